From an optimization exercise on the open Yosys and OpenROAD flow, aimed at small area and a short achievable clock period; shortcuts taken in it are not production practice.
RTL that was checked went through simulation tests only; none was proved equivalent to the original.
Runs are listed by start time; runs that overlapped did not see each other's results, and the first one shown may already differ from the original design.
Some runs may be left out. An edit can pass the tests and still lose a function that they never use.
For runs 2, 3, 8 to 10 and 20, only the layout was checked, not whether the RTL still works.
Power figures rest on the tool's default switching activity, not on a simulated workload.

### design.v
`timescale 1ns / 1ps
module stage1(
input logic clk, rst,
output logic [31:0] aluin1, aluin2,
output logic [2:0] operation_q, opselect_q,
output logic [4:0] shift_number,
output logic enable_arith, enable_shift,
input logic enable_ex,
input logic [31:0] src1, src2, imm,
input logic [6:0] control_in,
input logic [31:0] mem_data_read_in,
output logic mem_data_wr_en,
output logic [31:0] mem_data_write_out
    );
logic [2:0] operation, opselect;
logic immp_regn;
always_comb begin
    {operation, immp_regn, opselect} = control_in;
    mem_data_write_out = src2;
    if((opselect == 3'b100) && immp_regn)
        mem_data_wr_en  = 1;
    else
        mem_data_wr_en = 0;  
end    
always_ff@(posedge clk) begin
    if(rst)begin
        aluin1 <= 32'b0;
        aluin2 <= 32'b0;
        operation_q <= 3'b0;
        opselect_q <= 3'b0;
        shift_number <= 5'b0;
        enable_arith <= 1'b0;
        enable_shift <= 1'b0;
    end
    else if(enable_ex == 0) begin
        aluin1 <= aluin1;
        aluin2 <= aluin2;
        operation_q <= operation_q;
        opselect_q <= opselect_q;
        shift_number <= 5'b0;
        enable_arith <= 1'b0;
        enable_shift <= 1'b0;
    end
    else begin
        aluin1 <= src1;
        case({opselect, immp_regn})
            {3'b001, 1'b0}: aluin2 <= src2;
            {3'b001, 1'b1}: aluin2 <= imm;
            {3'b101, 1'b0}: aluin2 <= aluin2;
            {3'b101, 1'b1}: aluin2 <= mem_data_read_in;
            default: aluin2 <= aluin2;
        endcase
        operation_q <= operation;
        opselect_q <= opselect;
        case({opselect, imm[2]})
            {3'b000, 1'b0}: shift_number <= imm[10:6];
            {3'b000, 1'b1}: shift_number <= src2[4:0];  
            default: shift_number <= 0;
        endcase
        case({opselect, immp_regn})
            {3'b001, 1'b0}: enable_arith <= 1'b1;
            {3'b001, 1'b1}: enable_arith <= 1'b1;
            {3'b101, 1'b0}: enable_arith <= 1'b0;
            {3'b101, 1'b1}: enable_arith <= 1'b1;
            default: enable_arith <= 1'b0;
        endcase
        if(opselect == 3'b000)
            enable_shift <= 1'b1;
        else
            enable_shift <= 1'b0;
    end
end
endmodule
`timescale 1ns / 1ps
module stage2(
input logic clk, rst,
input logic [31:0] aluin1, aluin2,
input logic [2:0] operation, opselect,
input logic [4:0] shift_number,
input logic enable_arith, enable_shift,
output logic [31:0]aluout,
output logic carry
);
logic [15:0] h_add;
logic h_carry;
always_ff@(posedge clk) begin
    if(rst) begin
        aluout <= 32'b0;
        carry <= 1'b0;
    end
    else if(enable_shift) begin
        case(operation)
            3'b000: aluout <= aluin1 << shift_number;
            3'b001: aluout <= aluin1 << shift_number; 
            3'b010: aluout <= aluin1 >> shift_number;
            3'b011: aluout <= $signed(aluin1) >>> shift_number;
            default: aluout <= aluout;
        endcase
    end
    else if(enable_arith)begin
        case({opselect, operation})
            {3'b001, 3'b000}:
                {carry, aluout} <= $signed(aluin1) + $signed(aluin2);
            {3'b001, 3'b001}: begin
                {h_carry, h_add} = aluin1[15:0] + aluin2[15:0];
                carry <= h_carry;
                aluout <= $signed(h_add);
                end
            {3'b001, 3'b010}:
                {carry, aluout} <= $signed(aluin2) - $signed(aluin1);
            {3'b001, 3'b011}: begin
                carry <= 1'b0;
                aluout <= ~aluin2;
            end
            {3'b001, 3'b100}:
                aluout <= aluin1 & aluin2;
            {3'b001, 3'b101}:
                aluout <= aluin1 | aluin2;
            {3'b001, 3'b110}:
                aluout <= aluin1 ^ aluin2;
            {3'b001, 3'b111}: begin
                aluout <= {aluin2[15:0], 16'b0};
                carry <= 0;
            end
            {3'b101, 3'b000}: begin
                aluout <= $signed(aluin2[7:0]);
                carry <= 1'b0;
            end 
            {3'b101, 3'b100}: begin
                aluout <= {24'b0, aluin2[7:0]};
                carry <= 1'b0;
            end 
            {3'b101, 3'b001}: begin
                aluout <= $signed(aluin2[15:0]);
                carry <= 1'b0;
            end 
            {3'b101, 3'b101}: begin
                aluout <= {16'b0, aluin2[15 :0]};
                carry <= 1'b0;
            end    
            {3'b101, 3'b010}: begin
                aluout <= aluin2;
                carry <= 1'b0;
            end 
            {3'b101, 3'b110}: begin
                aluout <= aluin2;
                carry <= 1'b0;
            end   
            {3'b101, 3'b111}: begin
                aluout <= aluin2;
                carry <= 1'b0;
            end  
            default: begin
                aluout <= aluout;
                carry <= carry;
            end 
        endcase         
    end
    else begin
        aluout <= aluout;
        carry <= carry;
    end
end
endmodule
`timescale 1ns / 1ps
module DLX_top(
input logic clk, rst,
input logic enable_ex,
input logic [31:0] src1, src2, imm,
input logic [6:0] control_in,
input logic [31:0] mem_data_read_in,
output logic mem_data_wr_en,
output logic [31:0] mem_data_write_out,
output logic [31:0]aluout,
output logic carry
);
logic [31:0] aluin1, aluin2;
logic [2:0] operation, opselect;
logic [4:0] shift_number;
logic enable_arith, enable_shift;
stage1 s1(clk, rst, aluin1, aluin2, operation, opselect, shift_number, enable_arith, enable_shift, enable_ex, src1, src2, imm, control_in, mem_data_read_in, mem_data_wr_en, mem_data_write_out);
stage2 uut(clk, rst, aluin1, aluin2, operation, opselect, shift_number, enable_arith, enable_shift, aluout, carry);
endmodule
### run.sh
#!/bin/bash
# synth_recipe.tcl (not shown) runs the flow's synth.tcl, then flattens the netlist and writes it again
# the make line also repeats each setting of config.mk as NAME=value (left out here)
make -C /OpenROAD-flow-scripts/flow DESIGN_CONFIG=/design/flow/config.mk WORK_HOME=/design/flow/orfs CLKGATE_MAP_FILE= SYNTH_SCRIPT=/design/flow/synth_recipe.tcl finish
### config.mk
export PLATFORM = sky130hd
export DESIGN_NAME = DLX_top
export DESIGN_NICKNAME = DLX_top
export VERILOG_FILES = /design/flow/design.v
export SDC_FILE = /design/flow/constraint.sdc
export NUM_CORES = 4
export LEC_CHECK = 0
export CAP_MARGIN = 20
export CORE_MARGIN = 2
export CORE_UTILIZATION = 40
export SLEW_MARGIN = 20
### constraint.sdc
create_clock -name core_clock -period 4.5 [get_ports {clk}]
set_input_delay 0.9000 -clock core_clock [delete_from_list [all_inputs] [get_ports {clk}]]
set_output_delay 0.9000 -clock core_clock [all_outputs]
set_load 0.01 [all_outputs]
==> flow_summary.toml, run 1 <==
[timing]
finalCritPeriodShare_pct = 92.3
layout_min_cycle_time_ps = 4160
whs_ps = 450
report.final.hold_viol_count = 0
skew_ps = 21.5
worst_pin_slew_ps = 1030
fmax_ghz = 0.241
tns_ps = 0
setup-violations-final = 0
drv_slew = 0
rsz0062_at_grt = "false"
slew-limit-headroom_pct = 30.6

[global_routing]
grt_pass1_vias = 16000
antenna_found_initial = 3
track_usage_pct = 39.1
grt_max_degree = 71
grt_pass1_wl_um = 111000
grt-ovfl-total = 0

[clock_network]
cts_buffer_depth = 2
root_buffer = "clkbuf_16"
cts_buffers = 9
tritoncts = "built"
path_clk_slew_ps = 100
post_cts_buffers = 0
clk_latency_ps = 410
clock_sinks = 110
hold_buffers = 0
cts-htree-levels = 3
cts_resized = 0

[worst_setup_path]
path_class = "reg2reg"
required_ps = 4780
start_kind = "register"
endpoint_kind = "register"
arrival_ps = 4430
critPathMaxFanout = 14

[yosys]
synth-seq-area-share_pct = 14.9
synth-async-reset-ratio_pct = 0
synth_enable_flop_cells = 0
synthCells = 1995
ys_ff_latch = 110
syn_area_per_cell_um2 = 7.41
ys_warn_count = 2
netlist_top_cells_area = "dfxtp_1, mux2i_1, ha_1"
synth_area_leader_cell = "dfxtp_1"
synth_cell_types = 90
syn_nets = 2231
synth_area_um2 = 14800
yosys.area.top_type_share_pct = 14.9
yosys_most_used_dff = "dfxtp_1"

[layout]
fillers = 3741
instances_no_fill = 2588
final_nets = 2351
final_cell_mix = "nor2_1, clkdlybuf4s50_1, a21oi_1"
antennaDiodeCount = 0
final_common_cell = "nor2_1"
drive_above_1_share_pct = 10.5
design_area_um2 = 17500
area.growth.synth_to_final_pct = 18.5

[drt]
wire_per_inst_um = 29.6
via_count = 17300
drt_iter0_markers = 2290
wl_um = 76500
ant_nets = 0
route.detailed.drc = 0
dr.pass1.iters = 6
avgViaCountPerCell = 6.67

[power]
p_leak_uw = 0.00683
p_per_area_nw_per_um2 = 190
irDropWorstVdd_v = 0.000180
total_power_uw = 3330

[floorplan]
initial_core_util_pct = 40.5
rows = 70
die-area_um2 = 38500
die_y_um = 196
io_pins = 204
core_area_um2 = 36500
die_width_um = 196

[place]
placed_cells = 2572
io_buffer_count = 203
gp_congestion = 1.05
dp_hpwl_um = 60300
dpl-instance-area_um2 = 17200

[run]
maxCapViolations = 0

[status]
status = "timing/DRC/antenna clean"

[hold_path]
hp-class = "reg2reg"
==> report_power, final <==
part / switching [uW] / leakage, uW / total, uW / internal (uW)
logic: 822 / 0.00578 / 1350 / 526
registers: 72.5 / 0.000899 / 1080 / 1010
clock network: 509 / 0.000149 / 907 / 398
==> path summary, 6_finish.rpt <==
| check | start | endpoint | slack, ps | cells after the start |
|---|---|---|---|---|
| min | uut.aluout[24] | uut.aluout[24] | 450 | 2 |
| max reg2reg | s1.aluin1[8] | uut.aluout[21] | 340 | 12 |
| max | s1.aluin1[8] | uut.aluout[21] | 340 | 12 |
| min reg2reg | uut.aluout[24] | uut.aluout[24] | 450 | 2 |
==> registers in the layout, summed over array words and instances, names as in the netlist <==
name	cells
s1.aluin1	32
s1.enable_arith	1
s1.enable_shift	1
s1.operation_q	3
uut.carry	1
uut.aluout	32
s1.shift_number	5
s1.opselect_q	3
s1.aluin2	32
==> metal layers <==
layer,wire (um),part of all wire [%],GRT usage [%]
met5,14,0.018,0
met1,31100,41,52.1
met2,32000,42,58.7
met3,8170,11,7.98
met4,5180,6.8,22.6
==> cell families after synthesis <==
| group | Yosys count | share of synthesized area (%) |
|---|---|---|
| AOI/OAI and AO/OA | 640 | 29.9 |
| xor gates and xnor gates | 18 | 1.07 |
| adders and majority gates | 98 | 8.39 |
| buffers and inverters | 303 | 9.31 |
| DFF | 110 | 14.9 |
| muxes | 208 | 17.6 |
| and+or+nand+nor | 618 | 18.7 |
==> per-stage QoR <==
| step | worst slack [ps] | util, % |
|---|---|---|
| 2_1_floorplan | 1540 | - |
| 3_3_place_gp | 620 | 47.1 |
| 3_5_place_dp | 510 | 47.1 |
| 4_1_cts | 470 | 48.0 |
| 5_1_grt | 62.9 | 48.0 |
| 6_report | 345 | 48.0 |
==> critical path: stages, from the launching register on <==
cell and delay [ps]:
dfxtp_1 540, inv_1 140, ha_1 590, nand4_1 290, nor3_2 250, a221oi_2 120, o41ai_4 430, xnor2_1 200
a21oi_2 490, buf_4 260, o211ai_1 90, a221oi_1 510, o21ai_1 100
==> synth_stat cells (6+ instances only) <==
cell type / instances
a2111oi_0: 6
a211o_1: 7
a211oi_1: 71
a21o_1: 20
a21oi_1: 171
a221o_1: 7
a221oi_1: 28
a22o_1: 7
a22oi_1: 15
a311oi_1: 9
a31oi_1: 14
a32o_1: 10
and2_1: 13
buf_1: 22
buf_2: 32
buf_4: 45
clkbuf_1: 88
dfxtp_1: 110
ha_1: 96
inv_1: 110
mux2_2: 21
mux2i_1: 147
mux4_2: 40
nand2_1: 126
nand2b_1: 18
nand3_1: 44
nand4_1: 14
nor2_1: 296
nor2b_1: 14
nor3_1: 36
nor4_1: 15
o2111ai_1: 14
o211ai_1: 23
o21a_1: 10
o21ai_0: 86
o21ai_1: 7
o21bai_1: 11
o221ai_1: 17
o22ai_1: 31
o31ai_1: 17
o41ai_1: 6
or2_2: 8
or3_1: 6
xnor2_1: 18
==> cell type report <==
type	count	area [um^2]	area share, %
multi-input combinational	1582	11200	64.1
timing repair buffer	300	2770	15.8
sequential	110	2210	12.6
clock inverter	7	77.6	0.443
inverter	112	420	2.40
clock buffer	9	225	1.29
tap	468	586	3.34
==> run 2: changes to the inputs <==
==> design.v (replaced) <==
`timescale 1ns / 1ps
module stage1(
input logic clk, rst,
input logic enable_ex,
input logic [31:0] src1, src2, imm,
input logic [6:0] control_in,
input logic [31:0] mem_data_read_in,
input logic [31:0] aluout_d,
input logic carry_d,
output logic mem_data_wr_en,
output logic [31:0] mem_data_write_out,
output logic [31:0] res_q,
output logic carry_q
    );
logic [2:0] operation, opselect;
logic immp_regn;
assign {operation, immp_regn, opselect} = control_in;
assign mem_data_write_out = src2;
assign mem_data_wr_en = (opselect == 3'b100) && immp_regn;
logic [31:0] a, b, m, x;
assign a = src1;
assign b = immp_regn ? imm : src2;
assign m = mem_data_read_in;
logic sub;
assign sub = (operation == 3'b010);
assign x = sub ? ~a : a;
logic [15:0] sum_lo, sum_hi;
logic c16, c32;
assign {c16, sum_lo} = {1'b0, x[15:0]} + {1'b0, b[15:0]} + {16'b0, sub};
assign {c32, sum_hi} = {1'b0, x[31:16]} + {1'b0, b[31:16]} + {16'b0, c16};
logic [4:0] n;
assign n = imm[2] ? src2[4:0] : imm[10:6];
logic left;
assign left = ~operation[1];
logic [31:0] a_rev, sh_in, sh_out, sh_rev;
for (genvar i = 0; i < 32; i++) begin : g_rev
    assign a_rev[i] = a[31-i];
    assign sh_rev[i] = sh_out[31-i];
end
assign sh_in = left ? a_rev : a;
logic fill;
assign fill = operation[0] & operation[1] & a[31];
assign sh_out = $signed({fill, sh_in}) >>> n;
logic arith, memrd, shift;
assign arith = (opselect == 3'b001);
assign memrd = (opselect == 3'b101) && immp_regn;
assign shift = (opselect == 3'b000);
logic [31:0] res;
logic res_c, upd_a, upd_c;
always_comb begin
    res = 32'b0;
    res_c = 1'b0;
    upd_a = 1'b0;
    upd_c = 1'b0;
    if (arith) begin
        upd_a = 1'b1;
        case (operation)
            3'b000, 3'b010: begin res = {sum_hi, sum_lo}; res_c = x[31] ^ b[31] ^ c32; upd_c = 1'b1; end
            3'b001:      begin res = {{16{sum_lo[15]}}, sum_lo}; res_c = c16; upd_c = 1'b1; end
            3'b011:       begin res = ~b; upd_c = 1'b1; end
            3'b100:       res = a & b;
            3'b101:        res = a | b;
            3'b110:       res = a ^ b;
            default:    begin res = {b[15:0], 16'b0}; upd_c = 1'b1; end
        endcase
    end else if (memrd) begin
        upd_a = (operation != 3'b011);
        upd_c = upd_a;
        case (operation)
            3'b000:  res = {{24{m[7]}}, m[7:0]};
            3'b100: res = {24'b0, m[7:0]};
            3'b001:  res = {{16{m[15]}}, m[15:0]};
            3'b101: res = {16'b0, m[15:0]};
            default:    res = m;
        endcase
    end else if (shift) begin
        upd_a = ~operation[2];
        res = left ? sh_rev : sh_out;
    end
    if (!enable_ex || rst) begin
        upd_a = 1'b0;
        upd_c = 1'b0;
    end
end
always_ff@(posedge clk) begin
    res_q <= upd_a ? res : aluout_d;
    carry_q <= upd_c ? res_c : carry_d;
end
endmodule
`timescale 1ns / 1ps
module stage2(
input logic clk, rst,
input logic [31:0] res_q,
input logic carry_q,
output logic [31:0] aluout_d,
output logic carry_d,
output logic [31:0] aluout,
output logic carry
);
assign aluout_d = rst ? 32'b0 : res_q;
assign carry_d  = rst ? 1'b0 : carry_q;
always_ff@(posedge clk) begin
    aluout <= aluout_d;
    carry <= carry_d;
end
endmodule
`timescale 1ns / 1ps
module DLX_top(
input logic clk, rst,
input logic enable_ex,
input logic [31:0] src1, src2, imm,
input logic [6:0] control_in,
input logic [31:0] mem_data_read_in,
output logic mem_data_wr_en,
output logic [31:0] mem_data_write_out,
output logic [31:0]aluout,
output logic carry
);
logic [31:0] res_q, aluout_d;
logic        carry_q, carry_d;
stage1 s1(clk, rst, enable_ex, src1, src2, imm, control_in, mem_data_read_in,
          aluout_d, carry_d, mem_data_wr_en, mem_data_write_out, res_q, carry_q);
stage2 uut(clk, rst, res_q, carry_q, aluout_d, carry_d, aluout, carry);
endmodule
==> flow_summary.toml, run 2 <==
[layout]
final_common_cell = "buf_4"
largestRegisters = "s1.res_q (32), uut.aluout (32)"
design_area_um2 = 15000
instances_no_fill = 2036
final_nets = 1930
drive_above_1_share_pct = 23.6
area.growth.synth_to_final_pct = 41.2
final_cell_mix = "buf_4, clkdlybuf4s50_1, nor2_1"

[global_routing]
grt_pass1_wl_um = 80100
grt-ovfl-total = 0
grt_max_degree = 61
met3_usage_pct = 6.30
grt_pass1_vias = 12200
antenna_found_initial = 1
met2_usage_pct = 62.9
track_usage_pct = 38.3
met1_usage_pct = 49.0
grt-busiest-layer = "met2"

[floorplan]
die_y_um = 167
rows = 59
core_area_um2 = 26100
die-area_um2 = 27900
initial_core_util_pct = 40.8
io_pins = 204
die_width_um = 167

[clock_network]
root_buffer = "clkbuf_16"
clock_sinks = 66
cts_buffer_depth = 2
clk_latency_ps = 340
tritoncts = "built"
cts_buffers = 9
path_clk_slew_ps = 70
cts-htree-levels = 3
hold_buffers = 0

[yosys]
synth_area_leader_cell = "dfxtp_1"
syn_nets = 1592
yosys_most_used_dff = "dfxtp_1"
netlist_top_cells_area = "dfxtp_1, ha_1, mux2i_1"
ys_ff_latch = 66
synth_common_cells = "a21oi_1, nor2_1, nand2_1"
synth_enable_flop_cells = 0
ys_warn_count = 2
synth_cell_types = 83
yosys.area.top_type_share_pct = 12.4
yosysMostFrequentCell = "a21oi_1"
syn_area_per_cell_um2 = 7.83
synth_area_um2 = 10600
synth-async-reset-ratio_pct = 0
synthCells = 1357
synth-seq-area-share_pct = 12.4

[worst_setup_path]
ff2ff_setup_slack_ps = 3210
endpoint_kind = "register"
critPathMaxFanout = 4
start_kind = "primary input"
path_class = "in2reg"
arrival_ps = 5620
required_ps = 4730

[hold_path]
hp-class = "reg2reg"

[drt]
drt_iter0_markers = 1547
ant_nets = 0
via_count = 12800
avgViaCountPerCell = 6.28
wl_um = 55300
route.detailed.drc = 0
wire_per_inst_um = 27.2
dr.pass1.iters = 5

[timing]
fmax_ghz = 0.186
finalCritPeriodShare_pct = 120
fin_ws_ps = -887
rsz0062_at_grt = "true"
skew_ps = 9.68
worst_pin_slew_ps = 792
slew-limit-headroom_pct = 47.0
layout_min_cycle_time_ps = 5390
report.final.hold_viol_count = 0
drv_slew = 0
setup-violations-final = 16

[place]
dpl-instance-area_um2 = 14200
post-place-ws_ps = -1450
placed_cells = 1991
dp_hpwl_um = 44500
gp_congestion = 1.00
io_buffer_count = 203

[power]
p_leak_uw = 0.00640
irDropWorstVdd_v = 0.000268
p_per_area_nw_per_um2 = 225

[run]
maxCapViolations = 0

[status]
status = "failed layout checks"
violations = "setup timing"
run 2: cell count changes after synthesis, sizes merged, moves of 23 or more:
cell    before  now
nor2       296  104
a21oi      175  108
mux2i      147   91
a211oi      73   25
dfxtp      110   66
buf        103   69
inv        111   81
nand3       44   15
clkbuf      88   61
nor2b       14   40
nand2      127  104
run 2: path summary, 6_finish.rpt:
kind	from	to	depth (start not counted)
worst min register to register	s1.res_q[21]	uut.aluout[21]	1
worst max-delay path	control_in[4]	s1.res_q[30]	25
worst max register to register	s1.carry_q	s1.carry_q	4
worst min-delay path	s1.res_q[21]	uut.aluout[21]	1
run 2: cell type report:
type / count / area (um^2)
clock buffers: 9 / 225
diodes: 1 / 2.50
repair buffers: 457 / 4040
well taps: 335 / 419
multi-input cells: 1080 / 8620
fillers: 2482 / 11100
clock inverters: 7 / 75.1
inverters: 81 / 304
flip-flops and latches: 66 / 1320
run 2: power by group:
part	internal, uW	switching [uW]	leakage (uW)	total, uW
registers	612	5.70	0.000537	618
logic	903	1130	0.00571	2030
clock network	434	291	0.000151	725
run 2: through the flow:
stage               hold WS, ps  util, %  setup TNS (ps)  total power, uW
floorplan                   411        -           -9560             1660
global placement            459     54.7          -18600             2510
detailed placement          457     54.7          -19320             2510
CTS                         464     56.9           -9030             3280
global route                480     57.6          -13840             3510
finish                      464     57.6          -10510             3370
run 2: what timing repair did:
item / CTS / global route
setup endpoints to repair: 17 / 18
pin swaps: 16 / 36
buffers inserted: 27 / 9
cloned: 0 / 1
gates resized for setup: 32 / 28
endpoints found under the hold margin: 0 / 0
run 2: cell families after synthesis:
kind of cell	count (synthesis)	synth area share, %
multiplexers	147	19.3
AO/OA/AOI/OAI	446	28.3
adder cells (fa/ha/maj)	97	11.6
flip-flops	66	12.4
buffers and inverters	211	9.47
AND/OR/NAND/NOR	343	14.9
XOR/XNOR	47	3.88
run 2: critical path, cell delays in order:
cell and delay (ps):
buf_4 150, nor3b_4 270, buf_6 170, clkbuf_16 140
xnor2_1 110, ha_1 270, o21a_1 130, o31a_1 130
o31a_1 290, o2111a_1 290, o211a_1 250, o21ai_2 140
nand2b_1 80, a21oi_2 160, fa_2 240, inv_2 40
fa_2 360, a211oi_2 180, o21bai_1 100, o211ai_1 190
nand3_1 150, a31oi_2 170, nor3_1 70, o31a_1 320
o32a_1 300
run 2: per-layer routing:
metal	share of wire (%)	routed length (um)	up-vias
li1	-	-	5722
met2	45	25100	815
met5	0	0	-
met4	5.9	3240	0
met3	9.6	5330	159
met1	39	21600	6088
==> run 3: changes to the inputs <==
==> design.v (replaced) <==
`timescale 1ns / 1ps
module stage1(
input logic clk, rst,
input logic enable_ex,
input logic [31:0] src1, src2, imm,
input logic [6:0] control_in,
input logic [31:0] mem_data_read_in,
output logic mem_data_wr_en,
output logic [31:0] mem_data_write_out,
output logic [31:0] p_q, g_q,
output logic cin_q, hadd_q, upd_a_q,
output logic [1:0] cmode_q       
    );
logic [2:0] operation, opselect;
logic immp_regn;
assign {operation, immp_regn, opselect} = control_in;
assign mem_data_write_out = src2;
assign mem_data_wr_en = (opselect == 3'b100) && immp_regn;
logic [31:0] a, b, m;
assign a = src1;
assign b = immp_regn ? imm : src2;
assign m = mem_data_read_in;
logic [4:0] n;
assign n = imm[2] ? src2[4:0] : imm[10:6];
logic left;
assign left = ~operation[1];
logic [31:0] a_rev, sh_in, sh_out, sh_rev;
for (genvar i = 0; i < 32; i++) begin : g_rev
    assign a_rev[i] = a[31-i];
    assign sh_rev[i] = sh_out[31-i];
end
assign sh_in = left ? a_rev : a;
logic fill;
assign fill = operation[0] & operation[1] & a[31];
assign sh_out = $signed({fill, sh_in}) >>> n;
logic arith, memrd, shift;
assign arith = (opselect == 3'b001);
assign memrd = (opselect == 3'b101) && immp_regn;
assign shift = (opselect == 3'b000);
logic [31:0] p, g;
logic cin, hadd, upd_a;
logic [1:0] cmode;
always_comb begin
    p = 32'b0;
    g = 32'b0;
    cin = 1'b0;
    hadd = 1'b0;
    upd_a = 1'b0;
    cmode = 2'd0;
    if (arith) begin
        upd_a = 1'b1;
        case (operation)
            3'b000:  begin p = a ^ b; g = a & b; cmode = 2'd2; end
            3'b010:  begin p = ~a ^ b; g = ~a & b; cin = 1'b1; cmode = 2'd2; end
            3'b001: begin p = a ^ b; g = a & b; hadd = 1'b1; cmode = 2'd3; end
            3'b011:  begin p = ~b; cmode = 2'd1; end
            3'b100:  p = a & b;
            3'b101:   p = a | b;
            3'b110:  p = a ^ b;
            default: begin p = {b[15:0], 16'b0}; cmode = 2'd1; end
        endcase
    end else if (memrd) begin
        upd_a = (operation != 3'b011);
        cmode = upd_a ? 2'd1 : 2'd0;
        case (operation)
            3'b000:  p = {{24{m[7]}}, m[7:0]};
            3'b100: p = {24'b0, m[7:0]};
            3'b001:  p = {{16{m[15]}}, m[15:0]};
            3'b101: p = {16'b0, m[15:0]};
            default:    p = m;
        endcase
    end else if (shift) begin
        upd_a = ~operation[2];
        p = left ? sh_rev : sh_out;
    end
    if (!enable_ex || rst) begin
        upd_a = 1'b0;
        cmode = 2'd0;
    end
end
always_ff@(posedge clk) begin
    p_q <= p;
    g_q <= g;
    cin_q <= cin;
    hadd_q <= hadd;
    upd_a_q <= upd_a;
    cmode_q <= cmode;
end
endmodule
`timescale 1ns / 1ps
module stage2(
input logic clk, rst,
input logic [31:0] p, g,
input logic cin, hadd, upd_a,
input logic [1:0] cmode,
output logic [31:0] aluout,
output logic carry
);
logic [32:0] pp, gg, c;
always_comb begin
    pp = {p, 1'b0};
    gg = {g, cin};
    for (int l = 0; l < 6; l++)
        for (int i = 0; i < 33; i++)
            if ((i >> l) & 1) begin
                gg[i] = pp[i] ? gg[((i >> l) << l) - 1] : gg[i];
                pp[i] = pp[i] & pp[((i >> l) << l) - 1];
            end
    c = gg;
end
logic [31:0] sum, res;
assign sum = p ^ c[31:0];
assign res = hadd ? {{16{sum[15]}}, sum[15:0]} : sum;
logic cres;
always_comb begin
    case (cmode)
        2'd0: cres = carry;
        2'd1: cres = 1'b0;
        2'd2: cres = p[31] ^ c[32];
        default: cres = c[16];
    endcase
end
always_ff@(posedge clk) begin
    if (rst) begin
        aluout <= 32'b0;
        carry <= 1'b0;
    end else begin
        if (upd_a) aluout <= res;
        carry <= cres;
    end
end
endmodule
`timescale 1ns / 1ps
module DLX_top(
input logic clk, rst,
input logic enable_ex,
input logic [31:0] src1, src2, imm,
input logic [6:0] control_in,
input logic [31:0] mem_data_read_in,
output logic mem_data_wr_en,
output logic [31:0] mem_data_write_out,
output logic [31:0]aluout,
output logic carry
);
logic [31:0] p, g;
logic cin, hadd, upd_a;
logic [1:0] cmode;
stage1 s1(clk, rst, enable_ex, src1, src2, imm, control_in, mem_data_read_in,
          mem_data_wr_en, mem_data_write_out, p, g, cin, hadd, upd_a, cmode);
stage2 uut(clk, rst, p, g, cin, hadd, upd_a, cmode, aluout, carry);
endmodule
==> flow_summary.toml, run 3 <==
[layout]
drive_above_1_share_pct = 9.43
final_common_cell = "clkdlybuf4s50_1"
instances_no_fill = 1826
largestRegisters = "s1.g_q (32), s1.p_q (32), uut.aluout (32)"
design_area_um2 = 12600
area.growth.synth_to_final_pct = 23.2
final_nets = 1631
antennaDiodeCount = 0
final_cell_mix = "clkdlybuf4s50_1, nor2_1, a21oi_1"

[yosys]
synth_enable_flop_cells = 0
ys_warn_count = 2
syn_area_per_cell_um2 = 7.29
yosysMostFrequentCell = "nor2_1"
syn_nets = 1538
yosys.area.top_type_share_pct = 20.0
ys_ff_latch = 102
synth_common_cells = "nor2_1, a21oi_1, clkbuf_1"
netlist_top_cells_area = "dfxtp_1, mux2i_1, nor2_1"
synth_area_um2 = 10200
yosys_most_used_dff = "dfxtp_1"
synthCells = 1398
synth_area_leader_cell = "dfxtp_1"
synth-async-reset-ratio_pct = 0
synth_cell_types = 77
synth-seq-area-share_pct = 20.0

[worst_setup_path]
cp_cell_sequence = "clkdlybuf4s50_1 -> buf_4 -> mux2_1 -> nor2_1 -> a21oi_1 -> a21oi_1 -> a21oi_1 -> mux2_2 -> o21ai_0"
crit_top_cell = "a21oi_1"
endpoint_kind = "register"
max_stage_delay_ps = 600
start_kind = "primary input"
path_class = "in2reg"
path_delay_family = "compound AO/OA/AOI/OAI gates"
required_ps = 4750
critPathMaxFanout = 9
critPathBufInv = 2
arrival_ps = 4160
crit_slowest_cell = "nor2_1"

[place]
placed_cells = 1810
dpl-instance-area_um2 = 12200
dp_hpwl_um = 35600
io_buffer_count = 203
gp_congestion = 1.00

[floorplan]
die-area_um2 = 26800
initial_core_util_pct = 40.6
rows = 58
io_pins = 204
die_y_um = 164
core_area_um2 = 25100
die_width_um = 164

[global_routing]
grt_max_degree = 71
grt_pass1_vias = 10300
antenna_found_initial = 4
grt-ovfl-total = 0
track_usage_pct = 33.1
grt_pass1_wl_um = 66200

[drt]
avgViaCountPerCell = 6.33
route.detailed.drc = 0
via_count = 11600
dr.pass1.iters = 10
drt_iter0_markers = 1401
wire_per_inst_um = 24.9
wl_um = 45400
ant_nets = 0

[timing]
slew-limit-headroom_pct = 46.7
worst_pin_slew_ps = 799
fmax_ghz = 0.255
skew_ps = 12.8
rsz0062_at_grt = "false"
report.final.hold_viol_count = 0
setup-violations-final = 0
finalCritPeriodShare_pct = 87.0
tns_ps = 0
drv_slew = 0
layout_min_cycle_time_ps = 3920

[clock_network]
cts_buffers = 9
clk_latency_ps = 360
cts_buffer_depth = 2
hold_buffers = 0
path_clk_slew_ps = 80
cts-htree-levels = 3
post_cts_buffers = 0
tritoncts = "built"
root_buffer = "clkbuf_16"
clock_sinks = 102
cts_resized = 0

[status]
status = "timing/DRC/antenna clean"

[power]
power.share.switching_pct = 37.1
combinationalPowerShare_pct = 39.4
p_leak_uw = 0.00444
p_switching_uw = 1120
irDropWorstVdd_v = 0.000224
p_int_uw = 1890
pwr-share-clk_pct = 27.4
seqPwrFrac_pct = 33.2
p_per_area_nw_per_um2 = 240

[run]
maxCapViolations = 0

[hold_path]
hp-class = "reg2reg"
## run 3: final timing paths
check                                    start              to  slack (ps)  depth (start not counted)
worst min register to register  uut.aluout[27]  uut.aluout[27]         480                          2
worst max register to register       s1.p_q[0]  uut.aluout[29]        1480                          8
worst max-delay path                    imm[2]      s1.p_q[24]         580                          9
worst min-delay path            uut.aluout[27]  uut.aluout[27]         480                          2
## run 3: kinds of logic after synthesis
group           count (synthesis)  share of synthesized area (%)
mux                           133                           16.7
simple gates                  447                           19.8
buf+inv                       190                           8.59
xor+xnor                       43                           3.69
compound gates                479                           30.7
flops                         102                           20.0
fa+ha+maj                       4                          0.442
## run 3: tightest hold or removal path: stages (launching register included)
cell and delay (ps):
dfxtp_1 320, nor2_1 80, a211oi_1 40
## run 3: per-layer routing
metal	vias to the layer above	track usage, %	part of all wire [%]
li1	5366	-	-
met1	5410	46.0	42
met2	672	51.8	44
met3	112	4.65	8.6
met4	0	12.7	4.6
met5	-	0	0
## run 3: power by group through the flow
stage	Clock [uW]	Combinational, uW	Sequential [uW]
global placement	0	1160	1020
finish	825	1190	998
global route	877	1260	1000
CTS	833	1160	998
floorplan	0	729	996
detailed placement	0	1160	1020
## run 3: area by class of cell
cell class / instances / area [um^2]
clock inverter: 5 / 63.8
clock buffer: 11 / 243
fill: 2509 / 12600
sequential: 102 / 2040
timing repair buffer: 252 / 2400
multi-input combinational: 1106 / 7320
tap: 330 / 413
inverter: 20 / 75.1
## run 3: stage by stage
| step | total power [uW] | setup WS, ps | utilization (%) | hold WS (ps) |
|---|---|---|---|---|
| 2_1_floorplan | 1720 | 1300 | - | 497 |
| 3_3_place_gp | 2180 | 290 | 48.8 | 473 |
| 3_5_place_dp | 2170 | 317 | 48.8 | 470 |
| 4_1_cts | 2990 | 682 | 50.0 | 485 |
| 5_1_grt | 3150 | 434 | 50.0 | 517 |
| 6_report | 3010 | 583 | 50.0 | 484 |
==> run 4: changes to the inputs <==
==> design.v (replaced) <==
`timescale 1ns / 1ps
module stage1(
input logic clk, rst,
input logic enable_ex,
input logic [31:0] src1, src2, imm,
input logic [6:0] control_in,
input logic [31:0] mem_data_read_in,
output logic mem_data_wr_en,
output logic [31:0] mem_data_write_out,
output logic [31:0] p_q, g_q,
output logic [4:0] n_q,
output logic cin_q, hadd_q, fill_q, shr_q, shl_q, upd_a_q,
output logic [1:0] cmode_q       
    );
logic [2:0] operation, opselect;
logic immp_regn;
assign {operation, immp_regn, opselect} = control_in;
assign mem_data_write_out = src2;
assign mem_data_wr_en = (opselect == 3'b100) && immp_regn;
logic [31:0] a, a_rev;
for (genvar i = 0; i < 32; i++) begin : g_rev
    assign a_rev[i] = a[31-i];
end
assign a = src1;
logic arith, memrd, shift, issue;
assign issue = enable_ex & ~rst;
assign arith = (opselect == 3'b001);
assign memrd = (opselect == 3'b101) && immp_regn;
assign shift = (opselect == 3'b000);
logic [31:0] bm, b;
assign bm = memrd ? mem_data_read_in : immp_regn ? imm : src2;
logic lhg;
assign lhg = arith && (operation == 3'b111);
assign b = {lhg ? bm[15:0] : bm[31:16], bm[15:0]};
logic sub, shl_op;
assign sub = arith && (operation == 3'b010);
assign shl_op = shift & ~operation[1];
logic [31:0] x;
assign x = shl_op ? a_rev : a ^ {32{sub}};
logic [3:0] t_lo, t_mid, t_hi;
logic addop;
logic cin, hadd, fill, shr, shl, upd_a;
logic [1:0] cmode;
always_comb begin
    t_lo = 4'b0000;
    addop = 1'b0;
    cin = 1'b0;
    hadd = 1'b0;
    fill = 1'b0;
    shr = 1'b0;
    shl = 1'b0;
    upd_a = 1'b0;
    cmode = 2'd0;
    if (arith) begin
        upd_a = 1'b1;
        case (operation)
            3'b000:  begin t_lo = 4'b0110; addop = 1'b1; cmode = 2'd2; end
            3'b010:  begin t_lo = 4'b0110; addop = 1'b1; cin = 1'b1; cmode = 2'd2; end
            3'b001: begin t_lo = 4'b0110; addop = 1'b1; hadd = 1'b1; cmode = 2'd3; end
            3'b011:  begin t_lo = 4'b0101; cmode = 2'd1; end
            3'b100:  t_lo = 4'b1000;
            3'b101:   t_lo = 4'b1110;
            3'b110:  t_lo = 4'b0110;
            default: begin t_lo = 4'b0000; cmode = 2'd1; end
        endcase
    end else if (memrd) begin
        upd_a = (operation != 3'b011);
        cmode = upd_a ? 2'd1 : 2'd0;
        t_lo = 4'b1010;
    end else if (shift) begin
        upd_a = ~operation[2];
        shl = ~operation[1];
        shr = operation[1];
        fill = operation[0] & operation[1] & a[31];
        t_lo = 4'b1100;
    end
    t_mid = t_lo;
    t_hi = t_lo;
    if (lhg) t_hi = 4'b1010;
    if (memrd) begin
        if (operation[1:0] == 2'b00) t_mid = {4{~operation[2] & bm[7]}};
        if (operation[1] == 1'b0) t_hi = {4{~operation[2] & (operation[0] ? bm[15] : bm[7])}};
    end
    if (!issue) begin
        upd_a = 1'b0;
        cmode = 2'd0;
    end
end
logic [31:0] p, g;
for (genvar i = 0; i < 32; i++) begin : g_p
    if (i < 8) assign p[i] = t_lo[{x[i], b[i]}];
    else if (i < 16) assign p[i] = t_mid[{x[i], b[i]}];
    else assign p[i] = t_hi[{x[i], b[i]}];
end
assign g = addop ? x & b : 32'b0;
always_ff@(posedge clk) begin
    p_q <= p;
    g_q <= g;
    n_q <= imm[2] ? src2[4:0] : imm[10:6];
    cin_q <= cin;
    hadd_q <= hadd;
    fill_q <= fill;
    shr_q <= shr;
    shl_q <= shl;
    upd_a_q <= upd_a;
    cmode_q <= cmode;
end
endmodule
`timescale 1ns / 1ps
module stage2(
input logic clk, rst,
input logic [31:0] p, g,
input logic [4:0] n,
input logic cin, hadd, fill, shr, shl, upd_a,
input logic [1:0] cmode,
output logic [31:0] aluout,
output logic carry
);
logic [32:0] pp, gg, c;
always_comb begin
    pp = {p, 1'b0};
    gg = {g, cin};
    for (int l = 0; l < 6; l++)
        for (int i = 0; i < 33; i++)
            if ((i >> l) & 1) begin
                gg[i] = pp[i] ? gg[((i >> l) << l) - 1] : gg[i];
                pp[i] = pp[i] & pp[((i >> l) << l) - 1];
            end
    c = gg;
end
logic [31:0] sum, sh, sh_rev, res;
assign sum = p ^ c[31:0];
assign sh = $signed({fill, p}) >>> n;
for (genvar i = 0; i < 32; i++) begin : g_rev
    assign sh_rev[i] = sh[31-i];
end
always_comb begin
    if (shr) res = sh;
    else if (shl) res = sh_rev;
    else if (hadd) res = {{16{sum[15]}}, sum[15:0]};
    else res = sum;
end
logic cres;
always_comb begin
    case (cmode)
        2'd0: cres = carry;
        2'd1: cres = 1'b0;
        2'd2: cres = p[31] ^ c[32];
        default: cres = c[16];
    endcase
end
always_ff@(posedge clk) begin
    if (rst) begin
        aluout <= 32'b0;
        carry <= 1'b0;
    end else begin
        if (upd_a) aluout <= res;
        carry <= cres;
    end
end
endmodule
`timescale 1ns / 1ps
module DLX_top(
input logic clk, rst,
input logic enable_ex,
input logic [31:0] src1, src2, imm,
input logic [6:0] control_in,
input logic [31:0] mem_data_read_in,
output logic mem_data_wr_en,
output logic [31:0] mem_data_write_out,
output logic [31:0]aluout,
output logic carry
);
logic [31:0] p, g;
logic [4:0] n;
logic cin, hadd, fill, shr, shl, upd_a;
logic [1:0] cmode;
stage1 s1(clk, rst, enable_ex, src1, src2, imm, control_in, mem_data_read_in,
          mem_data_wr_en, mem_data_write_out,
          p, g, n, cin, hadd, fill, shr, shl, upd_a, cmode);
stage2 uut(clk, rst, p, g, n, cin, hadd, fill, shr, shl, upd_a, cmode, aluout, carry);
endmodule
==> flow_summary.toml, run 4 <==
[floorplan]
core_area_um2 = 24500
die-area_um2 = 26300
die_y_um = 162
die_width_um = 162
io_pins = 204
initial_core_util_pct = 40.9
rows = 57

[worst_setup_path]
start_kind = "primary input"
reg2reg_depth = 7
path_class = "in2reg"
endpoint_kind = "register"
cp_cell_sequence = "clkdlybuf4s50_1 -> or3b_1 -> or3_1 -> buf_4 -> o21ai_1 -> mux4_2"
r2r_end = "uut.aluout[21]"
arrival_ps = 3860
ff2ff_setup_slack_ps = 1130
critPathMaxFanout = 20
crit_slowest_cell = "clkdlybuf4s50_1"
r2r_start = "s1.n_q[0]"
max_stage_delay_ps = 660
required_ps = 4740

[drt]
ant_nets = 0
drt_iter0_markers = 819
wl_met3_um = 3160
wl_um = 38700
route.detailed.drc = 0
highest_layer = "met4"
dr.pass1.iters = 7
avgViaCountPerCell = 6.04
wire_per_inst_um = 23.4
via_count = 9990
wl_met2_um = 17800
drt-met1-wl_um = 15900

[timing]
fmax_ghz = 0.277
layout_min_cycle_time_ps = 3610
drv_slew = 0
tns_ps = 0
worst_pin_slew_ps = 960
report.final.hold_viol_count = 0
rsz0062_at_grt = "false"
finalCritPeriodShare_pct = 80.3
setup-violations-final = 0
skew_ps = 8.09
slew-limit-headroom_pct = 36.0

[global_routing]
antenna_found_initial = 1
grt_pass1_vias = 9455
track_usage_pct = 29.1
grt_pass1_wl_um = 57900
grt-ovfl-total = 0
grt_max_degree = 66

[layout]
final_common_cell = "clkdlybuf4s50_1"
instances_no_fill = 1655
final_nets = 1465
fin_util_pct = 50.0
drive_above_1_share_pct = 12.2
area.growth.synth_to_final_pct = 22.4
fillers = 2411
final_cell_mix = "clkdlybuf4s50_1, nand2_1, dfxtp_1"
largestRegisters = "s1.g_q (32), s1.p_q (32), uut.aluout (32)"

[power]
p_per_area_nw_per_um2 = 246
total_power_uw = 3010
p_leak_uw = 0.00455
irDropWorstVdd_v = 0.000229

[status]
status = "timing/DRC/antenna clean"

[clock_network]
post_cts_buffers = 0
clk_latency_ps = 370
cts_resized = 0
path_clk_slew_ps = 80
clock_sinks = 110
cts_buffers = 9
hold_buffers = 0
cts_buffer_depth = 2
cts-htree-levels = 3
tritoncts = "built"
root_buffer = "clkbuf_16"

[hold_path]
holdPathStages = 2
hp-class = "reg2reg"
holdPathEnd = "uut.aluout[20]"
hold_start = "uut.aluout[20]"

[yosys]
synth-seq-area-share_pct = 22.0
synth-async-reset-ratio_pct = 0
synth_area_um2 = 10000
yosys_most_used_dff = "dfxtp_1"
synth_enable_flop_cells = 0
synth_common_cells = "nand2_1, dfxtp_1, nor2_1"
yosys.area.top_type_share_pct = 22.0
yosysMostFrequentCell = "nand2_1"
synth_area_leader_cell = "dfxtp_1"
ys_warn_count = 2
ys_ff_latch = 110
syn_nets = 1360
synth_cell_types = 86
netlist_top_cells_area = "dfxtp_1, mux4_2, mux2i_1"
synthCells = 1220
syn_area_per_cell_um2 = 8.20

[place]
io_buffer_count = 203
placed_cells = 1638
gp_congestion = 0.949
dp_hpwl_um = 31100

[run]
maxCapViolations = 0
[run 4: cell count changes after synthesis, sizes merged, moves of 15 or more]
cell,delta
xor2,+36
nor3,-39
clkbuf,-41
mux4,+29
a2111oi,-21
nand2,+40
xnor2,-21
a21oi,-56
and2,-15
nor2,-89
[run 4: how the worst max path moves through the flow]
stage | depth (start not counted) | endpoint | startpoint | slack [ps]
final | 6 | s1.p_q[21] | control_in[0] | 890
after global routing | 6 | s1.p_q[21] | control_in[0] | 790
after CTS | 6 | s1.p_q[21] | control_in[0] | 920
after detailed placement | 6 | s1.p_q[21] | control_in[0] | 530
after global placement | 6 | s1.p_q[21] | control_in[0] | 580
after floorplan | 8 | s1.p_q[20] | control_in[2] | 1410
[run 4: metrics by stage]
stage	hold WS [ps]	worst slack, ps	instance area, um^2
floorplan	472	1410	10000
global placement	439	583	11900
detailed placement	446	531	11900
CTS	463	920	12200
global route	486	794	12200
finish	454	888	12200
[run 4: power by group]
group          switching (uW)  internal, uW  leakage [uW]
Combinational             539           504       0.00351
Clock                     406           404      0.000144
Sequential                134          1020      0.000897
Total                    1080          1930       0.00455
[run 4: cell type report]
type                    instances  area (um^2)  share of cell area, %
clock buffers                  11          243                   1.98
repair buffers                234         2260                   18.5
flip-flops and latches        110         2200                   18.0
multi-input cells             943         6970                   57.0
diodes                          1         2.50                 0.0204
clock inverters                 5         51.3                  0.419
inverters                      27          101                  0.828
well taps                     324          405                   3.31
[run 4: kinds of logic after synthesis]
kind of cell               Yosys count  synth area share, %
adders and majority gates            2                0.250
buffers and inverters              167                 8.34
xor gates and xnor gates            58                 5.08
DFF                                110                 22.0
and+or+nand+nor                    387                 18.5
muxes                              157                 23.0
AOI/OAI and AO/OA                  339                 22.8
[run 4: critical path: cells and delay by family]
kind	cells	cell delay, ps
and+or+nand+nor	2	1180
buffers and inverters	2	970
AOI/OAI and AO/OA	1	270
muxes	1	520
[run 4: metal layers]
metal | up-vias | GRT usage, %
li1 | 4663 | -
met2 | 565 | 47.7
met3 | 72 | 4.98
met1 | 4690 | 37.3
met4 | 0 | 13.6
met5 | - | 0
==> run 5: changes to the inputs <==
==> flow/run.sh (new file) <==
#!/bin/bash
# The standard layout, with plain buffers (not delay cells) on the ports.
set -euo pipefail
bash standard.sh "BUFFER_PORTS_ARGS=-buffer_cell sky130_fd_sc_hd__buf_1" finish > standard.log 2>&1
==> standard.sh (new file) <==
#!/bin/bash
# synth_recipe.tcl (not shown) runs the flow's synth.tcl, then flattens the netlist and writes it again
# the make line also repeats each setting of config.mk as NAME=value (left out here)
make -C /OpenROAD-flow-scripts/flow DESIGN_CONFIG=/design/flow/config.mk WORK_HOME=/design/flow/orfs CLKGATE_MAP_FILE= SYNTH_SCRIPT=/design/flow/synth_recipe.tcl "${@:-finish}"
--- a/config.mk
+++ b/config.mk
@@ -8,4 +8,5 @@
 export CAP_MARGIN = 20
 export CORE_MARGIN = 2
 export CORE_UTILIZATION = 40
+export SETUP_SLACK_MARGIN = 1.0
 export SLEW_MARGIN = 20
removed: run.sh
==> flow_summary.toml, run 5 <==
[timing]
rsz0062_at_grt = "false"
skew_ps = 14.1
finalCritPeriodShare_pct = 75.2
report.final.hold_viol_count = 0
layout_min_cycle_time_ps = 3380
drv_slew = 0
fmax_ghz = 0.296
slew-limit-headroom_pct = 48.2
fin_ws_ps = 1120
setup-violations-final = 0
tns_ps = 0
worst_pin_slew_ps = 778

[yosys]
netlist_top_cells_area = "dfxtp_1, mux4_2, mux2i_1"
syn_nets = 1360
synth_area_leader_cell = "dfxtp_1"
synth-seq-area-share_pct = 22.0
synthCells = 1220
synth_cell_types = 86
syn_area_per_cell_um2 = 8.20
synth_area_um2 = 10000
yosys_most_used_dff = "dfxtp_1"
synth_enable_flop_cells = 0
synth_common_cells = "nand2_1, dfxtp_1, nor2_1"
yosysMostFrequentCell = "nand2_1"
yosys.area.top_type_share_pct = 22.0
ys_warn_count = 2
synth-async-reset-ratio_pct = 0
ys_ff_latch = 110

[power]
p_per_area_nw_per_um2 = 268
irDropWorstVdd_v = 0.000193
p_leak_uw = 0.00403

[clock_network]
path_clk_slew_ps = 80
hold_buffers = 0
tritoncts = "built"
cts-htree-levels = 3
cts_resized = 0
cts_buffers = 9
clk_latency_ps = 380
clock_sinks = 110
post_cts_buffers = 0
root_buffer = "clkbuf_16"
cts_buffer_depth = 2

[drt]
route.detailed.drc = 0
via_count = 9985
ant_nets = 0
drt_iter0_markers = 1309
avgViaCountPerCell = 6.04
wl_um = 38300
dr.pass1.iters = 5
wire_per_inst_um = 23.2

[layout]
area.growth.synth_to_final_pct = 10.0
fin_util_pct = 45.0
fillers = 2475
antennaDiodeCount = 0
final_common_cell = "buf_1"
largestRegisters = "s1.g_q (32), s1.p_q (32), uut.aluout (32)"
final_cell_mix = "buf_1, nand2_1, dfxtp_1"
final_nets = 1464
drive_above_1_share_pct = 12.2

[global_routing]
grt_pass1_vias = 9346
grt-ovfl-total = 0
antenna_found_initial = 1
grt_max_degree = 66
grt_pass1_wl_um = 57300
track_usage_pct = 28.7

[place]
io_buffer_count = 203
post-place-ws_ps = 740
dp_hpwl_um = 30000
gp_congestion = 0.978

[floorplan]
core_area_um2 = 24500
die-area_um2 = 26300
die_y_um = 162
rows = 57
io_pins = 204
initial_core_util_pct = 40.9
die_width_um = 162

[worst_setup_path]
endpoint_kind = "register"
setup.worst_path.start = "control_in[5]"
start_kind = "primary input"
required_ps = 4740
path_class = "in2reg"
critPathMaxFanout = 17
r2r_start = "s1.n_q[1]"
reg2reg_depth = 8
arrival_ps = 3620
worstSetupEndpoint = "s1.p_q[19]"
ff2ff_setup_slack_ps = 1220
r2r_end = "uut.aluout[10]"

[status]
status = "timing/DRC/antenna clean"

[hold_path]
hp-class = "reg2reg"
holdPathStages = 2

[run]
maxCapViolations = 0
-- run 5: cell counts after synthesis --
Identical to the previous run, type by type.
-- run 5: area by class of cell --
class / count / area [um^2] / area share, %
Tap cell: 324 / 405 / 3.68
Clock inverter: 7 / 93.8 / 0.853
Clock buffer: 9 / 225 / 2.05
Sequential cell: 110 / 2200 / 20.0
Multi-Input combinational cell: 944 / 6980 / 63.4
Timing Repair Buffer: 232 / 993 / 9.03
Inverter: 27 / 101 / 0.921
-- run 5: worst min path at each step --
stage	from	to	slack [ps]
floorplan	uut.aluout[20]	uut.aluout[20]	470
global placement	uut.aluout[14]	uut.aluout[14]	440
detailed placement	uut.aluout[5]	uut.aluout[5]	450
CTS	uut.aluout[20]	uut.aluout[20]	460
global route	uut.aluout[21]	uut.aluout[21]	480
finish	uut.aluout[7]	uut.aluout[7]	460
-- run 5: stage by stage --
| stage | cell area (um^2) | power (uW) | hold WS (ps) | cells |
|---|---|---|---|---|
| finish | 11000 | 2950 | 460 | 1653 |
| global route | 11000 | 3060 | 482 | 1653 |
| CTS | 11000 | 2940 | 463 | 1652 |
| detailed placement | 10700 | 2100 | 447 | 1636 |
| global placement | 10700 | 2090 | 441 | 1636 |
| floorplan | 10000 | 1780 | 472 | 1220 |
-- run 5: critical path, stage by stage --
cell and delay, ps:
buf_1 570, nand2_1 310, or3_1 680, buf_4 330, o21ai_1 270, mux4_2 550
-- run 5: cell families after synthesis --
logic type / share of synthesized area, %
compound gates: 22.8
flops: 22.0
fa+ha+maj: 0.250
mux: 23.0
buf+inv: 8.34
xor+xnor: 5.08
simple gates: 18.5
-- run 5: power breakdown --
part	switching, uW	internal, uW	leakage [uW]
sequential	127	1020	0.000897
combinational	555	397	0.00298
clock	445	406	0.000154
-- run 5: per-layer routing --
layer  share of wire [%]  vias up  GRT usage, %
li1                    -     4665             -
met1                  41     4678          37.1
met2                  47      559          48.0
met3                 8.3       83          4.42
met4                 4.2        0          11.5
met5                   0        -             0
==> run 6: changes to the inputs <==
--- a/config.mk
+++ b/config.mk
@@ -8,5 +8,5 @@
 export CAP_MARGIN = 20
 export CORE_MARGIN = 2
 export CORE_UTILIZATION = 40
-export SETUP_SLACK_MARGIN = 1.0
+export SETUP_SLACK_MARGIN = 0.5
 export SLEW_MARGIN = 20
==> flow_summary.toml, run 6 <==
[power]
p_int_uw = 1820
seqPwrFrac_pct = 38.9
pwr-share-clk_pct = 28.9
p_per_area_nw_per_um2 = 268
total_power_uw = 2950
power.share.switching_pct = 38.2
combinationalPowerShare_pct = 32.3
p_switching_uw = 1130
p_leak_uw = 0.00402
irDropWorstVdd_v = 0.000193

[timing]
layout_min_cycle_time_ps = 3390
finalCritPeriodShare_pct = 75.2
skew_ps = 13.4
drv_slew = 0
slew-limit-headroom_pct = 48.4
whs_ps = 461
tns_ps = 0
setup-violations-final = 0
rsz0062_at_grt = "false"
worst_pin_slew_ps = 774
fmax_ghz = 0.295
report.final.hold_viol_count = 0

[floorplan]
io_pins = 204
die-area_um2 = 26300
core_area_um2 = 24500
die_width_um = 162
die_y_um = 162
initial_core_util_pct = 40.9
rows = 57

[layout]
final_cell_mix = "buf_1, nand2_1, dfxtp_1"
final_common_cell = "buf_1"
antennaDiodeCount = 0
drive_above_1_share_pct = 12.1
final_nets = 1463
largestRegisters = "s1.g_q (32), s1.p_q (32), uut.aluout (32)"
instances_no_fill = 1652
area.growth.synth_to_final_pct = 9.92
design_area_um2 = 11000

[clock_network]
root_buffer = "clkbuf_16"
cts-htree-levels = 3
cts_buffer_depth = 2
path_clk_slew_ps = 80
clk_latency_ps = 380
post_cts_buffers = 0
clock_sinks = 110
cts_resized = 0
hold_buffers = 0
cts_buffers = 9
tritoncts = "built"

[yosys]
syn_area_per_cell_um2 = 8.20
synth_enable_flop_cells = 0
synth-seq-area-share_pct = 22.0
synth_area_leader_cell = "dfxtp_1"
ys_ff_latch = 110
synth_cell_types = 86
synthCells = 1220
ys_warn_count = 2
synth-async-reset-ratio_pct = 0
yosys_most_used_dff = "dfxtp_1"
synth_area_um2 = 10000
netlist_top_cells_area = "dfxtp_1, mux4_2, mux2i_1"
yosys.area.top_type_share_pct = 22.0
synth_common_cells = "nand2_1, dfxtp_1, nor2_1"
syn_nets = 1360
yosysMostFrequentCell = "nand2_1"

[worst_setup_path]
critPathBufInv = 1
r2r_start = "s1.n_q[0]"
arrival_ps = 3650
required_ps = 4760
ff2ff_setup_slack_ps = 1230
cp_cell_sequence = "buf_1 -> or3b_1 -> nor2_4 -> nand3b_4 -> xor2_1 -> o21ai_1 -> mux2i_1 -> a221oi_1"
start_kind = "primary input"
path_class = "in2reg"
r2r_end = "uut.aluout[27]"
path_delay_family = "simple AND/OR/NAND/NOR gates"
critPathMaxFanout = 33
reg2reg_depth = 9
crit_slowest_cell = "or3b_1"
max_stage_delay_ps = 520
endpoint_kind = "register"

[drt]
wire_per_inst_um = 23.0
route.detailed.drc = 0
via_count = 9992
drt_iter0_markers = 1284
dr.pass1.iters = 5
ant_nets = 0
wl_um = 38000
avgViaCountPerCell = 6.05

[hold_path]
hp-class = "reg2reg"
holdPathEnd = "uut.aluout[7]"
holdPathStages = 2
hold_start = "uut.aluout[7]"

[place]
dpl-instance-area_um2 = 10700
gp_congestion = 0.978
dp_hpwl_um = 30000
placed_cells = 1636
io_buffer_count = 203

[global_routing]
grt_max_degree = 66
track_usage_pct = 28.7
grt_pass1_wl_um = 57300
antenna_found_initial = 1
grt-ovfl-total = 0
grt_pass1_vias = 9346

[run]
maxCapViolations = 0

[status]
status = "timing/DRC/antenna clean"
run 6: cell counts after synthesis:
No cell type changed its count.
run 6: power groups by stage:
stage / registers [uW] / logic [uW] / clock network [uW]
floorplan: 1070 / 712 / 0
global placement: 1170 / 930 / 0
detailed placement: 1160 / 932 / 0
CTS: 1140 / 936 / 859
global route: 1150 / 1020 / 886
finish: 1150 / 951 / 852
run 6: worst max path at each step:
stage                  to  slack [ps]  cells after the start     startpoint
2_1_floorplan  s1.p_q[20]        1410                      8  control_in[2]
3_3_place_gp    s1.p_q[1]         790                      8  control_in[0]
3_5_place_dp    s1.p_q[1]         740                      8  control_in[0]
4_1_cts         s1.p_q[1]        1120                      8  control_in[0]
5_1_grt         s1.p_q[4]         960                      8  control_in[0]
6_report        s1.p_q[4]        1110                      8  control_in[0]
run 6: kinds of logic (layout without fill, tap and decap cells):
family	after synthesis	after routing	share of synthesized area [%]
AND/OR/NAND/NOR	387	387	18.5
flip-flops	110	110	22.0
buffers and inverters	167	275	8.34
adder cells (fa/ha/maj)	2	2	0.250
AO/OA/AOI/OAI	339	339	22.8
XOR/XNOR	58	58	5.08
multiplexers	157	157	23.0
run 6: tightest hold or removal path, delay by kind of cell, from the launching register on:
family	cells	cell delay, ps
and+or+nand+nor	1	50
AOI/OAI and AO/OA	1	60
DFF	1	330
run 6: metal layers:
metal	track usage (%)	part of all wire, %	up-vias
li1	-	-	4658
met1	37.1	41	4687
met2	48.0	47	576
met3	4.42	8.2	71
met4	11.5	3.9	0
met5	0	0	-
run 6: area by class of cell:
| cell class | instances | area (um^2) |
|---|---|---|
| Multi-Input combinational cell | 943 | 6970 |
| Timing Repair Buffer | 232 | 993 |
| Fill cell | 2477 | 13500 |
| Sequential cell | 110 | 2200 |
| Clock inverter | 7 | 93.8 |
| Inverter | 27 | 101 |
| Tap cell | 324 | 405 |
| Clock buffer | 9 | 225 |
run 6: stage by stage:
step	setup slack, ps	util, %
3_5_place_dp	740	43.6
6_report	1110	44.9
2_1_floorplan	1410	-
5_1_grt	959	44.9
4_1_cts	1120	44.9
3_3_place_gp	791	43.6
==> run 7: changes to the inputs <==
--- a/config.mk
+++ b/config.mk
@@ -8,5 +8,4 @@
 export CAP_MARGIN = 20
 export CORE_MARGIN = 2
 export CORE_UTILIZATION = 40
-export SETUP_SLACK_MARGIN = 0.5
 export SLEW_MARGIN = 20
==> flow_summary.toml, run 7 <==
[worst_setup_path]
path_class = "in2reg"
required_ps = 4760
endpoint_kind = "register"
arrival_ps = 3650
critPathMaxFanout = 33
critPathBufInv = 1
cp_cell_sequence = "buf_1 -> or3b_1 -> nor2_4 -> nand3b_4 -> xor2_1 -> o21ai_1 -> mux2i_1 -> a221oi_1"
max_stage_delay_ps = 520
path_delay_family = "simple AND/OR/NAND/NOR gates"
start_kind = "primary input"
crit_slowest_cell = "or3b_1"

[drt]
drt_iter0_markers = 1284
via_count = 9992
route.detailed.drc = 0
wl_um = 38000
wire_per_inst_um = 23.0
ant_nets = 0
dr.pass1.iters = 5
avgViaCountPerCell = 6.05

[layout]
final_common_cell = "buf_1"
area.growth.synth_to_final_pct = 9.92
final_cell_mix = "buf_1, nand2_1, dfxtp_1"
drive_above_1_share_pct = 12.1
final_nets = 1463
antennaDiodeCount = 0
largestRegisters = "s1.g_q (32), s1.p_q (32), uut.aluout (32)"
instances_no_fill = 1652
design_area_um2 = 11000
fillers = 2477

[timing]
tns_ps = 0
rsz0062_at_grt = "false"
slew-limit-headroom_pct = 48.4
drv_slew = 0
setup-violations-final = 0
report.final.hold_viol_count = 0
skew_ps = 13.4
finalCritPeriodShare_pct = 75.2
whs_ps = 461
fin_ws_ps = 1110
worst_pin_slew_ps = 774
layout_min_cycle_time_ps = 3390
fmax_ghz = 0.295

[hold_path]
hp-class = "reg2reg"

[yosys]
synth-seq-area-share_pct = 22.0
synth_common_cells = "nand2_1, dfxtp_1, nor2_1"
yosysMostFrequentCell = "nand2_1"
synth_cell_types = 86
synthCells = 1220
yosys.area.top_type_share_pct = 22.0
synth-async-reset-ratio_pct = 0
ys_ff_latch = 110
yosys_most_used_dff = "dfxtp_1"
syn_area_per_cell_um2 = 8.20
netlist_top_cells_area = "dfxtp_1, mux4_2, mux2i_1"
synth_area_um2 = 10000
ys_warn_count = 2
syn_nets = 1360
synth_area_leader_cell = "dfxtp_1"
synth_enable_flop_cells = 0

[clock_network]
cts-htree-levels = 3
cts_resized = 0
post_cts_buffers = 0
root_buffer = "clkbuf_16"
path_clk_slew_ps = 80
tritoncts = "built"
cts_buffers = 9
clk_latency_ps = 380
hold_buffers = 0
clock_sinks = 110
cts_buffer_depth = 2

[place]
gp_congestion = 0.978
post-place-ws_ps = 740
dp_hpwl_um = 30000
io_buffer_count = 203
placed_cells = 1636
dpl-instance-area_um2 = 10700

[floorplan]
core_area_um2 = 24500
die_y_um = 162
rows = 57
die_width_um = 162
die-area_um2 = 26300
initial_core_util_pct = 40.9
io_pins = 204

[global_routing]
track_usage_pct = 28.7
grt_max_degree = 66
grt_pass1_vias = 9346
grt_pass1_wl_um = 57300
antenna_found_initial = 1
grt-ovfl-total = 0

[power]
p_per_area_nw_per_um2 = 268
p_leak_uw = 0.00402
irDropWorstVdd_v = 0.000193

[status]
status = "timing/DRC/antenna clean"

[run]
maxCapViolations = 0
==> run 7: stage by stage <==
stage               total power (uW)  util (%)
finish                          2950      44.9
CTS                             2940      44.9
floorplan                       1780         -
global placement                2090      43.6
detailed placement              2100      43.6
global route                    3060      44.9
==> run 7: area by class of cell <==
type,count,area (um^2),area share [%]
multi-input cells,943,6970,63.4
flip-flops and latches,110,2200,20.0
repair buffers,232,993,9.04
well taps,324,405,3.69
clock buffers,9,225,2.05
inverters,27,101,0.922
clock inverters,7,93.8,0.854
==> run 7: cells by family after synthesis <==
group | after synthesis | share of synthesized area, %
adders and majority gates | 2 | 0.250
and+or+nand+nor | 387 | 18.5
DFF | 110 | 22.0
xor gates and xnor gates | 58 | 5.08
AOI/OAI and AO/OA | 339 | 22.8
buffers and inverters | 167 | 8.34
muxes | 157 | 23.0
==> run 7: worst register-to-register path, delay by kind of cell, from the launching register on <==
family	cells	cell delay (ps)
mux	2	800
simple gates	1	170
buf+inv	2	710
flops	1	820
compound gates	4	710
==> run 7: final timing paths <==
check,startpoint,endpoint,slack [ps],depth (start not counted)
setup / recovery,control_in[0],s1.p_q[4],1110,8
hold / removal,uut.aluout[7],uut.aluout[7],460,2
setup reg to reg,s1.n_q[0],uut.aluout[27],1230,9
hold reg to reg,uut.aluout[7],uut.aluout[7],460,2
==> run 7: layer usage <==
layer  up-vias  part of all wire [%]  track usage (%)
met4         0                   3.9             11.5
met5         -                     0                0
met3        71                   8.2             4.42
met1      4687                    41             37.1
li1       4658                     -                -
met2       576                    47             48.0
==> run 7: report_power, final <==
| part | total [uW] | internal [uW] | switching (uW) |
|---|---|---|---|
| Clock | 852 | 406 | 445 |
| Sequential | 1150 | 1020 | 127 |
| Combinational | 951 | 397 | 555 |
| Total | 2950 | 1820 | 1130 |
==> run 8: changes to the inputs <==
--- a/design.v
+++ b/design.v
@@ -32,11 +32,10 @@
 logic lhg;
 assign lhg = arith && (operation == 3'b111);
 assign b = {lhg ? bm[15:0] : bm[31:16], bm[15:0]};
-logic sub, shl_op;
-assign sub = arith && (operation == 3'b010);
+logic shl_op;
 assign shl_op = shift & ~operation[1];
 logic [31:0] x;
-assign x = shl_op ? a_rev : a ^ {32{sub}};
+assign x = shl_op ? a_rev : a ^ {32{operation[1]}};
 logic [3:0] t_lo, t_mid, t_hi;
 logic addop;
 logic cin, hadd, fill, shr, shl, upd_a;
@@ -55,12 +54,12 @@
         upd_a = 1'b1;
         case (operation)
             3'b000:  begin t_lo = 4'b0110; addop = 1'b1; cmode = 2'd2; end
-            3'b010:  begin t_lo = 4'b0110; addop = 1'b1; cin = 1'b1; cmode = 2'd2; end
+            3'b010:  begin t_lo = 4'b0110; addop = 1'b1; cin = 1'b1; cmode = 2'd2; end   
             3'b001: begin t_lo = 4'b0110; addop = 1'b1; hadd = 1'b1; cmode = 2'd3; end
             3'b011:  begin t_lo = 4'b0101; cmode = 2'd1; end
             3'b100:  t_lo = 4'b1000;
             3'b101:   t_lo = 4'b1110;
-            3'b110:  t_lo = 4'b0110;
+            3'b110:  t_lo = 4'b1001;                    
             default: begin t_lo = 4'b0000; cmode = 2'd1; end
         endcase
     end else if (memrd) begin
@@ -72,7 +71,7 @@
         shl = ~operation[1];
         shr = operation[1];
         fill = operation[0] & operation[1] & a[31];
-        t_lo = 4'b1100;
+        t_lo = operation[1] ? 4'b0011 : 4'b1100;  
     end
     t_mid = t_lo;
     t_hi = t_lo;
@@ -130,7 +129,19 @@
 end
 logic [31:0] sum, sh, sh_rev, res;
 assign sum = p ^ c[31:0];
-assign sh = $signed({fill, p}) >>> n;
+logic [3:0] s0, s1;
+assign s0 = 4'b1 << n[1:0];
+assign s1 = 4'b1 << n[3:2];
+logic [34:0] e0;
+logic [43:0] e1;
+logic [31:0] l0, l1;
+assign e0 = {{3{fill}}, p};
+always_comb for (int i = 0; i < 32; i++)
+    l0[i] = (s0[0] & e0[i]) | (s0[1] & e0[i+1]) | (s0[2] & e0[i+2]) | (s0[3] & e0[i+3]);
+assign e1 = {{12{fill}}, l0};
+always_comb for (int i = 0; i < 32; i++)
+    l1[i] = (s1[0] & e1[i]) | (s1[1] & e1[i+4]) | (s1[2] & e1[i+8]) | (s1[3] & e1[i+12]);
+assign sh = n[4] ? {{16{fill}}, l1[31:16]} : l1;
 for (genvar i = 0; i < 32; i++) begin : g_rev
     assign sh_rev[i] = sh[31-i];
 end
--- a/config.mk
+++ b/config.mk
@@ -8,4 +8,5 @@
 export CAP_MARGIN = 20
 export CORE_MARGIN = 2
 export CORE_UTILIZATION = 40
+export SETUP_SLACK_MARGIN = 2.0
 export SLEW_MARGIN = 20
==> flow_summary.toml, run 8 <==
[hold_path]
holdPathStages = 2
hp-class = "reg2reg"
holdPathEnd = "uut.aluout[5]"
hold_start = "uut.aluout[5]"

[yosys]
syn_area_per_cell_um2 = 8.40
yosys_most_used_dff = "dfxtp_1"
synth_enable_flop_cells = 0
ys_ff_latch = 110
synth_area_leader_cell = "dfxtp_1"
ys_warn_count = 2
synth_common_cells = "nand2_1, dfxtp_1, o21ai_0"
netlist_top_cells_area = "dfxtp_1, mux4_2, mux2i_1"
synthCells = 1165
yosysMostFrequentCell = "nand2_1"
synth-seq-area-share_pct = 22.5
synth_cell_types = 86
yosys.area.top_type_share_pct = 22.5
synth_area_um2 = 9790
syn_nets = 1305
synth-async-reset-ratio_pct = 0

[drt]
via_count = 9733
ant_nets = 0
route.detailed.drc = 0
drt_iter0_markers = 925
wire_per_inst_um = 22.2
avgViaCountPerCell = 5.95
dr.pass1.iters = 7
wl_um = 36300

[place]
post-place-ws_ps = 1010
gp_congestion = 0.980
dp_hpwl_um = 27100
placed_cells = 1576
io_buffer_count = 203

[timing]
skew_ps = 9.20
fin_ws_ps = 1950
slew-limit-headroom_pct = 32.6
report.final.hold_viol_count = 0
layout_min_cycle_time_ps = 2550
fmax_ghz = 0.392
rsz0062_at_grt = "true"
tns_ps = 0
finalCritPeriodShare_pct = 56.7
worst_pin_slew_ps = 1000
setup-violations-final = 0
drv_slew = 0

[worst_setup_path]
endpoint_kind = "register"
required_ps = 4770
reg2reg_depth = 10
r2r_end = "uut.aluout[22]"
start_kind = "register"
critPathMaxFanout = 8
ff2ff_setup_slack_ps = 1950
r2r_start = "s1.n_q[0]"
path_class = "reg2reg"
arrival_ps = 2820

[clock_network]
cts_buffers = 9
cts-htree-levels = 3
cts_buffer_depth = 2
tritoncts = "built"
root_buffer = "clkbuf_16"
clock_sinks = 110
path_clk_slew_ps = 80
clk_latency_ps = 370

[global_routing]
antenna_found_initial = 0
grt-ovfl-total = 0
grt_pass1_vias = 9182
grt_max_degree = 41
track_usage_pct = 27.3
grt_pass1_wl_um = 54000

[power]
p_per_area_nw_per_um2 = 263
p_leak_uw = 0.00432
total_power_uw = 3130
irDropWorstVdd_v = 0.000185

[floorplan]
die-area_um2 = 25700
core_area_um2 = 24200
io_pins = 204
initial_core_util_pct = 40.5
rows = 57
die_width_um = 160
die_y_um = 160

[layout]
final_nets = 1446
antennaDiodeCount = 0
final_cell_mix = "buf_1, nand2_1, dfxtp_1"
drive_above_1_share_pct = 24.4
final_common_cell = "buf_1"
instances_no_fill = 1635
area.growth.synth_to_final_pct = 21.6
largestRegisters = "s1.g_q (32), s1.p_q (32), uut.aluout (32)"
fin_util_pct = 49.2

[status]
status = "timing/DRC/antenna clean"

[run]
maxCapViolations = 0
run 8: cell types whose count changed in the layout (fill, tap and decap cells not counted), sizes merged, moves of 7 or more:
cell	delta
nor2b	+7
buf	+28
xor2	-27
nor3	+9
mux2	+43
mux4	-8
nand2	-27
o211ai	+15
o21ai	+13
nor2	-14
run 8: logic make-up after synthesis:
kind of cell    after synthesis  share of synthesized area (%)
buf+inv                     160                           8.83
xor+xnor                     33                           3.03
compound gates              335                           22.2
fa+ha+maj                     2                          0.256
mux                         190                           26.7
flops                       110                           22.5
simple gates                335                           16.5
run 8: report_power, final:
part	total, uW	internal, uW	switching [uW]	leakage [uW]
clock	777	384	394	0.000142
combinational	1180	526	650	0.00328
sequential	1170	1030	139	0.000904
run 8: worst max-delay path by stage:
| stage | slack [ps] | from | depth (start not counted) | end |
|---|---|---|---|---|
| after global routing | 1870 | s1.n_q[0] | 9 | uut.aluout[25] |
| after global placement | 1060 | control_in[1] | 9 | s1.p_q[23] |
| after CTS | 1960 | s1.n_q[0] | 9 | uut.aluout[25] |
| final | 1950 | s1.n_q[0] | 10 | uut.aluout[22] |
| after detailed placement | 1010 | control_in[1] | 9 | s1.p_q[31] |
| after floorplan | 1810 | control_in[3] | 8 | s1.p_q[16] |
run 8: timing repair:
action,in CTS,in global routing
cloned,2,4
resized for setup,95,102
endpoints found under the setup margin,93,60
pin swaps,9,25
setup buffers,19,18
hold endpoints to repair,0,0
hold buffers,0,0
run 8: worst max-delay path, stage by stage, from the launching register on:
cell and delay [ps]:
dfxtp_4 410, buf_12 120, buf_12 120, mux4_2 530, mux2_2 330, mux2i_2 170
o21ai_1 110, a21o_1 250, nor3b_1 200, mux2_1 170, nor2_1 50
run 8: cell type report:
cell class / count / area, um^2
clock buffer: 9 / 225
tap: 324 / 405
fill: 2305 / 12300
timing repair buffer: 264 / 1400
sequential: 110 / 2240
clock inverter: 7 / 56.3
multi-input combinational: 900 / 7500
inverter: 21 / 78.8
run 8: metrics by stage:
stage	area (um^2)	hold WS [ps]
3_5_place_dp	10500	447
6_report	11900	456
5_1_grt	11900	497
4_1_cts	11300	459
3_3_place_gp	10500	436
2_1_floorplan	9990	470
run 8: layer usage:
layer / part of all wire, % / vias up / GRT usage (%) / wire length [um]
met2: 46 / 453 / 43.6 / 16900
met5: 0 / - / 0 / 0
met1: 42 / 4605 / 35.5 / 15300
met3: 5.8 / 98 / 3.59 / 2090
li1: - / 4577 / - / -
met4: 5.7 / 0 / 15.6 / 2060
==> run 9: changes to the inputs <==
--- a/config.mk
+++ b/config.mk
@@ -7,6 +7,6 @@
 export LEC_CHECK = 0
 export CAP_MARGIN = 20
 export CORE_MARGIN = 2
-export CORE_UTILIZATION = 40
+export CORE_UTILIZATION = 60
 export SETUP_SLACK_MARGIN = 2.0
 export SLEW_MARGIN = 20
==> flow_summary.toml, run 9 <==
[layout]
area.growth.synth_to_final_pct = 19.5
antennaDiodeCount = 0
final_nets = 1450
largestRegisters = "s1.g_q (32), s1.p_q (32), uut.aluout (32)"
final_cell_mix = "buf_1, nand2_1, dfxtp_1"
fin_util_pct = 73.6
fillers = 1251
final_common_cell = "buf_1"
drive_above_1_share_pct = 24.3

[floorplan]
die-area_um2 = 17300
die_width_um = 132
die_y_um = 132
initial_core_util_pct = 61.6
core_area_um2 = 15900
io_pins = 204
rows = 46

[drt]
via_count = 10100
wire_per_inst_um = 23.4
avgViaCountPerCell = 6.60
dr.pass1.iters = 5
route.detailed.drc = 0
wl_um = 35800
ant_nets = 0
drt_iter0_markers = 1001

[timing]
skew_ps = 9.38
fmax_ghz = 0.388
rsz0062_at_grt = "true"
report.final.hold_viol_count = 0
setup-violations-final = 0
fin_ws_ps = 1920
layout_min_cycle_time_ps = 2580
finalCritPeriodShare_pct = 57.3
drv_slew = 0
worst_pin_slew_ps = 964
slew-limit-headroom_pct = 35.3
tns_ps = 0
whs_ps = 452

[clock_network]
tritoncts = "built"
clk_latency_ps = 360
clock_sinks = 110
cts_buffers = 9
root_buffer = "clkbuf_16"
cts_buffer_depth = 2
cts-htree-levels = 3
path_clk_slew_ps = 70

[yosys]
yosysMostFrequentCell = "nand2_1"
syn_area_per_cell_um2 = 8.40
netlist_top_cells_area = "dfxtp_1, mux4_2, mux2i_1"
synth_area_um2 = 9790
synth_cell_types = 86
synth_area_leader_cell = "dfxtp_1"
synth_enable_flop_cells = 0
yosys_most_used_dff = "dfxtp_1"
yosys.area.top_type_share_pct = 22.5
ys_warn_count = 2
ys_ff_latch = 110
syn_nets = 1305
synth_common_cells = "nand2_1, dfxtp_1, o21ai_0"
synth-seq-area-share_pct = 22.5
synth-async-reset-ratio_pct = 0
synthCells = 1165

[power]
seqPwrFrac_pct = 37.6
combinationalPowerShare_pct = 37.3
irDropWorstVdd_v = 0.000180
p_switching_uw = 1160
p_per_area_nw_per_um2 = 267
p_int_uw = 1960
pwr-share-clk_pct = 25.1
total_power_uw = 3130
power.share.switching_pct = 37.3
p_leak_uw = 0.00436

[global_routing]
antenna_found_initial = 0
grt_pass1_wl_um = 51500
grt_max_degree = 47
grt-ovfl-total = 0
track_usage_pct = 38.2
met2_usage_pct = 61.7
met1_usage_pct = 45.8
grt-busiest-layer = "met2"
grt_pass1_vias = 8928
met3_usage_pct = 5.32

[status]
status = "timing/DRC/antenna clean"

[place]
dp_hpwl_um = 26300
io_buffer_count = 203
post-place-ws_ps = 983
gp_congestion = 1.01

[worst_setup_path]
critPathMaxFanout = 10
start_kind = "primary input"
required_ps = 4770
path_class = "in2reg"
arrival_ps = 2850
endpoint_kind = "register"

[hold_path]
hp-class = "reg2reg"

[run]
maxCapViolations = 0
==> run 9: metal layers <==
metal / up-vias / wire length (um)
li1: 4586 / -
met1: 4669 / 13000
met2: 707 / 16400
met3: 147 / 3330
met4: 0 / 3050
met5: - / 0
==> run 9: area by class of cell <==
type                            instances  area, um^2  share of cell area, %
Multi-Input combinational cell        899        7330                   62.7
Sequential cell                       110        2240                   19.2
Timing Repair Buffer                  269        1490                   12.7
Inverter                               21        78.8                  0.674
Clock buffer                           11         243                   2.07
Tap cell                              216         270                   2.31
Clock inverter                          5        41.3                  0.353
==> run 9: power by group through the flow <==
stage               logic, uW  clock network (uW)  registers [uW]
floorplan                 812                   0            1080
global placement          968                   0            1190
detailed placement        973                   0            1190
CTS                      1040                 789            1170
global route             1230                 827            1180
finish                   1160                 786            1170
==> run 9: stage by stage <==
| stage | instances | cell area, um^2 |
|---|---|---|
| after floorplan | 1165 | 9990 |
| after global placement | 1464 | 10300 |
| final | 1531 | 11700 |
| after global routing | 1531 | 11700 |
| after detailed placement | 1464 | 10300 |
| after CTS | 1500 | 11100 |
==> run 9: worst paths after layout <==
path / startpoint / to / slack, ps / cells after the start
setup / recovery: control_in[2] / s1.p_q[8] / 1920 / 9
hold / removal: uut.aluout[5] / uut.aluout[5] / 450 / 2
setup reg to reg: s1.n_q[0] / uut.aluout[22] / 1950 / 10
hold reg to reg: uut.aluout[5] / uut.aluout[5] / 450 / 2
==> run 9: worst max-delay path, stage by stage <==
cell	delay [ps]
buf_2	140
nor4_2	520
a21oi_1	80
o21ai_1	180
buf_4	220
nor2b_2	360
mux2_2	220
nor2_1	40
a21oi_1	170
==> run 9: cells by family (layout without fill, tap and decap cells) <==
kind of cell	count (synthesis)	count (layout)	share of synthesized area, %
adders and majority gates	2	2	0.256
buffers and inverters	160	306	8.83
DFF	110	110	22.5
muxes	190	190	26.7
and+or+nand+nor	335	336	16.5
AOI/OAI and AO/OA	335	338	22.2
xor gates and xnor gates	33	33	3.03
==> run 9: timing repair <==
item	4_1_cts	5_1_grt
setup endpoints to repair	87	58
hold buffers	0	0
resized for setup	79	86
buffers inserted	17	24
pin swaps	6	18
gates cloned	3	7
==> run 10: changes to the inputs <==
--- a/config.mk
+++ b/config.mk
@@ -7,6 +7,6 @@
 export LEC_CHECK = 0
 export CAP_MARGIN = 20
 export CORE_MARGIN = 2
-export CORE_UTILIZATION = 60
-export SETUP_SLACK_MARGIN = 2.0
+export CORE_UTILIZATION = 40
+export SETUP_SLACK_MARGIN = 2.5
 export SLEW_MARGIN = 20
==> flow_summary.toml, run 10 <==
[yosys]
synth-seq-area-share_pct = 22.5
synth-async-reset-ratio_pct = 0
ys_warn_count = 2
syn_area_per_cell_um2 = 8.40
yosysMostFrequentCell = "nand2_1"
synth_area_um2 = 9790
yosys.area.top_type_share_pct = 22.5
synth_common_cells = "nand2_1, dfxtp_1, o21ai_0"
netlist_top_cells_area = "dfxtp_1, mux4_2, mux2i_1"
ys_ff_latch = 110
synth_cell_types = 86
syn_nets = 1305
synth_area_leader_cell = "dfxtp_1"
synth_enable_flop_cells = 0
synthCells = 1165
yosys_most_used_dff = "dfxtp_1"

[hold_path]
holdPathStages = 2
hp-class = "reg2reg"

[global_routing]
antenna_found_initial = 0
grt_pass1_wl_um = 58400
grt-ovfl-total = 0
grt_pass1_vias = 10100
track_usage_pct = 29.1
grt_max_degree = 49

[layout]
fin_util_pct = 60.9
seqCellArea_um2 = 2280
final_nets = 1586
final_common_cell = "buf_1"
multiInputGateArea_um2 = 8360
drive_above_1_share_pct = 44.4
area.growth.synth_to_final_pct = 50.4
largestRegisters = "s1.g_q (32), s1.p_q (32), uut.aluout (32)"
final_cell_mix = "buf_1, buf_4, nand2_1"
fillers = 1890
antennaDiodeCount = 0

[timing]
layout_min_cycle_time_ps = 2540
drv_slew = 0
finalCritPeriodShare_pct = 56.5
worst_pin_slew_ps = 1010
whs_ps = 445
skew_ps = 15.5
tns_ps = 0
fmax_ghz = 0.393
rsz0062_at_grt = "true"
setup-violations-final = 0
report.final.hold_viol_count = 0
slew-limit-headroom_pct = 32.8

[power]
p_leak_uw = 0.00568
p_per_area_nw_per_um2 = 237
irDropWorstVdd_v = 0.000197

[floorplan]
core_area_um2 = 24200
rows = 57
initial_core_util_pct = 40.5
io_pins = 204
die_width_um = 160
die_y_um = 160
die-area_um2 = 25700

[clock_network]
clock_sinks = 110
cts_buffers = 9
clk_latency_ps = 370
cts_buffer_depth = 2
cts-htree-levels = 3
root_buffer = "clkbuf_16"
hold_buffers = 0
path_clk_slew_ps = 90
tritoncts = "built"

[worst_setup_path]
start_kind = "register"
reg2reg_depth = 10
required_ps = 4770
path_class = "reg2reg"
critPathMaxFanout = 4
endpoint_kind = "register"
arrival_ps = 2810

[drt]
wl_um = 40200
route.detailed.drc = 0
drt_iter0_markers = 948
dr.pass1.iters = 6
ant_nets = 0
wire_per_inst_um = 22.7
via_count = 10800
avgViaCountPerCell = 6.08

[place]
dp_hpwl_um = 26700
gp_congestion = 0.993
io_buffer_count = 203

[status]
status = "timing/DRC/antenna clean"

[run]
maxCapViolations = 0
==> run 10: timing repair <==
action                     4_1_cts  5_1_grt
gates resized for setup        359      158
setup buffers                  123       45
pin swaps                       67       54
hold endpoints to repair         0        0
setup endpoints to repair      133      130
gates cloned                    12        4
==> run 10: layout make-up <==
| type | instances | area share (%) |
|---|---|---|
| clock buffer | 9 | 1.53 |
| clock inverter | 7 | 0.408 |
| inverter | 21 | 0.561 |
| multi-input combinational | 899 | 56.8 |
| sequential | 110 | 15.5 |
| tap | 324 | 2.75 |
| timing repair buffer | 405 | 22.4 |
==> run 10: kinds of logic (layout without fill, tap and decap cells) <==
| kind of cell | after synthesis | in the layout | share of synthesized area, % |
|---|---|---|---|
| AO/OA/AOI/OAI | 335 | 338 | 22.2 |
| adder cells (fa/ha/maj) | 2 | 2 | 0.256 |
| buffers and inverters | 160 | 442 | 8.83 |
| multiplexers | 190 | 190 | 26.7 |
| flip-flops | 110 | 110 | 22.5 |
| AND/OR/NAND/NOR | 335 | 336 | 16.5 |
| XOR/XNOR | 33 | 33 | 3.03 |
==> run 10: worst paths after layout <==
check           startpoint             end  slack (ps)
max              s1.n_q[0]  uut.aluout[25]        1960
min          uut.aluout[1]   uut.aluout[1]         440
max reg2reg      s1.n_q[0]  uut.aluout[25]        1960
min reg2reg  uut.aluout[1]   uut.aluout[1]         440
==> run 10: per-layer routing <==
layer	vias up	global-route usage (%)	part of all wire, %
li1	4861	-	-
met1	5162	36.6	40
met2	611	48.6	48
met3	158	3.36	6.3
met4	0	16.4	5.9
met5	-	0	0
==> run 10: critical path, cell delays in order, from the launching register on <==
cell      delay [ps]
dfxtp_4          390
buf_12           130
buf_8            110
mux4_2           540
mux2_4           300
nand3b_1          80
o21ai_1           70
a211o_1          300
o21ai_2          170
a31oi_1           60
a32o_1           290
==> run 10: stage by stage <==
| stage | setup WS (ps) | std cells | power [uW] | cell area, um^2 |
|---|---|---|---|---|
| 2_1_floorplan | 1810 | 1165 | 1960 | 10400 |
| 3_3_place_gp | 949 | 1575 | 2230 | 10800 |
| 3_5_place_dp | 874 | 1575 | 2240 | 10800 |
| 4_1_cts | 1980 | 1726 | 3300 | 13700 |
| 5_1_grt | 1870 | 1775 | 3610 | 14700 |
| 6_report | 1960 | 1775 | 3490 | 14700 |
==> run 10: where the power goes <==
part,internal (uW),switching (uW)
registers,1040,128
logic,752,793
clock network,384,394
==> run 11: changes to the inputs <==
--- a/design.v
+++ b/design.v
@@ -8,7 +8,7 @@
 output logic mem_data_wr_en,
 output logic [31:0] mem_data_write_out,
 output logic [31:0] p_q, g_q,
-output logic [4:0] n_q,
+output logic [8:0] n_q,         
 output logic cin_q, hadd_q, fill_q, shr_q, shl_q, upd_a_q,
 output logic [1:0] cmode_q       
     );
@@ -38,8 +38,8 @@
 assign x = shl_op ? a_rev : a ^ {32{operation[1]}};
 logic [3:0] t_lo, t_mid, t_hi;
 logic addop;
-logic cin, hadd, fill, shr, shl, upd_a;
-logic [1:0] cmode;
+logic cin, hadd, fill, shr, shl, upd, upd_a;
+logic [1:0] cm, cmode;
 always_comb begin
     t_lo = 4'b0000;
     addop = 1'b0;
@@ -48,41 +48,41 @@
     fill = 1'b0;
     shr = 1'b0;
     shl = 1'b0;
-    upd_a = 1'b0;
-    cmode = 2'd0;
+    upd = 1'b0;
+    cm = 2'd0;
     if (arith) begin
-        upd_a = 1'b1;
+        upd = 1'b1;
         case (operation)
-            3'b000:  begin t_lo = 4'b0110; addop = 1'b1; cmode = 2'd2; end
-            3'b010:  begin t_lo = 4'b0110; addop = 1'b1; cin = 1'b1; cmode = 2'd2; end   
-            3'b001: begin t_lo = 4'b0110; addop = 1'b1; hadd = 1'b1; cmode = 2'd3; end
-            3'b011:  begin t_lo = 4'b0101; cmode = 2'd1; end
+            3'b000:  begin t_lo = 4'b0110; addop = 1'b1; cm = 2'd2; end
+            3'b010:  begin t_lo = 4'b0110; addop = 1'b1; cin = 1'b1; cm = 2'd2; end   
+            3'b001: begin t_lo = 4'b0110; addop = 1'b1; hadd = 1'b1; cm = 2'd3; end
+            3'b011:  begin t_lo = 4'b0101; cm = 2'd1; end
             3'b100:  t_lo = 4'b1000;
             3'b101:   t_lo = 4'b1110;
             3'b110:  t_lo = 4'b1001;                    
-            default: begin t_lo = 4'b0000; cmode = 2'd1; end
+            default: begin t_lo = 4'b0000; cm = 2'd1; end
         endcase
     end else if (memrd) begin
-        upd_a = (operation != 3'b011);
-        cmode = upd_a ? 2'd1 : 2'd0;
+        upd = (operation != 3'b011);
+        cm = (operation != 3'b011) ? 2'd1 : 2'd0;
         t_lo = 4'b1010;
     end else if (shift) begin
-        upd_a = ~operation[2];
+        upd = ~operation[2];
         shl = ~operation[1];
         shr = operation[1];
         fill = operation[0] & operation[1] & a[31];
         t_lo = operation[1] ? 4'b0011 : 4'b1100;  
     end
+end
+assign upd_a = upd & issue;
+assign cmode = issue ? cm : 2'd0;
+always_comb begin
     t_mid = t_lo;
     t_hi = t_lo;
     if (lhg) t_hi = 4'b1010;
     if (memrd) begin
-        if (operation[1:0] == 2'b00) t_mid = {4{~operation[2] & bm[7]}};
-        if (operation[1] == 1'b0) t_hi = {4{~operation[2] & (operation[0] ? bm[15] : bm[7])}};
-    end
-    if (!issue) begin
-        upd_a = 1'b0;
-        cmode = 2'd0;
+        if (operation[1:0] == 2'b00) t_mid = {4{~operation[2] & mem_data_read_in[7]}};
+        if (operation[1] == 1'b0) t_hi = {4{~operation[2] & (operation[0] ? mem_data_read_in[15] : mem_data_read_in[7])}};
     end
 end
 logic [31:0] p, g;
@@ -92,10 +92,12 @@
     else assign p[i] = t_hi[{x[i], b[i]}];
 end
 assign g = addop ? x & b : 32'b0;
+logic [4:0] n;
+assign n = imm[2] ? src2[4:0] : imm[10:6];
 always_ff@(posedge clk) begin
     p_q <= p;
     g_q <= g;
-    n_q <= imm[2] ? src2[4:0] : imm[10:6];
+    n_q <= {n[4], 4'b1 << n[3:2], 4'b1 << n[1:0]};
     cin_q <= cin;
     hadd_q <= hadd;
     fill_q <= fill;
@@ -109,39 +111,53 @@
 module stage2(
 input logic clk, rst,
 input logic [31:0] p, g,
-input logic [4:0] n,
+input logic [8:0] n,             
 input logic cin, hadd, fill, shr, shl, upd_a,
 input logic [1:0] cmode,
 output logic [31:0] aluout,
 output logic carry
 );
-logic [32:0] pp, gg, c;
-always_comb begin
-    pp = {p, 1'b0};
-    gg = {g, cin};
-    for (int l = 0; l < 6; l++)
-        for (int i = 0; i < 33; i++)
-            if ((i >> l) & 1) begin
-                gg[i] = pp[i] ? gg[((i >> l) << l) - 1] : gg[i];
-                pp[i] = pp[i] & pp[((i >> l) << l) - 1];
-            end
-    c = gg;
-end
+function automatic logic [65:0] sk_level(input logic [32:0] p_in, g_in, input int l);
+    logic [32:0] p_out, g_out;
+    for (int i = 0; i < 33; i++) begin
+        if ((i >> l) & 1) begin
+            g_out[i] = p_in[i] ? g_in[((i >> l) << l) - 1] : g_in[i];
+            p_out[i] = p_in[i] & p_in[((i >> l) << l) - 1];
+        end else begin
+            g_out[i] = g_in[i];
+            p_out[i] = p_in[i];
+        end
+    end
+    sk_level = {g_out, p_out};
+endfunction
+logic [32:0] pp0, pp1, pp2, pp3, pp4, pp5, gg0, gg1, gg2, gg3, gg4, gg5, gg6, pp6;
+logic [32:0] c;
+assign pp0 = {p, 1'b0};
+assign gg0 = {g, cin};
+assign {gg1, pp1} = sk_level(pp0, gg0, 0);
+assign {gg2, pp2} = sk_level(pp1, gg1, 1);
+assign {gg3, pp3} = sk_level(pp2, gg2, 2);
+assign {gg4, pp4} = sk_level(pp3, gg3, 3);
+assign {gg5, pp5} = sk_level(pp4, gg4, 4);
+assign {gg6, pp6} = sk_level(pp5, gg5, 5);
+assign c = gg6;
 logic [31:0] sum, sh, sh_rev, res;
 assign sum = p ^ c[31:0];
 logic [3:0] s0, s1;
-assign s0 = 4'b1 << n[1:0];
-assign s1 = 4'b1 << n[3:2];
+assign s0 = n[3:0];
+assign s1 = n[7:4];
 logic [34:0] e0;
 logic [43:0] e1;
 logic [31:0] l0, l1;
 assign e0 = {{3{fill}}, p};
-always_comb for (int i = 0; i < 32; i++)
-    l0[i] = (s0[0] & e0[i]) | (s0[1] & e0[i+1]) | (s0[2] & e0[i+2]) | (s0[3] & e0[i+3]);
+for (genvar i = 0; i < 32; i++) begin : g_l0
+    assign l0[i] = (s0[0] & e0[i]) | (s0[1] & e0[i+1]) | (s0[2] & e0[i+2]) | (s0[3] & e0[i+3]);
+end
 assign e1 = {{12{fill}}, l0};
-always_comb for (int i = 0; i < 32; i++)
-    l1[i] = (s1[0] & e1[i]) | (s1[1] & e1[i+4]) | (s1[2] & e1[i+8]) | (s1[3] & e1[i+12]);
-assign sh = n[4] ? {{16{fill}}, l1[31:16]} : l1;
+for (genvar i = 0; i < 32; i++) begin : g_l1
+    assign l1[i] = (s1[0] & e1[i]) | (s1[1] & e1[i+4]) | (s1[2] & e1[i+8]) | (s1[3] & e1[i+12]);
+end
+assign sh = n[8] ? {{16{fill}}, l1[31:16]} : l1;
 for (genvar i = 0; i < 32; i++) begin : g_rev
     assign sh_rev[i] = sh[31-i];
 end
@@ -183,7 +199,7 @@
 output logic carry
 );
 logic [31:0] p, g;
-logic [4:0] n;
+logic [8:0] n;
 logic cin, hadd, fill, shr, shl, upd_a;
 logic [1:0] cmode;
 stage1 s1(clk, rst, enable_ex, src1, src2, imm, control_in, mem_data_read_in,
--- a/config.mk
+++ b/config.mk
@@ -8,5 +8,5 @@
 export CAP_MARGIN = 20
 export CORE_MARGIN = 2
 export CORE_UTILIZATION = 40
-export SETUP_SLACK_MARGIN = 2.5
+export SETUP_SLACK_MARGIN = 1.7
 export SLEW_MARGIN = 20
==> flow_summary.toml, run 11 <==
[global_routing]
grt_pass1_wl_um = 54400
grt_pass1_vias = 9349
antenna_found_initial = 0
grt_max_degree = 44
track_usage_pct = 28.7
grt-ovfl-total = 0

[run]
maxCapViolations = 0

[yosys]
synth_area_leader_cell = "dfxtp_1"
ys_warn_count = 2
synth_enable_flop_cells = 0
yosys_most_used_dff = "dfxtp_1"
synth-async-reset-ratio_pct = 0
ys_ff_latch = 114
synth_cell_types = 75
synth_common_cells = "nand2_1, o21ai_0, dfxtp_1"
netlist_top_cells_area = "dfxtp_1, o21ai_0, mux2i_1"
yosys.area.top_type_share_pct = 24.0
synthCells = 1252
synth_area_um2 = 9510
syn_nets = 1392
yosysMostFrequentCell = "nand2_1"
syn_area_per_cell_um2 = 7.60
synth-seq-area-share_pct = 24.0

[worst_setup_path]
start_kind = "primary input"
critPathBufInv = 3
max_stage_delay_ps = 560
critPathMaxFanout = 18
arrival_ps = 2980
required_ps = 4790
path_delay_family = "compound AO/OA/AOI/OAI gates"
endpoint_kind = "register"
path_class = "in2reg"
crit_slowest_cell = "mux4_2"
crit_cells = 7
cp_cell_sequence = "buf_1 -> nand4b_1 -> buf_4 -> buf_4 -> o21ai_0 -> o21ai_0 -> mux4_2"
reg2reg_depth = 8

[layout]
antennaDiodeCount = 0
final_common_cell = "buf_1"
fin_util_pct = 46.4
final_nets = 1491
area.growth.synth_to_final_pct = 14.1
largestRegisters = "s1.g_q (32), s1.p_q (32), uut.aluout (32)"
instances_no_fill = 1683
drive_above_1_share_pct = 11.5
final_cell_mix = "buf_1, nand2_1, o21ai_0"

[drt]
via_count = 10300
wl_um = 36200
avgViaCountPerCell = 6.13
ant_nets = 0
dr.pass1.iters = 6
drt_iter0_markers = 1052
route.detailed.drc = 0
wire_per_inst_um = 21.5

[place]
gp_congestion = 1.05
dp_hpwl_um = 28300
io_buffer_count = 203
post-place-ws_ps = 878
placed_cells = 1648

[hold_path]
holdPathStages = 2
hp-class = "reg2reg"

[floorplan]
die_y_um = 158
io_pins = 204
rows = 56
core_area_um2 = 23400
die-area_um2 = 25000
initial_core_util_pct = 40.6
die_width_um = 158

[clock_network]
clock_sinks = 114
path_clk_slew_ps = 60
cts-htree-levels = 4
clk_latency_ps = 420
tritoncts = "built"
cts_buffer_depth = 2
root_buffer = "clkbuf_16"
cts_buffers = 17
hold_buffers = 0

[timing]
fmax_ghz = 0.373
tns_ps = 0
slew-limit-headroom_pct = 27.1
layout_min_cycle_time_ps = 2680
worst_pin_slew_ps = 1090
skew_ps = 11.5
finalCritPeriodShare_pct = 59.7
setup-violations-final = 0
fin_ws_ps = 1820
report.final.hold_viol_count = 0
drv_slew = 0
rsz0062_at_grt = "true"

[power]
total_power_uw = 3440
p_per_area_nw_per_um2 = 317
p_leak_uw = 0.00401
irDropWorstVdd_v = 0.000275

[status]
status = "timing/DRC/antenna clean"
run 11: changes by cell type in the layout (fill, tap and decap cells not counted), moves of 29 or more:
cell	previous run	this run
mux2_2	13	42
a22oi_1	0	70
buf_4	120	19
mux2_4	55	0
o21ai_0	27	110
o21ai_4	39	0
nand2_1	105	156
mux4_2	47	16
o21ai_2	39	1
buf_1	146	200
buf_6	76	2
run 11: cell families (layout without fill, tap and decap cells):
group | count (synthesis) | in the layout | share of synthesized area [%]
compound gates | 441 | 441 | 31.6
simple gates | 377 | 377 | 18.2
buf+inv | 173 | 285 | 8.31
mux | 122 | 122 | 15.5
flops | 114 | 114 | 24.0
xor+xnor | 23 | 23 | 2.12
fa+ha+maj | 2 | 2 | 0.263
run 11: path summary, 6_finish.rpt:
| check | endpoint | slack [ps] | start |
|---|---|---|---|
| max | s1.p_q[30] | 1820 | control_in[1] |
| max reg2reg | uut.aluout[19] | 1840 | s1.p_q[5] |
| min reg2reg | uut.aluout[15] | 460 | uut.aluout[15] |
| min | uut.aluout[15] | 460 | uut.aluout[15] |
run 11: worst register-to-register path, cell delays in order, from the launching register on:
cell and delay, ps:
dfxtp_1 580, nor2_1 70, a21oi_1 260, a22oi_4 170, o22ai_2 440, mux2i_1 250, a311o_1 340, a221o_1 350
a21oi_2 140
run 11: area by class of cell:
| class | count | area, um^2 |
|---|---|---|
| Sequential cell | 114 | 2300 |
| Timing Repair Buffer | 226 | 973 |
| Fill cell | 2401 | 12500 |
| Clock inverter | 13 | 138 |
| Multi-Input combinational cell | 965 | 6500 |
| Tap cell | 319 | 399 |
| Inverter | 27 | 101 |
| Clock buffer | 19 | 443 |
run 11: per-stage QoR:
step / hold WS (ps) / cell area, um^2
2_1_floorplan: 486 / 9530
3_3_place_gp: 448 / 10200
3_5_place_dp: 457 / 10200
4_1_cts: 465 / 10800
5_1_grt: 493 / 10900
6_report: 461 / 10900
run 11: metal layers:
metal  up-vias  share of wire (%)  global-route usage [%]
li1       4833                  -                       -
met1      4857                 43                    38.0
met2       539                 45                    45.8
met3        84                7.7                    4.74
met4         0                4.8                    13.1
met5         -                  0                       0
run 11: power breakdown:
group / internal [uW] / leakage (uW) / switching (uW)
registers: 1070 / 0.000934 / 180
logic: 350 / 0.00279 / 532
clock network: 825 / 0.000279 / 480
run 11: what timing repair did:
item,4_1_cts,5_1_grt
resized for setup,24,25
pin swaps,1,1
buffers inserted,2,1
setup endpoints to repair,40,41
==> run 12: changes to the inputs <==
--- a/config.mk
+++ b/config.mk
@@ -8,5 +8,6 @@
 export CAP_MARGIN = 20
 export CORE_MARGIN = 2
 export CORE_UTILIZATION = 40
-export SETUP_SLACK_MARGIN = 1.7
+export SETUP_SLACK_MARGIN = 2.0
 export SLEW_MARGIN = 20
+export TNS_END_PERCENT = 0
==> flow_summary.toml, run 12 <==
[worst_setup_path]
crit_slowest_cell = "mux4_2"
r2r_start = "s1.p_q[3]"
ff2ff_setup_slack_ps = 1920
reg2reg_depth = 8
path_delay_family = "multiplexers"
start_kind = "primary input"
cp_cell_sequence = "clkbuf_2 -> buf_12 -> buf_4 -> mux2i_1 -> nand2_1 -> o21ai_1 -> o21ai_1 -> mux4_2"
path_class = "in2reg"
arrival_ps = 2940
r2r_end = "uut.aluout[19]"
critPathMaxFanout = 16
max_stage_delay_ps = 480
required_ps = 4800
crit_top_cell = "o21ai_1"
endpoint_kind = "register"
critPathBufInv = 3

[yosys]
yosys.area.top_type_share_pct = 24.0
netlist_top_cells_area = "dfxtp_1, o21ai_0, mux2i_1"
synth_area_um2 = 9510
synth_common_cells = "nand2_1, o21ai_0, dfxtp_1"
yosysMostFrequentCell = "nand2_1"
synth-async-reset-ratio_pct = 0
synth_area_leader_cell = "dfxtp_1"
syn_nets = 1392
ys_warn_count = 2
synth-seq-area-share_pct = 24.0
ys_ff_latch = 114
synthCells = 1252
synth_enable_flop_cells = 0
syn_area_per_cell_um2 = 7.60
yosys_most_used_dff = "dfxtp_1"
synth_cell_types = 75

[layout]
final_cell_mix = "buf_1, nand2_1, dfxtp_1"
largestRegisters = "s1.g_q (32), s1.p_q (32), uut.aluout (32)"
seqCellArea_um2 = 2320
final_nets = 1500
antennaDiodeCount = 0
drive_above_1_share_pct = 13.6
final_common_cell = "buf_1"
design_area_um2 = 11100
fillers = 2389
multiInputGateArea_um2 = 6580
instances_no_fill = 1692
fin_util_pct = 47.3
area.growth.synth_to_final_pct = 16.5

[clock_network]
cts_buffers = 17
root_buffer = "clkbuf_16"
clock_sinks = 114
cts-htree-levels = 4
path_clk_slew_ps = 60
clk_latency_ps = 430
cts_buffer_depth = 2
tritoncts = "built"

[global_routing]
grt_max_degree = 56
grt-ovfl-total = 0
grt_pass1_vias = 9612
antenna_found_initial = 1
track_usage_pct = 31.0
grt_pass1_wl_um = 57900

[drt]
drt_iter0_markers = 1172
wire_per_inst_um = 23.0
via_count = 10300
route.detailed.drc = 0
avgViaCountPerCell = 6.11
wl_um = 38900
ant_nets = 0
dr.pass1.iters = 6

[hold_path]
hold_start = "uut.aluout[3]"
hp-class = "reg2reg"
holdPathEnd = "uut.aluout[3]"
holdPathStages = 2

[place]
gp_congestion = 0.987
placed_cells = 1650
dpl-instance-area_um2 = 10200
io_buffer_count = 203
dp_hpwl_um = 29800

[floorplan]
core_area_um2 = 23400
io_pins = 204
die_y_um = 158
rows = 56
initial_core_util_pct = 40.6
die-area_um2 = 25000
die_width_um = 158

[timing]
setup-violations-final = 0
finalCritPeriodShare_pct = 58.7
rsz0062_at_grt = "true"
fmax_ghz = 0.379
drv_slew = 0
slew-limit-headroom_pct = 36.2
skew_ps = 17.1
layout_min_cycle_time_ps = 2640
tns_ps = 0
worst_pin_slew_ps = 956
report.final.hold_viol_count = 0

[power]
p_leak_uw = 0.00407
p_per_area_nw_per_um2 = 321
irDropWorstVdd_v = 0.000246

[status]
status = "timing/DRC/antenna clean"

[run]
maxCapViolations = 0
[run 12: cell counts after synthesis]
No cell type changed its count.
[run 12: timing repair]
item / CTS / global route
pin swaps: 2 / 4
setup endpoints to repair: 57 / 71
resized for setup: 40 / 38
cloned: 1 / 0
setup buffers: 2 / 7
hold buffers: 0 / 0
[run 12: worst register-to-register path, cell delays in order (launching register included)]
cell and delay [ps]:
dfxtp_1 530, and4_1 300, a22oi_4 100, buf_4 160
o221a_4 290, or3_1 340, a311o_1 340, a221o_1 330
a21oi_2 130
[run 12: per-stage QoR]
| step | total power (uW) | setup slack, ps | hold WS (ps) |
|---|---|---|---|
| 6_report | 3550 | 1860 | 466 |
| 3_5_place_dp | 2140 | 1120 | 460 |
| 3_3_place_gp | 2140 | 1180 | 449 |
| 2_1_floorplan | 1810 | 1940 | 486 |
| 5_1_grt | 3680 | 1830 | 495 |
| 4_1_cts | 3510 | 1900 | 470 |
[run 12: metal layers]
| layer | GRT usage, % | share of wire, % |
|---|---|---|
| met5 | 0 | 0.031 |
| met2 | 50.6 | 45 |
| met1 | 38.6 | 41 |
| met4 | 16.7 | 6.1 |
| met3 | 5.91 | 8.3 |
[run 12: area by class of cell]
| type | instances | share of cell area, % |
|---|---|---|
| inverter | 27 | 0.915 |
| clock buffer | 19 | 4.00 |
| sequential | 114 | 21.0 |
| clock inverter | 13 | 1.38 |
| timing repair buffer | 235 | 9.76 |
| multi-input combinational | 965 | 59.4 |
| tap | 319 | 3.60 |
[run 12: cell families (layout without fill, tap and decap cells)]
kind of cell,Yosys count,after routing,share of synthesized area (%)
XOR/XNOR,23,23,2.12
buffers and inverters,173,294,8.31
adder cells (fa/ha/maj),2,2,0.263
flip-flops,114,114,24.0
multiplexers,122,122,15.5
AO/OA/AOI/OAI,441,441,31.6
AND/OR/NAND/NOR,377,377,18.2
[run 12: worst max path at each step]
stage	slack, ps	from	cells past startpoint	to
after floorplan	1940	control_in[0]	6	s1.p_q[12]
after global placement	1180	control_in[2]	6	s1.p_q[25]
after detailed placement	1120	control_in[2]	6	s1.p_q[25]
after CTS	1900	s1.p_q[4]	8	uut.aluout[14]
after global routing	1830	s1.n_q[3]	9	uut.aluout[23]
final	1860	control_in[3]	8	s1.p_q[25]
[run 12: report_power, final]
part	leakage [uW]	total (uW)	switching, uW	internal [uW]
registers	0.000939	1240	163	1070
clock network	0.000281	1360	520	837
logic	0.00285	957	586	371
==> run 13: changes to the inputs <==
--- a/config.mk
+++ b/config.mk
@@ -10,4 +10,3 @@
 export CORE_UTILIZATION = 40
 export SETUP_SLACK_MARGIN = 2.0
 export SLEW_MARGIN = 20
-export TNS_END_PERCENT = 0
==> flow_summary.toml, run 13 <==
[status]
status = "timing/DRC/antenna clean"

[global_routing]
grt_pass1_vias = 9466
grt_max_degree = 75
grt_pass1_wl_um = 54200
track_usage_pct = 28.6
grt-ovfl-total = 0
antenna_found_initial = 0

[worst_setup_path]
critPathMaxFanout = 7
r2r_end = "uut.aluout[14]"
start_kind = "register"
r2r_start = "s1.p_q[0]"
ff2ff_setup_slack_ps = 1980
reg2reg_depth = 8
endpoint_kind = "register"
required_ps = 4830
path_class = "reg2reg"
arrival_ps = 2850

[floorplan]
die_width_um = 158
initial_core_util_pct = 40.6
core_area_um2 = 23400
die-area_um2 = 25000
die_y_um = 158
rows = 56
io_pins = 204

[timing]
slew-limit-headroom_pct = 34.9
skew_ps = 9.73
setup-violations-final = 0
layout_min_cycle_time_ps = 2520
report.final.hold_viol_count = 0
drv_slew = 0
finalCritPeriodShare_pct = 56.0
rsz0062_at_grt = "true"
worst_pin_slew_ps = 976
fmax_ghz = 0.397
tns_ps = 0

[drt]
wl_um = 36800
wire_per_inst_um = 21.6
dr.pass1.iters = 8
drt_iter0_markers = 1151
route.detailed.drc = 0
avgViaCountPerCell = 6.20
via_count = 10600
ant_nets = 0

[yosys]
yosys_most_used_dff = "dfxtp_1"
synth_area_um2 = 9510
syn_nets = 1392
netlist_top_cells_area = "dfxtp_1, o21ai_0, mux2i_1"
synth_area_leader_cell = "dfxtp_1"
synth_common_cells = "nand2_1, o21ai_0, dfxtp_1"
synth_cell_types = 75
ys_warn_count = 2
yosysMostFrequentCell = "nand2_1"
yosys.area.top_type_share_pct = 24.0
synthCells = 1252
syn_area_per_cell_um2 = 7.60
ys_ff_latch = 114
synth_enable_flop_cells = 0
synth-async-reset-ratio_pct = 0
synth-seq-area-share_pct = 24.0

[clock_network]
hold_buffers = 0
path_clk_slew_ps = 60
clk_latency_ps = 420
cts_buffers = 17
cts-htree-levels = 4
cts_buffer_depth = 2
root_buffer = "clkbuf_16"
clock_sinks = 114
tritoncts = "built"

[place]
dp_hpwl_um = 27300
io_buffer_count = 203
gp_congestion = 0.955

[layout]
drive_above_1_share_pct = 17.3
largestRegisters = "s1.g_q (32), s1.p_q (32), uut.aluout (32)"
fillers = 2355
fin_util_pct = 49.1
final_nets = 1512
final_cell_mix = "buf_1, nand2_1, nor2_1, dfxtp_1, o21ai_0"
area.growth.synth_to_final_pct = 20.7
final_common_cell = "buf_1"

[hold_path]
holdPathStages = 2
holdPathEnd = "uut.aluout[15]"
hp-class = "reg2reg"
hold_start = "uut.aluout[15]"

[power]
p_leak_uw = 0.00421
p_per_area_nw_per_um2 = 319
irDropWorstVdd_v = 0.000262

[run]
maxCapViolations = 0
## run 13: power by group
| part | total (uW) | switching (uW) | leakage [uW] | internal, uW |
|---|---|---|---|---|
| Combinational | 972 | 584 | 0.00296 | 388 |
| Clock | 1450 | 492 | 0.000307 | 956 |
| Sequential | 1240 | 164 | 0.000941 | 1080 |
## run 13: layout make-up
class	instances	area [um^2]	area share, %
multi-input combinational	967	6820	59.4
sequential	114	2340	20.4
timing repair buffer	245	1180	10.3
clock buffer	20	457	3.98
tap	319	399	3.48
clock inverter	12	180	1.57
inverter	27	106	0.926
antenna	1	2.50	0.0218
## run 13: metal layers
layer / share of wire, % / up-vias / global-route usage (%) / routed length, um
li1: - / 4894 / - / -
met1: 40 / 4919 / 37.1 / 14700
met2: 45 / 649 / 44.6 / 16500
met3: 9.6 / 109 / 5.50 / 3540
met4: 5.5 / 0 / 16.2 / 2040
met5: 0 / - / 0 / 0
## run 13: worst max path at each step
| stage | startpoint | endpoint | slack, ps | depth (start not counted) |
|---|---|---|---|---|
| 2_1_floorplan | control_in[0] | s1.p_q[12] | 1940 | 6 |
| 3_3_place_gp | control_in[5] | s1.p_q[21] | 1000 | 7 |
| 4_1_cts | control_in[0] | s1.p_q[24] | 1990 | 7 |
| 5_1_grt | s1.p_q[0] | uut.aluout[14] | 1900 | 8 |
| 3_5_place_dp | control_in[2] | s1.p_q[29] | 880 | 6 |
| 6_report | s1.p_q[0] | uut.aluout[14] | 1980 | 8 |
## run 13: metrics by stage
stage                     setup WS (ps)  area [um^2]  hold WS (ps)  std cells  total power, uW
after CTS                          1990        11200           469       1695             3600
after global placement              998        10200           457       1646             2110
after detailed placement            885        10200           460       1646             2120
after global routing               1900        11500           499       1704             3780
final                              1980        11500           466       1705             3660
after floorplan                    1940         9630           486       1252             1820
## run 13: worst max-delay path, stage by stage, from the launching register on
cell and delay (ps):
dfxtp_2 350, mux2i_4 210, o211ai_4 230, a22oi_4 140
o22ai_1 340, o21ai_1 220, or4b_1 500, a31o_2 240
a211oi_1 200
## run 13: timing repair
item                                    4_1_cts  5_1_grt
buffers inserted                             15        7
endpoints found under the setup margin       88       50
gates resized for setup                      85       54
cloned                                        2        2
pin swaps                                     9       11
## run 13: logic make-up after synthesis
family	share of synthesized area [%]
AOI/OAI and AO/OA	31.6
buffers and inverters	8.31
DFF	24.0
muxes	15.5
xor gates and xnor gates	2.12
adders and majority gates	0.263
and+or+nand+nor	18.2
==> run 14: changes to the inputs <==
--- a/config.mk
+++ b/config.mk
@@ -8,5 +8,6 @@
 export CAP_MARGIN = 20
 export CORE_MARGIN = 2
 export CORE_UTILIZATION = 40
+export CTS_BUF_LIST = sky130_fd_sc_hd__clkbuf_4 sky130_fd_sc_hd__clkbuf_8
 export SETUP_SLACK_MARGIN = 2.0
 export SLEW_MARGIN = 20
==> flow_summary.toml, run 14 <==
[worst_setup_path]
r2r_end = "uut.aluout[31]"
ff2ff_setup_slack_ps = 2070
endpoint_kind = "register"
path_class = "in2reg"
critPathMaxFanout = 24
start_kind = "primary input"
cp_cell_sequence = "buf_2 -> nor3_4 -> buf_8 -> mux2_2 -> o21ai_2 -> mux2i_1 -> o21ai_0"
required_ps = 4780
crit_slowest_cell = "o21ai_0"
arrival_ps = 2820
reg2reg_depth = 8
r2r_start = "s1.p_q[17]"
max_stage_delay_ps = 390

[yosys]
ys_warn_count = 2
synth_top_family_by_area = "compound AO/OA/AOI/OAI gates"
synth_area_leader_cell = "dfxtp_1"
synth-async-reset-ratio_pct = 0
synth_xor_area_share_pct = 2.12
ys_ff_latch = 114
synthSimpleGateAreaFrac_pct = 18.2
syn_area_per_cell_um2 = 7.60
synth_compound_area_share_pct = 31.6
yosys_most_used_dff = "dfxtp_1"
netlist_top_cells_area = "dfxtp_1, o21ai_0, mux2i_1"
synthMuxAreaShare_pct = 15.5
synth_common_cells = "nand2_1, o21ai_0, dfxtp_1"
yosysMostFrequentCell = "nand2_1"
yosys.area_share.adder_pct = 0.263
synth_area_um2 = 9510
synth_enable_flop_cells = 0
synth-seq-area-share_pct = 24.0
syn_nets = 1392
yosys.area.top_type_share_pct = 24.0
synth_cell_types = 75
synthCells = 1252

[power]
total_power_uw = 3290
power.share.switching_pct = 36.0
p_switching_uw = 1190
combinationalPowerShare_pct = 29.4
p_leak_uw = 0.00413
p_per_area_nw_per_um2 = 292
p_int_uw = 2100
pwr-share-clk_pct = 33.0
seqPwrFrac_pct = 37.6
irDropWorstVdd_v = 0.000161

[hold_path]
hp-class = "reg2reg"
holdPathEnd = "uut.aluout[15]"
holdPathStages = 2
hold_start = "uut.aluout[15]"

[global_routing]
grt_pass1_vias = 9473
met2_usage_pct = 44.9
grt_pass1_wl_um = 54000
met1_usage_pct = 37.5
met3_usage_pct = 4.71
track_usage_pct = 28.4
grt-busiest-layer = "met2"
grt-ovfl-total = 0
grt_max_degree = 75
antenna_found_initial = 0

[timing]
rsz0062_at_grt = "true"
worst_pin_slew_ps = 948
fin_ws_ps = 1960
skew_ps = 19.0
report.final.hold_viol_count = 0
drv_slew = 0
tns_ps = 0
layout_min_cycle_time_ps = 2540
fmax_ghz = 0.393
finalCritPeriodShare_pct = 56.5
setup-violations-final = 0
slew-limit-headroom_pct = 36.7

[clock_network]
root_buffer = "clkbuf_8"
tritoncts = "built"
cts-htree-levels = 4
clk_latency_ps = 450
cts_buffer_depth = 2
cts_buffers = 17
path_clk_slew_ps = 70
hold_buffers = 0
clock_sinks = 114

[floorplan]
initial_core_util_pct = 40.6
rows = 56
core_area_um2 = 23400
die-area_um2 = 25000
die_width_um = 158
io_pins = 204
die_y_um = 158

[place]
gp_congestion = 0.955
post-place-ws_ps = 885
dp_hpwl_um = 27300
io_buffer_count = 203

[drt]
avgViaCountPerCell = 6.17
ant_nets = 0
wl_um = 36400
drt_iter0_markers = 1131
route.detailed.drc = 0
dr.pass1.iters = 7
wire_per_inst_um = 21.4
via_count = 10500

[layout]
final_common_cell = "buf_1"
area.growth.synth_to_final_pct = 18.5
final_nets = 1507
drive_above_1_share_pct = 17.2
largestRegisters = "s1.g_q (32), s1.p_q (32), uut.aluout (32)"
fin_util_pct = 48.2
final_cell_mix = "buf_1, nand2_1, dfxtp_1"
antennaDiodeCount = 0

[status]
status = "timing/DRC/antenna clean"

[run]
maxCapViolations = 0
-- run 14: cell counts after synthesis --
Identical to the previous run, type by type.
-- run 14: power by group through the flow --
stage | clock (uW) | sequential (uW) | combinational [uW]
2_1_floorplan | 0 | 1120 | 700
3_3_place_gp | 0 | 1240 | 868
3_5_place_dp | 0 | 1240 | 873
4_1_cts | 1100 | 1220 | 919
5_1_grt | 1130 | 1240 | 1040
6_report | 1080 | 1240 | 968
-- run 14: how the worst max path moves through the flow --
| stage | start | depth (start not counted) | to | slack (ps) |
|---|---|---|---|---|
| finish | control_in[1] | 7 | s1.p_q[4] | 1960 |
| global route | s1.p_q[23] | 8 | uut.aluout[31] | 1950 |
| CTS | s1.p_q[17] | 8 | uut.aluout[31] | 2000 |
| detailed placement | control_in[2] | 6 | s1.p_q[29] | 880 |
| global placement | control_in[5] | 7 | s1.p_q[21] | 1000 |
| floorplan | control_in[0] | 6 | s1.p_q[12] | 1940 |
-- run 14: worst max-delay path, delay by kind of cell --
kind                   cells  cell delay [ps]
buffers and inverters      2              400
AO/OA/AOI/OAI              2              690
AND/OR/NAND/NOR            1              330
multiplexers               2              500
-- run 14: per-stage QoR --
step / cells / hold WS (ps) / cell area (um^2)
6_report: 1699 / 469 / 11300
3_5_place_dp: 1646 / 460 / 10200
4_1_cts: 1691 / 471 / 11000
3_3_place_gp: 1646 / 457 / 10200
5_1_grt: 1699 / 502 / 11300
2_1_floorplan: 1252 / 486 / 9630
-- run 14: cell type report --
type                    count  area, um^2
flip-flops and latches    114        2340
well taps                 319         399
repair buffers            241        1170
multi-input cells         966        6810
fillers                  2363       12100
clock buffers              20         269
inverters                  27         106
clock inverters            12         180
-- run 14: metal layers --
metal | vias up | routed length (um) | part of all wire, %
li1 | 4881 | - | -
met2 | 584 | 16500 | 45
met4 | 0 | 1840 | 5.0
met1 | 4918 | 15000 | 41
met5 | - | 0 | 0
met3 | 104 | 3060 | 8.4
-- run 14: timing repair --
action / CTS / global route
gates cloned: 2 / 1
gates resized for setup: 87 / 53
pin swaps: 7 / 11
buffers inserted: 11 / 7
setup endpoints to repair: 87 / 49
-- run 14: kinds of logic after synthesis --
kind of cell,after synthesis
compound gates,441
xor+xnor,23
fa+ha+maj,2
buf+inv,173
flops,114
mux,122
simple gates,377
==> run 15: changes to the inputs <==
==> config.mk (replaced) <==
export PLATFORM = sky130hd
export DESIGN_NAME = DLX_top
export DESIGN_NICKNAME = DLX_top
export VERILOG_FILES = /design/flow/design.v
export SDC_FILE = /design/flow/constraint.sdc
export NUM_CORES = 4
export LEC_CHECK = 0
export CAP_MARGIN = 0
export CORE_MARGIN = 2
export CORE_UTILIZATION = 40
export SETUP_SLACK_MARGIN = 2.0
export SLEW_MARGIN = 0
==> flow_summary.toml, run 15 <==
[timing]
report.final.hold_viol_count = 0
setup-violations-final = 0
drv_slew = 0
whs_ps = 466
finalCritPeriodShare_pct = 56.0
fmax_ghz = 0.397
fin_ws_ps = 1980
rsz0062_at_grt = "true"
slew-limit-headroom_pct = 34.9
worst_pin_slew_ps = 976
skew_ps = 9.73
tns_ps = 0
layout_min_cycle_time_ps = 2520

[worst_setup_path]
crit_slowest_cell = "or4b_1"
max_stage_delay_ps = 500
ff2ff_setup_slack_ps = 1980
start_kind = "register"
arrival_ps = 2850
r2r_start = "s1.p_q[0]"
endpoint_kind = "register"
critPathBufInv = 0
path_class = "reg2reg"
r2r_end = "uut.aluout[14]"
cp_cell_sequence = "mux2i_4 -> o211ai_4 -> a22oi_4 -> o22ai_1 -> o21ai_1 -> or4b_1 -> a31o_2 -> a211oi_1"
required_ps = 4830
critPathMaxFanout = 7
path_delay_family = "compound AO/OA/AOI/OAI gates"
reg2reg_depth = 8

[global_routing]
grt-ovfl-total = 0
met2_usage_pct = 44.6
grt_pass1_wl_um = 54200
grt-busiest-layer = "met2"
grt_pass1_vias = 9466
track_usage_pct = 28.6
met3_usage_pct = 5.50
antenna_found_initial = 0
met1_usage_pct = 37.1
grt_max_degree = 75

[floorplan]
die_width_um = 158
rows = 56
die_y_um = 158
core_area_um2 = 23400
io_pins = 204
initial_core_util_pct = 40.6
die-area_um2 = 25000

[drt]
wire_per_inst_um = 21.6
drt_iter0_markers = 1151
wl_um = 36800
route.detailed.drc = 0
via_count = 10600
avgViaCountPerCell = 6.20
dr.pass1.iters = 8
ant_nets = 0

[clock_network]
cts_buffer_depth = 2
root_buffer = "clkbuf_16"
hold_buffers = 0
path_clk_slew_ps = 60
cts_buffers = 17
clk_latency_ps = 420
tritoncts = "built"
clock_sinks = 114
cts-htree-levels = 4

[yosys]
synth-async-reset-ratio_pct = 0
yosys_most_used_dff = "dfxtp_1"
syn_area_per_cell_um2 = 7.60
ys_warn_count = 2
synth_cell_types = 75
ys_ff_latch = 114
yosysMostFrequentCell = "nand2_1"
synth_area_um2 = 9510
synth_area_leader_cell = "dfxtp_1"
netlist_top_cells_area = "dfxtp_1, o21ai_0, mux2i_1"
synth-seq-area-share_pct = 24.0
synth_enable_flop_cells = 0
yosys.area.top_type_share_pct = 24.0
synth_common_cells = "nand2_1, o21ai_0, dfxtp_1"
synthCells = 1252
syn_nets = 1392

[power]
combinationalPowerShare_pct = 26.6
p_switching_uw = 1240
pwr-share-clk_pct = 39.6
p_leak_uw = 0.00421
irDropWorstVdd_v = 0.000262
total_power_uw = 3660
p_per_area_nw_per_um2 = 319
p_int_uw = 2420
seqPwrFrac_pct = 33.9
power.share.switching_pct = 33.9

[place]
gp_congestion = 0.955
io_buffer_count = 203
dp_hpwl_um = 27300
post-place-ws_ps = 885

[hold_path]
holdPathEnd = "uut.aluout[15]"
holdPathStages = 2
hp-class = "reg2reg"
hold_start = "uut.aluout[15]"

[layout]
final_nets = 1512
final_common_cell = "buf_1"
largestRegisters = "s1.g_q (32), s1.p_q (32), uut.aluout (32)"
final_cell_mix = "buf_1, nand2_1, nor2_1, dfxtp_1, o21ai_0"
fin_util_pct = 49.1
area.growth.synth_to_final_pct = 20.7
fillers = 2355
drive_above_1_share_pct = 17.3

[run]
maxCapViolations = 0

[status]
status = "timing/DRC/antenna clean"
## run 15: cell families after synthesis
| family | count (synthesis) | share of synthesized area [%] |
|---|---|---|
| flip-flops | 114 | 24.0 |
| AND/OR/NAND/NOR | 377 | 18.2 |
| XOR/XNOR | 23 | 2.12 |
| multiplexers | 122 | 15.5 |
| adder cells (fa/ha/maj) | 2 | 0.263 |
| AO/OA/AOI/OAI | 441 | 31.6 |
| buffers and inverters | 173 | 8.31 |
## run 15: area by class of cell
| type | count | area, um^2 | share of cell area, % |
|---|---|---|---|
| clock buffers | 20 | 457 | 3.98 |
| inverters | 27 | 106 | 0.926 |
| repair buffers | 245 | 1180 | 10.3 |
| well taps | 319 | 399 | 3.48 |
| clock inverters | 12 | 180 | 1.57 |
| multi-input cells | 967 | 6820 | 59.4 |
| flip-flops and latches | 114 | 2340 | 20.4 |
| diodes | 1 | 2.50 | 0.0218 |
## run 15: power groups by stage
stage	Sequential [uW]	Combinational, uW	Clock, uW
2_1_floorplan	1120	700	0
3_3_place_gp	1240	868	0
3_5_place_dp	1240	873	0
4_1_cts	1230	918	1460
5_1_grt	1240	1040	1500
6_report	1240	972	1450
## run 15: what timing repair did
action,CTS,global route
pin swaps,9,11
setup buffers,15,7
resized for setup,85,54
endpoints found under the setup margin,88,50
cloned,2,2
## run 15: how the worst max path moves through the flow
stage | depth (start not counted) | startpoint | slack, ps | endpoint
after detailed placement | 6 | control_in[2] | 880 | s1.p_q[29]
after global routing | 8 | s1.p_q[0] | 1900 | uut.aluout[14]
final | 8 | s1.p_q[0] | 1980 | uut.aluout[14]
after floorplan | 6 | control_in[0] | 1940 | s1.p_q[12]
after CTS | 7 | control_in[0] | 1990 | s1.p_q[24]
after global placement | 7 | control_in[5] | 1000 | s1.p_q[21]
## run 15: stage by stage
| stage | std cells | area [um^2] |
|---|---|---|
| floorplan | 1252 | 9630 |
| global placement | 1646 | 10200 |
| detailed placement | 1646 | 10200 |
| CTS | 1695 | 11200 |
| global route | 1704 | 11500 |
| finish | 1705 | 11500 |
## run 15: worst reg2reg max path, delay by kind of cell (launching register included)
kind	cells	cell delay, ps
compound gates	6	1370
simple gates	1	510
flops	1	350
mux	1	210
## run 15: metal layers
| layer | up-vias | wire (um) |
|---|---|---|
| met5 | - | 0 |
| met4 | 0 | 2040 |
| met3 | 109 | 3540 |
| met2 | 649 | 16500 |
| met1 | 4919 | 14700 |
| li1 | 4894 | - |
==> run 16: changes to the inputs <==
--- a/design.v
+++ b/design.v
@@ -141,7 +141,7 @@
 assign {gg5, pp5} = sk_level(pp4, gg4, 4);
 assign {gg6, pp6} = sk_level(pp5, gg5, 5);
 assign c = gg6;
-logic [31:0] sum, sh, sh_rev, res;
+logic [31:0] sum, sh, sh_rev;
 assign sum = p ^ c[31:0];
 logic [3:0] s0, s1;
 assign s0 = n[3:0];
@@ -161,11 +161,20 @@
 for (genvar i = 0; i < 32; i++) begin : g_rev
     assign sh_rev[i] = sh[31-i];
 end
-always_comb begin
-    if (shr) res = sh;
-    else if (shl) res = sh_rev;
-    else if (hadd) res = {{16{sum[15]}}, sum[15:0]};
-    else res = sum;
+logic k_shr, k_shl, k_sum_lo, k_sum_hi, k_sext, k_hold;
+assign k_hold   = ~rst & ~upd_a;
+assign k_shr    = ~rst & upd_a & shr;
+assign k_shl    = ~rst & upd_a & shl;
+assign k_sum_lo = ~rst & upd_a & ~shr & ~shl;
+assign k_sum_hi = k_sum_lo & ~hadd;
+assign k_sext   = k_sum_lo & hadd;
+logic [31:0] aluout_d;
+for (genvar i = 0; i < 32; i++) begin : g_d
+    if (i < 16) begin : g_lo
+        assign aluout_d[i] = (k_shr & sh[i]) | (k_shl & sh_rev[i]) | (k_sum_lo & sum[i]) | (k_hold & aluout[i]);
+    end else begin : g_hi
+        assign aluout_d[i] = (k_shr & sh[i]) | (k_shl & sh_rev[i]) | (k_sum_hi & sum[i]) | (k_sext & sum[15]) | (k_hold & aluout[i]);
+    end
 end
 logic cres;
 always_comb begin
@@ -177,13 +186,8 @@
     endcase
 end
 always_ff@(posedge clk) begin
-    if (rst) begin
-        aluout <= 32'b0;
-        carry <= 1'b0;
-    end else begin
-        if (upd_a) aluout <= res;
-        carry <= cres;
-    end
+    aluout <= aluout_d;
+    carry <= ~rst & cres;
 end
 endmodule
 `timescale 1ns / 1ps
--- a/config.mk
+++ b/config.mk
@@ -5,8 +5,10 @@
 export SDC_FILE = /design/flow/constraint.sdc
 export NUM_CORES = 4
 export LEC_CHECK = 0
-export CAP_MARGIN = 0
+export CAP_MARGIN = 20
 export CORE_MARGIN = 2
 export CORE_UTILIZATION = 40
+export CTS_BUF_LIST = sky130_fd_sc_hd__clkbuf_4 sky130_fd_sc_hd__clkbuf_8
+export GPL_TIMING_DRIVEN = 0
 export SETUP_SLACK_MARGIN = 2.0
-export SLEW_MARGIN = 0
+export SLEW_MARGIN = 20
==> flow_summary.toml, run 16 <==
[worst_setup_path]
required_ps = 4810
setup.worst_path.start = "control_in[1]"
r2r_start = "s1.n_q[0]"
endpoint_kind = "register"
start_kind = "primary input"
path_class = "in2reg"
reg2reg_depth = 9
critPathMaxFanout = 10
r2r_end = "uut.aluout[10]"
arrival_ps = 2870
ff2ff_setup_slack_ps = 2040

[floorplan]
core_area_um2 = 22700
die-area_um2 = 24400
die_y_um = 156
initial_core_util_pct = 40.9
die_width_um = 156
io_pins = 204
rows = 55

[drt]
wl_um = 39900
drt_iter0_markers = 999
dr.pass1.iters = 6
wire_per_inst_um = 23.4
via_count = 10400
avgViaCountPerCell = 6.13
route.detailed.drc = 0
ant_nets = 0

[timing]
skew_ps = 13.3
fin_ws_ps = 1940
drv_slew = 0
slew-limit-headroom_pct = 50.7
tns_ps = 0
layout_min_cycle_time_ps = 2560
rsz0062_at_grt = "true"
fmax_ghz = 0.391
report.final.hold_viol_count = 0
finalCritPeriodShare_pct = 56.8
setup-violations-final = 0
worst_pin_slew_ps = 739

[hold_path]
holdPathEnd = "uut.aluout[11]"
hold_start = "uut.aluout[11]"
hp-class = "reg2reg"
holdPathStages = 2

[clock_network]
hold_buffers = 0
path_clk_slew_ps = 80
clock_sinks = 114
clk_latency_ps = 460
cts_buffer_depth = 2
cts-htree-levels = 4
cts_buffers = 17
tritoncts = "built"
root_buffer = "clkbuf_8"

[global_routing]
grt_pass1_vias = 9765
grt_max_degree = 17
track_usage_pct = 32.3
antenna_found_initial = 1
grt-ovfl-total = 0
grt_pass1_wl_um = 59400

[yosys]
synth_enable_flop_cells = 0
synth_area_leader_cell = "dfxtp_1"
ys_ff_latch = 114
synth_cell_types = 80
syn_area_per_cell_um2 = 7.97
syn_nets = 1303
synth_common_cells = "nand2_1, dfxtp_1, o21ai_0"
synth-seq-area-share_pct = 24.6
ys_warn_count = 2
netlist_top_cells_area = "dfxtp_1, mux2i_1, a22oi_1"
yosys_most_used_dff = "dfxtp_1"
synth_area_um2 = 9290
yosys.area.top_type_share_pct = 24.6
synth-async-reset-ratio_pct = 0
synthCells = 1165
yosysMostFrequentCell = "nand2_1"

[layout]
design_area_um2 = 11500
area.growth.synth_to_final_pct = 23.9
final_nets = 1543
final_cell_mix = "buf_1, nand2_1, dfxtp_1"
fin_util_pct = 50.7
fillers = 2256
final_common_cell = "buf_1"
drive_above_1_share_pct = 22.4
largestRegisters = "s1.g_q (32), s1.p_q (32), uut.aluout (32)"
antennaDiodeCount = 0

[power]
total_power_uw = 3200
p_leak_uw = 0.00427
power.share.switching_pct = 38.4
irDropWorstVdd_v = 0.000163
seqPwrFrac_pct = 34.0
combinationalPowerShare_pct = 33.8
p_switching_uw = 1230
p_per_area_nw_per_um2 = 278
p_int_uw = 1970
pwr-share-clk_pct = 32.2

[place]
dpl-instance-area_um2 = 10600
dp_hpwl_um = 31900
gp_congestion = 1.04
io_buffer_count = 200
post-place-ws_ps = 1210

[status]
status = "timing/DRC/antenna clean"

[run]
maxCapViolations = 0
## run 16: cells by family after synthesis
| group | after synthesis | synth area share (%) |
|---|---|---|
| AOI/OAI and AO/OA | 411 | 30.5 |
| and+or+nand+nor | 324 | 17.5 |
| buffers and inverters | 164 | 8.66 |
| muxes | 124 | 16.1 |
| DFF | 114 | 24.6 |
| xor gates and xnor gates | 28 | 2.64 |
## run 16: worst max-delay path, stage by stage
cell,delay (ps)
buf_2,180
nor2_4,70
and2_1,230
a21oi_1,310
o21ai_4,160
nand2b_1,260
clkbuf_2,220
mux4_2,530
## run 16: cell type report
class | instances | area [um^2] | share of cell area [%]
clock inverters | 15 | 184 | 1.60
plain buffers | 145 | 866 | 7.52
well taps | 285 | 357 | 3.10
repair buffers | 221 | 913 | 7.94
flip-flops and latches | 114 | 2280 | 19.8
clock buffers | 17 | 234 | 2.03
inverters | 19 | 71.3 | 0.620
multi-input cells | 887 | 6600 | 57.3
## run 16: metal layers
metal	up-vias	routed length, um	GRT usage (%)	part of all wire, %
met4	2	1920	16.0	4.8
met5	-	9	0	0.023
met3	99	2900	4.51	7.3
met2	635	18700	53.9	47
met1	4852	16300	40.9	41
li1	4845	-	-	-
## run 16: worst max path at each step
stage	to	slack, ps	cells after the start
5_1_grt	s1.p_q[27]	1910	8
2_1_floorplan	mem_data_wr_en	1990	5
3_3_place_gp	s1.p_q[27]	1200	7
3_5_place_dp	s1.p_q[27]	1210	7
4_1_cts	s1.p_q[27]	1890	7
6_report	s1.p_q[27]	1940	8
## run 16: through the flow
step,std cells,hold WS (ps)
detailed placement,1650,466
global placement,1650,466
CTS,1688,486
floorplan,1165,510
global route,1703,505
finish,1703,484
## run 16: what timing repair did
item | CTS | global route
buffers inserted | 6 | 15
resized for setup | 27 | 84
pin swaps | 2 | 11
gates cloned | 0 | 0
setup endpoints to repair | 44 | 60
## run 16: power by group through the flow
stage / registers [uW] / clock network (uW) / logic, uW
2_1_floorplan: 1100 / 0 / 650
3_3_place_gp: 1110 / 0 / 993
3_5_place_dp: 1110 / 0 / 993
4_1_cts: 1090 / 1040 / 1010
5_1_grt: 1090 / 1080 / 1140
6_report: 1090 / 1030 / 1080
==> run 17: changes to the inputs <==
--- a/config.mk
+++ b/config.mk
@@ -9,6 +9,5 @@
 export CORE_MARGIN = 2
 export CORE_UTILIZATION = 40
 export CTS_BUF_LIST = sky130_fd_sc_hd__clkbuf_4 sky130_fd_sc_hd__clkbuf_8
-export GPL_TIMING_DRIVEN = 0
 export SETUP_SLACK_MARGIN = 2.0
 export SLEW_MARGIN = 20
==> flow_summary.toml, run 17 <==
[yosys]
synth-seq-area-share_pct = 24.6
synth_xor_area_share_pct = 2.64
yosys.area_share.adder_pct = 0
ys_ff_latch = 114
yosys_most_used_dff = "dfxtp_1"
synth_compound_area_share_pct = 30.5
syn_nets = 1303
synthCells = 1165
ys_warn_count = 2
synth_area_leader_cell = "dfxtp_1"
synth_common_cells = "nand2_1, dfxtp_1, o21ai_0"
synth_cell_types = 80
yosys.area.top_type_share_pct = 24.6
synth_top_family_by_area = "compound AO/OA/AOI/OAI gates"
synth_area_um2 = 9290
synth-async-reset-ratio_pct = 0
synthMuxAreaShare_pct = 16.1
synth_enable_flop_cells = 0
yosysMostFrequentCell = "nand2_1"
netlist_top_cells_area = "dfxtp_1, mux2i_1, a22oi_1"
synthSimpleGateAreaFrac_pct = 17.5
syn_area_per_cell_um2 = 7.97

[floorplan]
die_y_um = 156
die_width_um = 156
die-area_um2 = 24400
rows = 55
io_pins = 204
core_area_um2 = 22700
initial_core_util_pct = 40.9

[global_routing]
grt-ovfl-total = 0
grt_pass1_vias = 9349
track_usage_pct = 31.0
grt_pass1_wl_um = 56700
antenna_found_initial = 1
grt_max_degree = 42

[clock_network]
clock_sinks = 114
cts_buffer_depth = 2
clk_latency_ps = 460
root_buffer = "clkbuf_8"
path_clk_slew_ps = 70
tritoncts = "built"
cts-htree-levels = 4
cts_buffers = 17

[timing]
setup-violations-final = 0
layout_min_cycle_time_ps = 2480
skew_ps = 17.9
rsz0062_at_grt = "true"
finalCritPeriodShare_pct = 55.0
tns_ps = 0
worst_pin_slew_ps = 1050
drv_slew = 0
report.final.hold_viol_count = 0
slew-limit-headroom_pct = 29.9
fmax_ghz = 0.404

[hold_path]
hp-class = "reg2reg"
hold_start = "uut.aluout[9]"

[drt]
via_count = 10000
dr.pass1.iters = 8
route.detailed.drc = 0
ant_nets = 0
drt_iter0_markers = 1197
avgViaCountPerCell = 6.32
wl_um = 38300
wire_per_inst_um = 24.2

[worst_setup_path]
endpoint_kind = "register"
critPathMaxFanout = 33
r2r_start = "s1.p_q[6]"
arrival_ps = 2800
path_class = "in2reg"
setup.worst_path.start = "control_in[1]"
start_kind = "primary input"
required_ps = 4830

[run]
maxCapViolations = 0

[layout]
final_nets = 1423
antennaDiodeCount = 0
fin_util_pct = 47.6
drive_above_1_share_pct = 19.0
final_common_cell = "buf_1"
fillers = 2272
largestRegisters = "s1.g_q (32), s1.p_q (32), uut.aluout (32)"
final_cell_mix = "buf_1, nand2_1, dfxtp_1"
instances_no_fill = 1583
area.growth.synth_to_final_pct = 16.4

[place]
dp_hpwl_um = 29300
io_buffer_count = 203
gp_congestion = 0.969
placed_cells = 1539

[power]
p_per_area_nw_per_um2 = 277
irDropWorstVdd_v = 0.000164
p_leak_uw = 0.00383
total_power_uw = 2990

[status]
status = "timing/DRC/antenna clean"
==> run 17: timing repair <==
action | 4_1_cts | 5_1_grt
endpoints found under the setup margin | 80 | 46
hold buffers | 0 | 0
gates resized for setup | 35 | 35
gates cloned | 2 | 0
endpoints found under the hold margin | 0 | 0
buffers inserted | 9 | 1
pin swaps | 4 | 4
==> run 17: critical path, cell delays in order <==
cell and delay [ps]:
clkbuf_2 150, nor2_2 180, nand2_1 120, or3_1 430
buf_12 210, o21ai_2 250, mux4_2 530
==> run 17: cells by family (layout without fill, tap and decap cells) <==
logic type / count (synthesis) / count (layout)
AOI/OAI and AO/OA: 411 / 411
and+or+nand+nor: 324 / 325
buffers and inverters: 164 / 296
muxes: 124 / 124
DFF: 114 / 114
xor gates and xnor gates: 28 / 28
==> run 17: final timing paths <==
kind,depth (start not counted),slack (ps),endpoint
worst max-delay path,7,2020,s1.p_q[30]
worst min-delay path,2,490,uut.aluout[9]
worst max register to register,7,2030,uut.aluout[20]
worst min register to register,2,490,uut.aluout[9]
==> run 17: power breakdown <==
group          leakage, uW  internal, uW  switching [uW]  total [uW]
Clock             0.000175           438             474         912
Combinational      0.00272           340             532         872
Sequential        0.000934          1060             145        1210
==> run 17: layout make-up <==
type / instances / area, um^2 / area share [%]
Multi-Input combinational cell: 888 / 6520 / 60.3
Sequential cell: 114 / 2310 / 21.4
Timing Repair Buffer: 245 / 1180 / 10.9
Tap cell: 285 / 357 / 3.30
Clock buffer: 17 / 234 / 2.17
Clock inverter: 15 / 135 / 1.25
Inverter: 19 / 71.3 / 0.660
==> run 17: per-stage QoR <==
stage / worst slack (ps) / hold WS, ps / cell area (um^2)
finish: 2020 / 493 / 10800
global placement: 976 / 452 / 10100
global route: 1960 / 515 / 10800
detailed placement: 850 / 476 / 10100
CTS: 1990 / 497 / 10700
floorplan: 1990 / 510 / 9520
==> run 17: layer usage <==
metal	track usage (%)	up-vias	part of all wire (%)
li1	-	4617	-
met1	39.0	4726	40
met2	50.3	556	46
met3	5.73	99	8.3
met4	16.5	2	5.2
met5	0	-	0.023
==> run 18: changes to the inputs <==
--- a/design.v
+++ b/design.v
@@ -27,15 +27,28 @@
 assign arith = (opselect == 3'b001);
 assign memrd = (opselect == 3'b101) && immp_regn;
 assign shift = (opselect == 3'b000);
-logic [31:0] bm, b;
-assign bm = memrd ? mem_data_read_in : immp_regn ? imm : src2;
+logic [31:0] b;
 logic lhg;
 assign lhg = arith && (operation == 3'b111);
-assign b = {lhg ? bm[15:0] : bm[31:16], bm[15:0]};
+logic k_m, k_imm, k_s2, k_imm_hi, k_s2_hi, k_imm_lhg, k_s2_lhg;
+assign k_m = memrd;
+assign k_imm = ~memrd & immp_regn;
+assign k_s2 = ~memrd & ~immp_regn;
+assign k_imm_hi = k_imm & ~lhg;
+assign k_s2_hi = k_s2 & ~lhg;
+assign k_imm_lhg = k_imm & lhg;
+assign k_s2_lhg = k_s2 & lhg;
+assign b[15:0] = ({16{k_m}} & mem_data_read_in[15:0]) | ({16{k_imm}} & imm[15:0]) | ({16{k_s2}} & src2[15:0]);
+assign b[31:16] = ({16{k_m}} & mem_data_read_in[31:16]) | ({16{k_imm_hi}} & imm[31:16]) | ({16{k_s2_hi}} & src2[31:16])
+                | ({16{k_imm_lhg}} & imm[15:0]) | ({16{k_s2_lhg}} & src2[15:0]);
 logic shl_op;
 assign shl_op = shift & ~operation[1];
 logic [31:0] x;
-assign x = shl_op ? a_rev : a ^ {32{operation[1]}};
+logic k_rev, k_a, k_na;
+assign k_rev = shl_op;
+assign k_a = ~shl_op & ~operation[1];
+assign k_na = ~shl_op & operation[1];
+assign x = ({32{k_rev}} & a_rev) | ({32{k_a}} & a) | ({32{k_na}} & ~a);
 logic [3:0] t_lo, t_mid, t_hi;
 logic addop;
 logic cin, hadd, fill, shr, shl, upd, upd_a;
--- a/config.mk
+++ b/config.mk
@@ -9,5 +9,5 @@
 export CORE_MARGIN = 2
 export CORE_UTILIZATION = 40
 export CTS_BUF_LIST = sky130_fd_sc_hd__clkbuf_4 sky130_fd_sc_hd__clkbuf_8
-export SETUP_SLACK_MARGIN = 2.0
+export SETUP_SLACK_MARGIN = 2.2
 export SLEW_MARGIN = 20
==> flow_summary.toml, run 18 <==
[timing]
fin_ws_ps = 2090
rsz0062_at_grt = "true"
report.final.hold_viol_count = 0
fmax_ghz = 0.415
whs_ps = 477
finalCritPeriodShare_pct = 53.6
tns_ps = 0
drv_slew = 0
setup-violations-final = 0
worst_pin_slew_ps = 687
layout_min_cycle_time_ps = 2410
slew-limit-headroom_pct = 53.8
skew_ps = 13.1

[worst_setup_path]
critPathMaxFanout = 8
reg2reg_depth = 8
start_kind = "register"
endpoint_kind = "register"
ff2ff_setup_slack_ps = 2090
path_class = "reg2reg"
r2r_end = "uut.aluout[26]"
arrival_ps = 2740
required_ps = 4830
r2r_start = "s1.p_q[0]"

[clock_network]
clk_latency_ps = 450
clock_sinks = 114
root_buffer = "clkbuf_8"
path_clk_slew_ps = 80
cts_buffer_depth = 2
cts_buffers = 17
cts-htree-levels = 4
tritoncts = "built"

[yosys]
synth_enable_flop_cells = 0
ys_warn_count = 2
syn_area_per_cell_um2 = 8.04
synth-seq-area-share_pct = 26.1
synth_common_cells = "nand2_1, dfxtp_1, a22oi_1"
ys_ff_latch = 114
netlist_top_cells_area = "dfxtp_1, a22oi_1, mux4_2"
synth_area_leader_cell = "dfxtp_1"
syn_nets = 1225
yosysMostFrequentCell = "nand2_1"
yosys.area.top_type_share_pct = 26.1
synth-async-reset-ratio_pct = 0
synth_area_um2 = 8740
synthCells = 1087
synth_cell_types = 71
yosys_most_used_dff = "dfxtp_1"

[power]
seqPwrFrac_pct = 38.0
power.share.switching_pct = 37.4
p_per_area_nw_per_um2 = 272
pwr-share-clk_pct = 31.5
combinationalPowerShare_pct = 30.5
irDropWorstVdd_v = 0.000126
p_leak_uw = 0.00407
p_switching_uw = 1170
p_int_uw = 1950

[hold_path]
holdPathEnd = "uut.aluout[11]"
hold_start = "uut.aluout[11]"
hp-class = "reg2reg"
holdPathStages = 2

[global_routing]
grt_max_degree = 50
grt-ovfl-total = 0
grt_pass1_vias = 8983
grt_pass1_wl_um = 57500
antenna_found_initial = 0
track_usage_pct = 34.0

[drt]
drt_iter0_markers = 1208
via_count = 10100
dr.pass1.iters = 9
wl_um = 40400
route.detailed.drc = 0
ant_nets = 0
wire_per_inst_um = 25.9
avgViaCountPerCell = 6.48

[layout]
area.growth.synth_to_final_pct = 31.4
final_common_cell = "buf_1"
final_nets = 1403
antennaDiodeCount = 0
drive_above_1_share_pct = 29.3
largestRegisters = "s1.g_q (32), s1.p_q (32), uut.aluout (32)"
final_cell_mix = "buf_1, nand2_1, a22oi_1"

[run]
maxCapViolations = 0

[floorplan]
io_pins = 204
rows = 54
core_area_um2 = 21600
die_width_um = 152
die_y_um = 152
initial_core_util_pct = 40.4
die-area_um2 = 23000

[place]
post-place-ws_ps = 867
gp_congestion = 0.965
io_buffer_count = 203
dp_hpwl_um = 29800

[status]
status = "timing/DRC/antenna clean"
==> run 18: layout make-up <==
| cell class | count | area (um^2) |
|---|---|---|
| Clock buffer | 18 | 241 |
| Clock inverter | 14 | 155 |
| Fill cell | 2076 | 10100 |
| Inverter | 14 | 57.6 |
| Multi-Input combinational cell | 826 | 6690 |
| Sequential cell | 114 | 2360 |
| Tap cell | 280 | 350 |
| Timing Repair Buffer | 292 | 1620 |
==> run 18: worst max path at each step <==
stage	from	endpoint	slack, ps	cells after the start
finish	s1.p_q[0]	uut.aluout[26]	2090	8
global route	s1.n_q[0]	uut.aluout[28]	2010	9
CTS	control_in[2]	s1.p_q[4]	2150	6
detailed placement	control_in[3]	s1.p_q[17]	870	7
global placement	control_in[3]	s1.p_q[30]	990	8
floorplan	control_in[3]	s1.p_q[17]	1900	8
==> run 18: power by group through the flow <==
stage	Combinational, uW	Sequential [uW]	Clock, uW
floorplan	579	1100	0
global placement	758	1200	0
detailed placement	754	1200	0
CTS	858	1170	984
global route	998	1190	1030
finish	950	1190	983
==> run 18: critical path, cell delays in order (launching register included) <==
cell      delay (ps)
dfxtp_4          360
mux2i_4          190
o211ai_4         200
a22oi_4           90
nor4_4           530
o31ai_2          160
o211ai_1         340
mux2i_1          340
o21ai_1           80
==> run 18: what timing repair did <==
action	in CTS	in global routing
pin swaps	25	37
cloned	4	4
setup buffers	40	25
resized for setup	158	98
endpoints found under the setup margin	94	55
hold buffers	0	0
==> run 18: stage by stage <==
| stage | cells | utilization (%) | total power [uW] | area (um^2) |
|---|---|---|---|---|
| detailed placement | 1453 | 44.3 | 1950 | 9570 |
| global route | 1558 | 53.1 | 3220 | 11500 |
| global placement | 1453 | 44.3 | 1960 | 9570 |
| floorplan | 1087 | - | 1680 | 9050 |
| CTS | 1529 | 50.4 | 3020 | 10900 |
| finish | 1558 | 53.1 | 3120 | 11500 |
==> run 18: logic make-up after synthesis <==
group,count (synthesis),synth area share (%)
buffers and inverters,154,8.29
XOR/XNOR,26,2.61
multiplexers,84,14.7
AND/OR/NAND/NOR,321,17.3
AO/OA/AOI/OAI,388,31.0
flip-flops,114,26.1
==> run 18: metal layers <==
layer / up-vias / track usage, % / wire length [um]
li1: 4496 / - / -
met1: 4828 / 44.0 / 16000
met2: 661 / 54.4 / 18500
met3: 114 / 6.62 / 3490
met4: 0 / 16.7 / 2460
met5: - / 0 / 0
==> run 19: changes to the inputs <==
--- a/config.mk
+++ b/config.mk
@@ -9,5 +9,5 @@
 export CORE_MARGIN = 2
 export CORE_UTILIZATION = 40
 export CTS_BUF_LIST = sky130_fd_sc_hd__clkbuf_4 sky130_fd_sc_hd__clkbuf_8
-export SETUP_SLACK_MARGIN = 2.2
+export SETUP_SLACK_MARGIN = 1.8
 export SLEW_MARGIN = 20
==> flow_summary.toml, run 19 <==
[worst_setup_path]
r2r_end = "uut.aluout[28]"
endpoint_kind = "register"
arrival_ps = 3050
worstSetupEndpoint = "uut.aluout[28]"
reg2reg_depth = 6
required_ps = 4850
critPathMaxFanout = 27
setup.worst_path.start = "s1.n_q[7]"
path_class = "reg2reg"
ff2ff_setup_slack_ps = 1800
start_kind = "register"
r2r_start = "s1.n_q[7]"

[drt]
avgViaCountPerCell = 6.39
wl_um = 36500
dr.pass1.iters = 9
ant_nets = 0
route.detailed.drc = 0
via_count = 9497
drt_iter0_markers = 1198
wire_per_inst_um = 24.6

[place]
dpl-instance-area_um2 = 9320
gp_congestion = 1.02
dp_hpwl_um = 28400
io_buffer_count = 203

[yosys]
yosys_most_used_dff = "dfxtp_1"
yosys.area.top_type_share_pct = 26.1
synth_area_leader_cell = "dfxtp_1"
synth-async-reset-ratio_pct = 0
synth_enable_flop_cells = 0
synthCells = 1087
synth-seq-area-share_pct = 26.1
ys_warn_count = 2
synth_common_cells = "nand2_1, dfxtp_1, a22oi_1"
netlist_top_cells_area = "dfxtp_1, a22oi_1, mux4_2"
ys_ff_latch = 114
synth_area_um2 = 8740
syn_nets = 1225
syn_area_per_cell_um2 = 8.04
synth_cell_types = 71
yosysMostFrequentCell = "nand2_1"

[power]
irDropWorstVdd_v = 0.000158
combinationalPowerShare_pct = 25.6
p_per_area_nw_per_um2 = 293
p_switching_uw = 1090
seqPwrFrac_pct = 41.0
pwr-share-clk_pct = 33.5
p_leak_uw = 0.00348
power.share.switching_pct = 37.1
p_int_uw = 1840

[global_routing]
antenna_found_initial = 0
grt_pass1_wl_um = 53400
grt_max_degree = 64
grt_pass1_vias = 8585
grt-ovfl-total = 0
track_usage_pct = 31.5

[timing]
layout_min_cycle_time_ps = 2700
skew_ps = 14.9
fmax_ghz = 0.370
drv_slew = 0
worst_pin_slew_ps = 1120
rsz0062_at_grt = "true"
setup-violations-final = 0
finalCritPeriodShare_pct = 60.0
slew-limit-headroom_pct = 25.0
tns_ps = 0
report.final.hold_viol_count = 0

[layout]
final_nets = 1333
drive_above_1_share_pct = 14.9
antennaDiodeCount = 0
design_area_um2 = 9980
fin_util_pct = 46.1
fillers = 2266
largestRegisters = "s1.g_q (32), s1.p_q (32), uut.aluout (32)"
final_common_cell = "buf_1"
final_cell_mix = "buf_1, nand2_1, a22oi_1"
area.growth.synth_to_final_pct = 14.2

[floorplan]
rows = 54
die-area_um2 = 23000
core_area_um2 = 21600
die_width_um = 152
initial_core_util_pct = 40.4
die_y_um = 152
io_pins = 204

[run]
maxCapViolations = 0

[clock_network]
clock_sinks = 114
cts_buffer_depth = 2
cts_buffers = 17
path_clk_slew_ps = 70
root_buffer = "clkbuf_8"
cts-htree-levels = 4
hold_buffers = 0
tritoncts = "built"
clk_latency_ps = 460

[hold_path]
hp-class = "reg2reg"

[status]
status = "timing/DRC/antenna clean"
-- run 19: power by group through the flow --
stage          logic [uW]  registers (uW)  clock network [uW]
2_1_floorplan         550            1100                   0
6_report              747            1200                 978
3_3_place_gp          703            1210                   0
3_5_place_dp          704            1210                   0
4_1_cts               723            1190                 983
5_1_grt               794            1200                1030
-- run 19: cell type report --
cell class | instances | area [um^2] | share of cell area (%)
tap | 280 | 350 | 3.51
sequential | 114 | 2290 | 23.0
timing repair buffer | 229 | 981 | 9.83
clock inverter | 14 | 156 | 1.57
multi-input combinational | 819 | 5900 | 59.2
inverter | 14 | 57.6 | 0.577
clock buffer | 17 | 234 | 2.35
-- run 19: critical path: stages (launching register included) --
cell and delay, ps:
dfxtp_1 640, o31a_1 470, a21o_1 180, o21ai_0 480, o221ai_1 250, or3_1 380
a31o_1 190
-- run 19: metal layers --
metal	vias up	track usage [%]	part of all wire, %
met5	-	0	0
met4	0	17.1	5.6
met3	89	6.08	8.3
met2	603	48.3	44
met1	4462	41.7	42
li1	4343	-	-
-- run 19: worst min path at each step --
stage | start | endpoint | slack, ps | depth (start not counted)
CTS | uut.aluout[11] | uut.aluout[11] | 480 | 2
global placement | uut.aluout[11] | uut.aluout[11] | 460 | 2
floorplan | uut.aluout[11] | uut.aluout[11] | 510 | 2
global route | uut.aluout[11] | uut.aluout[11] | 500 | 2
finish | uut.aluout[11] | uut.aluout[11] | 480 | 2
detailed placement | uut.aluout[11] | uut.aluout[11] | 460 | 2
-- run 19: cells by family after synthesis --
| family | count (synthesis) | share of synthesized area [%] |
|---|---|---|
| muxes | 84 | 14.7 |
| and+or+nand+nor | 321 | 17.3 |
| xor gates and xnor gates | 26 | 2.61 |
| buffers and inverters | 154 | 8.29 |
| AOI/OAI and AO/OA | 388 | 31.0 |
| DFF | 114 | 26.1 |
-- run 19: through the flow --
| step | power [uW] | hold WS (ps) | std cells | setup WS [ps] |
|---|---|---|---|---|
| finish | 2920 | 481 | 1487 | 1800 |
| global route | 3030 | 498 | 1487 | 1790 |
| CTS | 2890 | 479 | 1481 | 1800 |
| detailed placement | 1920 | 461 | 1446 | 673 |
| global placement | 1910 | 456 | 1446 | 726 |
| floorplan | 1650 | 510 | 1087 | 1810 |
-- run 19: what timing repair did --
| item | CTS | global route |
|---|---|---|
| resized for setup | 37 | 21 |
| pin swaps | 3 | 4 |
| setup buffers | 4 | 6 |
| endpoints found under the setup margin | 52 | 50 |
| gates cloned | 0 | 0 |
==> run 20: changes to the inputs <==
--- a/design.v
+++ b/design.v
@@ -27,28 +27,24 @@
 assign arith = (opselect == 3'b001);
 assign memrd = (opselect == 3'b101) && immp_regn;
 assign shift = (opselect == 3'b000);
+logic shl_op;
+assign shl_op = shift & ~operation[1];
 logic [31:0] b;
 logic lhg;
 assign lhg = arith && (operation == 3'b111);
 logic k_m, k_imm, k_s2, k_imm_hi, k_s2_hi, k_imm_lhg, k_s2_lhg;
 assign k_m = memrd;
-assign k_imm = ~memrd & immp_regn;
-assign k_s2 = ~memrd & ~immp_regn;
+assign k_imm = ~memrd & ~shl_op & immp_regn;
+assign k_s2 = ~memrd & ~shl_op & ~immp_regn;
 assign k_imm_hi = k_imm & ~lhg;
 assign k_s2_hi = k_s2 & ~lhg;
 assign k_imm_lhg = k_imm & lhg;
 assign k_s2_lhg = k_s2 & lhg;
-assign b[15:0] = ({16{k_m}} & mem_data_read_in[15:0]) | ({16{k_imm}} & imm[15:0]) | ({16{k_s2}} & src2[15:0]);
-assign b[31:16] = ({16{k_m}} & mem_data_read_in[31:16]) | ({16{k_imm_hi}} & imm[31:16]) | ({16{k_s2_hi}} & src2[31:16])
+assign b[15:0] = ({16{shl_op}} & a_rev[15:0]) | ({16{k_m}} & mem_data_read_in[15:0]) | ({16{k_imm}} & imm[15:0]) | ({16{k_s2}} & src2[15:0]);
+assign b[31:16] = ({16{shl_op}} & a_rev[31:16]) | ({16{k_m}} & mem_data_read_in[31:16]) | ({16{k_imm_hi}} & imm[31:16]) | ({16{k_s2_hi}} & src2[31:16])
                 | ({16{k_imm_lhg}} & imm[15:0]) | ({16{k_s2_lhg}} & src2[15:0]);
-logic shl_op;
-assign shl_op = shift & ~operation[1];
 logic [31:0] x;
-logic k_rev, k_a, k_na;
-assign k_rev = shl_op;
-assign k_a = ~shl_op & ~operation[1];
-assign k_na = ~shl_op & operation[1];
-assign x = ({32{k_rev}} & a_rev) | ({32{k_a}} & a) | ({32{k_na}} & ~a);
+assign x = a ^ {32{operation[1]}};
 logic [3:0] t_lo, t_mid, t_hi;
 logic addop;
 logic cin, hadd, fill, shr, shl, upd, upd_a;
@@ -84,7 +80,7 @@
         shl = ~operation[1];
         shr = operation[1];
         fill = operation[0] & operation[1] & a[31];
-        t_lo = operation[1] ? 4'b0011 : 4'b1100;  
+        t_lo = operation[1] ? 4'b0011 : 4'b1010;  
     end
 end
 assign upd_a = upd & issue;
--- a/config.mk
+++ b/config.mk
@@ -9,5 +9,5 @@
 export CORE_MARGIN = 2
 export CORE_UTILIZATION = 40
 export CTS_BUF_LIST = sky130_fd_sc_hd__clkbuf_4 sky130_fd_sc_hd__clkbuf_8
-export SETUP_SLACK_MARGIN = 1.8
+export SETUP_SLACK_MARGIN = 2.0
 export SLEW_MARGIN = 20
==> flow_summary.toml, run 20 <==
[place]
placed_cells = 1433
gp_congestion = 1.01
dp_hpwl_um = 32000
io_buffer_count = 203

[yosys]
netlist_top_cells_area = "dfxtp_1, mux4_2, a22o_1"
ys_ff_latch = 114
synth_area_leader_cell = "dfxtp_1"
synth-async-reset-ratio_pct = 0
syn_nets = 1202
synth_enable_flop_cells = 0
synthCells = 1064
yosys.area.top_type_share_pct = 26.0
ys_warn_count = 2
yosys_most_used_dff = "dfxtp_1"
synth_common_cells = "dfxtp_1, o21ai_0, nand2_1"
synth_cell_types = 70
syn_area_per_cell_um2 = 8.24
synth-seq-area-share_pct = 26.0
synth_area_um2 = 8760
yosysMostFrequentCell = "dfxtp_1"

[timing]
drv_slew = 0
finalCritPeriodShare_pct = 57.7
report.final.hold_viol_count = 0
layout_min_cycle_time_ps = 2600
skew_ps = 12.0
rsz0062_at_grt = "true"
whs_ps = 472
fmax_ghz = 0.385
tns_ps = 0
worst_pin_slew_ps = 721
setup-violations-final = 0
slew-limit-headroom_pct = 51.8

[worst_setup_path]
crit_slowest_cell = "a222oi_1"
start_kind = "primary input"
critPathMaxFanout = 7
cp_cell_sequence = "buf_12 -> or2_4 -> nor3_4 -> buf_6 -> nor3_4 -> buf_12 -> a222oi_1 -> o211a_1 -> mux4_2"
path_class = "in2reg"
arrival_ps = 2930
reg2reg_depth = 6
endpoint_kind = "register"
ff2ff_setup_slack_ps = 1980
r2r_start = "s1.p_q[8]"
max_stage_delay_ps = 510
required_ps = 4840
r2r_end = "uut.aluout[18]"

[clock_network]
path_clk_slew_ps = 70
clk_latency_ps = 470
clock_sinks = 114
cts_buffers = 17
cts-htree-levels = 4
cts_buffer_depth = 2
tritoncts = "built"
hold_buffers = 0
root_buffer = "clkbuf_8"

[drt]
dr.pass1.iters = 7
wl_um = 40800
ant_nets = 0
avgViaCountPerCell = 6.46
drt_iter0_markers = 1115
via_count = 9645
route.detailed.drc = 0
wire_per_inst_um = 27.3

[global_routing]
grt_pass1_vias = 9369
track_usage_pct = 34.1
antenna_found_initial = 0
grt_pass1_wl_um = 59400
grt_max_degree = 40
grt-ovfl-total = 0

[layout]
area.growth.synth_to_final_pct = 18.7
drive_above_1_share_pct = 16.4
final_common_cell = "buf_1"
final_cell_mix = "buf_1, dfxtp_1, o21ai_0"
instances_no_fill = 1494
largestRegisters = "s1.g_q (32), s1.p_q (32), uut.aluout (32)"
final_nets = 1339
fin_util_pct = 48.0
antennaDiodeCount = 0

[floorplan]
die_y_um = 152
initial_core_util_pct = 40.4
die-area_um2 = 23100
rows = 54
die_width_um = 152
io_pins = 204
core_area_um2 = 21700

[power]
irDropWorstVdd_v = 0.000146
total_power_uw = 3020
p_per_area_nw_per_um2 = 290
p_leak_uw = 0.00359

[status]
status = "timing/DRC/antenna clean"

[hold_path]
holdPathStages = 2
hold_start = "uut.aluout[11]"
holdPathEnd = "uut.aluout[11]"
hp-class = "reg2reg"

[run]
maxCapViolations = 0
run 20: changes by cell type after synthesis, moves of 20 or more:
cell / before / now
a22o_1: 7 / 52
a22oi_1: 111 / 54
a221oi_1: 28 / 8
nand2_1: 149 / 83
mux2_2: 32 / 3
xnor2_1: 17 / 51
run 20: report_power, final:
part | internal, uW | switching, uW | total, uW | leakage [uW]
Clock | 511 | 482 | 993 | 0.000196
Sequential | 1060 | 139 | 1200 | 0.000937
Combinational | 331 | 493 | 824 | 0.00245
Total | 1900 | 1110 | 3020 | 0.00359
run 20: worst max path at each step:
stage                  start        endpoint  slack, ps  cells after the start
6_report       control_in[1]      s1.p_q[24]       1900                      9
5_1_grt            s1.p_q[0]  uut.aluout[18]       1920                      8
4_1_cts        control_in[2]      s1.p_q[11]       1970                      9
3_5_place_dp   control_in[1]      s1.p_q[11]       1100                      7
3_3_place_gp   control_in[1]      s1.g_q[17]       1110                      7
2_1_floorplan  control_in[1]       s1.p_q[9]       1860                      7
run 20: per-layer routing:
metal | GRT usage [%] | vias to the layer above | routed length [um]
met5 | 0 | - | 0
li1 | - | 4330 | -
met3 | 6.62 | 131 | 3330
met4 | 21.3 | 0 | 2740
met2 | 55.6 | 593 | 18900
met1 | 41.4 | 4591 | 15800
run 20: final cells by class:
class / count / area [um^2]
fillers: 2229 / 11300
multi-input cells: 792 / 5980
flip-flops and latches: 114 / 2320
repair buffers: 252 / 1260
well taps: 280 / 350
clock buffers: 18 / 248
clock inverters: 14 / 154
inverters: 24 / 90.1
run 20: metrics by stage:
stage	cell area, um^2	setup slack (ps)
2_1_floorplan	8830	1860
3_3_place_gp	9430	1110
3_5_place_dp	9430	1100
4_1_cts	10200	1970
5_1_grt	10400	1920
6_report	10400	1900
run 20: worst max-delay path: cells and delay by family:
| kind | cells | cell delay [ps] |
|---|---|---|
| muxes | 1 | 310 |
| and+or+nand+nor | 3 | 470 |
| buffers and inverters | 3 | 400 |
| AOI/OAI and AO/OA | 2 | 850 |
run 20: cells by family after synthesis:
family / synth area share (%)
flops: 26.0
buf+inv: 8.45
mux: 10.2
xor+xnor: 6.20
simple gates: 17.8
compound gates: 31.3
run 20: what timing repair did:
| item | in CTS | in global routing |
|---|---|---|
| gates cloned | 1 | 0 |
| endpoints found under the setup margin | 82 | 55 |
| setup buffers | 13 | 15 |
| pin swaps | 11 | 20 |
| hold endpoints to repair | 0 | 0 |
| resized for setup | 56 | 34 |
==> run 21: changes to the inputs <==
--- a/design.v
+++ b/design.v
@@ -27,24 +27,28 @@
 assign arith = (opselect == 3'b001);
 assign memrd = (opselect == 3'b101) && immp_regn;
 assign shift = (opselect == 3'b000);
-logic shl_op;
-assign shl_op = shift & ~operation[1];
 logic [31:0] b;
 logic lhg;
 assign lhg = arith && (operation == 3'b111);
 logic k_m, k_imm, k_s2, k_imm_hi, k_s2_hi, k_imm_lhg, k_s2_lhg;
 assign k_m = memrd;
-assign k_imm = ~memrd & ~shl_op & immp_regn;
-assign k_s2 = ~memrd & ~shl_op & ~immp_regn;
+assign k_imm = ~memrd & immp_regn;
+assign k_s2 = ~memrd & ~immp_regn;
 assign k_imm_hi = k_imm & ~lhg;
 assign k_s2_hi = k_s2 & ~lhg;
 assign k_imm_lhg = k_imm & lhg;
 assign k_s2_lhg = k_s2 & lhg;
-assign b[15:0] = ({16{shl_op}} & a_rev[15:0]) | ({16{k_m}} & mem_data_read_in[15:0]) | ({16{k_imm}} & imm[15:0]) | ({16{k_s2}} & src2[15:0]);
-assign b[31:16] = ({16{shl_op}} & a_rev[31:16]) | ({16{k_m}} & mem_data_read_in[31:16]) | ({16{k_imm_hi}} & imm[31:16]) | ({16{k_s2_hi}} & src2[31:16])
+assign b[15:0] = ({16{k_m}} & mem_data_read_in[15:0]) | ({16{k_imm}} & imm[15:0]) | ({16{k_s2}} & src2[15:0]);
+assign b[31:16] = ({16{k_m}} & mem_data_read_in[31:16]) | ({16{k_imm_hi}} & imm[31:16]) | ({16{k_s2_hi}} & src2[31:16])
                 | ({16{k_imm_lhg}} & imm[15:0]) | ({16{k_s2_lhg}} & src2[15:0]);
+logic shl_op;
+assign shl_op = shift & ~operation[1];
 logic [31:0] x;
-assign x = a ^ {32{operation[1]}};
+logic k_rev, k_a, k_na;
+assign k_rev = shl_op;
+assign k_a = ~shl_op & ~operation[1];
+assign k_na = ~shl_op & operation[1];
+assign x = ({32{k_rev}} & a_rev) | ({32{k_a}} & a) | ({32{k_na}} & ~a);
 logic [3:0] t_lo, t_mid, t_hi;
 logic addop;
 logic cin, hadd, fill, shr, shl, upd, upd_a;
@@ -80,7 +84,7 @@
         shl = ~operation[1];
         shr = operation[1];
         fill = operation[0] & operation[1] & a[31];
-        t_lo = operation[1] ? 4'b0011 : 4'b1010;  
+        t_lo = operation[1] ? 4'b0011 : 4'b1100;  
     end
 end
 assign upd_a = upd & issue;
==> flow_summary.toml, run 21 <==
[place]
io_buffer_count = 203
placed_cells = 1447
gp_congestion = 0.985
dp_hpwl_um = 28400

[layout]
fin_util_pct = 48.3
multiInputGateArea_um2 = 6190
final_nets = 1352
area.growth.synth_to_final_pct = 19.4
fillers = 2207
final_common_cell = "buf_1"
final_cell_mix = "buf_1, nand2_1, a22oi_1"
largestRegisters = "s1.g_q (32), s1.p_q (32), uut.aluout (32)"
drive_above_1_share_pct = 20.5
seqCellArea_um2 = 2330
instances_no_fill = 1508

[global_routing]
track_usage_pct = 31.9
antenna_found_initial = 2
grt_max_degree = 43
grt_pass1_vias = 8687
grt-ovfl-total = 0
grt_pass1_wl_um = 54400

[floorplan]
die_width_um = 152
io_pins = 204
core_area_um2 = 21600
die_y_um = 152
die-area_um2 = 23000
initial_core_util_pct = 40.4
rows = 54

[worst_setup_path]
cp_cell_sequence = "buf_2 -> nor3_4 -> buf_4 -> buf_12 -> mux2_2 -> o21ai_1 -> mux4_2"
arrival_ps = 2850
endpoint_kind = "register"
crit_slowest_cell = "o21ai_1"
critPathMaxFanout = 26
start_kind = "primary input"
max_stage_delay_ps = 440
path_class = "in2reg"
required_ps = 4830

[drt]
avgViaCountPerCell = 6.42
dr.pass1.iters = 8
route.detailed.drc = 0
wl_um = 37500
drt_iter0_markers = 1149
via_count = 9682
wire_per_inst_um = 24.9
ant_nets = 0

[clock_network]
hold_buffers = 0
cts_buffers = 17
clock_sinks = 114
cts-htree-levels = 4
clk_latency_ps = 460
path_clk_slew_ps = 80
root_buffer = "clkbuf_8"
tritoncts = "built"
cts_buffer_depth = 2

[hold_path]
hp-class = "reg2reg"

[run]
maxCapViolations = 0

[yosys]
synth-seq-area-share_pct = 26.1
synthSimpleGateAreaFrac_pct = 17.3
synthCells = 1087
synth_area_leader_cell = "dfxtp_1"
synth_xor_area_share_pct = 2.61
synth_top_family_by_area = "compound AO/OA/AOI/OAI gates"
synth_cell_types = 71
yosysMostFrequentCell = "nand2_1"
yosys_most_used_dff = "dfxtp_1"
synth_common_cells = "nand2_1, dfxtp_1, a22oi_1"
syn_area_per_cell_um2 = 8.04
syn_nets = 1225
yosys.area.top_type_share_pct = 26.1
synth_enable_flop_cells = 0
synthMuxAreaShare_pct = 14.7
synth_area_um2 = 8740
yosys.area_share.adder_pct = 0
ys_warn_count = 2
netlist_top_cells_area = "dfxtp_1, a22oi_1, mux4_2"
synth-async-reset-ratio_pct = 0
ys_ff_latch = 114
synth_compound_area_share_pct = 31.0

[timing]
worst_pin_slew_ps = 863
rsz0062_at_grt = "true"
skew_ps = 15.9
layout_min_cycle_time_ps = 2520
report.final.hold_viol_count = 0
drv_slew = 0
slew-limit-headroom_pct = 41.9
setup-violations-final = 0
finalCritPeriodShare_pct = 56.0
whs_ps = 484
tns_ps = 0
fmax_ghz = 0.397

[power]
p_per_area_nw_per_um2 = 284
p_leak_uw = 0.00363
irDropWorstVdd_v = 0.000154

[status]
status = "timing/DRC/antenna clean"
run 21: area by class of cell:
class / instances / share of cell area (%)
inverters: 14 / 0.588
repair buffers: 243 / 10.7
well taps: 280 / 3.36
diodes: 1 / 0.0240
clock inverters: 13 / 1.20
clock buffers: 19 / 2.51
multi-input cells: 823 / 59.3
flip-flops and latches: 114 / 22.3
repair inverters: 1 / 0.0480
run 21: cell families after synthesis:
group / after synthesis
AO/OA/AOI/OAI: 388
XOR/XNOR: 26
buffers and inverters: 154
flip-flops: 114
multiplexers: 84
AND/OR/NAND/NOR: 321
run 21: stage by stage:
step / power (uW) / setup WS, ps / area (um^2)
6_report: 2960 / 1980 / 10400
5_1_grt: 3080 / 1970 / 10400
4_1_cts: 2910 / 2000 / 10100
3_5_place_dp: 1930 / 918 / 9460
3_3_place_gp: 1930 / 1050 / 9460
2_1_floorplan: 1670 / 1900 / 8960
run 21: worst paths after layout:
check,start,endpoint,slack (ps),cells after the start
worst max-delay path,control_in[1],s1.p_q[6],1980,7
worst min-delay path,uut.aluout[11],uut.aluout[11],480,2
worst max register to register,s1.n_q[0],uut.aluout[28],2020,8
worst min register to register,uut.aluout[11],uut.aluout[11],480,2
run 21: report_power, final:
group          switching, uW  internal [uW]
registers                133           1060
logic                    498            308
clock network            488            475
run 21: timing repair:
action                     CTS  global route
buffers inserted            12            11
pin swaps                    3             9
cloned                       2             3
gates resized for setup     50            61
setup endpoints to repair   68            48
run 21: metal layers:
metal	up-vias	part of all wire, %	wire (um)	global-route usage (%)
met5	-	0	0	0
met2	670	44	16600	49.1
met3	111	9.9	3700	6.68
met1	4513	40	14900	41.6
met4	0	6.0	2230	17.8
li1	4388	-	-	-
run 21: worst max-delay path: cells and delay by family:
kind	cells	cell delay, ps
muxes	2	730
buffers and inverters	3	610
AOI/OAI and AO/OA	1	440
and+or+nand+nor	1	160
==> run 22: changes to the inputs <==
--- a/config.mk
+++ b/config.mk
@@ -9,5 +9,6 @@
 export CORE_MARGIN = 2
 export CORE_UTILIZATION = 40
 export CTS_BUF_LIST = sky130_fd_sc_hd__clkbuf_4 sky130_fd_sc_hd__clkbuf_8
+export PLACE_DENSITY = 0.8
 export SETUP_SLACK_MARGIN = 2.0
 export SLEW_MARGIN = 20
==> flow_summary.toml, run 22 <==
[clock_network]
cts_buffers = 17
root_buffer = "clkbuf_8"
clk_latency_ps = 450
tritoncts = "built"
hold_buffers = 0
cts-htree-levels = 4
path_clk_slew_ps = 80
cts_buffer_depth = 2
clock_sinks = 114

[floorplan]
initial_core_util_pct = 40.4
core_area_um2 = 21600
io_pins = 204
rows = 54
die_y_um = 152
die_width_um = 152
die-area_um2 = 23000

[yosys]
synthCells = 1087
synth-async-reset-ratio_pct = 0
ys_ff_latch = 114
synth_area_um2 = 8740
yosys_most_used_dff = "dfxtp_1"
yosysMostFrequentCell = "nand2_1"
synth_enable_flop_cells = 0
synth_cell_types = 71
synth_area_leader_cell = "dfxtp_1"
syn_area_per_cell_um2 = 8.04
syn_nets = 1225
synth-seq-area-share_pct = 26.1
ys_warn_count = 2
netlist_top_cells_area = "dfxtp_1, a22oi_1, mux4_2"
synth_common_cells = "nand2_1, dfxtp_1, a22oi_1"
yosys.area.top_type_share_pct = 26.1

[place]
dpl-instance-area_um2 = 9430
dp_hpwl_um = 27500
post-place-ws_ps = 973
placed_cells = 1443
io_buffer_count = 203
gp_congestion = 1.02

[worst_setup_path]
crit_top_cell = "and2_4"
crit_slowest_cell = "mux4_2"
arrival_ps = 2820
cp_cell_sequence = "clkbuf_4 -> nor3b_4 -> and2_4 -> nand3_4 -> and2_4 -> nand2_1 -> o21ai_1 -> a221oi_2 -> mux4_2"
required_ps = 4830
reg2reg_depth = 9
path_class = "in2reg"
r2r_end = "uut.aluout[28]"
endpoint_kind = "register"
critPathMaxFanout = 12
ff2ff_setup_slack_ps = 2010
max_stage_delay_ps = 370
start_kind = "primary input"
r2r_start = "s1.p_q[5]"

[timing]
report.final.hold_viol_count = 0
rsz0062_at_grt = "true"
slew-limit-headroom_pct = 32.3
layout_min_cycle_time_ps = 2500
fmax_ghz = 0.401
finalCritPeriodShare_pct = 55.5
whs_ps = 491
tns_ps = 0
setup-violations-final = 0
worst_pin_slew_ps = 1010
fin_ws_ps = 2000
drv_slew = 0
skew_ps = 15.1

[power]
irDropWorstVdd_v = 0.000171
p_per_area_nw_per_um2 = 293
p_leak_uw = 0.00363

[drt]
wl_um = 36800
route.detailed.drc = 0
ant_nets = 0
avgViaCountPerCell = 6.65
dr.pass1.iters = 9
wire_per_inst_um = 24.5
via_count = 9978
drt_iter0_markers = 1791

[status]
status = "timing/DRC/antenna clean"

[layout]
design_area_um2 = 10400
area.growth.synth_to_final_pct = 19.4
largestRegisters = "s1.g_q (32), s1.p_q (32), uut.aluout (32)"
antennaDiodeCount = 0
final_common_cell = "buf_1"
drive_above_1_share_pct = 20.1
final_cell_mix = "buf_1, nand2_1, a22oi_1"
instances_no_fill = 1501
final_nets = 1346

[global_routing]
grt_pass1_wl_um = 53600
track_usage_pct = 31.1
grt_pass1_vias = 8828
grt_max_degree = 60
antenna_found_initial = 0
grt-ovfl-total = 0

[run]
maxCapViolations = 0

[hold_path]
holdPathStages = 2
hp-class = "reg2reg"
holdPathEnd = "uut.aluout[7]"
hold_start = "uut.aluout[7]"
## run 22: cell counts after synthesis
Identical to the previous run, type by type.
## run 22: worst max-delay path, delay by kind of cell
family / cells / cell delay [ps]
compound gates: 2 / 400
buf+inv: 1 / 200
mux: 1 / 370
simple gates: 5 / 950
## run 22: report_power, final
group | switching [uW] | internal [uW]
logic | 485 | 310
registers | 142 | 1060
clock network | 477 | 577
total | 1100 | 1950
## run 22: per-stage QoR
step	total power, uW	util (%)
floorplan	1670	-
global placement	1910	43.6
detailed placement	1920	43.6
CTS	2980	47.0
global route	3140	48.2
finish	3050	48.2
## run 22: worst max-delay path by stage
stage	start	end	slack (ps)	cells past startpoint
2_1_floorplan	control_in[3]	s1.p_q[17]	1900	8
3_3_place_gp	control_in[0]	s1.p_q[28]	1140	7
3_5_place_dp	control_in[0]	s1.p_q[30]	970	7
4_1_cts	control_in[2]	s1.p_q[13]	2000	6
5_1_grt	s1.n_q[7]	uut.aluout[28]	1900	6
6_report	control_in[0]	s1.p_q[26]	2000	9
## run 22: kinds of logic (layout without fill, tap and decap cells)
kind of cell	after synthesis	in the layout	synth area share (%)
simple gates	321	323	17.3
mux	84	84	14.7
compound gates	388	388	31.0
buf+inv	154	286	8.29
xor+xnor	26	26	2.61
flops	114	114	26.1
## run 22: timing repair
action / 4_1_cts / 5_1_grt
gates cloned: 2 / 1
endpoints found under the hold margin: 0 / 0
buffers inserted: 11 / 12
resized for setup: 58 / 51
setup endpoints to repair: 62 / 42
pin swaps: 5 / 11
## run 22: area by class of cell
cell class	count	area, um^2
Fill cell	2036	11200
Multi-Input combinational cell	821	6140
Sequential cell	114	2320
Timing Repair Buffer	239	1110
Tap cell	280	350
Clock buffer	19	255
Clock inverter	13	174
Inverter	14	61.3
Timing Repair inverter	1	5.00
## run 22: routing by layer
metal	GRT usage, %	part of all wire (%)
met4	14.9	5.3
met3	6.86	12
met5	0	0
met2	47.6	44
met1	41.5	38
==> run 23: changes to the inputs <==
--- a/config.mk
+++ b/config.mk
@@ -9,6 +9,5 @@
 export CORE_MARGIN = 2
 export CORE_UTILIZATION = 40
 export CTS_BUF_LIST = sky130_fd_sc_hd__clkbuf_4 sky130_fd_sc_hd__clkbuf_8
-export PLACE_DENSITY = 0.8
-export SETUP_SLACK_MARGIN = 2.0
+export SETUP_SLACK_MARGIN = 1.9
 export SLEW_MARGIN = 20
==> flow_summary.toml, run 23 <==
[status]
status = "timing/DRC/antenna clean"

[worst_setup_path]
critPathMaxFanout = 17
arrival_ps = 2950
required_ps = 4840
path_class = "in2reg"
start_kind = "primary input"
endpoint_kind = "register"

[layout]
seqCellArea_um2 = 2310
drive_above_1_share_pct = 17.5
final_nets = 1343
area.growth.synth_to_final_pct = 15.5
antennaDiodeCount = 0
fillers = 2213
final_common_cell = "buf_1"
multiInputGateArea_um2 = 5980
final_cell_mix = "buf_1, nand2_1, a22oi_1"
largestRegisters = "s1.g_q (32), s1.p_q (32), uut.aluout (32)"

[floorplan]
io_pins = 204
die-area_um2 = 23000
die_width_um = 152
rows = 54
initial_core_util_pct = 40.4
die_y_um = 152
core_area_um2 = 21600

[yosys]
syn_nets = 1225
synth-async-reset-ratio_pct = 0
synth_common_cells = "nand2_1, dfxtp_1, a22oi_1"
synthCells = 1087
syn_area_per_cell_um2 = 8.04
ys_warn_count = 2
synth_enable_flop_cells = 0
netlist_top_cells_area = "dfxtp_1, a22oi_1, mux4_2"
synth_area_um2 = 8740
yosys.area.top_type_share_pct = 26.1
yosys_most_used_dff = "dfxtp_1"
ys_ff_latch = 114
yosysMostFrequentCell = "nand2_1"
synth_cell_types = 71
synth_area_leader_cell = "dfxtp_1"
synth-seq-area-share_pct = 26.1

[drt]
via_count = 9697
wl_um = 38100
dr.pass1.iters = 8
route.detailed.drc = 0
ant_nets = 0
avgViaCountPerCell = 6.47
drt_iter0_markers = 1049
wire_per_inst_um = 25.4

[timing]
slew-limit-headroom_pct = 32.6
rsz0062_at_grt = "true"
setup-violations-final = 0
finalCritPeriodShare_pct = 57.9
drv_slew = 0
layout_min_cycle_time_ps = 2610
tns_ps = 0
skew_ps = 14.1
report.final.hold_viol_count = 0
fmax_ghz = 0.384
worst_pin_slew_ps = 1010

[power]
p_switching_uw = 1110
total_power_uw = 2840
irDropWorstVdd_v = 0.000140
combinationalPowerShare_pct = 27.7
p_int_uw = 1740
power.share.switching_pct = 38.9
p_leak_uw = 0.00349
seqPwrFrac_pct = 41.8
pwr-share-clk_pct = 30.5
p_per_area_nw_per_um2 = 282

[clock_network]
clock_sinks = 114
root_buffer = "clkbuf_8"
cts_buffer_depth = 2
clk_latency_ps = 470
tritoncts = "built"
cts-htree-levels = 4
path_clk_slew_ps = 80
cts_buffers = 17

[place]
dp_hpwl_um = 29700
gp_congestion = 1.07
io_buffer_count = 203

[hold_path]
hp-class = "reg2reg"

[global_routing]
grt_pass1_vias = 8760
grt_max_degree = 39
antenna_found_initial = 0
grt_pass1_wl_um = 55700
grt-ovfl-total = 0
track_usage_pct = 33.1

[run]
maxCapViolations = 0
[run 23: cell counts after synthesis]
Identical to the previous run, type by type.
[run 23: what timing repair did]
item	4_1_cts	5_1_grt
cloned	2	0
gates resized for setup	36	44
buffers inserted	5	6
pin swaps	3	6
setup endpoints to repair	56	39
hold buffers	0	0
[run 23: power by group through the flow]
stage	Combinational (uW)	Clock (uW)	Sequential [uW]
CTS	750	874	1180
global route	833	921	1200
global placement	736	0	1200
floorplan	560	0	1100
finish	786	868	1190
detailed placement	734	0	1200
[run 23: cells by family after synthesis]
logic type	count (synthesis)	synth area share, %
simple gates	321	17.3
xor+xnor	26	2.61
compound gates	388	31.0
mux	84	14.7
flops	114	26.1
buf+inv	154	8.29
[run 23: per-stage QoR]
stage	utilization [%]	hold WS, ps	instance area (um^2)	std cells	setup WS, ps
2_1_floorplan	-	510	8850	1087	1860
3_3_place_gp	43.6	461	9430	1453	1020
3_5_place_dp	43.6	459	9430	1453	984
4_1_cts	45.9	478	9930	1492	1860
5_1_grt	46.7	496	10100	1498	1830
6_report	46.7	477	10100	1498	1890
[run 23: final cells by class]
type	instances	share of cell area (%)
Clock buffer	17	2.32
Clock inverter	15	1.10
Inverter	14	0.571
Multi-Input combinational cell	821	59.3
Sequential cell	114	22.9
Tap cell	280	3.47
Timing Repair Buffer	237	10.3
[run 23: worst paths after layout]
path	startpoint	endpoint	slack (ps)	depth (start not counted)
worst max register to register	s1.p_q[7]	uut.aluout[24]	1990	7
worst max-delay path	control_in[3]	s1.p_q[26]	1890	8
worst min register to register	uut.aluout[13]	uut.aluout[13]	480	2
worst min-delay path	uut.aluout[13]	uut.aluout[13]	480	2
[run 23: critical path, stage by stage]
cell,delay (ps)
buf_2,240
clkinv_4,210
a21oi_4,320
buf_4,290
a22oi_1,140
o21ai_0,400
a221oi_2,110
mux4_2,320
[run 23: routing by layer]
metal	track usage [%]	wire, um	vias up
met4	23.5	3010	0
met3	6.41	3490	132
met5	0	0	-
met2	50.1	16500	690
li1	-	-	4359
met1	42.3	15100	4516
==> run 24: changes to the inputs <==
--- a/config.mk
+++ b/config.mk
@@ -9,5 +9,6 @@
 export CORE_MARGIN = 2
 export CORE_UTILIZATION = 40
 export CTS_BUF_LIST = sky130_fd_sc_hd__clkbuf_4 sky130_fd_sc_hd__clkbuf_8
-export SETUP_SLACK_MARGIN = 1.9
+export SETUP_SLACK_MARGIN = 2.0
 export SLEW_MARGIN = 20
+export TNS_END_PERCENT = 0
==> flow_summary.toml, run 24 <==
[layout]
area.growth.synth_to_final_pct = 15.6
drive_above_1_share_pct = 16.4
final_nets = 1335
final_cell_mix = "buf_1, nand2_1, a22oi_1"
final_common_cell = "buf_1"
antennaDiodeCount = 0
fillers = 2219
largestRegisters = "s1.g_q (32), s1.p_q (32), uut.aluout (32)"

[global_routing]
antenna_found_initial = 0
track_usage_pct = 32.5
grt-ovfl-total = 0
grt_max_degree = 61
grt_pass1_wl_um = 55300
grt_pass1_vias = 8880

[clock_network]
root_buffer = "clkbuf_8"
cts_buffer_depth = 2
cts-htree-levels = 4
tritoncts = "built"
clk_latency_ps = 460
clock_sinks = 114
cts_buffers = 17
path_clk_slew_ps = 80

[yosys]
ys_warn_count = 2
syn_area_per_cell_um2 = 8.04
synth_common_cells = "nand2_1, dfxtp_1, a22oi_1"
synth-async-reset-ratio_pct = 0
syn_nets = 1225
synth_area_um2 = 8740
synth_enable_flop_cells = 0
ys_ff_latch = 114
synthCells = 1087
synth-seq-area-share_pct = 26.1
netlist_top_cells_area = "dfxtp_1, a22oi_1, mux4_2"
synth_area_leader_cell = "dfxtp_1"
yosys_most_used_dff = "dfxtp_1"
yosysMostFrequentCell = "nand2_1"
synth_cell_types = 71
yosys.area.top_type_share_pct = 26.1

[timing]
finalCritPeriodShare_pct = 59.4
rsz0062_at_grt = "true"
setup-violations-final = 0
layout_min_cycle_time_ps = 2670
tns_ps = 0
fmax_ghz = 0.374
skew_ps = 14.7
whs_ps = 491
worst_pin_slew_ps = 813
report.final.hold_viol_count = 0
slew-limit-headroom_pct = 45.6
drv_slew = 0

[power]
combinationalPowerShare_pct = 25.0
seqPwrFrac_pct = 38.6
p_per_area_nw_per_um2 = 305
irDropWorstVdd_v = 0.000189
pwr-share-clk_pct = 36.4
power.share.switching_pct = 36.0
p_leak_uw = 0.00353
p_switching_uw = 1110
p_int_uw = 1970

[worst_setup_path]
critPathMaxFanout = 19
endpoint_kind = "register"
required_ps = 4830
cp_cell_sequence = "buf_2 -> nor3b_4 -> and2_4 -> nand3_4 -> and2_4 -> nand2_1 -> o21ai_0 -> a221oi_2 -> mux4_2"
max_stage_delay_ps = 370
crit_slowest_cell = "mux4_2"
crit_top_cell = "and2_4"
path_class = "in2reg"
critPathBufInv = 1
path_delay_family = "simple AND/OR/NAND/NOR gates"
arrival_ps = 3010
start_kind = "primary input"

[place]
dp_hpwl_um = 29400
io_buffer_count = 203
gp_congestion = 1.04

[floorplan]
core_area_um2 = 21600
die_width_um = 152
die_y_um = 152
io_pins = 204
initial_core_util_pct = 40.4
rows = 54
die-area_um2 = 23000

[drt]
avgViaCountPerCell = 6.42
ant_nets = 0
wire_per_inst_um = 24.9
route.detailed.drc = 0
drt_iter0_markers = 1117
via_count = 9559
dr.pass1.iters = 8
wl_um = 37100

[status]
status = "timing/DRC/antenna clean"

[run]
maxCapViolations = 0

[hold_path]
hp-class = "reg2reg"
## run 24: cell count changes in the layout (fill, tap and decap cells not counted), moves of 5 or more
cell,delta
dfxtp_1,+9
o21ai_0,+5
a221oi_1,-5
o21ai_2,+9
clkinvlp_4,-6
o21ai_1,-14
buf_4,-6
dfxtp_2,-7
a221oi_2,+5
## run 24: layout make-up
type                    instances  area [um^2]  share of cell area [%]
clock buffers                  17          234                    2.32
inverters                      14         53.8                   0.533
flip-flops and latches        114         2300                    22.8
well taps                     280          350                    3.47
clock inverters                15          219                    2.17
multi-input cells             820         5970                    59.1
repair buffers                230          972                    9.63
## run 24: logic make-up (layout without fill, tap and decap cells)
kind of cell / Yosys count / count (layout) / share of synthesized area (%)
compound gates: 388 / 388 / 31.0
mux: 84 / 84 / 14.7
buf+inv: 154 / 276 / 8.29
xor+xnor: 26 / 26 / 2.61
flops: 114 / 114 / 26.1
simple gates: 321 / 322 / 17.3
## run 24: final timing paths
| path | from | end | slack [ps] | cells after the start |
|---|---|---|---|---|
| max | control_in[0] | s1.p_q[25] | 1830 | 9 |
| min | uut.aluout[11] | uut.aluout[11] | 490 | 2 |
| max reg2reg | s1.p_q[0] | uut.aluout[28] | 1940 | 8 |
| min reg2reg | uut.aluout[11] | uut.aluout[11] | 490 | 2 |
## run 24: routing by layer
| layer | global-route usage, % | up-vias | part of all wire (%) |
|---|---|---|---|
| met2 | 51.3 | 597 | 45 |
| met1 | 42.3 | 4519 | 40 |
| met5 | 0 | - | 0 |
| met3 | 6.32 | 89 | 9.0 |
| li1 | - | 4354 | - |
| met4 | 16.9 | 0 | 5.6 |
## run 24: worst register-to-register path, stage by stage (launching register included)
cell	delay [ps]
dfxtp_2	370
mux2i_2	300
o211ai_2	210
a22oi_4	270
nor4_4	110
or3_1	340
and4_4	280
or3_1	390
a31o_1	190
## run 24: repair_timing
| item | CTS | global route |
|---|---|---|
| endpoints found under the setup margin | 56 | 69 |
| pin swaps | 2 | 2 |
| hold buffers | 0 | 0 |
| cloned | 1 | 0 |
| setup buffers | 4 | 2 |
| resized for setup | 23 | 26 |
## run 24: power groups by stage
stage,Sequential (uW),Combinational (uW),Clock (uW)
2_1_floorplan,1100,565,0
3_3_place_gp,1200,729,0
3_5_place_dp,1200,729,0
4_1_cts,1180,741,1130
5_1_grt,1200,821,1180
6_report,1190,770,1120
## run 24: per-stage QoR
step	std cells	worst slack, ps	instance area [um^2]	total power [uW]	util [%]
floorplan	1087	1900	8900	1660	-
global placement	1451	1160	9440	1930	43.7
detailed placement	1451	1060	9440	1930	43.7
CTS	1488	1850	10000	3050	46.2
global route	1490	1770	10100	3190	46.7
finish	1490	1830	10100	3080	46.7
==> run 25: changes to the inputs <==
--- a/config.mk
+++ b/config.mk
@@ -7,8 +7,7 @@
 export LEC_CHECK = 0
 export CAP_MARGIN = 20
 export CORE_MARGIN = 2
-export CORE_UTILIZATION = 40
+export CORE_UTILIZATION = 50
 export CTS_BUF_LIST = sky130_fd_sc_hd__clkbuf_4 sky130_fd_sc_hd__clkbuf_8
 export SETUP_SLACK_MARGIN = 2.0
 export SLEW_MARGIN = 20
-export TNS_END_PERCENT = 0
==> flow_summary.toml, run 25 <==
[floorplan]
initial_core_util_pct = 50.9
io_pins = 204
rows = 48
die-area_um2 = 18500
core_area_um2 = 17200
die_y_um = 136
die_width_um = 136

[layout]
fillers = 1613
antennaDiodeCount = 0
drive_above_1_share_pct = 21.2
multiInputGateArea_um2 = 6120
final_common_cell = "buf_1"
fin_util_pct = 60.5
instances_no_fill = 1458
design_area_um2 = 10400
largestRegisters = "s1.g_q (32), s1.p_q (32), uut.aluout (32)"
final_nets = 1358
area.growth.synth_to_final_pct = 18.9
seqCellArea_um2 = 2330
final_cell_mix = "buf_1, nand2_1, a22oi_1"

[power]
irDropWorstVdd_v = 0.000197
p_leak_uw = 0.00368
p_per_area_nw_per_um2 = 294

[hold_path]
holdPathStages = 2
holdPathEnd = "uut.aluout[13]"
hp-class = "reg2reg"
hold_start = "uut.aluout[13]"

[clock_network]
tritoncts = "built"
clock_sinks = 114
clk_latency_ps = 450
path_clk_slew_ps = 70
cts_buffer_depth = 2
cts_buffers = 17
cts-htree-levels = 4
root_buffer = "clkbuf_8"

[yosys]
synth-async-reset-ratio_pct = 0
syn_area_per_cell_um2 = 8.04
synth_cell_types = 71
netlist_top_cells_area = "dfxtp_1, a22oi_1, mux4_2"
syn_nets = 1225
yosys_most_used_dff = "dfxtp_1"
ys_ff_latch = 114
synth_common_cells = "nand2_1, dfxtp_1, a22oi_1"
yosys.area.top_type_share_pct = 26.1
yosysMostFrequentCell = "nand2_1"
synth_enable_flop_cells = 0
synth_area_leader_cell = "dfxtp_1"
ys_warn_count = 2
synth-seq-area-share_pct = 26.1
synth_area_um2 = 8740
synthCells = 1087

[global_routing]
grt_pass1_wl_um = 53300
grt-ovfl-total = 0
grt_max_degree = 61
grt_pass1_vias = 8921
track_usage_pct = 38.4
antenna_found_initial = 2

[place]
placed_cells = 1396
dp_hpwl_um = 27100
dpl-instance-area_um2 = 9420
io_buffer_count = 203
gp_congestion = 0.986

[drt]
avgViaCountPerCell = 6.70
dr.pass1.iters = 8
wire_per_inst_um = 24.6
wl_um = 35900
ant_nets = 0
route.detailed.drc = 0
drt_iter0_markers = 1448
via_count = 9763

[timing]
rsz0062_at_grt = "true"
worst_pin_slew_ps = 744
layout_min_cycle_time_ps = 2520
skew_ps = 10.7
finalCritPeriodShare_pct = 55.9
setup-violations-final = 0
fmax_ghz = 0.397
drv_slew = 0
report.final.hold_viol_count = 0
slew-limit-headroom_pct = 49.9
tns_ps = 0

[worst_setup_path]
endpoint_kind = "register"
arrival_ps = 2830
path_class = "in2reg"
r2r_start = "s1.n_q[5]"
critPathMaxFanout = 16
r2r_end = "uut.aluout[30]"
ff2ff_setup_slack_ps = 2000
reg2reg_depth = 7
start_kind = "primary input"
required_ps = 4810

[status]
status = "timing/DRC/antenna clean"

[run]
maxCapViolations = 0
[run 25: cell counts after synthesis]
No cell type changed its count.
[run 25: area by class of cell]
class / count / area share [%]
inverters: 14 / 0.518
well taps: 225 / 2.71
clock buffers: 19 / 2.40
multi-input cells: 820 / 58.9
flip-flops and latches: 114 / 22.4
clock inverters: 13 / 1.77
repair buffers: 253 / 11.3
[run 25: stage by stage]
| step | hold WS, ps | power, uW | setup WS, ps |
|---|---|---|---|
| finish | 491 | 3060 | 1980 |
| global route | 515 | 3160 | 1940 |
| CTS | 478 | 3010 | 1980 |
| detailed placement | 456 | 1920 | 907 |
| global placement | 460 | 1920 | 999 |
| floorplan | 510 | 1670 | 1900 |
[run 25: timing repair]
item | in CTS | in global routing
cloned | 1 | 0
setup endpoints to repair | 61 | 47
pin swaps | 6 | 7
hold buffers | 0 | 0
setup buffers | 17 | 12
resized for setup | 45 | 57
[run 25: report_power, final]
part / internal (uW) / leakage [uW] / switching, uW
Combinational: 306 / 0.00253 / 485
Clock: 616 / 0.000213 / 459
Sequential: 1060 / 0.000939 / 129
[run 25: cells by family after synthesis]
kind of cell	Yosys count	share of synthesized area [%]
AOI/OAI and AO/OA	388	31.0
buffers and inverters	154	8.29
and+or+nand+nor	321	17.3
DFF	114	26.1
muxes	84	14.7
xor gates and xnor gates	26	2.61
[run 25: critical path, stage by stage]
cell,delay [ps]
clkbuf_4,170
nor3b_4,170
buf_4,150
buf_4,130
buf_4,130
a211o_4,370
nor2_2,140
o21ai_4,150
mux4_2,500
[run 25: how the worst max path moves through the flow]
| stage | depth (start not counted) | slack [ps] | end | from |
|---|---|---|---|---|
| after global placement | 7 | 1000 | s1.p_q[17] | control_in[0] |
| final | 9 | 1980 | s1.p_q[27] | control_in[0] |
| after floorplan | 8 | 1900 | s1.p_q[17] | control_in[3] |
| after CTS | 9 | 1980 | s1.p_q[17] | control_in[0] |
| after global routing | 10 | 1940 | s1.g_q[29] | control_in[3] |
| after detailed placement | 7 | 910 | s1.p_q[17] | control_in[0] |
[run 25: layer usage]
metal | GRT usage, % | wire length [um]
met2 | 60.9 | 16400
met3 | 6.56 | 3120
met4 | 20.8 | 2020
met1 | 49.7 | 14300
met5 | 0 | 13

[port drivers added, routing unchanged]
The flow's constraints put no driver on any port. The routed layouts listed below were extracted and timed again, unchanged, in two steps.
Step 1 assumes that a clkbuf_16 drives the clock port and a buf_2 every other input.
Step 2 adds t to the input delays and takes it off the output delays; t is the mean of the earliest and latest rising clock arrival at the registers after step 1. Input paths then give back, and output paths get back, about the clock's delay inside the block.
Three values: ideal ports, drivers, drivers and shift; two values: the first two.
run | t (ns) | slack for setup (ns) | hold slack, ns | worst slew at a driven data input, ns
run 1 | 0.459 | 0.345 / 0.345 / 0.345 | 0.450 / 0.450 / 0.450 | 0.07
run 2 | 0.376 | -0.887 / -0.881 / -1.257 | 0.464 / 0.464 / 0.464 | 0.05
run 3 | 0.397 | 0.583 / 0.606 / 0.209 | 0.484 / 0.484 / 0.484 | 0.05
run 4 | 0.408 | 0.888 / 0.912 / 0.503 | 0.454 / 0.454 / 0.454 | 0.06
run 5 | 0.416 | 1.118 / 1.133 / 0.716 | 0.460 / 0.460 / 0.460 | 0.04
run 6 | 0.415 | 1.115 / 1.131 / 0.716 | 0.461 / 0.461 / 0.461 | 0.04
run 7 | 0.415 | 1.115 / 1.131 / 0.716 | 0.461 / 0.461 / 0.461 | 0.04
run 8 | 0.408 | 1.949 / 1.949 / 1.599 | 0.456 / 0.456 / 0.456 | 0.04
run 9 | 0.391 | 1.922 / 1.929 / 1.538 | 0.452 / 0.452 / 0.452 | 0.07
run 10 | 0.403 | 1.958 / 1.958 / 1.647 | 0.445 / 0.445 / 0.445 | 0.06
run 11 | 0.463 | 1.816 / 1.825 / 1.377 | 0.461 / 0.461 / 0.461 | 0.05
run 12 | 0.475 | 1.860 / 1.882 / 1.407 | 0.466 / 0.466 / 0.466 | 0.07
run 13 | 0.465 | 1.980 / 1.980 / 1.557 | 0.466 / 0.466 / 0.466 | 0.04
run 14 | 0.481 | 1.956 / 1.981 / 1.499 | 0.469 / 0.469 / 0.469 | 0.05
run 15 | 0.465 | 1.980 / 1.980 / 1.557 | 0.466 / 0.466 / 0.466 | 0.04
run 16 | 0.495 | 1.943 / 1.964 / 1.468 | 0.484 / 0.484 / 0.484 | 0.06
run 17 | 0.498 | 2.023 / 2.030 / 1.550 | 0.493 / 0.493 / 0.493 | 0.05
run 18 | 0.487 | 2.088 / 2.084 / 1.664 | 0.477 / 0.477 / 0.477 | 0.06
run 19 | 0.495 | 1.801 / 1.801 / 1.373 | 0.481 / 0.481 / 0.481 | 0.05
run 20 | 0.512 | 1.904 / 1.898 / 1.386 | 0.472 / 0.472 / 0.472 | 0.07
run 21 | 0.490 | 1.980 / 2.003 / 1.512 | 0.484 / 0.484 / 0.484 | 0.05
run 22 | 0.490 | 2.004 / 2.013 / 1.531 | 0.491 / 0.491 / 0.491 | 0.06
run 23 | 0.507 | 1.895 / 1.910 / 1.403 | 0.476 / 0.476 / 0.476 | 0.05
run 24 | 0.494 | 1.828 / 1.845 / 1.351 | 0.491 / 0.491 / 0.491 | 0.05
run 25 | 0.481 | 1.984 / 1.997 / 1.517 | 0.491 / 0.491 / 0.491 | 0.06
For run 20, which loses most, drivers alone change the setup slack by -0.006 ns; drivers and shift together by -0.518 ns.
